What follows belongs to an exercise in optimizing a design on an open flow for small area, a short achievable clock period and few clock cycles per item; a production flow would make more cautious choices.
Where RTL was checked, it was by simulation tests only, not by an equivalence proof against the original.
Runs are listed by start time; runs that overlapped did not see each other's results, and the first one shown may already differ from the original design.
Some runs may be left out. An edit can pass the tests and still lose a function that they never use.
Function not checked in runs 5, 6, 21 and 32: the RTL went through the layout flow alone.
In runs 14 to 35 the design's own scripts or RTL, not TritonCTS, make the clock network.
No driver is modelled on the clock port, so clock power and skew are understated where the tree is cut down; a real chip needs a root buffer or a tree.
No activity file was given, so power comes from the tool's default toggle rates.

### flow/design.v
module RIM(
    input clk,rst_n,in_valid,
    input [7:0] maze,
    output reg out_valid,
    output reg [2:0] out_row,out_col
);
reg [79:0] map;
reg [3:0] count_rat;
reg [2:0] count_maze;
reg [2:0] col,row;
reg [2:0] ans_col [0:14];
reg [2:0] ans_row [0:14];
reg [3:0] path_num;
wire [3:0] stack_path_num;
wire [2:0] stack_row,stack_col;
wire down_right;
wire [6:0] project_p,project_p_d,project_p_r;
assign project_p = (row<<3)+row+col;
assign project_p_d = project_p+9;
assign project_p_r = project_p+1;
wire dead_path;
wire [6:0] map_l;
assign map_l = {count_maze,count_maze};
wire complete_ans;
assign complete_ans = (path_num==15 && count_rat!=15)? 1'b1:1'b0;
always@(posedge clk or negedge rst_n)begin
    if(!rst_n)begin
        count_maze <= 3'd0;
        col <= 3'd0;
        row <= 3'd0;
        map <= 80'd0;
        path_num <= 4'd15;
    end else begin
        if(in_valid)begin
            map[map_l]   <= maze[0];
            map[map_l+1] <= maze[1];
            map[map_l+2] <= maze[2];
            map[map_l+3] <= maze[3];
            map[map_l+4] <= maze[4];
            map[map_l+5] <= maze[5];
            map[map_l+6] <= maze[6];
            map[map_l+7] <= maze[7];
            map[79] <= 1'b1;
            count_maze <= count_maze+1;
            col<=3'd0;
            row<=3'd0;
            path_num <= 4'd0;
        end else begin
            map[project_p] <= 1'b0;
            if (path_num != 4'd15) begin
                if(dead_path) begin
                    row <= stack_row;
                    col <= stack_col;
                    path_num <= stack_path_num;
                end else begin
                    ans_row[path_num] <= row;
                    ans_col[path_num] <= col;
                    if(down_right)
                        col<=col+1;
                    else
                        row<=row+1;
                    path_num <= path_num+1;
                end
            end 
        end
    end
end
wire stack_w_en;
corner now_corner(
    .down_p(map[project_p_d]),
    .right_p(map[project_p_r]),
    .down_right(down_right),
    .dead_path(dead_path),
    .is_corner_out(stack_w_en)
);
stack my_stack(
    .clk(clk),
    .rst_n(rst_n),
    .w_en(stack_w_en),
    .pop(dead_path),
    .clr(in_valid),
    .row_in(row),
    .col_in(col),
    .path_num_in(path_num),
    .row_out(stack_row),
    .col_out(stack_col),
    .path_num_out(stack_path_num)
);
always@(posedge clk or negedge rst_n)begin
    if(!rst_n)begin
        count_rat<=4'd15;
        out_col<=0;
        out_row<=0;
    end else begin
        if(in_valid)begin
            count_rat<=0;
            out_col<=0;
            out_row<=0;
        end else if(complete_ans)begin
            out_col <=ans_col[count_rat];
            out_row <=ans_row[count_rat];
            count_rat <= count_rat+1;
        end else begin
            out_col<=0;
            out_row<=0;
        end
    end
end
always@(posedge clk,negedge rst_n)begin
    if(!rst_n)begin
        out_valid<=0;
    end else begin
        if(complete_ans)
            out_valid <= 1;
        else 
            out_valid <= 0;
    end
end
endmodule
module corner(
    input down_p,right_p,
    output down_right,dead_path,
    output is_corner_out
);
assign is_corner_out = down_p & right_p;
assign down_right = right_p ^ is_corner_out;
assign dead_path = ~(right_p | down_p);
endmodule
module stack(
    input clk,rst_n,w_en,pop,clr,
    input [2:0] row_in,col_in,
    input [3:0] path_num_in,
    output [2:0] row_out,col_out,
    output [3:0] path_num_out
);
reg [2:0] count;
reg [2:0] stack_row [0:6];
reg [2:0] stack_col [0:6];
reg [3:0] stack_path_num [0:6];
assign row_out=stack_row[count-1];
assign col_out=stack_col[count-1];
assign path_num_out=stack_path_num[count-1];
always@(posedge clk or negedge rst_n)begin
    if(!rst_n)begin
        count<=0;
    end else begin
        if(clr)
            count<=0;
        else if(w_en)begin
            stack_row[count] <= row_in;
            stack_col[count] <= col_in;
            stack_path_num[count] <= path_num_in;
            count <= count + 1;
        end else if(pop)
            count <= count - 1; 
    end
end
endmodule
### flow/run.sh
#!/bin/bash
# synth_recipe.tcl (not shown) runs the flow's synth.tcl, then flattens the netlist and writes it again
# the make line also repeats each setting of config.mk as NAME=value (left out here)
make -C /OpenROAD-flow-scripts/flow DESIGN_CONFIG=/design/flow/config.mk WORK_HOME=/design/flow/orfs CLKGATE_MAP_FILE= SYNTH_SCRIPT=/design/flow/synth_recipe.tcl finish
### flow/config.mk
export PLATFORM = sky130hd
export DESIGN_NAME = RIM
export DESIGN_NICKNAME = RIM
export VERILOG_FILES = /design/flow/design.v
export SDC_FILE = /design/flow/constraint.sdc
export NUM_CORES = 4
export LEC_CHECK = 0
export CAP_MARGIN = 20
export CORE_MARGIN = 2
export CORE_UTILIZATION = 40
export SLEW_MARGIN = 20
### flow/constraint.sdc
create_clock -name core_clock -period 8.0 [get_ports {clk}]
set_input_delay 1.6000 -clock core_clock [delete_from_list [all_inputs] [get_ports {clk}]]
set_output_delay 1.6000 -clock core_clock [all_outputs]
set_load 0.01 [all_outputs]
==> flow_summary.toml, run 1 <==
[status]
status = "complete, no violations"

[clock_network]
cts_tree = "done"
post_cts_resized = 0
clk_path_buf_depth = 3
ctsHoldBuffers = 0
root_buffer = "clkbuf_16"
cts_buffers = 26
clk_pin_slew_ps = 70
ctsHtreeMaxLevel = 1
cts_setup_buffers = 0
clock_latency_ps = 560
clock-sinks = 267

[timing]
fin_setup_tns_ps = 0
maxSlewHeadroom_pct = 8.78
slew_violations = 0
fin_crit_ps = 5840
clock_skew_ps = 12.2
rsz0062_at_grt = "no"
hold_viol_final = 0
finalSetupViolations = 0
tightestPinTransition_ps = 1360
fin_crit_sh_pct = 72.9
max_freq_ghz = 0.171

[critical_path]
critPathRequiredTime_ps = 8460
end_kind = "flop"
crit_cells = 14
crit_end = "map[12]"
cp_top_family = "compound AO/OA/AOI/OAI gates"
startpoint_type = "flop"
slowest_delay_ps = 850
cp_max_fo = 21
startpoint = "count_maze[2]"
crit_path_top_delay_cell = "o22ai_1"
cp_num_buf_inv = 3
reg2regPathDepth = 14
r2r_setup_slack_ps = 2160
r2r-start = "count_maze[2]"
worstPathArrival_ps = 6300
reg2reg_to = "map[12]"
crit_path_cell_trace = "buf_4, inv_1, ha_1, inv_1, ha_1, a211o_1, or3_1, nor2_1, mux2i_1, o22ai_1, a22oi_1, o22ai_1, a22oi_1, o21ai_0"
criticalPathCategory = "reg2reg"

[floorplan]
rows = 86
die_y_um = 240
dieWidth_um = 240
design.portCount = 18
die_area_mm2 = 0.0578
coreArea_mm2 = 0.0552
initial_core_util_pct = 40.5

[global_routing]
grt_usage_pct = 51.2
grt_pass1_wl_um = 205000
grt_overflow = 0
grt_pass1_vias = 24526
grt_max_degree = 87
grt-busiest-layer = "met1"
grt_use_met1_pct = 65.4
use_met3_pct = 28.5
met2_usage_pct = 65.0
antenna_found_initial = 10

[synth]
synth_top_flop_cell = "edfxtp_1"
muxShareOfSynthArea_pct = 4.06
synth_top_area_share_pct = 21.5
ys_async_sr_fraction_pct = 40.1
synth-simple-area-share_pct = 22.4
ys_ff_latch = 267
synthAdderAreaFrac_pct = 3.26
yosysSeqAreaShare_pct = 33.5
synth.cell_area_mm2 = 0.0224
synth_top_cell_by_area = "edfxtp_1"
postSynthAreaPerCell_um2 = 8.07
yosysWarnings = 7
synthXorXnorAreaFrac_pct = 1.49
synth.net_count = 2839
synth-edff-count = 160
synth_top_family_by_area = "compound AO/OA/AOI/OAI gates"
synth.distinct_cells = 105
synth_compound_area_share_pct = 30.6
syn_inst = 2772
yosys-top-cells-area = "edfxtp_1 21%, dfrtp_1 11%, nand2_1 6.7%, nor2_1 4.9%, o21ai_0 4.6%"

[finish]
fill_cells = 5468
drive_above_1_share_pct = 8.77
syn_to_final_growth_pct = 7.88
fin_area_mm2 = 0.0241
final_nets = 2739

[detailed_routing]
vias_per_cell = 7.90
finalWirelength_um = 151000
antenna_left = 0
first_iter_violations = 6608
detail_route.wl_per_cell_um = 43.8
firstDrtPassIters = 13
drc = 0
dr_total_vias = 27219

[flow_run]
maxCapViolations = 0

[place]
place.gp.congestion = 1.17
place_area_mm2 = 0.0232
hpwl_um = 114000
io_buffers = 17

[min_path]
hp-class = "reg2reg"
routing by layer:
metal | vias up | wire length (um)
met5 | - | 107
met4 | 10 | 13500
met3 | 671 | 27600
met2 | 2941 | 54100
met1 | 13149 | 55400
li1 | 10448 | -
through the flow:
| stage | setup WS (ps) | cells | hold WS, ps | utilization (%) |
|---|---|---|---|---|
| 6_report | 2160 | 3444 | 479 | 43.7 |
| 5_1_grt | 2020 | 3440 | 503 | 43.7 |
| 4_1_cts | 2170 | 3439 | 472 | 43.7 |
| 3_5_place_dp | 2210 | 3391 | 457 | 42.0 |
| 3_3_place_gp | 2210 | 3391 | 446 | 42.0 |
| 2_1_floorplan | 3380 | 2772 | 434 | - |
logic make-up (layout without fill, tap and decap cells):
logic type	count (synthesis)	after routing
other cells	0	4
compound gates	986	986
mux	70	70
simple gates	1099	1099
buf+inv	262	182
fa+ha+maj	58	58
flops	267	267
xor+xnor	30	30
cell usage in the layout (no fill, tap or decap), types with 15 or more instances in the layout:
cell type / instances
edfxtp_1: 160
nor2_1: 289
mux4_2: 15
mux2_2: 15
a211oi_1: 23
ha_1: 53
o21a_1: 17
nor2b_1: 21
and2_1: 39
mux2i_1: 39
a221oi_1: 24
clkbuf_16: 26
a31oi_1: 34
a22o_1: 20
and3_1: 37
buf_4: 88
clkdlybuf4s50_1: 15
nor3_1: 60
inv_1: 27
a22oi_1: 73
o211ai_1: 35
a222oi_1: 61
nand4_1: 18
a21oi_1: 129
or2_2: 15
nand2_1: 397
dfrtp_1: 99
a32oi_1: 20
o21ai_0: 204
o221ai_1: 46
nand2b_1: 29
nand3_1: 118
o22ai_1: 157
how the worst min path moves through the flow:
stage / start / endpoint / slack [ps] / cells past startpoint
final: map[79] / map[79] / 480 / 1
after global routing: map[79] / map[79] / 500 / 1
after CTS: map[79] / map[79] / 470 / 1
after detailed placement: map[79] / map[79] / 460 / 1
after global placement: map[79] / map[79] / 450 / 1
after floorplan: map[79] / map[79] / 430 / 1
registers in the layout, summed over array words and instances, names as in the netlist:
name,flops
map,80
ans_col,45
ans_row,45
my_stack.stack_path_num,28
my_stack.stack_col,21
my_stack.stack_row,21
count_rat,4
path_num,4
col,3
count_maze,3
my_stack.count,3
out_col,3
out_row,3
row,3
out_valid,1
cell usage after synthesis (all sizes together), types with 47 or more instances:
library cell	count
a21oi	130
edfxtp	160
clkbuf	185
o221ai	47
dfrtp	99
nand2	400
o21ai	219
o22ai	158
ha	55
nand3	118
nor2	294
nor3	62
a222oi	61
a22oi	73
layout make-up:
class	instances	area, um2	area share (%)
clock buffers	36	728	3.02
repair buffers	103	811	3.36
inverters	31	116	0.482
diodes	4	10.0	0.0415
flip-flops and latches	267	7490	31.1
well taps	748	936	3.88
clock inverters	12	168	0.695
multi-input cells	2243	13900	57.5
Testbench counts, summed over its fixed seeds: cycles 19,984, mazes 480.
Power of run 1 is not shown: the default activity estimate is doubtful for this run.
==> run 2: changes to the inputs <==
==> flow/design.v (replaced) <==
module RIM(
    input clk,rst_n,in_valid,
    input [7:0] maze,
    output reg out_valid,
    output reg [2:0] out_row,out_col
);
reg  [62:8] a;
wire [63:8] R = {1'b1, a};
wire [71:8] B;    
reg  [2:0] cnt;
reg        m_prev;
assign B[71:64] = 8'd0;
genvar r, c;
generate
    for (r = 1; r <= 7; r = r + 1) begin : g_r
        for (c = 0; c <= 7; c = c + 1) begin : g_c
            if (r == 7 && c == 7) begin : g_t
                assign B[63] = 1'b1;
            end else if (c == 7) begin : g_e
                assign B[r*8+c] = R[r*8+c] & B[(r+1)*8+c];
            end else begin : g_i
                assign B[r*8+c] = R[r*8+c] & (B[(r+1)*8+c] | B[r*8+c+1]);
            end
        end
    end
endgenerate
wire shift = ~out_valid | m_prev;
integer i;
always @(posedge clk) begin
    for (i = 8; i < 56; i = i + 1)
        a[i] <= shift ? R[i+8] : B[i];
    for (i = 56; i < 63; i = i + 1)
        a[i] <= ~out_valid ? maze[i-56] : (m_prev | B[i]);
end
wire at_start = (out_row == 3'd0) && (out_col == 3'd0);
wire at_end   = (out_row == 3'd7) && (out_col == 3'd7);
wire [7:0] below = m_prev ? R[23:16] : R[15:8];
wire down = at_start ? B[8] : ((out_row != 3'd7) && below[out_col]);
always @(posedge clk) begin
    m_prev <= out_valid & ~at_end & down;
end
always @(posedge clk or negedge rst_n) begin
    if (!rst_n) begin
        cnt <= 3'd0;
        out_valid <= 1'b0;
        out_row <= 3'd0;
        out_col <= 3'd0;
    end else begin
        if (in_valid)
            cnt <= cnt + 3'd1;
        if (out_valid) begin
            if (at_end) begin
                out_valid <= 1'b0;
                out_row <= 3'd0;
                out_col <= 3'd0;
            end else if (down)
                out_row <= out_row + 3'd1;
            else
                out_col <= out_col + 3'd1;
        end else if (in_valid && cnt == 3'd7)
            out_valid <= 1'b1;
    end
end
endmodule
==> flow_summary.toml, run 2 <==
[status]
status = "complete, no violations"

[finish]
antennaDiodeCount = 0
final_nets = 324
multi_input_area_mm2 = 0.00134
layout_commonest_cell = "nand2_1"
syn_to_final_growth_pct = 14.8
regArea_mm2 = 0.00131
fill_cells = 648
top_register = "a"
post-route-util_pct = 46.8
instances_no_fill = 390
drive_above_1_share_pct = 11.6
largest_reg_flops = 49
final_cell_mix = "70 x nand2_1, 44 x dfxtp_1, 22 x o21ai_0, 16 x clkdlybuf4s50_1, 13 x clkbuf_8"

[power_and_ir_drop]
powerDensity_mw_per_mm2 = 363
vdd_ir_drop_max_mv = 0.175
leakagePower_nw = 1.32

[timing]
finalSetupViolations = 0
fin_crit_sh_pct = 44.2
rsz0062_at_grt = "no"
hold_viol_final = 0
clock_skew_ps = 7.15
maxSlewHeadroom_pct = 63.4
hold_slack_ps = 448
fin_setup_tns_ps = 0
slew_violations = 0
fin_crit_ps = 3540
max_freq_ghz = 0.283
tightestPinTransition_ps = 549

[critical_path]
critPathRequiredTime_ps = 8220
crit_path_cell_trace = "a21oi_1, o22ai_1, o31a_1, o21ai_1, a21bo_2, a32oi_2, and2_4, o22ai_1, o2111a_1, nor4_2, nand2b_1, mux2_1"
worstPathArrival_ps = 3760
end_kind = "flop"
cp_max_fo = 5
criticalPathCategory = "reg2reg"
startpoint_type = "flop"
cp_num_buf_inv = 0
cp_top_family = "compound AO/OA/AOI/OAI gates"
crit_top_cell = "o22ai_1"
crit_path_top_delay_cell = "edfxtp_1"
slowest_delay_ps = 460

[detailed_routing]
vias_per_cell = 5.28
drc = 0
finalWirelength_um = 5120
dr_total_vias = 2058
firstDrtPassIters = 5
first_iter_violations = 78
antenna_left = 0
detail_route.wl_per_cell_um = 13.1

[clock_network]
ctsHtreeMaxLevel = 3
post_cts_resized = 0
clk_path_buf_depth = 2
clk_pin_slew_ps = 70
root_buffer = "clkbuf_8"
ctsHoldBuffers = 0
clock_latency_ps = 330
cts_buffers = 9
clock-sinks = 60
cts_setup_buffers = 0
cts_tree = "done"

[flow_run]
maxCapViolations = 0

[floorplan]
dieWidth_um = 86.8
rows = 30
design.portCount = 18
initial_core_util_pct = 40.8
die_y_um = 86.8
coreArea_mm2 = 0.00672
die_area_mm2 = 0.00753

[synth]
ys_ff_latch = 60
synth_most_common_cell = "nand2_1"
ys_top_cells_by_count = "70 x nand2_1, 44 x dfxtp_1, 22 x o21ai_0"
synth.distinct_cells = 54
synth.net_count = 308
yosys-top-cells-area = "dfxtp_1 32%, nand2_1 9.6%, dfrtp_1 9.1%, edfxtp_1 6.6%, o21ai_0 4.0%"
synth.cell_area_mm2 = 0.00274
synth_top_area_share_pct = 32.1
yosysSeqAreaShare_pct = 47.9
syn_inst = 289
postSynthAreaPerCell_um2 = 9.48
synth_top_cell_by_area = "dfxtp_1"
yosysWarnings = 1
synth-edff-count = 6
synth_top_flop_cell = "dfxtp_1"
ys_async_sr_fraction_pct = 16.7

[global_routing]
grt_overflow = 0
grt_usage_pct = 15.6
grt_pass1_wl_um = 9200
antenna_found_initial = 0
grt_max_degree = 48
grt_pass1_vias = 2011

[place]
io_buffers = 16
dp_cells = 374
hpwl_um = 3490
place.gp.congestion = 0.739

[min_path]
hp-class = "reg2reg"
==> run 2: cell types whose count changed after synthesis, moves of 108 or more <==
cell	previous run	this run
nand2_1	397	70
nor2_1	294	9
o21ai_0	206	22
clkbuf_1	185	9
edfxtp_1	160	6
o22ai_1	157	3
a21oi_1	129	9
nand3_1	118	10
==> run 2: cell families after synthesis <==
kind of cell / synth area share, %
AO/OA/AOI/OAI: 20.4
AND/OR/NAND/NOR: 17.9
buffers and inverters: 3.29
adder cells (fa/ha/maj): 3.65
flip-flops: 47.9
multiplexers: 6.53
XOR/XNOR: 0.320
==> run 2: worst paths after layout <==
check                       from         end  slack, ps  cells after the start
max                        a[54]  out_row[2]       4460                     12
min                        a[58]       a[50]        450                      2
max reg2reg                a[54]  out_row[2]       4460                     12
min reg2reg                a[58]       a[50]        450                      2
max in group asynchronous  rst_n      cnt[2]       6100                      1
min in group asynchronous  rst_n  out_row[0]       1580                      1
==> run 2: report_power, final <==
| group | internal (mW) | switching, mW | total [mW] | leakage [nW] |
|---|---|---|---|---|
| Sequential | 0.417 | 0.111 | 0.528 | 0.536 |
| Combinational | 0.161 | 0.195 | 0.357 | 0.682 |
| Clock | 0.146 | 0.111 | 0.258 | 0.0997 |
==> run 2: final cells by class <==
class / count / share of cell area (%)
multi-input cells: 208 / 42.5
flip-flops and latches: 60 / 41.7
repair buffers: 18 / 5.57
clock buffers: 15 / 5.92
well taps: 80 / 3.18
inverters: 8 / 0.954
clock inverters: 1 / 0.159
==> run 2: worst reg2reg max path, stage by stage, from the launching register on <==
cell and delay (ps):
edfxtp_1 460, a21oi_1 180, o22ai_1 170, o31a_1 340, o21ai_1 230, a21bo_2 280, a32oi_2 270, and2_4 210
o22ai_1 110, o2111a_1 290, nor4_2 350, nand2b_1 210, mux2_1 330
==> run 2: stage by stage <==
| stage | setup WS [ps] | total power [mW] | cell area (um2) |
|---|---|---|---|
| 2_1_floorplan | 4860 | 0.780 | 2740 |
| 3_3_place_gp | 4470 | 0.883 | 2960 |
| 3_5_place_dp | 4480 | 0.894 | 2960 |
| 4_1_cts | 4450 | 1.16 | 3150 |
| 5_1_grt | 4180 | 1.24 | 3150 |
| 6_report | 4460 | 1.14 | 3150 |
==> run 2: layer usage <==
layer | vias to the layer above | track usage [%] | routed length [um]
met3 | 6 | 3.43 | 137
met2 | 31 | 24.4 | 2310
met4 | 0 | 8.24 | 75
met1 | 955 | 20.2 | 2600
met5 | - | 0 | 0
li1 | 1066 | - | -
Testbench counts for the RTL of run 2, summed over its fixed seeds: cycles 10,560, mazes 480.
==> run 3: changes to the inputs <==
--- a/flow/config.mk
+++ b/flow/config.mk
@@ -7,5 +7,6 @@
 export LEC_CHECK = 0
 export CAP_MARGIN = 20
 export CORE_MARGIN = 2
-export CORE_UTILIZATION = 40
+export CORE_UTILIZATION = 60
+export SETUP_SLACK_MARGIN = 5
 export SLEW_MARGIN = 20
==> flow_summary.toml, run 3 <==
[status]
status = "complete, no violations"

[global_routing]
grt_pass1_vias = 2001
grt_pass1_wl_um = 9350
grt_max_degree = 45
grt_usage_pct = 23.9
antenna_found_initial = 0
grt_overflow = 0

[finish]
syn_to_final_growth_pct = 23.1
layout_commonest_cell = "nand2_1"
final_cell_mix = "68 x nand2_1, 41 x dfxtp_1, 21 x o21ai_0, 16 x clkdlybuf4s50_1"
antennaDiodeCount = 0
post-route-util_pct = 76.9
fill_cells = 300
final_nets = 334
top_register = "a"
regArea_mm2 = 0.00132
drive_above_1_share_pct = 23.4
largest_reg_flops = 49
multi_input_area_mm2 = 0.00153

[synth]
ys_async_sr_fraction_pct = 16.7
synth_top_area_share_pct = 32.1
synth.net_count = 308
synth.cell_area_mm2 = 0.00274
yosysSeqAreaShare_pct = 47.9
synth_most_common_cell = "nand2_1"
ys_ff_latch = 60
synth.distinct_cells = 54
postSynthAreaPerCell_um2 = 9.48
synth_top_flop_cell = "dfxtp_1"
synth-edff-count = 6
yosysWarnings = 1
syn_inst = 289
yosys-top-cells-area = "dfxtp_1 32%, nand2_1 9.6%, dfrtp_1 9.1%, edfxtp_1 6.6%, o21ai_0 4.0%"
synth_top_cell_by_area = "dfxtp_1"
ys_top_cells_by_count = "70 x nand2_1, 44 x dfxtp_1, 22 x o21ai_0"

[clock_network]
root_buffer = "clkbuf_8"
ctsHtreeMaxLevel = 3
cts_tree = "done"
clock-sinks = 60
ctsHoldBuffers = 0
clk_path_buf_depth = 2
clock_latency_ps = 340
clk_pin_slew_ps = 60
cts_buffers = 9

[critical_path]
startpoint_type = "flop"
criticalPathCategory = "reg2reg"
cp_max_fo = 5
r2r-start = "a[60]"
worstPathArrival_ps = 3530
critPathRequiredTime_ps = 8220
r2r_setup_slack_ps = 4700
reg2reg_to = "out_row[2]"
end_kind = "flop"
reg2regPathDepth = 13
startpoint = "a[60]"

[detailed_routing]
dr_total_vias = 2171
finalWirelength_um = 5790
vias_per_cell = 5.84
antenna_left = 0
first_iter_violations = 94
drc = 0
firstDrtPassIters = 4
detail_route.wl_per_cell_um = 15.6

[floorplan]
die_y_um = 71.6
initial_core_util_pct = 62.5
dieWidth_um = 71.6
coreArea_mm2 = 0.00438
rows = 24
die_area_mm2 = 0.00512
design.portCount = 18

[place]
place.gp.congestion = 0.765
hpwl_um = 3630
io_buffers = 16

[power_and_ir_drop]
power.total_mw = 1.19
vdd_ir_drop_max_mv = 0.257
powerDensity_mw_per_mm2 = 353
leakagePower_nw = 1.37

[timing]
fin_crit_ps = 3300
fin_crit_sh_pct = 41.3
tightestPinTransition_ps = 650
max_freq_ghz = 0.303
finalSetupViolations = 0
clock_skew_ps = 8.20
hold_viol_final = 0
slew_violations = 0
fin_setup_tns_ps = 0
maxSlewHeadroom_pct = 56.6
rsz0062_at_grt = "yes"

[min_path]
hp-class = "reg2reg"
worstHoldStart = "a[32]"
hold-path-endpoint = "a[24]"
hold_depth = 2

[flow_run]
maxCapViolations = 0
run 3: cell count changes in the layout (fill, tap and decap cells not counted), sizes merged:
cell | previous run | this run
buf | 2 | 12
clkinv | 1 | 2
clkbuf | 15 | 14
run 3: final cells by class:
| cell class | instances | area share, % |
|---|---|---|
| flip-flops and latches | 60 | 39.1 |
| clock inverters | 2 | 0.297 |
| multi-input cells | 208 | 45.4 |
| inverters | 8 | 0.891 |
| repair buffers | 28 | 7.53 |
| clock buffers | 14 | 4.82 |
| well taps | 52 | 1.93 |
run 3: metal layers:
| metal | wire length, um | part of all wire [%] | global-route usage, % |
|---|---|---|---|
| met1 | 2680 | 46 | 33.5 |
| met5 | 0 | 0 | 0 |
| met2 | 2720 | 47 | 34.4 |
| met3 | 250 | 4.3 | 5.91 |
| met4 | 133 | 2.3 | 11.9 |
run 3: worst max path at each step:
stage | to | cells after the start
6_report | out_row[2] | 13
5_1_grt | out_row[2] | 13
4_1_cts | out_row[2] | 12
3_5_place_dp | out_row[2] | 12
3_3_place_gp | out_row[2] | 12
2_1_floorplan | out_row[2] | 12
run 3: stage by stage:
stage / std cells / hold WS [ps] / cell area [um2] / worst slack (ps)
floorplan: 289 / 409 / 2760 / 4940
global placement: 346 / 426 / 2940 / 4530
detailed placement: 346 / 431 / 2940 / 4510
CTS: 368 / 446 / 3210 / 4590
global route: 372 / 462 / 3370 / 4520
finish: 372 / 436 / 3370 / 4700
run 3: critical path, cell delays in order (launching register included):
cell and delay [ps]:
dfxtp_1 350, o2111a_1 290, o31a_1 330, buf_4 170, o21ai_4 190, nand2_2 80, a22o_4 250, a32oi_4 230
a21boi_1 130, o21ai_2 250, a21oi_4 110, nor4_4 320, nand2b_4 190, mux2_4 300
run 3: power by group:
| part | total (mW) | internal (mW) | switching [mW] |
|---|---|---|---|
| combinational | 0.419 | 0.193 | 0.226 |
| clock | 0.242 | 0.129 | 0.113 |
| sequential | 0.529 | 0.421 | 0.108 |
run 3: kinds of logic after synthesis:
kind of cell | count (synthesis) | synth area share [%]
compound gates | 78 | 20.4
xor+xnor | 1 | 0.320
fa+ha+maj | 8 | 3.65
buf+inv | 21 | 3.29
flops | 60 | 47.9
mux | 12 | 6.53
simple gates | 109 | 17.9
run 3: what timing repair did:
item,4_1_cts,5_1_grt
pin swaps,9,16
buffers inserted,6,4
gates resized for setup,15,27
endpoints found under the setup margin,9,9
==> run 4: changes to the inputs <==
--- a/flow/config.mk
+++ b/flow/config.mk
@@ -5,8 +5,9 @@
 export SDC_FILE = /design/flow/constraint.sdc
 export NUM_CORES = 4
 export LEC_CHECK = 0
+export ABC_CLOCK_PERIOD_IN_PS = 2500
 export CAP_MARGIN = 20
 export CORE_MARGIN = 2
-export CORE_UTILIZATION = 60
+export CORE_UTILIZATION = 40
 export SETUP_SLACK_MARGIN = 5
 export SLEW_MARGIN = 20
==> flow_summary.toml, run 4 <==
[synth]
yosysSeqAreaShare_pct = 47.9
synth_top_cell_by_area = "dfxtp_1"
ys_async_sr_fraction_pct = 16.7
synth_top_flop_cell = "dfxtp_1"
synth.net_count = 308
syn_inst = 289
ys_ff_latch = 60
postSynthAreaPerCell_um2 = 9.48
ys_top_cells_by_count = "70 x nand2_1, 44 x dfxtp_1, 22 x o21ai_0"
synth_most_common_cell = "nand2_1"
synth.distinct_cells = 54
synth_top_area_share_pct = 32.1
synth-edff-count = 6
yosys-top-cells-area = "dfxtp_1 32%, nand2_1 9.6%, dfrtp_1 9.1%, edfxtp_1 6.6%, o21ai_0 4.0%"
yosysWarnings = 1
synth.cell_area_mm2 = 0.00274

[detailed_routing]
antenna_left = 0
drc = 0
vias_per_cell = 5.26
firstDrtPassIters = 4
finalWirelength_um = 5250
dr_total_vias = 2088
detail_route.wl_per_cell_um = 13.2
first_iter_violations = 81

[global_routing]
grt_overflow = 0
grt_pass1_vias = 2000
grt-busiest-layer = "met2"
antenna_found_initial = 0
grt_usage_pct = 15.4
grt_use_met1_pct = 19.5
grt_pass1_wl_um = 9040
grt_max_degree = 36
use_met3_pct = 4.57
met2_usage_pct = 24.6

[timing]
rsz0062_at_grt = "yes"
tightestPinTransition_ps = 742
hold_viol_final = 0
fin_crit_sh_pct = 41.0
max_freq_ghz = 0.305
slew_violations = 0
fin_setup_tns_ps = 0
hold_slack_ps = 436
layout_setup_ws_ps = 4720
fin_crit_ps = 3280
finalSetupViolations = 0
maxSlewHeadroom_pct = 50.5
clock_skew_ps = 6.54

[power_and_ir_drop]
vdd_ir_drop_max_mv = 0.171
seq_power_share_pct = 44.1
pwr-share-comb_pct = 35.2
power.total_mw = 1.20
switchingPower_mw = 0.450
p_clk_share_pct = 20.7
powerDensity_mw_per_mm2 = 350
intPower_mw = 0.746
leakagePower_nw = 1.36
p_sw_share_pct = 37.6

[place]
dp_cells = 374
io_buffers = 16
pre_cts_ws_ps = 4530
place.gp.congestion = 0.732
place_area_mm2 = 0.00297
hpwl_um = 3510

[floorplan]
rows = 30
initial_core_util_pct = 40.8
die_area_mm2 = 0.00753
dieWidth_um = 86.8
design.portCount = 18
coreArea_mm2 = 0.00672
die_y_um = 86.8

[critical_path]
slowest_delay_ps = 500
critPathRequiredTime_ps = 8230
crit_path_cell_trace = "and3_4, o31a_1, o31ai_4, nand2_2, a22o_4, a32oi_4, buf_6, a21boi_4, o21ai_4, a21oi_4, nor4_4, nand2b_4, mux2_4"
r2r-start = "a[54]"
reg2regPathDepth = 13
criticalPathCategory = "reg2reg"
startpoint_type = "flop"
startpoint = "a[54]"
end_kind = "flop"
worstPathArrival_ps = 3510
cp_max_fo = 5
reg2reg_to = "out_row[2]"
r2r_setup_slack_ps = 4720
crit_path_top_delay_cell = "edfxtp_1"

[finish]
final_cell_mix = "68 x nand2_1, 40 x dfxtp_1, 21 x o21ai_0, 16 x clkdlybuf4s50_1, 11 x clkbuf_8"
final_nets = 331
antennaDiodeCount = 0
drive_above_1_share_pct = 25.6
top_register = "a"
post-route-util_pct = 50.8
syn_to_final_growth_pct = 24.7
fin_area_mm2 = 0.00342
layout_commonest_cell = "nand2_1"
largest_reg_flops = 49
instances_no_fill = 397

[min_path]
hold-path-endpoint = "a[24]"
hp-class = "reg2reg"
worstHoldStart = "a[32]"
hold_depth = 2

[clock_network]
clk_path_buf_depth = 2
clock_latency_ps = 340
ctsHoldBuffers = 0
clk_pin_slew_ps = 70
cts_buffers = 9
clock-sinks = 60
root_buffer = "clkbuf_8"
ctsHtreeMaxLevel = 3
cts_tree = "done"

[flow_run]
maxCapViolations = 0

[status]
status = "complete, no violations"
[run 4: routing by layer]
metal	share of wire (%)	up-vias
met5	0	-
met4	1.8	0
met3	3.3	10
met2	47	32
met1	48	970
li1	-	1076
[run 4: final cells by class]
class                   instances  area [um2]
repair buffers                 25         231
well taps                      80         100
clock buffers                  12         155
multi-input cells             208        1550
flip-flops and latches         60        1320
inverters                       8        30.0
fillers                       627        3300
clock inverters                 4        23.8
[run 4: what timing repair did]
action / 4_1_cts / 5_1_grt
gates resized for setup: 14 / 37
setup buffers: 5 / 2
setup endpoints to repair: 9 / 9
cloned: 0 / 0
pin swaps: 7 / 17
[run 4: power by group through the flow]
stage | Clock (mW) | Sequential (mW) | Combinational [mW]
final | 0.247 | 0.528 | 0.420
after global routing | 0.269 | 0.546 | 0.473
after CTS | 0.255 | 0.518 | 0.401
after detailed placement | 0 | 0.534 | 0.363
after global placement | 0 | 0.533 | 0.355
after floorplan | 0 | 0.496 | 0.288
[run 4: kinds of logic (layout without fill, tap and decap cells)]
family                     after synthesis  after routing  synth area share (%)
and+or+nand+nor                        109            109                  17.9
AOI/OAI and AO/OA                       78             78                  20.4
DFF                                     60             60                  47.9
buffers and inverters                   21             49                  3.29
muxes                                   12             12                  6.53
adders and majority gates                8              8                  3.65
xor gates and xnor gates                 1              1                 0.320
[run 4: worst max path at each step]
stage / endpoint / slack (ps) / cells after the start
finish: out_row[2] / 4720 / 13
global route: out_row[2] / 4560 / 13
CTS: out_row[2] / 4610 / 12
detailed placement: out_row[2] / 4530 / 12
global placement: out_row[2] / 4520 / 12
floorplan: out_row[2] / 4940 / 12
[run 4: worst max-delay path: cells and delay by family (launching register included)]
kind	cells	cell delay, ps
AO/OA/AOI/OAI	7	1450
AND/OR/NAND/NOR	4	790
multiplexers	1	290
flip-flops	1	500
buffers and inverters	1	140
==> run 5: changes to the inputs <==
==> flow/design.v (replaced) <==
module RIM(
    input clk,rst_n,in_valid,
    input [7:0] maze,
    output reg out_valid,
    output reg [2:0] out_row,out_col
);
localparam CUT = 7;
reg  [62:8] a;
wire [63:8] R = {1'b1, a};
wire [71:8] B;    
reg  [2:0] cnt;
reg        calc;
reg        m_prev;
assign B[71:64] = 8'd0;
genvar r, c;
generate
    for (r = 1; r <= 7; r = r + 1) begin : g_r
        for (c = 0; c <= 7; c = c + 1) begin : g_c
            if (r == 7 && c == 7) begin : g_t
                assign B[63] = 1'b1;
            end else if (r + c == CUT - 1) begin : g_u
                assign B[r*8+c] = R[r*8+c] & (R[(r+1)*8+c] | ((c == 7) ? 1'b0 : R[r*8+c+1]));
            end else if (c == 7) begin : g_e
                assign B[r*8+c] = R[r*8+c] & B[(r+1)*8+c];
            end else begin : g_i
                assign B[r*8+c] = R[r*8+c] & (B[(r+1)*8+c] | B[r*8+c+1]);
            end
        end
    end
endgenerate
wire busy = calc | out_valid;
wire shift = ~busy | m_prev;
integer i;
always @(posedge clk) begin
    for (i = 8; i < 56; i = i + 1)
        a[i] <= shift ? R[i+8] : B[i];
    for (i = 56; i < 63; i = i + 1)
        a[i] <= ~busy ? maze[i-56] : (m_prev | B[i]);
end
wire at_start = (out_row == 3'd0) && (out_col == 3'd0);
wire at_end   = (out_row == 3'd7) && (out_col == 3'd7);
wire [7:0] below = m_prev ? R[23:16] : R[15:8];
wire down_w = (out_row != 3'd7) && below[out_col];
wire down = at_start ? B[8] : down_w;
always @(posedge clk) begin
    m_prev <= out_valid & ~at_end & down;
end
always @(posedge clk or negedge rst_n) begin
    if (!rst_n) begin
        cnt <= 3'd0;
        calc <= 1'b0;
        out_valid <= 1'b0;
        out_row <= 3'd0;
        out_col <= 3'd0;
    end else begin
        if (in_valid)
            cnt <= cnt + 3'd1;
        calc <= in_valid && cnt == 3'd7;
        if (calc)
            out_valid <= 1'b1;
        else if (out_valid) begin
            if (at_end) begin
                out_valid <= 1'b0;
                out_row <= 3'd0;
                out_col <= 3'd0;
            end else if (at_start) begin
                out_row <= {2'b00, B[8]};
                out_col <= {2'b00, ~B[8]};
            end else if (down_w)
                out_row <= out_row + 3'd1;
            else
                out_col <= out_col + 3'd1;
        end
    end
end
endmodule
==> flow/config.mk (replaced) <==
export PLATFORM = sky130hd
export DESIGN_NAME = RIM
export DESIGN_NICKNAME = RIM
export VERILOG_FILES = /design/flow/design.v
export SDC_FILE = /design/flow/constraint.sdc
export NUM_CORES = 4
export LEC_CHECK = 0
export CAP_MARGIN = 20
export CORE_MARGIN = 2
export CORE_UTILIZATION = 40
export SLEW_MARGIN = 20
==> flow_summary.toml, run 5 <==
[place]
place.gp.congestion = 0.746
io_buffers = 16
hpwl_um = 3330

[synth]
synth.distinct_cells = 43
syn_inst = 292
ys_top_cells_by_count = "62 x nand2_1, 44 x dfxtp_1, 38 x o21ai_0"
synth_top_cell_by_area = "dfxtp_1"
yosys-top-cells-area = "dfxtp_1 33%, dfrtp_1 10%, nand2_1 8.8%, o21ai_0 7.2%, edfxtp_1 6.8%"
synth_most_common_cell = "nand2_1"
yosysWarnings = 1
synth_top_area_share_pct = 33.3
synth_top_flop_cell = "dfxtp_1"
postSynthAreaPerCell_um2 = 9.07
synth.net_count = 311
ys_async_sr_fraction_pct = 18.0
ys_ff_latch = 61
synth-edff-count = 6
yosysSeqAreaShare_pct = 50.5
synth.cell_area_mm2 = 0.00265

[detailed_routing]
finalWirelength_um = 5000
dr_total_vias = 2029
drc = 0
first_iter_violations = 161
antenna_left = 0
detail_route.wl_per_cell_um = 12.8
vias_per_cell = 5.19
firstDrtPassIters = 4

[finish]
layout_commonest_cell = "nand2_1"
fill_cells = 634
drive_above_1_share_pct = 8.60
final_nets = 328
top_register = "a"
syn_to_final_growth_pct = 16.0
final_cell_mix = "62 x nand2_1, 44 x dfxtp_1, 38 x o21ai_0, 22 x nor2_1, 16 x clkdlybuf4s50_1"
largest_reg_flops = 49
antennaDiodeCount = 0

[timing]
max_freq_ghz = 0.321
fin_setup_tns_ps = 0
rsz0062_at_grt = "no"
clock_skew_ps = 6.30
hold_viol_final = 0
fin_crit_sh_pct = 38.9
fin_crit_ps = 3110
finalSetupViolations = 0
maxSlewHeadroom_pct = 40.4
slew_violations = 0
tightestPinTransition_ps = 892

[critical_path]
cp_num_buf_inv = 1
startpoint_type = "flop"
reg2regPathDepth = 6
r2r_setup_slack_ps = 5660
cp_top_family = "buffers and inverters"
slowest_delay_ps = 610
criticalPathCategory = "reg2out"
cp_max_fo = 11
worstPathArrival_ps = 1510
r2r-start = "out_valid"
crit_path_top_delay_cell = "clkdlybuf4s50_1"
reg2reg_to = "a[35]"
end_kind = "output pin"
crit_path_cell_trace = "clkdlybuf4s50_1"
critPathRequiredTime_ps = 6400

[clock_network]
clock-sinks = 61
cts_buffers = 9
clock_latency_ps = 330
clk_path_buf_depth = 2
cts_setup_buffers = 0
ctsHoldBuffers = 0
clk_pin_slew_ps = 70
post_cts_resized = 0
root_buffer = "clkbuf_8"
ctsHtreeMaxLevel = 3
cts_tree = "done"

[power_and_ir_drop]
power.total_mw = 1.26
powerDensity_mw_per_mm2 = 410
vdd_ir_drop_max_mv = 0.260
seq_power_share_pct = 42.4
pwr-share-comb_pct = 35.0
p_sw_share_pct = 37.0
p_clk_share_pct = 22.6
leakagePower_nw = 1.24
intPower_mw = 0.795
switchingPower_mw = 0.466

[floorplan]
initial_core_util_pct = 41.5
die_area_mm2 = 0.00729
rows = 29
dieWidth_um = 85.4
design.portCount = 18
die_y_um = 85.4
coreArea_mm2 = 0.00639

[global_routing]
grt-busiest-layer = "met2"
grt_pass1_wl_um = 8780
grt_pass1_vias = 1880
grt_use_met1_pct = 21.6
grt_max_degree = 58
met2_usage_pct = 21.7
use_met3_pct = 3.21
antenna_found_initial = 0
grt_overflow = 0
grt_usage_pct = 15.3

[min_path]
hold-path-endpoint = "a[17]"
hold_depth = 2
hp-class = "reg2reg"
worstHoldStart = "a[25]"

[status]
status = "complete, no violations"

[flow_run]
maxCapViolations = 0
==> run 5: how the worst max path moves through the flow <==
stage | depth (start not counted) | end | startpoint
5_1_grt | 1 | out_valid | out_valid
3_3_place_gp | 1 | out_valid | out_valid
6_report | 1 | out_valid | out_valid
4_1_cts | 1 | out_valid | out_valid
2_1_floorplan | 8 | out_col[1] | out_col[1]
3_5_place_dp | 1 | out_valid | out_valid
==> run 5: power groups by stage <==
stage                     logic, mW  clock network, mW  registers, mW
final                         0.442              0.284          0.535
after detailed placement      0.447                  0          0.543
after CTS                     0.448              0.292          0.537
after global routing          0.510              0.307          0.555
after global placement        0.439                  0          0.540
after floorplan               0.358                  0          0.505
==> run 5: through the flow <==
stage / instances / hold slack (ps) / instance area [um2] / worst slack, ps / util (%)
global route: 391 / 451 / 3070 / 4840 / 48.1
finish: 391 / 435 / 3070 / 4890 / 48.1
floorplan: 292 / 416 / 2650 / 5830 / -
CTS: 391 / 438 / 3070 / 4880 / 48.1
detailed placement: 375 / 428 / 2860 / 5240 / 44.8
global placement: 375 / 423 / 2860 / 5250 / 44.8
==> run 5: final cells by class <==
type / count / area (um2) / area share [%]
flip-flops and latches: 61 / 1340 / 43.5
multi-input cells: 210 / 1220 / 39.8
repair buffers: 17 / 168 / 5.46
clock buffers: 12 / 165 / 5.38
well taps: 77 / 96.3 / 3.14
clock inverters: 4 / 45.0 / 1.47
inverters: 10 / 37.5 / 1.22
==> run 5: cells by family after synthesis <==
family / synth area share, %
adders and majority gates: 3.78
AOI/OAI and AO/OA: 20.2
DFF: 50.5
muxes: 5.58
and+or+nand+nor: 16.3
xor gates and xnor gates: 0.331
buffers and inverters: 3.31
==> run 5: per-layer routing <==
| metal | wire (um) | vias up |
|---|---|---|
| li1 | - | 1059 |
| met1 | 2580 | 931 |
| met2 | 2150 | 32 |
| met3 | 170 | 7 |
| met4 | 100 | 0 |
| met5 | 0 | - |
==> run 6: changes to the inputs <==
--- a/flow/config.mk
+++ b/flow/config.mk
@@ -5,7 +5,9 @@
 export SDC_FILE = /design/flow/constraint.sdc
 export NUM_CORES = 4
 export LEC_CHECK = 0
+export ABC_CLOCK_PERIOD_IN_PS = 2500
 export CAP_MARGIN = 20
 export CORE_MARGIN = 2
 export CORE_UTILIZATION = 40
+export SETUP_SLACK_MARGIN = 5
 export SLEW_MARGIN = 20
==> flow_summary.toml, run 6 <==
[synth]
syn_inst = 292
ys_top_cells_by_count = "62 x nand2_1, 44 x dfxtp_1, 38 x o21ai_0"
synth.cell_area_mm2 = 0.00265
postSynthAreaPerCell_um2 = 9.07
ys_ff_latch = 61
synth_top_cell_by_area = "dfxtp_1"
synth.net_count = 311
yosysWarnings = 1
synth.distinct_cells = 43
ys_async_sr_fraction_pct = 18.0
yosysSeqAreaShare_pct = 50.5
synth-edff-count = 6
synth_top_flop_cell = "dfxtp_1"
yosys-top-cells-area = "dfxtp_1 33%, dfrtp_1 10%, nand2_1 8.8%, o21ai_0 7.2%, edfxtp_1 6.8%"
synth_top_area_share_pct = 33.3
synth_most_common_cell = "nand2_1"

[critical_path]
cp_max_fo = 9
slowest_delay_ps = 560
cp_top_family = "buffers and inverters"
crit_path_top_delay_cell = "clkdlybuf4s50_1"
reg2reg_to = "a[35]"
r2r_setup_slack_ps = 5620
cp_num_buf_inv = 1
startpoint = "out_col[0]"
criticalPathCategory = "reg2out"
end_kind = "output pin"
startpoint_type = "flop"
r2r-start = "out_valid"
reg2regPathDepth = 7
worstPathArrival_ps = 1330
crit_path_cell_trace = "clkdlybuf4s50_1"
critPathRequiredTime_ps = 6400

[status]
status = "complete, no violations"

[detailed_routing]
finalWirelength_um = 5020
antenna_left = 0
firstDrtPassIters = 4
dr_total_vias = 2043
wl_met2_um = 2120
vias_per_cell = 5.20
wl_met1_um = 2640
routed.top_layer = "met4"
detail_route.wl_per_cell_um = 12.8
wl_met3_um = 157
drc = 0
first_iter_violations = 164

[finish]
syn_to_final_growth_pct = 16.8
drive_above_1_share_pct = 10.4
largest_reg_flops = 49
layout_commonest_cell = "nand2_1"
instances_no_fill = 393
final_nets = 330
antennaDiodeCount = 0
final_cell_mix = "62 x nand2_1, 44 x dfxtp_1, 38 x o21ai_0, 22 x nor2_1, 16 x clkdlybuf4s50_1"
top_register = "a"

[place]
hpwl_um = 3330
place.gp.congestion = 0.746
dp_cells = 375
io_buffers = 16

[floorplan]
rows = 29
dieWidth_um = 85.4
die_area_mm2 = 0.00729
coreArea_mm2 = 0.00639
initial_core_util_pct = 41.5
design.portCount = 18
die_y_um = 85.4

[clock_network]
clock-sinks = 61
clk_pin_slew_ps = 70
cts_tree = "done"
cts_buffers = 9
ctsHoldBuffers = 0
root_buffer = "clkbuf_8"
clock_latency_ps = 330
ctsHtreeMaxLevel = 3
clk_path_buf_depth = 2

[timing]
finalSetupViolations = 0
clock_skew_ps = 5.64
hold_slack_ps = 436
fin_crit_sh_pct = 36.6
hold_viol_final = 0
fin_setup_tns_ps = 0
slew_violations = 0
rsz0062_at_grt = "no"
maxSlewHeadroom_pct = 40.4
fin_crit_ps = 2930
tightestPinTransition_ps = 893
max_freq_ghz = 0.341

[global_routing]
grt_pass1_vias = 1880
antenna_found_initial = 0
grt_usage_pct = 15.3
grt_overflow = 0
grt_pass1_wl_um = 8780
grt_max_degree = 58

[power_and_ir_drop]
seq_power_share_pct = 41.3
vdd_ir_drop_max_mv = 0.267
p_clk_share_pct = 22.3
switchingPower_mw = 0.470
powerDensity_mw_per_mm2 = 412
pwr-share-comb_pct = 36.4
intPower_mw = 0.803
p_sw_share_pct = 36.9
leakagePower_nw = 1.24

[flow_run]
maxCapViolations = 0

[min_path]
hold_depth = 2
hold-path-endpoint = "a[17]"
hp-class = "reg2reg"
worstHoldStart = "a[25]"
## run 6: power groups by stage
stage | Clock, mW | Combinational [mW] | Sequential [mW]
finish | 0.284 | 0.463 | 0.525
global route | 0.307 | 0.530 | 0.545
CTS | 0.292 | 0.448 | 0.539
detailed placement | 0 | 0.447 | 0.543
global placement | 0 | 0.439 | 0.540
floorplan | 0 | 0.358 | 0.505
## run 6: worst max-delay path by stage
stage | depth (start not counted) | slack [ps] | endpoint
CTS | 1 | 4990 | out_valid
floorplan | 8 | 5830 | out_col[1]
global route | 1 | 5030 | out_col[0]
detailed placement | 1 | 5240 | out_valid
global placement | 1 | 5250 | out_valid
finish | 1 | 5070 | out_col[0]
## run 6: cells by family after synthesis
| kind of cell | Yosys count | share of synthesized area [%] |
|---|---|---|
| flip-flops | 61 | 50.5 |
| multiplexers | 11 | 5.58 |
| AO/OA/AOI/OAI | 87 | 20.2 |
| buffers and inverters | 21 | 3.31 |
| AND/OR/NAND/NOR | 103 | 16.3 |
| XOR/XNOR | 1 | 0.331 |
| adder cells (fa/ha/maj) | 8 | 3.78 |
## run 6: worst min-delay path, cell delays in order (launching register included)
cell	delay [ps]
dfxtp_1	310
nand2_1	50
nand2_1	40
## run 6: what timing repair did
action                                  CTS  global route
buffers inserted                          0             2
endpoints found under the setup margin    3             3
resized for setup                         3             1
## run 6: area by class of cell
cell class,instances,area (um2)
Multi-Input combinational cell,210,1220
Tap cell,77,96.3
Clock buffer,12,165
Timing Repair Buffer,19,183
Fill cell,632,3290
Inverter,10,37.5
Clock inverter,4,45.0
Sequential cell,61,1340
## run 6: layer usage
| layer | up-vias | global-route usage [%] |
|---|---|---|
| met5 | - | 0 |
| met4 | 0 | 8.23 |
| met3 | 8 | 3.21 |
| met2 | 33 | 21.7 |
| met1 | 939 | 21.6 |
| li1 | 1063 | - |
## run 6: per-stage QoR
stage / power (mW) / util, % / area [um2] / setup slack (ps)
CTS: 1.28 / 48.2 / 3080 / 4990
floorplan: 0.863 / - / 2650 / 5830
detailed placement: 0.990 / 44.8 / 2860 / 5240
global route: 1.38 / 48.4 / 3090 / 5030
finish: 1.27 / 48.4 / 3090 / 5070
global placement: 0.979 / 44.8 / 2860 / 5250
==> run 7: changes to the inputs <==
==> flow/design.v (replaced) <==
module RIM(
    input clk,rst_n,in_valid,
    input [7:0] maze,
    output reg out_valid,
    output reg [2:0] out_row,out_col
);
reg  [62:8] a;
wire [63:8] R = {1'b1, a};
wire [71:8] B;    
reg  [2:0] cnt;
reg        m_prev;
assign B[71:64] = 8'd0;
genvar r, c;
generate
    for (r = 1; r <= 7; r = r + 1) begin : g_r
        for (c = 0; c <= 7; c = c + 1) begin : g_c
            if (r == 7 && c == 7) begin : g_t
                assign B[63] = 1'b1;
            end else if (c == 7) begin : g_e
                assign B[r*8+c] = R[r*8+c] & B[(r+1)*8+c];
            end else begin : g_i
                assign B[r*8+c] = R[r*8+c] & (B[(r+1)*8+c] | B[r*8+c+1]);
            end
        end
    end
endgenerate
wire shift = ~out_valid | m_prev;
integer i;
always @(posedge clk) begin
    for (i = 8; i < 56; i = i + 1)
        a[i] <= shift ? R[i+8] : B[i];
    for (i = 56; i < 63; i = i + 1)
        a[i] <= ~out_valid ? maze[i-56] : (m_prev | B[i]);
end
wire at_start = (out_row == 3'd0) && (out_col == 3'd0);
wire at_end   = (out_row == 3'd7) && (out_col == 3'd7);
wire [7:0] below = m_prev ? R[23:16] : R[15:8];
wire down = at_start ? B[8] : ((out_row != 3'd7) && below[out_col]);
always @(posedge clk) begin
    m_prev <= out_valid & ~at_end & down;
end
always @(posedge clk or negedge rst_n) begin
    if (!rst_n) begin
        cnt <= 3'd0;
        out_valid <= 1'b0;
        out_row <= 3'd0;
        out_col <= 3'd0;
    end else begin
        if (in_valid)
            cnt <= cnt + 3'd1;
        if (out_valid) begin
            if (at_end) begin
                out_valid <= 1'b0;
                out_row <= 3'd0;
                out_col <= 3'd0;
            end else if (down)
                out_row <= out_row + 3'd1;
            else
                out_col <= out_col + 3'd1;
        end else if (in_valid && cnt == 3'd7)
            out_valid <= 1'b1;
    end
end
endmodule
==> flow/flow/run.sh (new file) <==
#!/bin/bash
set -euo pipefail
MARGIN=$(cat flow/margin.txt)
bash standard.sh SETUP_SLACK_MARGIN=$MARGIN finish > standard_flow.log 2>&1
==> flow/flow/margin.txt (new file) <==
5.6
==> flow/standard.sh (new file) <==
#!/bin/bash
# synth_recipe.tcl (not shown) runs the flow's synth.tcl, then flattens the netlist and writes it again
# the make line also repeats each setting of config.mk as NAME=value (left out here)
make -C /OpenROAD-flow-scripts/flow DESIGN_CONFIG=/design/flow/config.mk WORK_HOME=/design/flow/orfs CLKGATE_MAP_FILE= SYNTH_SCRIPT=/design/flow/synth_recipe.tcl "${@:-finish}"
--- a/flow/config.mk
+++ b/flow/config.mk
@@ -9,5 +9,4 @@
 export CAP_MARGIN = 20
 export CORE_MARGIN = 2
 export CORE_UTILIZATION = 40
-export SETUP_SLACK_MARGIN = 5
 export SLEW_MARGIN = 20
removed: flow/run.sh
==> flow_summary.toml, run 7 <==
[status]
status = "complete, no violations"

[global_routing]
antenna_found_initial = 0
grt_max_degree = 49
grt_pass1_wl_um = 9800
grt_usage_pct = 16.5
grt_pass1_vias = 2218
grt_overflow = 0

[detailed_routing]
wl_met3_um = 211
wl_met1_um = 2740
detail_route.wl_per_cell_um = 13.6
dr_total_vias = 2212
antenna_left = 0
finalWirelength_um = 5760
first_iter_violations = 69
vias_per_cell = 5.24
wl_met2_um = 2700
routed.top_layer = "met4"
firstDrtPassIters = 5
drc = 0

[finish]
fill_cells = 601
antennaDiodeCount = 0
multi_input_area_mm2 = 0.00160
syn_to_final_growth_pct = 34.3
regArea_mm2 = 0.00132
drive_above_1_share_pct = 33.3
final_nets = 356
final_cell_mix = "66 x nand2_1, 40 x dfxtp_1, 27 x buf_4, 20 x o21ai_0, 11 x clkbuf_8"
post-route-util_pct = 54.8
largest_reg_flops = 49
layout_commonest_cell = "nand2_1"
top_register = "a"

[clock_network]
clk_pin_slew_ps = 70
ctsHtreeMaxLevel = 3
root_buffer = "clkbuf_8"
clock-sinks = 60
clk_path_buf_depth = 2
cts_buffers = 9
cts_tree = "done"
ctsHoldBuffers = 0
clock_latency_ps = 340

[synth]
synth.distinct_cells = 54
synth_most_common_cell = "nand2_1"
synth.net_count = 308
synth_top_family_by_area = "compound AO/OA/AOI/OAI gates"
synth_compound_area_share_pct = 20.4
synth.cell_area_mm2 = 0.00274
synth_top_area_share_pct = 32.1
ys_async_sr_fraction_pct = 16.7
syn_inst = 289
synthXorXnorAreaFrac_pct = 0.320
ys_top_cells_by_count = "70 x nand2_1, 44 x dfxtp_1, 22 x o21ai_0"
synth_top_cell_by_area = "dfxtp_1"
yosysWarnings = 1
yosys-top-cells-area = "dfxtp_1 32%, nand2_1 9.6%, dfrtp_1 9.1%, edfxtp_1 6.6%, o21ai_0 4.0%"
yosysSeqAreaShare_pct = 47.9
synth-simple-area-share_pct = 17.9
synthAdderAreaFrac_pct = 3.65
synth-edff-count = 6
ys_ff_latch = 60
synth_top_flop_cell = "dfxtp_1"
postSynthAreaPerCell_um2 = 9.48
muxShareOfSynthArea_pct = 6.53

[critical_path]
end_kind = "flop"
crit_path_cell_trace = "and3_4, o31a_1, o31ai_4, nand2_2, a22o_4, a32oi_4, and2_4, o22ai_4, o2111a_2, buf_6, nor3_4, o21ai_2, mux2_4"
cp_max_fo = 5
crit_path_top_delay_cell = "edfxtp_1"
cp_num_buf_inv = 1
slowest_delay_ps = 500
cp_top_family = "compound AO/OA/AOI/OAI gates"
startpoint_type = "flop"
worstPathArrival_ps = 3570
critPathRequiredTime_ps = 8220
criticalPathCategory = "reg2reg"

[timing]
tightestPinTransition_ps = 690
hold_slack_ps = 432
rsz0062_at_grt = "yes"
slew_violations = 0
maxSlewHeadroom_pct = 53.9
clock_skew_ps = 7.44
fin_crit_sh_pct = 41.9
fin_crit_ps = 3350
hold_viol_final = 0
finalSetupViolations = 0
fin_setup_tns_ps = 0
max_freq_ghz = 0.298

[floorplan]
dieWidth_um = 86.8
die_area_mm2 = 0.00753
die_y_um = 86.8
rows = 30
coreArea_mm2 = 0.00672
initial_core_util_pct = 40.8
design.portCount = 18

[power_and_ir_drop]
powerDensity_mw_per_mm2 = 350
leakagePower_nw = 1.53
vdd_ir_drop_max_mv = 0.268

[flow_run]
maxCapViolations = 0

[place]
place.gp.congestion = 0.752
io_buffers = 16
hpwl_um = 3510

[min_path]
hp-class = "reg2reg"
==> run 7: cell count changes after synthesis, sizes merged, moves of 4 or more <==
cell / change
a21boi: -8
a21oi: -4
a22oi: -5
and2: +4
mux2i: -4
nand2: +8
nor2: -14
o21ai: -11
o22a: +6
==> run 7: metal layers <==
metal	global-route usage [%]	vias to the layer above
li1	-	1130
met1	20.0	1037
met2	27.7	35
met4	5.54	0
met5	0	-
met3	5.52	10
==> run 7: final cells by class <==
cell class	instances	share of cell area (%)
Multi-Input combinational cell	208	43.5
Tap cell	80	2.72
Timing Repair Buffer	50	11.6
Clock buffer	12	4.21
Inverter	8	0.816
Sequential cell	60	35.9
Clock inverter	4	1.29
==> run 7: final timing paths <==
kind | startpoint | end | slack (ps) | depth (start not counted)
max | a[54] | out_col[1] | 4650 | 13
min | a[32] | a[24] | 430 | 2
max reg2reg | a[54] | out_col[1] | 4650 | 13
min reg2reg | a[32] | a[24] | 430 | 2
max in group asynchronous | rst_n | out_col[1] | 6100 | 1
min in group asynchronous | rst_n | out_row[2] | 1570 | 1
==> run 7: logic make-up (layout without fill, tap and decap cells) <==
| family | Yosys count | after routing |
|---|---|---|
| flip-flops | 60 | 60 |
| buffers and inverters | 21 | 74 |
| AO/OA/AOI/OAI | 78 | 78 |
| adder cells (fa/ha/maj) | 8 | 8 |
| XOR/XNOR | 1 | 1 |
| AND/OR/NAND/NOR | 109 | 109 |
| multiplexers | 12 | 12 |
==> run 7: worst min-delay path: stages, from the launching register on <==
cell,delay [ps]
dfxtp_1,310
nand2_1,50
nand2_1,40
==> run 7: timing repair <==
action / in CTS / in global routing
endpoints found under the setup margin: 21 / 24
endpoints found under the hold margin: 0 / 0
resized for setup: 43 / 45
pin swaps: 11 / 16
setup buffers: 16 / 15
==> run 7: per-stage QoR <==
step                      power, mW  std cells  setup slack (ps)  cell area, um2
after floorplan               0.789        289              4950            2770
after global placement        0.897        375              4580            2990
after detailed placement      0.906        375              4540            2990
final                          1.29        422              4650            3680
after CTS                      1.23        407              4620            3360
after global routing           1.38        422              4490            3680
==> run 7: power by group <==
group / leakage, nW / switching, mW / internal [mW]
clock network: 0.102 / 0.116 / 0.160
registers: 0.535 / 0.0947 / 0.421
logic: 0.888 / 0.260 / 0.236
total: 1.53 / 0.471 / 0.817
Testbench counts for the RTL of run 7, summed over its fixed seeds: cycles 10,560, mazes 480.
==> run 8: changes to the inputs <==
==> flow/design.v (replaced) <==
module RIM(
    input clk,rst_n,in_valid,
    input [7:0] maze,
    output reg out_valid,
    output reg [2:0] out_row,out_col
);
localparam CUT = 7;
reg  [62:8] a;
wire [63:8] R = {1'b1, a};
wire [71:8] B;    
reg  [2:0] cnt;
reg        calc;
reg        m_prev;
assign B[71:64] = 8'd0;
genvar r, c;
generate
    for (r = 1; r <= 7; r = r + 1) begin : g_r
        for (c = 0; c <= 7; c = c + 1) begin : g_c
            if (r == 7 && c == 7) begin : g_t
                assign B[63] = 1'b1;
            end else if (r + c == CUT - 1) begin : g_u
                assign B[r*8+c] = R[r*8+c] & (((r == 7) ? 1'b0 : R[(r+1)*8+c]) | ((c == 7) ? 1'b0 : R[r*8+c+1]));
            end else if (c == 7) begin : g_e
                assign B[r*8+c] = R[r*8+c] & B[(r+1)*8+c];
            end else begin : g_i
                assign B[r*8+c] = R[r*8+c] & (B[(r+1)*8+c] | B[r*8+c+1]);
            end
        end
    end
endgenerate
wire busy = calc | out_valid;
wire shift = ~busy | m_prev;
integer i;
always @(posedge clk) begin
    for (i = 8; i < 56; i = i + 1)
        a[i] <= shift ? R[i+8] : B[i];
    for (i = 56; i < 63; i = i + 1)
        a[i] <= ~busy ? maze[i-56] : (m_prev | B[i]);
end
wire at_start = (out_row == 3'd0) && (out_col == 3'd0);
wire at_end   = (out_row == 3'd7) && (out_col == 3'd7);
wire [7:0] below = m_prev ? R[23:16] : R[15:8];
wire down_w = (out_row != 3'd7) && below[out_col];
wire down = at_start ? B[8] : down_w;
always @(posedge clk) begin
    m_prev <= out_valid & ~at_end & down;
end
always @(posedge clk or negedge rst_n) begin
    if (!rst_n) begin
        cnt <= 3'd0;
        calc <= 1'b0;
        out_valid <= 1'b0;
        out_row <= 3'd0;
        out_col <= 3'd0;
    end else begin
        if (in_valid)
            cnt <= cnt + 3'd1;
        calc <= in_valid && cnt == 3'd7;
        if (calc)
            out_valid <= 1'b1;
        else if (out_valid) begin
            if (at_end) begin
                out_valid <= 1'b0;
                out_row <= 3'd0;
                out_col <= 3'd0;
            end else if (at_start) begin
                out_row <= {2'b00, B[8]};
                out_col <= {2'b00, ~B[8]};
            end else if (down_w)
                out_row <= out_row + 3'd1;
            else
                out_col <= out_col + 3'd1;
        end
    end
end
endmodule
==> flow_summary.toml, run 8 <==
[status]
status = "complete, no violations"

[place]
place.gp.congestion = 0.746
place_area_mm2 = 0.00286
hpwl_um = 3330
io_buffers = 16

[timing]
maxSlewHeadroom_pct = 62.3
fin_crit_ps = 2470
fin_setup_tns_ps = 0
slew_violations = 0
tightestPinTransition_ps = 563
finalSetupViolations = 0
hold_viol_final = 0
fin_crit_sh_pct = 30.8
hold_slack_ps = 436
max_freq_ghz = 0.405
clock_skew_ps = 7.12
rsz0062_at_grt = "yes"

[synth]
yosysSeqAreaShare_pct = 50.5
synth-edff-count = 6
synth.cell_area_mm2 = 0.00265
synth.net_count = 311
ys_async_sr_fraction_pct = 18.0
syn_inst = 292
ys_top_cells_by_count = "62 x nand2_1, 44 x dfxtp_1, 38 x o21ai_0"
synth_top_cell_by_area = "dfxtp_1"
synth_top_flop_cell = "dfxtp_1"
ys_ff_latch = 61
postSynthAreaPerCell_um2 = 9.07
yosys-top-cells-area = "dfxtp_1 33%, dfrtp_1 10%, nand2_1 8.8%, o21ai_0 7.2%, edfxtp_1 6.8%"
synth_most_common_cell = "nand2_1"
synth_top_area_share_pct = 33.3
yosysWarnings = 1
synth.distinct_cells = 43

[finish]
final_cell_mix = "62 x nand2_1, 44 x dfxtp_1, 38 x o21ai_0, 22 x nor2_1, 14 x a21oi_1"
syn_to_final_growth_pct = 18.2
layout_commonest_cell = "nand2_1"
drive_above_1_share_pct = 14.3
post-route-util_pct = 49.0
largest_reg_flops = 49
top_register = "a"
antennaDiodeCount = 0
multi_input_area_mm2 = 0.00122
fin_area_mm2 = 0.00313
final_nets = 336
regArea_mm2 = 0.00134
fill_cells = 637

[critical_path]
critPathRequiredTime_ps = 6400
cp_top_family = "flip-flops"
crit_path_cell_trace = "buf_2"
worstPathArrival_ps = 870
crit_path_top_delay_cell = "dfrtp_1"
slowest_delay_ps = 390
cp_max_fo = 2
criticalPathCategory = "reg2out"
startpoint_type = "flop"
cp_num_buf_inv = 1
end_kind = "output pin"

[power_and_ir_drop]
leakagePower_nw = 1.28
seq_power_share_pct = 40.0
p_sw_share_pct = 36.8
vdd_ir_drop_max_mv = 0.268
p_clk_share_pct = 22.1
switchingPower_mw = 0.474
powerDensity_mw_per_mm2 = 412
pwr-share-comb_pct = 37.9
intPower_mw = 0.814

[floorplan]
die_area_mm2 = 0.00729
rows = 29
design.portCount = 18
die_y_um = 85.4
dieWidth_um = 85.4
initial_core_util_pct = 41.5
coreArea_mm2 = 0.00639

[detailed_routing]
drc = 0
vias_per_cell = 5.14
dr_total_vias = 2052
antenna_left = 0
detail_route.wl_per_cell_um = 12.6
finalWirelength_um = 5030
firstDrtPassIters = 4
first_iter_violations = 147

[clock_network]
clk_pin_slew_ps = 70
clk_path_buf_depth = 2
root_buffer = "clkbuf_8"
ctsHtreeMaxLevel = 3
ctsHoldBuffers = 0
clock-sinks = 61
cts_buffers = 9
clock_latency_ps = 330
cts_tree = "done"

[global_routing]
grt_max_degree = 58
antenna_found_initial = 0
grt_usage_pct = 15.5
grt_overflow = 0
grt_pass1_vias = 1913
grt_pass1_wl_um = 8910

[flow_run]
maxCapViolations = 0

[min_path]
hp-class = "reg2reg"
run 8: cell count changes in the layout (fill, tap and decap cells not counted), moves of 5 or more:
cell      change
a21oi_1       +7
buf_4        -18
nor2_1       +14
a21boi_0     +10
o22a_1        -5
a22oi_1       +6
o21ai_0      +18
run 8: logic make-up (layout without fill, tap and decap cells):
family / count (synthesis) / in the layout / share of synthesized area [%]
DFF: 61 / 61 / 50.5
adders and majority gates: 8 / 8 / 3.78
muxes: 11 / 11 / 5.58
buffers and inverters: 21 / 51 / 3.31
and+or+nand+nor: 103 / 103 / 16.3
AOI/OAI and AO/OA: 87 / 87 / 20.2
xor gates and xnor gates: 1 / 1 / 0.331
run 8: repair_timing:
item	CTS	global route
endpoints found under the setup margin	7	52
pin swaps	0	0
buffers inserted	7	1
gates resized for setup	35	4
run 8: path summary, 6_finish.rpt:
check	slack, ps	endpoint	cells past startpoint	from
max reg2reg	5760	out_col[1]	8	out_col[1]
min	440	a[17]	2	a[25]
min reg2reg	440	a[17]	2	a[25]
max	5530	out_row[0]	1	out_row[0]
min in group asynchronous	1630	out_row[2]	1	rst_n
max in group asynchronous	5970	out_col[1]	1	rst_n
run 8: stage by stage:
step	power [mW]	setup slack (ps)	cells
floorplan	0.863	5830	292
global placement	0.979	5250	375
detailed placement	0.990	5240	375
CTS	1.30	5510	398
global route	1.40	5500	399
finish	1.29	5530	399
run 8: tightest hold or removal path, delay by kind of cell (launching register included):
| family | cells | cell delay, ps |
|---|---|---|
| flip-flops | 1 | 310 |
| AND/OR/NAND/NOR | 2 | 90 |
run 8: area by class of cell:
| class | count | area share (%) |
|---|---|---|
| timing repair buffer | 25 | 6.96 |
| inverter | 10 | 1.28 |
| multi-input combinational | 210 | 39.1 |
| sequential | 61 | 42.9 |
| clock inverter | 4 | 1.44 |
| tap | 77 | 3.08 |
| clock buffer | 12 | 5.28 |
run 8: power groups by stage:
stage | Sequential, mW | Clock [mW] | Combinational, mW
detailed placement | 0.543 | 0 | 0.447
CTS | 0.516 | 0.292 | 0.489
global placement | 0.540 | 0 | 0.439
finish | 0.515 | 0.285 | 0.488
global route | 0.532 | 0.307 | 0.561
floorplan | 0.505 | 0 | 0.358
run 8: routing by layer:
| metal | up-vias | track usage [%] | routed length, um |
|---|---|---|---|
| li1 | 1079 | - | - |
| met4 | 0 | 8.23 | 104 |
| met1 | 934 | 21.8 | 2580 |
| met3 | 8 | 3.21 | 160 |
| met5 | - | 0 | 0 |
| met2 | 31 | 22.3 | 2190 |
Testbench counts for the RTL of run 8, summed over its fixed seeds: cycles 11,040, mazes 480.
==> run 9: changes to the inputs <==
==> flow/flow/run.sh (replaced) <==
#!/bin/bash
# Standard ORFS layout (standard.sh, standard synthesis unchanged),
# with the extra make settings listed in flow/args.txt (one per line).
set -euo pipefail
mapfile -t ARGS < <(grep -v '^#' flow/args.txt | grep -v '^$')
bash standard.sh "${ARGS[@]}" finish > standard_flow.log 2>&1
==> flow/flow/args.txt (new file) <==
SETUP_SLACK_MARGIN=5.7
BUFFER_PORTS_ARGS=-buffer_cell sky130_fd_sc_hd__buf_2
removed: flow/flow/margin.txt
==> flow_summary.toml, run 9 <==
[clock_network]
ctsHtreeMaxLevel = 3
ctsHoldBuffers = 0
cts_buffers = 9
clk_path_buf_depth = 2
clock-sinks = 61
clk_pin_slew_ps = 70
cts_tree = "done"
clock_latency_ps = 330
root_buffer = "clkbuf_8"

[detailed_routing]
routed.top_layer = "met4"
detail_route.wl_per_cell_um = 12.9
antenna_left = 0
drc = 0
first_iter_violations = 153
wl_met1_um = 2590
dr_total_vias = 2092
wl_met2_um = 2330
finalWirelength_um = 5190
wl_met3_um = 178
firstDrtPassIters = 4
vias_per_cell = 5.20

[timing]
layout_setup_ws_ps = 5540
fin_crit_sh_pct = 30.8
finalSetupViolations = 0
fin_crit_ps = 2460
clock_skew_ps = 8.30
hold_slack_ps = 438
tightestPinTransition_ps = 542
hold_viol_final = 0
fin_setup_tns_ps = 0
max_freq_ghz = 0.406
slew_violations = 0
maxSlewHeadroom_pct = 63.8
rsz0062_at_grt = "yes"

[synth]
yosys-top-cells-area = "dfxtp_1 33%, dfrtp_1 10%, nand2_1 8.8%, o21ai_0 7.2%, edfxtp_1 6.8%"
synth_top_area_share_pct = 33.3
synth_most_common_cell = "nand2_1"
ys_top_cells_by_count = "62 x nand2_1, 44 x dfxtp_1, 38 x o21ai_0"
yosysSeqAreaShare_pct = 50.5
synth.cell_area_mm2 = 0.00265
yosysWarnings = 1
synth.net_count = 311
synth_top_cell_by_area = "dfxtp_1"
synth-edff-count = 6
synth_top_flop_cell = "dfxtp_1"
ys_async_sr_fraction_pct = 18.0
synth.distinct_cells = 43
syn_inst = 292
ys_ff_latch = 61
postSynthAreaPerCell_um2 = 9.07

[global_routing]
antenna_found_initial = 0
grt_pass1_wl_um = 8800
grt_pass1_vias = 1908
grt_max_degree = 58
grt_overflow = 0
grt_usage_pct = 15.4

[place]
hpwl_um = 3350
io_buffers = 16
pre_cts_ws_ps = 5630
place.gp.congestion = 0.752

[min_path]
hold_depth = 2
hold-path-endpoint = "a[17]"
worstHoldStart = "a[25]"
hp-class = "reg2reg"

[critical_path]
startpoint_type = "flop"
reg2reg_to = "out_col[1]"
crit_path_cell_trace = "buf_6"
reg2regPathDepth = 8
cp_top_family = "flip-flops"
r2r-start = "out_col[1]"
end_kind = "output pin"
worstPathArrival_ps = 860
crit_path_top_delay_cell = "dfrtp_2"
cp_max_fo = 2
r2r_setup_slack_ps = 5770
cp_num_buf_inv = 1
critPathRequiredTime_ps = 6400
slowest_delay_ps = 410
criticalPathCategory = "reg2out"

[floorplan]
rows = 29
initial_core_util_pct = 41.5
design.portCount = 18
dieWidth_um = 85.4
coreArea_mm2 = 0.00639
die_y_um = 85.4
die_area_mm2 = 0.00729

[flow_run]
maxCapViolations = 0

[power_and_ir_drop]
leakagePower_nw = 1.30
powerDensity_mw_per_mm2 = 424
vdd_ir_drop_max_mv = 0.267

[finish]
post-route-util_pct = 48.9
top_register = "a"
final_cell_mix = "62 x nand2_1, 44 x dfxtp_1, 37 x o21ai_0, 22 x nor2_1, 14 x a21oi_1"
drive_above_1_share_pct = 17.5
final_nets = 339
largest_reg_flops = 49
antennaDiodeCount = 0
syn_to_final_growth_pct = 18.1
layout_commonest_cell = "nand2_1"
fill_cells = 606

[status]
status = "complete, no violations"
-- run 9: cell count changes in the layout (fill, tap and decap cells not counted), sizes merged --
cell,delta
clkdlybuf4s50,-9
bufinv,+1
clkbuf,-1
buf,+12
-- run 9: what timing repair did --
item                                    4_1_cts  5_1_grt
resized for setup                             8        8
endpoints found under the setup margin       17       13
buffers inserted                              8        3
pin swaps                                     0        2
-- run 9: stage by stage --
step	total power, mW	area [um2]	instances
2_1_floorplan	0.863	2650	292
3_3_place_gp	0.961	2780	375
3_5_place_dp	0.972	2780	375
4_1_cts	1.31	3070	399
5_1_grt	1.43	3130	402
6_report	1.33	3130	402
-- run 9: logic make-up (layout without fill, tap and decap cells) --
| family | after synthesis | in the layout | synth area share (%) |
|---|---|---|---|
| simple gates | 103 | 103 | 16.3 |
| xor+xnor | 1 | 1 | 0.331 |
| fa+ha+maj | 8 | 8 | 3.78 |
| flops | 61 | 61 | 50.5 |
| compound gates | 87 | 87 | 20.2 |
| buf+inv | 21 | 54 | 3.31 |
| mux | 11 | 11 | 5.58 |
-- run 9: how the worst max path moves through the flow --
| stage | from | end | slack, ps | depth (start not counted) |
|---|---|---|---|---|
| finish | out_col[2] | out_col[2] | 5540 | 1 |
| global route | out_col[0] | out_col[0] | 5510 | 1 |
| CTS | out_col[0] | out_col[0] | 5520 | 1 |
| detailed placement | out_valid | a[35] | 5630 | 6 |
| global placement | out_valid | a[35] | 5650 | 6 |
| floorplan | out_col[1] | out_col[1] | 5830 | 8 |
-- run 9: cell type report --
class	instances	area, um2	area share (%)
tap	77	96.3	3.08
multi-input combinational	210	1250	39.9
sequential	61	1340	42.9
inverter	10	40.0	1.28
clock buffer	11	131	4.20
clock inverter	5	75.1	2.40
timing repair buffer	28	195	6.24
-- run 9: power by group --
part / switching [mW] / total, mW / internal, mW
clock: 0.115 / 0.289 / 0.174
combinational: 0.293 / 0.522 / 0.229
sequential: 0.0835 / 0.514 / 0.430
-- run 9: layer usage --
metal | up-vias | track usage, %
met5 | - | 0
met4 | 0 | 7.79
met3 | 11 | 3.21
met2 | 42 | 23.2
met1 | 961 | 21.0
li1 | 1078 | -
==> run 10: changes to the inputs <==
==> flow/flow/args.txt (replaced) <==
SETUP_SLACK_MARGIN=5.7
CTS_CLUSTER_SIZE=40
CTS_CLUSTER_DIAMETER=100
BUFFER_PORTS_ARGS=-buffer_cell sky130_fd_sc_hd__buf_1
==> flow_summary.toml, run 10 <==
[clock_network]
ctsHtreeMaxLevel = 3
cts_tree = "done"
clk_path_buf_depth = 2
clock_latency_ps = 330
cts_buffers = 9
clock-sinks = 61
ctsHoldBuffers = 0
clk_pin_slew_ps = 70
root_buffer = "clkbuf_8"

[critical_path]
cp_num_buf_inv = 1
end_kind = "output pin"
startpoint_type = "flop"
criticalPathCategory = "reg2out"
crit_path_cell_trace = "clkbuf_2"
worstPathArrival_ps = 880
startpoint = "out_col[0]"
critPathRequiredTime_ps = 6400
crit_cells = 1
cp_top_family = "flip-flops"
reg2regPathDepth = 8
r2r-start = "out_col[1]"
crit_path_top_delay_cell = "dfrtp_2"
slowest_delay_ps = 420
cp_max_fo = 2

[min_path]
hold_depth = 2
worstHoldStart = "a[25]"
hp-class = "reg2reg"

[detailed_routing]
routed.top_layer = "met4"
finalWirelength_um = 5030
vias_per_cell = 5.13
first_iter_violations = 93
wl_met3_um = 228
detail_route.wl_per_cell_um = 12.5
wl_met1_um = 2510
firstDrtPassIters = 4
antenna_left = 0
wl_met2_um = 2210
drc = 0
dr_total_vias = 2056

[synth]
synthAdderAreaFrac_pct = 3.78
synth_compound_area_share_pct = 20.2
synth.distinct_cells = 43
yosysWarnings = 1
ys_top_cells_by_count = "62 x nand2_1, 44 x dfxtp_1, 38 x o21ai_0"
ys_async_sr_fraction_pct = 18.0
synth.cell_area_mm2 = 0.00265
syn_inst = 292
yosysSeqAreaShare_pct = 50.5
synth-simple-area-share_pct = 16.3
synth_top_family_by_area = "compound AO/OA/AOI/OAI gates"
synth_top_flop_cell = "dfxtp_1"
yosys-top-cells-area = "dfxtp_1 33%, dfrtp_1 10%, nand2_1 8.8%, o21ai_0 7.2%, edfxtp_1 6.8%"
synth_top_area_share_pct = 33.3
muxShareOfSynthArea_pct = 5.58
synth-edff-count = 6
postSynthAreaPerCell_um2 = 9.07
ys_ff_latch = 61
synth_top_cell_by_area = "dfxtp_1"
synthXorXnorAreaFrac_pct = 0.331
synth.net_count = 311
synth_most_common_cell = "nand2_1"

[finish]
antennaDiodeCount = 0
drive_above_1_share_pct = 14.5
layout_commonest_cell = "nand2_1"
top_register = "a"
fill_cells = 626
final_nets = 338
final_cell_mix = "62 x nand2_1, 44 x dfxtp_1, 37 x o21ai_0, 22 x nor2_1, 14 x a21oi_1"
syn_to_final_growth_pct = 15.9
largest_reg_flops = 49
post-route-util_pct = 48.1

[place]
place.gp.congestion = 0.763
pre_cts_ws_ps = 5610
io_buffers = 16
hpwl_um = 3230

[global_routing]
grt_usage_pct = 14.7
grt_pass1_wl_um = 8390
antenna_found_initial = 0
grt_overflow = 0
grt_max_degree = 58
grt_pass1_vias = 1853

[timing]
hold_viol_final = 0
tightestPinTransition_ps = 601
slew_violations = 0
rsz0062_at_grt = "yes"
fin_setup_tns_ps = 0
maxSlewHeadroom_pct = 60.0
finalSetupViolations = 0
fin_crit_sh_pct = 31.0
max_freq_ghz = 0.404
clock_skew_ps = 9.79
layout_setup_ws_ps = 5520
fin_crit_ps = 2480

[floorplan]
die_area_mm2 = 0.00729
design.portCount = 18
rows = 29
die_y_um = 85.4
dieWidth_um = 85.4
initial_core_util_pct = 41.5
coreArea_mm2 = 0.00639

[power_and_ir_drop]
leakagePower_nw = 1.25
vdd_ir_drop_max_mv = 0.256
powerDensity_mw_per_mm2 = 418

[status]
status = "complete, no violations"

[flow_run]
maxCapViolations = 0
-- run 10: cell counts after synthesis --
No cell type changed its count.
-- run 10: layer usage --
layer | vias to the layer above | global-route usage, %
li1 | 1075 | -
met1 | 945 | 19.6
met2 | 30 | 22.3
met3 | 6 | 4.38
met4 | 0 | 6.06
met5 | - | 0
-- run 10: where the power goes --
part | switching, mW | internal [mW] | total, mW
Clock | 0.114 | 0.151 | 0.265
Sequential | 0.0838 | 0.430 | 0.514
Combinational | 0.286 | 0.217 | 0.503
Total | 0.483 | 0.799 | 1.28
-- run 10: through the flow --
| stage | total power, mW | std cells | hold WS (ps) | area (um2) |
|---|---|---|---|---|
| finish | 1.28 | 401 | 436 | 3070 |
| global placement | 0.956 | 375 | 424 | 2760 |
| CTS | 1.27 | 400 | 441 | 3030 |
| global route | 1.38 | 401 | 459 | 3070 |
| floorplan | 0.863 | 292 | 416 | 2650 |
| detailed placement | 0.964 | 375 | 429 | 2760 |
-- run 10: layout make-up --
type                            instances  area [um2]  area share [%]
Clock buffer                           12         145            4.73
Clock inverter                          4        47.5            1.55
Inverter                               10        40.0            1.30
Multi-Input combinational cell        210        1240            40.3
Sequential cell                        61        1340            43.7
Tap cell                               77        96.3            3.14
Timing Repair Buffer                   27         161            5.26
-- run 10: worst reg2reg max path, cell delays in order (launching register included) --
cell and delay, ps:
dfrtp_2 380, buf_6 140, mux4_2 480, nand2b_1 160
a31oi_2 220, a211oi_4 90, and2_4 200, nor2_2 120
mux2_4 300
-- run 10: cell families (layout without fill, tap and decap cells) --
family | after synthesis | after routing
and+or+nand+nor | 103 | 103
adders and majority gates | 8 | 8
DFF | 61 | 61
muxes | 11 | 11
xor gates and xnor gates | 1 | 1
buffers and inverters | 21 | 53
AOI/OAI and AO/OA | 87 | 87
-- run 10: what timing repair did --
action                                  4_1_cts  5_1_grt
buffers inserted                              9        1
pin swaps                                     0        2
resized for setup                             7       14
gates cloned                                  0        0
endpoints found under the setup margin       17       12
-- run 10: path summary, 6_finish.rpt --
path | end | slack, ps
setup / recovery | out_col[0] | 5520
hold / removal | a[17] | 440
setup reg to reg | out_col[1] | 5800
hold reg to reg | a[17] | 440
max in group asynchronous | out_valid | 6330
min in group asynchronous | out_row[2] | 1240
==> run 11: changes to the inputs <==
==> flow/flow/args.txt (replaced) <==
SETUP_SLACK_MARGIN=5.5
BUFFER_PORTS_ARGS=-buffer_cell sky130_fd_sc_hd__buf_1
==> flow_summary.toml, run 11 <==
[finish]
drive_above_1_share_pct = 12.7
top_register = "a"
syn_to_final_growth_pct = 14.6
instances_no_fill = 400
layout_commonest_cell = "nand2_1"
final_nets = 337
largest_reg_flops = 49
final_cell_mix = "62 x nand2_1, 44 x dfxtp_1, 38 x o21ai_0, 22 x nor2_1, 14 x a21oi_1"
antennaDiodeCount = 0

[synth]
ys_ff_latch = 61
synth_top_cell_by_area = "dfxtp_1"
synth_most_common_cell = "nand2_1"
yosysSeqAreaShare_pct = 50.5
synth.cell_area_mm2 = 0.00265
ys_async_sr_fraction_pct = 18.0
syn_inst = 292
synth_top_area_share_pct = 33.3
yosysWarnings = 1
synth_top_flop_cell = "dfxtp_1"
synth.net_count = 311
yosys-top-cells-area = "dfxtp_1 33%, dfrtp_1 10%, nand2_1 8.8%, o21ai_0 7.2%, edfxtp_1 6.8%"
ys_top_cells_by_count = "62 x nand2_1, 44 x dfxtp_1, 38 x o21ai_0"
synth-edff-count = 6
postSynthAreaPerCell_um2 = 9.07
synth.distinct_cells = 43

[power_and_ir_drop]
leakagePower_nw = 1.23
vdd_ir_drop_max_mv = 0.254
powerDensity_mw_per_mm2 = 415

[global_routing]
grt_pass1_vias = 1853
grt_pass1_wl_um = 8390
use_met3_pct = 4.38
grt_use_met1_pct = 19.6
grt-busiest-layer = "met2"
grt_max_degree = 58
met2_usage_pct = 22.3
grt_usage_pct = 14.7
antenna_found_initial = 0
grt_overflow = 0

[clock_network]
clock_latency_ps = 330
clk_path_buf_depth = 2
clock-sinks = 61
cts_tree = "done"
root_buffer = "clkbuf_8"
clk_pin_slew_ps = 70
ctsHoldBuffers = 0
ctsHtreeMaxLevel = 3
cts_buffers = 9

[critical_path]
worstPathArrival_ps = 880
cp_top_family = "flip-flops"
startpoint = "out_col[0]"
cp_max_fo = 2
crit_path_top_delay_cell = "dfrtp_2"
startpoint_type = "flop"
critPathRequiredTime_ps = 6400
slowest_delay_ps = 420
crit_path_cell_trace = "clkbuf_2"
cp_num_buf_inv = 1
criticalPathCategory = "reg2out"
r2r-start = "out_col[1]"
end_kind = "output pin"

[detailed_routing]
firstDrtPassIters = 4
antenna_left = 0
dr_total_vias = 2042
finalWirelength_um = 5000
vias_per_cell = 5.11
detail_route.wl_per_cell_um = 12.5
drc = 0
first_iter_violations = 92

[place]
io_buffers = 16
hpwl_um = 3230
place.gp.congestion = 0.763
dp_cells = 375

[flow_run]
maxCapViolations = 0

[timing]
hold_viol_final = 0
clock_skew_ps = 11.2
fin_setup_tns_ps = 0
fin_crit_sh_pct = 31.0
rsz0062_at_grt = "no"
max_freq_ghz = 0.403
fin_crit_ps = 2480
finalSetupViolations = 0
slew_violations = 0
maxSlewHeadroom_pct = 59.9
tightestPinTransition_ps = 601

[floorplan]
die_area_mm2 = 0.00729
design.portCount = 18
dieWidth_um = 85.4
die_y_um = 85.4
initial_core_util_pct = 41.5
coreArea_mm2 = 0.00639
rows = 29

[min_path]
hp-class = "reg2reg"
worstHoldStart = "a[25]"

[status]
status = "complete, no violations"
run 11: cell counts after synthesis:
No cell type changed its count.
run 11: timing repair:
item / CTS / global route
hold endpoints to repair: 0 / 0
endpoints found under the setup margin: 7 / 3
gates resized for setup: 6 / 3
buffers inserted: 9 / 0
gates cloned: 0 / 0
run 11: worst paths after layout:
path | slack (ps) | depth (start not counted) | endpoint
setup / recovery | 5520 | 1 | out_col[0]
min in group asynchronous | 1240 | 1 | out_row[2]
max in group asynchronous | 6330 | 1 | out_valid
setup reg to reg | 5770 | 8 | out_col[1]
hold reg to reg | 440 | 2 | a[17]
hold / removal | 440 | 2 | a[17]
run 11: per-layer routing:
layer / vias to the layer above / share of wire (%)
met5: - / 0
met4: 0 / 1.5
met3: 6 / 4.4
met2: 30 / 44
met1: 925 / 50
li1: 1081 / -
run 11: where the power goes:
group	internal, mW	switching, mW
Sequential	0.430	0.0826
Clock	0.151	0.115
Combinational	0.203	0.277
Total	0.785	0.474
run 11: final cells by class:
| class | instances | area [um2] |
|---|---|---|
| clock buffers | 12 | 145 |
| clock inverters | 4 | 47.5 |
| fillers | 630 | 3350 |
| inverters | 10 | 40.0 |
| multi-input cells | 210 | 1220 |
| flip-flops and latches | 61 | 1340 |
| well taps | 77 | 96.3 |
| repair buffers | 26 | 139 |
run 11: logic make-up (layout without fill, tap and decap cells):
group | count (synthesis) | in the layout | synth area share (%)
buffers and inverters | 21 | 52 | 3.31
AND/OR/NAND/NOR | 103 | 103 | 16.3
XOR/XNOR | 1 | 1 | 0.331
multiplexers | 11 | 11 | 5.58
adder cells (fa/ha/maj) | 8 | 8 | 3.78
AO/OA/AOI/OAI | 87 | 87 | 20.2
flip-flops | 61 | 61 | 50.5
run 11: metrics by stage:
step                cell area [um2]  util, %  power (mW)  setup WS (ps)  hold slack [ps]
floorplan                      2650        -       0.863           5830              416
global placement               2760     43.2       0.956           5650              424
detailed placement             2760     43.2       0.964           5610              429
CTS                            3030     47.4        1.27           5510              441
global route                   3030     47.5        1.36           5500              459
finish                         3030     47.5        1.26           5520              437
==> run 12: changes to the inputs <==
==> flow/flow/args.txt (replaced) <==
SETUP_SLACK_MARGIN=5.7
BUFFER_PORTS_ARGS=-buffer_cell sky130_fd_sc_hd__buf_1
--- a/flow/config.mk
+++ b/flow/config.mk
@@ -8,5 +8,5 @@
 export ABC_CLOCK_PERIOD_IN_PS = 2500
 export CAP_MARGIN = 20
 export CORE_MARGIN = 2
-export CORE_UTILIZATION = 40
+export CORE_UTILIZATION = 65
 export SLEW_MARGIN = 20
==> flow_summary.toml, run 12 <==
[detailed_routing]
detail_route.wl_per_cell_um = 14.4
vias_per_cell = 5.76
drc = 0
dr_total_vias = 2149
antenna_left = 0
firstDrtPassIters = 4
first_iter_violations = 190
finalWirelength_um = 5350

[synth]
synth_top_flop_cell = "dfxtp_1"
synthAdderAreaFrac_pct = 3.78
muxShareOfSynthArea_pct = 5.58
synth_top_area_share_pct = 33.3
postSynthAreaPerCell_um2 = 9.07
syn_inst = 292
yosysSeqAreaShare_pct = 50.5
synth.net_count = 311
ys_ff_latch = 61
synth.cell_area_mm2 = 0.00265
synth-simple-area-share_pct = 16.3
yosys-top-cells-area = "dfxtp_1 33%, dfrtp_1 10%, nand2_1 8.8%, o21ai_0 7.2%, edfxtp_1 6.8%"
synth_compound_area_share_pct = 20.2
synth_top_family_by_area = "compound AO/OA/AOI/OAI gates"
synth_most_common_cell = "nand2_1"
synthXorXnorAreaFrac_pct = 0.331
ys_async_sr_fraction_pct = 18.0
yosysWarnings = 1
synth.distinct_cells = 43
synth_top_cell_by_area = "dfxtp_1"
synth-edff-count = 6
ys_top_cells_by_count = "62 x nand2_1, 44 x dfxtp_1, 38 x o21ai_0"

[finish]
final_cell_mix = "62 x nand2_1, 44 x dfxtp_1, 36 x o21ai_0, 22 x nor2_1, 14 x a21oi_1"
regArea_mm2 = 0.00134
syn_to_final_growth_pct = 15.4
fill_cells = 295
layout_commonest_cell = "nand2_1"
final_nets = 337
largest_reg_flops = 49
instances_no_fill = 373
top_register = "a"
drive_above_1_share_pct = 13.9
multi_input_area_mm2 = 0.00124
antennaDiodeCount = 0

[timing]
max_freq_ghz = 0.404
finalSetupViolations = 0
fin_crit_ps = 2470
rsz0062_at_grt = "yes"
fin_setup_tns_ps = 0
tightestPinTransition_ps = 639
hold_slack_ps = 442
clock_skew_ps = 8.42
hold_viol_final = 0
fin_crit_sh_pct = 30.9
slew_violations = 0
maxSlewHeadroom_pct = 57.4

[place]
hpwl_um = 3370
place.gp.congestion = 0.846
io_buffers = 16
dp_cells = 348

[critical_path]
cp_num_buf_inv = 1
startpoint_type = "flop"
worstPathArrival_ps = 870
cp_max_fo = 2
cp_top_family = "flip-flops"
end_kind = "output pin"
slowest_delay_ps = 420
critPathRequiredTime_ps = 6400
criticalPathCategory = "reg2out"
crit_path_cell_trace = "buf_6"
crit_path_top_delay_cell = "dfrtp_2"

[global_routing]
grt_overflow = 0
grt_pass1_vias = 1941
antenna_found_initial = 0
grt_max_degree = 58
grt_usage_pct = 25.8
grt_pass1_wl_um = 8720

[clock_network]
clock_latency_ps = 340
clk_path_buf_depth = 2
root_buffer = "clkbuf_8"
clk_pin_slew_ps = 60
ctsHtreeMaxLevel = 3
clock-sinks = 61
cts_buffers = 9
cts_tree = "done"

[power_and_ir_drop]
vdd_ir_drop_max_mv = 0.391
leakagePower_nw = 1.26
powerDensity_mw_per_mm2 = 434

[floorplan]
rows = 23
coreArea_mm2 = 0.00397
design.portCount = 18
die_y_um = 67.8
dieWidth_um = 67.8
die_area_mm2 = 0.00460
initial_core_util_pct = 66.7

[status]
status = "complete, no violations"

[flow_run]
maxCapViolations = 0

[min_path]
hp-class = "reg2reg"
## run 12: cell count changes in the layout (fill, tap and decap cells not counted), sizes merged
cell	before	now
inv	10	11
clkinv	2	4
buf	25	23
bufinv	1	2
clkbuf	13	12
clkinvlp	1	0
## run 12: area by class of cell
class | count | share of cell area, %
clock inverter | 7 | 2.91
timing repair buffer | 26 | 5.12
multi-input combinational | 210 | 40.6
clock buffer | 9 | 4.05
sequential | 61 | 43.9
inverter | 10 | 1.39
tap | 50 | 2.05
## run 12: worst paths after layout
| check | slack, ps | start | depth (start not counted) | endpoint |
|---|---|---|---|---|
| max in group asynchronous | 6290 | rst_n | 1 | out_col[0] |
| setup / recovery | 5530 | out_col[0] | 1 | out_col[0] |
| hold reg to reg | 440 | a[25] | 2 | a[17] |
| setup reg to reg | 5730 | out_col[1] | 8 | out_col[1] |
| min in group asynchronous | 1250 | rst_n | 1 | cnt[2] |
| hold / removal | 440 | a[25] | 2 | a[17] |
## run 12: cell families after synthesis
group	count (synthesis)
AO/OA/AOI/OAI	87
XOR/XNOR	1
adder cells (fa/ha/maj)	8
buffers and inverters	21
flip-flops	61
multiplexers	11
AND/OR/NAND/NOR	103
## run 12: per-stage QoR
stage	cell area [um2]	setup WS, ps	util [%]	power [mW]
floorplan	2650	5830	-	0.863
global placement	2730	5690	68.7	0.949
detailed placement	2730	5660	68.7	0.965
CTS	3000	5530	75.6	1.29
global route	3060	5510	76.9	1.42
finish	3060	5530	76.9	1.33
## run 12: layer usage
metal  global-route usage (%)  share of wire (%)
met2                     40.1                 46
met4                     12.8                2.1
met3                     4.93                4.2
met5                        0                  0
met1                     34.7                 47
## run 12: tightest hold or removal path, delay by kind of cell (launching register included)
family	cells	cell delay, ps
DFF	1	310
and+or+nand+nor	2	90
## run 12: repair_timing
item | 4_1_cts | 5_1_grt
hold buffers | 0 | 0
buffers inserted | 7 | 2
resized for setup | 6 | 17
endpoints found under the setup margin | 11 | 14
pin swaps | 0 | 2
endpoints found under the hold margin | 0 | 0
## run 12: where the power goes
group / total, mW / leakage, nW / internal [mW] / switching (mW)
clock network: 0.294 / 0.106 / 0.174 / 0.120
registers: 0.517 / 0.547 / 0.430 / 0.0876
logic: 0.514 / 0.607 / 0.218 / 0.297
total: 1.33 / 1.26 / 0.821 / 0.504
==> run 13: changes to the inputs <==
--- a/flow/design.v
+++ b/flow/design.v
@@ -35,15 +35,15 @@
     for (i = 8; i < 56; i = i + 1)
         a[i] <= shift ? R[i+8] : B[i];
     for (i = 56; i < 63; i = i + 1)
-        a[i] <= ~busy ? maze[i-56] : (m_prev | B[i]);
+        a[i] <= ~busy ? maze[i-56] : (~m_prev & B[i]);
 end
 wire at_start = (out_row == 3'd0) && (out_col == 3'd0);
 wire at_end   = (out_row == 3'd7) && (out_col == 3'd7);
 wire [7:0] below = m_prev ? R[23:16] : R[15:8];
-wire down_w = (out_row != 3'd7) && below[out_col];
+wire down_w = below[out_col];
 wire down = at_start ? B[8] : down_w;
 always @(posedge clk) begin
-    m_prev <= out_valid & ~at_end & down;
+    m_prev <= out_valid & down;
 end
 always @(posedge clk or negedge rst_n) begin
     if (!rst_n) begin
@@ -63,10 +63,7 @@
                 out_valid <= 1'b0;
                 out_row <= 3'd0;
                 out_col <= 3'd0;
-            end else if (at_start) begin
-                out_row <= {2'b00, B[8]};
-                out_col <= {2'b00, ~B[8]};
-            end else if (down_w)
+            end else if (down)
                 out_row <= out_row + 3'd1;
             else
                 out_col <= out_col + 3'd1;
==> flow/flow/args.txt (replaced) <==
SETUP_SLACK_MARGIN=5.5
BUFFER_PORTS_ARGS=-buffer_cell sky130_fd_sc_hd__buf_1
--- a/flow/config.mk
+++ b/flow/config.mk
@@ -8,5 +8,5 @@
 export ABC_CLOCK_PERIOD_IN_PS = 2500
 export CAP_MARGIN = 20
 export CORE_MARGIN = 2
-export CORE_UTILIZATION = 65
+export CORE_UTILIZATION = 40
 export SLEW_MARGIN = 20
==> flow_summary.toml, run 13 <==
[detailed_routing]
antenna_left = 0
first_iter_violations = 119
finalWirelength_um = 4700
vias_per_cell = 4.93
detail_route.wl_per_cell_um = 12.5
drc = 0
firstDrtPassIters = 6
dr_total_vias = 1858

[critical_path]
crit_path_cell_trace = "buf_6"
criticalPathCategory = "reg2out"
cp_max_fo = 6
critPathRequiredTime_ps = 6400
crit_path_top_delay_cell = "dfrtp_2"
r2r_setup_slack_ps = 5670
reg2reg_to = "out_col[1]"
startpoint = "out_valid"
worstPathArrival_ps = 900
cp_num_buf_inv = 1
reg2regPathDepth = 9
r2r-start = "a[14]"
end_kind = "output pin"
slowest_delay_ps = 440
startpoint_type = "flop"
cp_top_family = "flip-flops"

[global_routing]
grt_overflow = 0
grt_max_degree = 53
grt_pass1_wl_um = 8400
grt_pass1_vias = 1804
grt_usage_pct = 15.1
antenna_found_initial = 0

[finish]
fill_cells = 601
top_register = "a"
final_cell_mix = "59 x nand2_1, 44 x dfxtp_1, 28 x o21ai_1, 17 x nor2_1, 12 x clkbuf_8"
layout_commonest_cell = "nand2_1"
drive_above_1_share_pct = 18.7
syn_to_final_growth_pct = 16.7
antennaDiodeCount = 0
final_nets = 314
multi_input_area_mm2 = 0.00118
regArea_mm2 = 0.00134
fin_area_mm2 = 0.00300
largest_reg_flops = 49

[synth]
synth-edff-count = 6
yosysSeqAreaShare_pct = 51.9
ys_top_cells_by_count = "59 x nand2_1, 44 x dfxtp_1, 28 x o21ai_1"
synth.net_count = 286
postSynthAreaPerCell_um2 = 9.64
yosysWarnings = 1
synth_top_area_share_pct = 34.2
synth_most_common_cell = "nand2_1"
syn_inst = 267
yosys-top-cells-area = "dfxtp_1 34%, dfrtp_1 11%, nand2_1 8.6%, edfxtp_1 7.0%, o21ai_1 5.4%"
synth.distinct_cells = 38
synth.cell_area_mm2 = 0.00257
synth_top_cell_by_area = "dfxtp_1"
ys_ff_latch = 61
ys_async_sr_fraction_pct = 18.0
synth_top_flop_cell = "dfxtp_1"

[floorplan]
die_area_mm2 = 0.00710
initial_core_util_pct = 41.0
rows = 29
die_y_um = 84.2
coreArea_mm2 = 0.00628
design.portCount = 18
dieWidth_um = 84.2

[clock_network]
clk_pin_slew_ps = 70
cts_buffers = 9
clk_path_buf_depth = 2
cts_tree = "done"
clock_latency_ps = 330
root_buffer = "clkbuf_8"
ctsHtreeMaxLevel = 3
clock-sinks = 61

[timing]
fin_setup_tns_ps = 0
hold_slack_ps = 445
finalSetupViolations = 0
rsz0062_at_grt = "yes"
clock_skew_ps = 6.38
max_freq_ghz = 0.399
maxSlewHeadroom_pct = 59.5
fin_crit_ps = 2500
layout_setup_ws_ps = 5500
fin_crit_sh_pct = 31.3
slew_violations = 0
hold_viol_final = 0
tightestPinTransition_ps = 608

[power_and_ir_drop]
p_clk_share_pct = 28.0
pwr-share-comb_pct = 29.6
seq_power_share_pct = 42.4
switchingPower_mw = 0.331
leakagePower_nw = 1.19
intPower_mw = 0.684
p_sw_share_pct = 32.6
vdd_ir_drop_max_mv = 0.216
powerDensity_mw_per_mm2 = 338

[place]
place.gp.congestion = 0.741
place_area_mm2 = 0.00271
io_buffers = 16
pre_cts_ws_ps = 5480
hpwl_um = 3110

[flow_run]
maxCapViolations = 0

[min_path]
hold-path-endpoint = "a[36]"
worstHoldStart = "a[44]"
hold_depth = 2
hp-class = "reg2reg"

[status]
status = "complete, no violations"
run 13: how the worst max path moves through the flow:
stage               depth (start not counted)          to
floorplan                                   7  out_row[2]
global placement                            6       a[56]
detailed placement                          6       a[56]
CTS                                         1   out_valid
global route                                1   out_valid
finish                                      1   out_valid
run 13: logic make-up (layout without fill, tap and decap cells):
logic type | count (synthesis) | in the layout | synth area share (%)
AO/OA/AOI/OAI | 81 | 81 | 20.9
XOR/XNOR | 1 | 1 | 0.340
adder cells (fa/ha/maj) | 8 | 8 | 3.89
buffers and inverters | 16 | 49 | 2.33
flip-flops | 61 | 61 | 51.9
multiplexers | 13 | 13 | 6.95
AND/OR/NAND/NOR | 87 | 87 | 13.7
run 13: power by group through the flow:
stage          registers, mW  clock network [mW]  logic, mW
2_1_floorplan          0.437                   0      0.195
3_3_place_gp           0.448                   0      0.250
3_5_place_dp           0.452                   0      0.255
4_1_cts                0.432               0.291      0.297
5_1_grt                0.441               0.307      0.342
6_report               0.430               0.284      0.300
run 13: stage by stage:
| stage | std cells | total power [mW] | util [%] |
|---|---|---|---|
| global placement | 353 | 0.698 | 43.2 |
| CTS | 375 | 1.02 | 47.4 |
| global route | 377 | 1.09 | 47.9 |
| floorplan | 267 | 0.632 | - |
| detailed placement | 353 | 0.707 | 43.2 |
| finish | 377 | 1.01 | 47.9 |
run 13: what timing repair did:
item                                    CTS  global route
setup buffers                             6             2
resized for setup                         6             6
hold buffers                              0             0
pin swaps                                 0             1
endpoints found under the setup margin    8             6
run 13: metal layers:
layer  track usage (%)  vias up  routed length (um)
li1                  -      991                   -
met1              20.0      839                2340
met2              22.9       18                2150
met3              2.75       10                  84
met4              9.24        0                 132
met5                 0        -                   0
run 13: cell type report:
| class | count | area share (%) |
|---|---|---|
| clock inverter | 4 | 1.50 |
| multi-input combinational | 190 | 39.2 |
| timing repair buffer | 25 | 4.91 |
| clock buffer | 12 | 5.50 |
| inverter | 8 | 1.08 |
| sequential | 61 | 44.6 |
| tap | 77 | 3.21 |
Testbench counts for the RTL of run 13, summed over its fixed seeds: cycles 11,040, mazes 480.
==> run 14: changes to the inputs <==
==> flow/flow/run.sh (replaced) <==
#!/bin/bash
# Standard ORFS layout (standard.sh, standard synthesis unchanged),
# with the extra make settings listed in flow/args.txt (one per line), and
# the clock tree replaced by flow/oneclk.tcl (run as the PRE_CTS hook).
set -euo pipefail
mapfile -t ARGS < <(grep -v '^#' flow/args.txt | grep -v '^$')
bash standard.sh "${ARGS[@]}" PRE_CTS_TCL=$PWD/flow/oneclk.tcl finish > standard_flow.log 2>&1
==> flow/flow/args.txt (replaced) <==
SETUP_SLACK_MARGIN=5.8
BUFFER_PORTS_ARGS=-buffer_cell sky130_fd_sc_hd__buf_1
==> flow/flow/oneclk.tcl (new file) <==
# PRE_CTS hook: replace the clock tree by a few clock buffers, each driving an
# equal share of the clock sinks (split by x position) from the centre of its
# share, so the clock reaches every register through exactly one buffer.
# TritonCTS is then skipped: clock_tree_synthesis becomes a no-op.
set clkbuf_cell sky130_fd_sc_hd__clkbuf_16
set sinks_per_buf 32
set db [ord::get_db]
set block [ord::get_db_block]
set m [$db findMaster $clkbuf_cell]
set clk [$block findNet clk]
set sinks {}
foreach it [$clk getITerms] {
  set bb [[$it getInst] getBBox]
  lappend sinks [list [expr {([$bb xMin]+[$bb xMax])/2}] [expr {([$bb yMin]+[$bb yMax])/2}] $it]
}
set sinks [lsort -integer -index 0 $sinks]
set ns [llength $sinks]
set nb [expr {($ns + $sinks_per_buf - 1) / $sinks_per_buf}]
puts "oneclk: $ns clock sinks, $nb buffers ($clkbuf_cell)"
for {set g 0} {$g < $nb} {incr g} {
  set lo [expr {$g*$ns/$nb}]
  set hi [expr {($g+1)*$ns/$nb - 1}]
  set nn [odb::dbNet_create $block clknet_root_$g]
  $nn setSigType CLOCK
  set inst [odb::dbInst_create $block $m clkbuf_root_$g]
  set xs 0; set ys 0; set n 0
  foreach s [lrange $sinks $lo $hi] {
    lassign $s x y it
    incr xs $x; incr ys $y; incr n
    $it disconnect
    $it connect $nn
  }
  $inst setLocation [expr {$xs/$n}] [expr {$ys/$n}]
  $inst setPlacementStatus PLACED
  foreach it [$inst getITerms] {
    set mt [[$it getMTerm] getName]
    if {$mt == "A"} {$it connect $clk}
    if {$mt == "X"} {$it connect $nn}
  }
}
detailed_placement
rename clock_tree_synthesis {}
proc clock_tree_synthesis {args} { puts "clock_tree_synthesis skipped: clock buffers placed by oneclk.tcl" }
==> flow_summary.toml, run 14 <==
[global_routing]
grt_max_degree = 53
grt_pass1_wl_um = 8120
grt_pass1_vias = 1749
antenna_found_initial = 0
grt_overflow = 0
grt_usage_pct = 13.3

[floorplan]
die_area_mm2 = 0.00710
dieWidth_um = 84.2
initial_core_util_pct = 41.0
rows = 29
die_y_um = 84.2
coreArea_mm2 = 0.00628
design.portCount = 18

[critical_path]
cp_num_buf_inv = 1
critPathRequiredTime_ps = 6400
crit_path_top_delay_cell = "dfrtp_1"
criticalPathCategory = "reg2out"
worstPathArrival_ps = 740
startpoint_type = "flop"
cp_top_family = "flip-flops"
crit_path_cell_trace = "clkbuf_2"
cp_max_fo = 4
end_kind = "output pin"
slowest_delay_ps = 430

[synth]
syn_inst = 267
ys_top_cells_by_count = "59 x nand2_1, 44 x dfxtp_1, 28 x o21ai_1"
synth_top_flop_cell = "dfxtp_1"
synth.net_count = 286
postSynthAreaPerCell_um2 = 9.64
yosysWarnings = 1
ys_ff_latch = 61
yosys-top-cells-area = "dfxtp_1 34%, dfrtp_1 11%, nand2_1 8.6%, edfxtp_1 7.0%, o21ai_1 5.4%"
yosysSeqAreaShare_pct = 51.9
synth-edff-count = 6
synth.distinct_cells = 38
synth_most_common_cell = "nand2_1"
ys_async_sr_fraction_pct = 18.0
synth.cell_area_mm2 = 0.00257
synth_top_area_share_pct = 34.2
synth_top_cell_by_area = "dfxtp_1"

[finish]
top_register = "a"
layout_commonest_cell = "nand2_1"
fill_cells = 593
final_nets = 316
fin_area_mm2 = 0.00302
largest_reg_flops = 49
regArea_mm2 = 0.00135
drive_above_1_share_pct = 25.4
antennaDiodeCount = 0
syn_to_final_growth_pct = 17.3
final_cell_mix = "59 x nand2_1, 37 x dfxtp_1, 28 x o21ai_1, 15 x nor2_1, 15 x buf_4"
multi_input_area_mm2 = 0.00126

[detailed_routing]
first_iter_violations = 84
drc = 0
finalWirelength_um = 4680
dr_total_vias = 1871
detail_route.wl_per_cell_um = 12.6
vias_per_cell = 5.03
firstDrtPassIters = 4
antenna_left = 0

[clock_network]
clock_latency_ps = 180
ctsHoldBuffers = 0
clk_pin_slew_ps = 120

[min_path]
hp-class = "reg2reg"

[timing]
fin_crit_ps = 2340
fin_setup_tns_ps = 0
tightestPinTransition_ps = 615
finalSetupViolations = 0
hold_viol_final = 0
clock_skew_ps = 17.0
maxSlewHeadroom_pct = 59.0
fin_crit_sh_pct = 29.3
max_freq_ghz = 0.427
slew_violations = 0
rsz0062_at_grt = "yes"

[place]
place.gp.congestion = 0.741
hpwl_um = 3110
place_area_mm2 = 0.00271
io_buffers = 16

[power_and_ir_drop]
vdd_ir_drop_max_mv = 0.191
powerDensity_mw_per_mm2 = 303
leakagePower_nw = 1.17

[flow_run]
maxCapViolations = 0

[status]
status = "complete, no violations"
-- run 14: cell counts after synthesis --
No cell type changed its count.
-- run 14: timing repair --
| item | 4_1_cts | 5_1_grt |
|---|---|---|
| gates resized for setup | 18 | 31 |
| cloned | 0 | 0 |
| endpoints found under the setup margin | 25 | 45 |
| buffers inserted | 7 | 10 |
| pin swaps | 10 | 10 |
-- run 14: layout make-up --
class                           count  share of cell area, %
Inverter                            8                   1.24
Buffer                              2                   1.66
Tap cell                           77                   3.19
Multi-Input combinational cell    190                   41.6
Timing Repair Buffer               34                   7.58
Sequential cell                    61                   44.7
-- run 14: worst paths after layout --
path / startpoint / to / slack [ps] / depth (start not counted)
worst max-delay path: out_row[0] / out_row[0] / 5660 / 1
worst min-delay path: a[44] / a[36] / 430 / 2
worst max register to register: a[42] / out_col[1] / 5750 / 9
worst min register to register: a[44] / a[36] / 430 / 2
max in group asynchronous: rst_n / out_valid / 6160 / 1
min in group asynchronous: rst_n / out_col[2] / 1390 / 1
-- run 14: stage by stage --
stage,util (%),hold slack (ps),cells,setup WS (ps),power [mW]
after floorplan,-,417,267,5870,0.632
after global placement,43.2,425,353,5490,0.698
after detailed placement,43.2,433,353,5480,0.707
after CTS,45.6,433,362,5770,0.827
after global routing,48.1,470,372,5620,0.986
final,48.1,431,372,5660,0.915
-- run 14: report_power, final --
group	internal, mW	switching [mW]	leakage, nW	total [mW]
Combinational	0.175	0.183	0.604	0.357
Sequential	0.384	0.0499	0.545	0.434
Clock	0.0467	0.0771	0.0246	0.124
-- run 14: routing by layer --
metal  track usage [%]  vias to the layer above  share of wire, %  wire length, um
li1                  -                      985                 -                -
met1              18.5                      864                49             2300
met2              24.0                       18                48             2240
met3             0.688                        4               1.8               84
met4             0.880                        0               1.3               62
met5                 0                        -                 0                0
-- run 14: kinds of logic (layout without fill, tap and decap cells) --
logic type / count (synthesis) / in the layout / share of synthesized area, %
compound gates: 81 / 81 / 20.9
xor+xnor: 1 / 1 / 0.340
fa+ha+maj: 8 / 8 / 3.89
buf+inv: 16 / 44 / 2.33
flops: 61 / 61 / 51.9
mux: 13 / 13 / 6.95
simple gates: 87 / 87 / 13.7
==> run 15: changes to the inputs <==
==> flow/flow/args.txt (replaced) <==
SETUP_SLACK_MARGIN=6.0
BUFFER_PORTS_ARGS=-buffer_cell sky130_fd_sc_hd__buf_1
==> flow_summary.toml, run 15 <==
[status]
status = "complete, no violations"

[finish]
final_cell_mix = "59 x nand2_1, 35 x dfxtp_1, 29 x o21ai_1, 17 x buf_4, 15 x nor2_1"
fin_area_mm2 = 0.00301
post-route-util_pct = 48.0
largest_reg_flops = 49
top_register = "a"
instances_no_fill = 371
drive_above_1_share_pct = 25.2
final_nets = 315
syn_to_final_growth_pct = 17.0
antennaDiodeCount = 0
fill_cells = 604
layout_commonest_cell = "nand2_1"

[synth]
yosys-top-cells-area = "dfxtp_1 34%, dfrtp_1 11%, nand2_1 8.6%, edfxtp_1 7.0%, o21ai_1 5.4%"
synth.distinct_cells = 38
synth.cell_area_mm2 = 0.00257
syn_inst = 267
synth_top_flop_cell = "dfxtp_1"
ys_ff_latch = 61
synth.net_count = 286
ys_async_sr_fraction_pct = 18.0
synth-edff-count = 6
ys_top_cells_by_count = "59 x nand2_1, 44 x dfxtp_1, 28 x o21ai_1"
yosysWarnings = 1
synth_top_cell_by_area = "dfxtp_1"
postSynthAreaPerCell_um2 = 9.64
synth_most_common_cell = "nand2_1"
synth_top_area_share_pct = 34.2
yosysSeqAreaShare_pct = 51.9

[power_and_ir_drop]
leakagePower_nw = 1.18
vdd_ir_drop_max_mv = 0.183
power.total_mw = 0.911
powerDensity_mw_per_mm2 = 302

[critical_path]
criticalPathCategory = "reg2out"
startpoint_type = "flop"
r2r-start = "a[42]"
crit_path_cell_trace = "buf_6"
slowest_delay_ps = 460
crit_path_top_delay_cell = "dfrtp_2"
end_kind = "output pin"
critPathRequiredTime_ps = 6400
cp_num_buf_inv = 1
cp_top_family = "flip-flops"
cp_max_fo = 3
startpoint = "out_col[0]"
worstPathArrival_ps = 760

[timing]
hold_viol_final = 0
fin_crit_sh_pct = 29.5
clock_skew_ps = 10.4
tightestPinTransition_ps = 483
rsz0062_at_grt = "yes"
maxSlewHeadroom_pct = 67.7
max_freq_ghz = 0.424
fin_setup_tns_ps = 0
fin_crit_ps = 2360
slew_violations = 0
finalSetupViolations = 0

[global_routing]
antenna_found_initial = 0
grt_pass1_wl_um = 8120
grt_overflow = 0
grt_pass1_vias = 1756
grt_usage_pct = 13.3
grt_max_degree = 53

[detailed_routing]
wl_met1_um = 2340
firstDrtPassIters = 4
wl_met3_um = 79
first_iter_violations = 71
dr_total_vias = 1890
antenna_left = 0
wl_met2_um = 2250
vias_per_cell = 5.09
detail_route.wl_per_cell_um = 12.7
finalWirelength_um = 4710
drc = 0
routed.top_layer = "met4"

[floorplan]
initial_core_util_pct = 41.0
rows = 29
design.portCount = 18
coreArea_mm2 = 0.00628
die_y_um = 84.2
die_area_mm2 = 0.00710
dieWidth_um = 84.2

[flow_run]
maxCapViolations = 0

[place]
place_area_mm2 = 0.00274
dp_cells = 353
io_buffers = 16
place.gp.congestion = 0.703
hpwl_um = 3080

[clock_network]
clk_pin_slew_ps = 120
ctsHoldBuffers = 0
clock_latency_ps = 180

[min_path]
worstHoldStart = "a[43]"
hp-class = "reg2reg"
## run 15: cell counts after synthesis
Identical to the previous run, type by type.
## run 15: timing repair
| action | in CTS | in global routing |
|---|---|---|
| cloned | 0 | 0 |
| buffers inserted | 11 | 5 |
| setup endpoints to repair | 68 | 18 |
| gates resized for setup | 22 | 16 |
| pin swaps | 7 | 12 |
| endpoints found under the hold margin | 0 | 0 |
## run 15: path summary, 6_finish.rpt
kind	to	slack, ps	cells after the start
max	out_col[0]	5640	1
min	a[35]	430	2
max reg2reg	out_col[1]	5770	9
min reg2reg	a[35]	430	2
max in group asynchronous	out_col[0]	6520	1
min in group asynchronous	out_row[2]	1270	1
## run 15: logic make-up after synthesis
family                     after synthesis  share of synthesized area (%)
AOI/OAI and AO/OA                       81                           20.9
xor gates and xnor gates                 1                          0.340
adders and majority gates                8                           3.89
buffers and inverters                   16                           2.33
DFF                                     61                           51.9
muxes                                   13                           6.95
and+or+nand+nor                         87                           13.7
## run 15: area by class of cell
type,instances,area [um2],share of cell area (%)
Multi-Input combinational cell,190,1250,41.6
Timing Repair Buffer,33,221,7.35
Sequential cell,61,1360,45.0
Buffer,2,50.0,1.66
Tap cell,77,96.3,3.20
Inverter,8,37.5,1.25
## run 15: report_power, final
part / switching (mW) / internal [mW] / leakage, nW
logic: 0.183 / 0.173 / 0.613
clock network: 0.0771 / 0.0467 / 0.0246
registers: 0.0477 / 0.384 / 0.546
## run 15: metrics by stage
stage               setup slack (ps)  hold WS, ps
CTS                             5790          434
detailed placement              5460          434
floorplan                       5950          415
finish                          5640          433
global placement                5460          423
global route                    5620          468
## run 15: routing by layer
metal / track usage, % / vias up
met5: 0 / -
met4: 1.03 / 0
met3: 0.590 / 3
met2: 22.5 / 15
met1: 19.9 / 882
li1: - / 990
==> run 16: changes to the inputs <==
==> flow/flow/args.txt (replaced) <==
SETUP_SLACK_MARGIN=5.3
BUFFER_PORTS_ARGS=-buffer_cell sky130_fd_sc_hd__buf_1
==> flow_summary.toml, run 16 <==
[critical_path]
criticalPathCategory = "reg2out"
cp_top_family = "flip-flops"
r2r_setup_slack_ps = 5630
startpoint_type = "flop"
worstPathArrival_ps = 890
r2r-start = "a[14]"
reg2regPathDepth = 9
end_kind = "output pin"
cp_max_fo = 7
reg2reg_to = "out_col[1]"
crit_path_top_delay_cell = "dfrtp_1"
slowest_delay_ps = 520
crit_path_cell_trace = "buf_1"
critPathRequiredTime_ps = 6400
cp_num_buf_inv = 1

[clock_network]
cts_setup_buffers = 0
ctsHoldBuffers = 0
clk_pin_slew_ps = 120
clock_latency_ps = 170

[global_routing]
grt_pass1_wl_um = 8060
grt_overflow = 0
grt_usage_pct = 13.2
grt_pass1_vias = 1728
grt_max_degree = 53
antenna_found_initial = 0

[floorplan]
die_area_mm2 = 0.00710
design.portCount = 18
die_y_um = 84.2
initial_core_util_pct = 41.0
coreArea_mm2 = 0.00628
dieWidth_um = 84.2
rows = 29

[synth]
syn_inst = 267
synth.distinct_cells = 38
ys_async_sr_fraction_pct = 18.0
ys_top_cells_by_count = "59 x nand2_1, 44 x dfxtp_1, 28 x o21ai_1"
synth.net_count = 286
synth.cell_area_mm2 = 0.00257
synth-edff-count = 6
yosysWarnings = 1
yosys-top-cells-area = "dfxtp_1 34%, dfrtp_1 11%, nand2_1 8.6%, edfxtp_1 7.0%, o21ai_1 5.4%"
postSynthAreaPerCell_um2 = 9.64
yosysSeqAreaShare_pct = 51.9
synth_top_flop_cell = "dfxtp_1"
synth_top_cell_by_area = "dfxtp_1"
synth_most_common_cell = "nand2_1"
synth_top_area_share_pct = 34.2
ys_ff_latch = 61

[finish]
antennaDiodeCount = 0
final_cell_mix = "59 x nand2_1, 44 x dfxtp_1, 28 x o21ai_1, 17 x nor2_1, 16 x buf_1"
syn_to_final_growth_pct = 7.19
top_register = "a"
fin_area_mm2 = 0.00276
post-route-util_pct = 44.0
layout_commonest_cell = "nand2_1"
instances_no_fill = 355
drive_above_1_share_pct = 9.35
largest_reg_flops = 49
final_nets = 299

[place]
io_buffers = 16
dp_cells = 353
place.gp.congestion = 0.741
place_area_mm2 = 0.00271
hpwl_um = 3110

[detailed_routing]
firstDrtPassIters = 4
finalWirelength_um = 4470
antenna_left = 0
drc = 0
vias_per_cell = 5.00
detail_route.wl_per_cell_um = 12.6
dr_total_vias = 1774
first_iter_violations = 95

[timing]
clock_skew_ps = 12.2
tightestPinTransition_ps = 669
hold_viol_final = 0
finalSetupViolations = 0
slew_violations = 0
max_freq_ghz = 0.401
fin_crit_sh_pct = 31.1
fin_crit_ps = 2490
fin_setup_tns_ps = 0
hold_slack_ps = 434
rsz0062_at_grt = "no"
maxSlewHeadroom_pct = 55.4

[min_path]
worstHoldStart = "a[44]"
hold_depth = 2
hold-path-endpoint = "a[36]"
hp-class = "reg2reg"

[power_and_ir_drop]
leakagePower_nw = 1.04
vdd_ir_drop_max_mv = 0.192
powerDensity_mw_per_mm2 = 296

[flow_run]
maxCapViolations = 0

[status]
status = "complete, no violations"
[run 16: cell counts after synthesis]
Identical to the previous run, type by type.
[run 16: cell type report]
class	count	area (um2)
buffer	2	50.0
fill	629	3520
inverter	8	31.3
multi-input combinational	190	1180
sequential	61	1340
tap	77	96.3
timing repair buffer	17	67.6
[run 16: how the worst max path moves through the flow]
stage	from	endpoint	slack (ps)	depth (start not counted)
after floorplan	m_prev	out_row[2]	5870	7
after global placement	out_valid	a[56]	5490	6
after detailed placement	out_valid	a[56]	5480	6
after CTS	out_valid	a[56]	5480	6
after global routing	out_valid	a[56]	5320	6
final	out_col[0]	out_col[0]	5510	1
[run 16: cell families (layout without fill, tap and decap cells)]
logic type	Yosys count	after routing	synth area share [%]
buffers and inverters	16	27	2.33
AND/OR/NAND/NOR	87	87	13.7
XOR/XNOR	1	1	0.340
adder cells (fa/ha/maj)	8	8	3.89
multiplexers	13	13	6.95
flip-flops	61	61	51.9
AO/OA/AOI/OAI	81	81	20.9
[run 16: layer usage]
layer  GRT usage (%)  wire, um
met3           0.688        72
met5               0         0
met2            23.7      2130
met1            18.5      2230
met4           0.880        40
[run 16: timing repair]
action                                 in CTS  in global routing
setup endpoints to repair                   0                  3
endpoints found under the hold margin       0                  0
gates resized for setup                     0                  1
[run 16: power breakdown]
group,internal [mW],switching [mW]
logic,0.102,0.149
registers,0.383,0.0596
clock network,0.0466,0.0761
total,0.532,0.285
[run 16: stage by stage]
stage	setup slack, ps	total power [mW]
after detailed placement	5480	0.707
after global routing	5320	0.886
after CTS	5480	0.800
final	5510	0.817
after global placement	5490	0.698
after floorplan	5870	0.632
==> run 17: changes to the inputs <==
==> flow/flow/args.txt (replaced) <==
SETUP_SLACK_MARGIN=5.65
BUFFER_PORTS_ARGS=-buffer_cell sky130_fd_sc_hd__buf_1
==> flow_summary.toml, run 17 <==
[status]
status = "complete, no violations"

[timing]
fin_setup_tns_ps = 0
hold_viol_final = 0
max_freq_ghz = 0.414
fin_crit_ps = 2420
rsz0062_at_grt = "yes"
finalSetupViolations = 0
maxSlewHeadroom_pct = 59.3
clock_skew_ps = 17.4
fin_crit_sh_pct = 30.2
slew_violations = 0
tightestPinTransition_ps = 610

[critical_path]
slowest_delay_ps = 470
end_kind = "output pin"
r2r-start = "a[14]"
critPathRequiredTime_ps = 6400
cp_max_fo = 7
worstPathArrival_ps = 820
r2r_setup_slack_ps = 5760
cp_num_buf_inv = 1
startpoint = "out_col[0]"
startpoint_type = "flop"
reg2regPathDepth = 9
criticalPathCategory = "reg2out"
reg2reg_to = "out_col[1]"
cp_top_family = "flip-flops"
crit_path_cell_trace = "buf_1"
crit_path_top_delay_cell = "dfrtp_2"

[place]
place_area_mm2 = 0.00271
io_buffers = 16
hpwl_um = 3110
place.gp.congestion = 0.741

[synth]
syn_inst = 267
synth.distinct_cells = 38
synth-edff-count = 6
synth.net_count = 286
synth_most_common_cell = "nand2_1"
synth_top_cell_by_area = "dfxtp_1"
yosys-top-cells-area = "dfxtp_1 34%, dfrtp_1 11%, nand2_1 8.6%, edfxtp_1 7.0%, o21ai_1 5.4%"
synth.cell_area_mm2 = 0.00257
synth_top_area_share_pct = 34.2
postSynthAreaPerCell_um2 = 9.64
ys_ff_latch = 61
yosysSeqAreaShare_pct = 51.9
ys_top_cells_by_count = "59 x nand2_1, 44 x dfxtp_1, 28 x o21ai_1"
synth_top_flop_cell = "dfxtp_1"
ys_async_sr_fraction_pct = 18.0
yosysWarnings = 1

[finish]
final_cell_mix = "59 x nand2_1, 36 x dfxtp_1, 31 x o21ai_1, 16 x nor2_1, 12 x buf_1"
syn_to_final_growth_pct = 12.4
post-route-util_pct = 46.1
largest_reg_flops = 49
antennaDiodeCount = 0
final_nets = 307
layout_commonest_cell = "nand2_1"
top_register = "a"
fill_cells = 613
regArea_mm2 = 0.00135
drive_above_1_share_pct = 19.9
multi_input_area_mm2 = 0.00122
fin_area_mm2 = 0.00290

[clock_network]
clock_latency_ps = 180
ctsHoldBuffers = 0
clk_pin_slew_ps = 120

[detailed_routing]
detail_route.wl_per_cell_um = 12.7
dr_total_vias = 1815
antenna_left = 0
firstDrtPassIters = 4
finalWirelength_um = 4610
first_iter_violations = 70
drc = 0
vias_per_cell = 5.00

[min_path]
worstHoldStart = "a[44]"
hold_depth = 2
hp-class = "reg2reg"
hold-path-endpoint = "a[36]"

[global_routing]
grt_overflow = 0
antenna_found_initial = 0
grt_usage_pct = 13.2
grt_max_degree = 53
grt_pass1_vias = 1728
grt_pass1_wl_um = 8060

[floorplan]
coreArea_mm2 = 0.00628
design.portCount = 18
dieWidth_um = 84.2
initial_core_util_pct = 41.0
die_y_um = 84.2
rows = 29
die_area_mm2 = 0.00710

[power_and_ir_drop]
leakagePower_nw = 1.11
powerDensity_mw_per_mm2 = 297
power.total_mw = 0.859
vdd_ir_drop_max_mv = 0.197

[flow_run]
maxCapViolations = 0
run 17: cell counts after synthesis:
Identical to the previous run, type by type.
run 17: report_power, final:
| group | total [mW] | switching (mW) | leakage [nW] | internal [mW] |
|---|---|---|---|---|
| logic | 0.295 | 0.164 | 0.542 | 0.131 |
| registers | 0.440 | 0.0556 | 0.545 | 0.385 |
| clock network | 0.124 | 0.0776 | 0.0246 | 0.0467 |
| total | 0.859 | 0.297 | 1.11 | 0.562 |
run 17: layout make-up:
class | instances | area share, %
repair buffers | 25 | 4.80
plain buffers | 2 | 1.73
well taps | 77 | 3.33
inverters | 8 | 1.12
multi-input cells | 190 | 42.3
flip-flops and latches | 61 | 46.7
run 17: worst max path at each step:
stage            endpoint  slack, ps  cells past startpoint
6_report       out_col[0]       5580                      1
5_1_grt        out_col[0]       5520                      1
4_1_cts        out_col[1]       5660                      9
3_5_place_dp        a[56]       5480                      6
3_3_place_gp        a[56]       5490                      6
2_1_floorplan  out_row[2]       5870                      7
run 17: metrics by stage:
stage	cells	hold slack (ps)	worst slack, ps
2_1_floorplan	267	417	5870
3_3_place_gp	353	425	5490
4_1_cts	355	434	5660
5_1_grt	363	464	5520
6_report	363	430	5580
3_5_place_dp	353	433	5480
run 17: per-layer routing:
layer | vias to the layer above | global-route usage, % | share of wire, %
met2 | 15 | 23.7 | 47
met5 | - | 0 | 0
met4 | 0 | 0.880 | 0.87
met1 | 827 | 18.5 | 50
li1 | 971 | - | -
met3 | 2 | 0.688 | 2.0
run 17: cells by family after synthesis:
logic type | after synthesis | synth area share [%]
AOI/OAI and AO/OA | 81 | 20.9
and+or+nand+nor | 87 | 13.7
adders and majority gates | 8 | 3.89
DFF | 61 | 51.9
buffers and inverters | 16 | 2.33
muxes | 13 | 6.95
xor gates and xnor gates | 1 | 0.340
run 17: timing repair:
action | in CTS | in global routing
pin swaps | 0 | 6
endpoints found under the hold margin | 0 | 0
setup endpoints to repair | 3 | 14
gates resized for setup | 1 | 32
buffers inserted | 0 | 8
run 17: worst reg2reg max path: cells and delay by family, from the launching register on:
kind	cells	cell delay (ps)
flip-flops	1	430
multiplexers	1	310
AO/OA/AOI/OAI	8	1370
==> run 18: changes to the inputs <==
==> flow/flow/args.txt (replaced) <==
SETUP_SLACK_MARGIN=5.5
BUFFER_PORTS_ARGS=-buffer_cell sky130_fd_sc_hd__buf_1
==> flow_summary.toml, run 18 <==
[critical_path]
end_kind = "output pin"
crit_path_cell_trace = "buf_1"
critPathRequiredTime_ps = 6400
cp_top_family = "flip-flops"
crit_cells = 1
reg2regPathDepth = 9
cp_num_buf_inv = 1
cp_max_fo = 7
startpoint_type = "flop"
criticalPathCategory = "reg2out"
crit_path_top_delay_cell = "dfrtp_2"
worstPathArrival_ps = 820
slowest_delay_ps = 470

[detailed_routing]
routed.top_layer = "met4"
firstDrtPassIters = 4
drc = 0
dr_total_vias = 1782
finalWirelength_um = 4470
wl_met3_um = 72
detail_route.wl_per_cell_um = 12.6
antenna_left = 0
vias_per_cell = 5.01
wl_met1_um = 2230
first_iter_violations = 80
wl_met2_um = 2130

[synth]
synth-edff-count = 6
synth_most_common_cell = "nand2_1"
ys_async_sr_fraction_pct = 18.0
yosys-top-cells-area = "dfxtp_1 34%, dfrtp_1 11%, nand2_1 8.6%, edfxtp_1 7.0%, o21ai_1 5.4%"
synth.distinct_cells = 38
syn_inst = 267
synth_top_flop_cell = "dfxtp_1"
synth.net_count = 286
synth.cell_area_mm2 = 0.00257
ys_top_cells_by_count = "59 x nand2_1, 44 x dfxtp_1, 28 x o21ai_1"
synth_top_cell_by_area = "dfxtp_1"
ys_ff_latch = 61
postSynthAreaPerCell_um2 = 9.64
synth_top_area_share_pct = 34.2
yosysSeqAreaShare_pct = 51.9
yosysWarnings = 1

[timing]
fin_setup_tns_ps = 0
clock_skew_ps = 11.5
layout_setup_ws_ps = 5580
max_freq_ghz = 0.414
hold_viol_final = 0
rsz0062_at_grt = "no"
maxSlewHeadroom_pct = 59.6
fin_crit_sh_pct = 30.2
slew_violations = 0
finalSetupViolations = 0
fin_crit_ps = 2420
tightestPinTransition_ps = 606

[finish]
drive_above_1_share_pct = 10.4
final_cell_mix = "59 x nand2_1, 44 x dfxtp_1, 28 x o21ai_1, 16 x nor2_1, 16 x buf_1"
final_nets = 300
layout_commonest_cell = "nand2_1"
largest_reg_flops = 49
antennaDiodeCount = 0
syn_to_final_growth_pct = 7.68
top_register = "a"

[floorplan]
design.portCount = 18
dieWidth_um = 84.2
die_y_um = 84.2
initial_core_util_pct = 41.0
rows = 29
die_area_mm2 = 0.00710
coreArea_mm2 = 0.00628

[power_and_ir_drop]
powerDensity_mw_per_mm2 = 295
vdd_ir_drop_max_mv = 0.196
power.total_mw = 0.818
seq_power_share_pct = 54.2
p_sw_share_pct = 34.9
switchingPower_mw = 0.286
intPower_mw = 0.533
pwr-share-comb_pct = 30.9
p_clk_share_pct = 15.0
leakagePower_nw = 1.05

[clock_network]
clock_latency_ps = 170
ctsHoldBuffers = 0
clk_pin_slew_ps = 110

[place]
io_buffers = 16
place.gp.congestion = 0.741
hpwl_um = 3110
pre_cts_ws_ps = 5480

[flow_run]
maxCapViolations = 0

[status]
status = "complete, no violations"

[global_routing]
grt_pass1_vias = 1728
grt_usage_pct = 13.2
grt_max_degree = 53
grt_pass1_wl_um = 8060
grt_overflow = 0
antenna_found_initial = 0

[min_path]
hold_depth = 2
hp-class = "reg2reg"
run 18: cell counts after synthesis:
No cell type changed its count.
run 18: cell type report:
type | instances | area, um2
Fill cell | 625 | 3500
Sequential cell | 61 | 1340
Multi-Input combinational cell | 190 | 1180
Tap cell | 77 | 96.3
Timing Repair Buffer | 18 | 75.1
Buffer | 2 | 50.0
Inverter | 8 | 32.5
run 18: per-layer routing:
layer	global-route usage, %	vias up
li1	-	950
met1	18.5	817
met2	23.7	13
met3	0.688	2
met4	0.880	0
met5	0	-
run 18: what timing repair did:
item | in CTS | in global routing
setup endpoints to repair | 1 | 4
setup buffers | 0 | 1
pin swaps | 0 | 1
gates resized for setup | 1 | 2
run 18: power by group through the flow:
stage	combinational, mW	sequential (mW)	clock (mW)
floorplan	0.195	0.437	0
global placement	0.250	0.448	0
detailed placement	0.255	0.452	0
CTS	0.257	0.453	0.0915
global route	0.292	0.457	0.139
finish	0.253	0.443	0.122
run 18: per-stage QoR:
| stage | utilization (%) | instances | hold slack [ps] | area [um2] |
|---|---|---|---|---|
| 2_1_floorplan | - | 267 | 417 | 2570 |
| 3_3_place_gp | 43.2 | 353 | 425 | 2710 |
| 3_5_place_dp | 43.2 | 353 | 433 | 2710 |
| 4_1_cts | 44.0 | 355 | 434 | 2760 |
| 5_1_grt | 44.2 | 356 | 470 | 2770 |
| 6_report | 44.2 | 356 | 435 | 2770 |
run 18: path summary, 6_finish.rpt:
check / start / endpoint / slack, ps
max: out_col[0] / out_col[0] / 5580
min: a[44] / a[36] / 440
max reg2reg: a[14] / out_col[1] / 5630
min reg2reg: a[44] / a[36] / 440
max in group asynchronous: rst_n / out_col[0] / 6190
min in group asynchronous: rst_n / out_col[2] / 1390
run 18: cell families (layout without fill, tap and decap cells):
logic type,count (synthesis),count (layout),synth area share [%]
muxes,13,13,6.95
AOI/OAI and AO/OA,81,81,20.9
xor gates and xnor gates,1,1,0.340
DFF,61,61,51.9
buffers and inverters,16,28,2.33
adders and majority gates,8,8,3.89
and+or+nand+nor,87,87,13.7
==> run 19: changes to the inputs <==
--- a/flow/flow/oneclk.tcl
+++ b/flow/flow/oneclk.tcl
@@ -2,8 +2,8 @@
 # equal share of the clock sinks (split by x position) from the centre of its
 # share, so the clock reaches every register through exactly one buffer.
 # TritonCTS is then skipped: clock_tree_synthesis becomes a no-op.
-set clkbuf_cell sky130_fd_sc_hd__clkbuf_16
-set sinks_per_buf 32
+set clkbuf_cell sky130_fd_sc_hd__clkbuf_8
+set sinks_per_buf 16
 set db [ord::get_db]
 set block [ord::get_db_block]
 set m [$db findMaster $clkbuf_cell]
==> flow_summary.toml, run 19 <==
[timing]
rsz0062_at_grt = "no"
slew_violations = 0
hold_viol_final = 0
fin_crit_ps = 2400
fin_setup_tns_ps = 0
max_freq_ghz = 0.417
hold_slack_ps = 438
maxSlewHeadroom_pct = 59.4
fin_crit_sh_pct = 30.0
clock_skew_ps = 12.0
finalSetupViolations = 0
tightestPinTransition_ps = 609

[synth]
synth_top_flop_cell = "dfxtp_1"
yosysSeqAreaShare_pct = 51.9
synth.distinct_cells = 38
yosysWarnings = 1
synth_most_common_cell = "nand2_1"
synth.net_count = 286
ys_async_sr_fraction_pct = 18.0
postSynthAreaPerCell_um2 = 9.64
ys_top_cells_by_count = "59 x nand2_1, 44 x dfxtp_1, 28 x o21ai_1"
synth_top_area_share_pct = 34.2
yosys-top-cells-area = "dfxtp_1 34%, dfrtp_1 11%, nand2_1 8.6%, edfxtp_1 7.0%, o21ai_1 5.4%"
synth-edff-count = 6
synth_top_cell_by_area = "dfxtp_1"
syn_inst = 267
synth.cell_area_mm2 = 0.00257
ys_ff_latch = 61

[critical_path]
worstPathArrival_ps = 800
cp_num_buf_inv = 1
criticalPathCategory = "reg2out"
crit_path_top_delay_cell = "dfrtp_2"
crit_path_cell_trace = "buf_1"
cp_top_family = "flip-flops"
slowest_delay_ps = 470
startpoint_type = "flop"
critPathRequiredTime_ps = 6400
cp_max_fo = 7
end_kind = "output pin"

[finish]
syn_to_final_growth_pct = 7.87
fin_area_mm2 = 0.00278
antennaDiodeCount = 0
instances_no_fill = 358
layout_commonest_cell = "nand2_1"
largest_reg_flops = 49
top_register = "a"
drive_above_1_share_pct = 11.0
final_cell_mix = "59 x nand2_1, 44 x dfxtp_1, 29 x o21ai_1, 16 x nor2_1, 16 x buf_1"
final_nets = 302

[power_and_ir_drop]
power.total_mw = 0.819
vdd_ir_drop_max_mv = 0.196
leakagePower_nw = 1.05
powerDensity_mw_per_mm2 = 295

[detailed_routing]
antenna_left = 0
dr_total_vias = 1804
drc = 0
finalWirelength_um = 4510
detail_route.wl_per_cell_um = 12.6
firstDrtPassIters = 4
first_iter_violations = 88
vias_per_cell = 5.04

[place]
io_buffers = 16
place.gp.congestion = 0.741
hpwl_um = 3110
place_area_mm2 = 0.00271
dp_cells = 353

[floorplan]
initial_core_util_pct = 41.0
die_area_mm2 = 0.00710
dieWidth_um = 84.2
rows = 29
die_y_um = 84.2
design.portCount = 18
coreArea_mm2 = 0.00628

[global_routing]
grt_pass1_wl_um = 8140
grt_usage_pct = 13.3
antenna_found_initial = 0
grt_overflow = 0
grt_pass1_vias = 1757
grt_max_degree = 53

[flow_run]
maxCapViolations = 0

[clock_network]
ctsHoldBuffers = 0
clk_pin_slew_ps = 100
clock_latency_ps = 160

[min_path]
hp-class = "reg2reg"

[status]
status = "complete, no violations"
## run 19: cell counts after synthesis
No cell type changed its count.
## run 19: final cells by class
cell class	count	area [um2]
repair buffers	18	75.1
flip-flops and latches	61	1340
inverters	8	32.5
plain buffers	4	55.1
fillers	622	3500
multi-input cells	190	1180
well taps	77	96.3
## run 19: metal layers
layer	global-route usage (%)	share of wire [%]	vias up
met5	0	0	-
met4	1.47	1.2	0
met3	0.787	2.0	3
met2	24.0	48	18
met1	18.4	48	832
li1	-	-	951
## run 19: cell families (layout without fill, tap and decap cells)
kind of cell	Yosys count	in the layout	synth area share, %
AO/OA/AOI/OAI	81	81	20.9
adder cells (fa/ha/maj)	8	8	3.89
multiplexers	13	13	6.95
XOR/XNOR	1	1	0.340
buffers and inverters	16	30	2.33
flip-flops	61	61	51.9
AND/OR/NAND/NOR	87	87	13.7
## run 19: path summary, 6_finish.rpt
path	start	to	slack (ps)	cells after the start
worst min-delay path	a[29]	a[21]	440	2
worst min register to register	a[29]	a[21]	440	2
max in group asynchronous	rst_n	out_col[0]	6170	1
worst max register to register	a[34]	out_col[1]	5690	9
worst max-delay path	out_col[0]	out_col[0]	5600	1
min in group asynchronous	rst_n	out_col[2]	1410	1
## run 19: what timing repair did
action / in CTS / in global routing
setup endpoints to repair: 1 / 4
buffers inserted: 0 / 1
pin swaps: 0 / 1
gates resized for setup: 1 / 3
## run 19: tightest hold or removal path, delay by kind of cell (launching register included)
kind / cells / cell delay [ps]
AOI/OAI and AO/OA: 1 / 50
DFF: 1 / 320
and+or+nand+nor: 1 / 50
## run 19: stage by stage
step,worst slack (ps),util (%)
floorplan,5870,-
CTS,5670,44.1
finish,5600,44.2
global placement,5490,43.2
global route,5520,44.2
detailed placement,5480,43.2
## run 19: report_power, final
group / switching (mW) / total, mW / internal (mW) / leakage (nW)
sequential: 0.0598 / 0.443 / 0.383 / 0.542
combinational: 0.150 / 0.253 / 0.103 / 0.481
clock: 0.0769 / 0.123 / 0.0463 / 0.0288
==> run 20: changes to the inputs <==
--- a/flow/flow/oneclk.tcl
+++ b/flow/flow/oneclk.tcl
@@ -2,8 +2,8 @@
 # equal share of the clock sinks (split by x position) from the centre of its
 # share, so the clock reaches every register through exactly one buffer.
 # TritonCTS is then skipped: clock_tree_synthesis becomes a no-op.
-set clkbuf_cell sky130_fd_sc_hd__clkbuf_8
-set sinks_per_buf 16
+set clkbuf_cell sky130_fd_sc_hd__clkbuf_16
+set sinks_per_buf 21
 set db [ord::get_db]
 set block [ord::get_db_block]
 set m [$db findMaster $clkbuf_cell]
==> flow_summary.toml, run 20 <==
[timing]
fin_crit_ps = 2390
tightestPinTransition_ps = 602
rsz0062_at_grt = "no"
clock_skew_ps = 9.08
max_freq_ghz = 0.419
hold_slack_ps = 441
fin_setup_tns_ps = 0
maxSlewHeadroom_pct = 59.9
hold_viol_final = 0
finalSetupViolations = 0
fin_crit_sh_pct = 29.8
slew_violations = 0

[synth]
ys_async_sr_fraction_pct = 18.0
syn_inst = 267
synth.cell_area_mm2 = 0.00257
muxShareOfSynthArea_pct = 6.95
synth.net_count = 286
synth-simple-area-share_pct = 13.7
synth_most_common_cell = "nand2_1"
synth_top_area_share_pct = 34.2
synth-edff-count = 6
synth_top_flop_cell = "dfxtp_1"
yosysWarnings = 1
synth_compound_area_share_pct = 20.9
synthXorXnorAreaFrac_pct = 0.340
synth_top_family_by_area = "compound AO/OA/AOI/OAI gates"
synth_top_cell_by_area = "dfxtp_1"
postSynthAreaPerCell_um2 = 9.64
ys_ff_latch = 61
yosys-top-cells-area = "dfxtp_1 34%, dfrtp_1 11%, nand2_1 8.6%, edfxtp_1 7.0%, o21ai_1 5.4%"
synthAdderAreaFrac_pct = 3.89
yosysSeqAreaShare_pct = 51.9
synth.distinct_cells = 38
ys_top_cells_by_count = "59 x nand2_1, 44 x dfxtp_1, 28 x o21ai_1"

[clock_network]
clock_latency_ps = 150
clk_pin_slew_ps = 90

[global_routing]
grt_pass1_wl_um = 8140
antenna_found_initial = 0
grt_max_degree = 53
grt_overflow = 0
grt_usage_pct = 13.3
grt_pass1_vias = 1744

[floorplan]
coreArea_mm2 = 0.00628
die_y_um = 84.2
rows = 29
design.portCount = 18
dieWidth_um = 84.2
die_area_mm2 = 0.00710
initial_core_util_pct = 41.0

[finish]
largest_reg_flops = 49
syn_to_final_growth_pct = 8.65
instances_no_fill = 357
drive_above_1_share_pct = 10.7
final_cell_mix = "59 x nand2_1, 44 x dfxtp_1, 29 x o21ai_1, 16 x nor2_1, 16 x buf_1"
final_nets = 301
layout_commonest_cell = "nand2_1"
top_register = "a"
antennaDiodeCount = 0

[detailed_routing]
dr_total_vias = 1799
drc = 0
firstDrtPassIters = 4
vias_per_cell = 5.04
first_iter_violations = 80
antenna_left = 0
finalWirelength_um = 4510
detail_route.wl_per_cell_um = 12.6

[place]
io_buffers = 16
place.gp.congestion = 0.741
dp_cells = 353
hpwl_um = 3110

[critical_path]
reg2regPathDepth = 9
crit_cells = 1
worstPathArrival_ps = 790
critPathRequiredTime_ps = 6400
cp_top_family = "flip-flops"
slowest_delay_ps = 460
cp_num_buf_inv = 1
crit_path_top_delay_cell = "dfrtp_2"
crit_path_cell_trace = "buf_1"
r2r-start = "a[34]"
startpoint_type = "flop"
cp_max_fo = 7
end_kind = "output pin"
criticalPathCategory = "reg2out"
r2r_setup_slack_ps = 5690
reg2reg_to = "out_col[1]"

[min_path]
worstHoldStart = "a[37]"
hold-path-endpoint = "a[29]"
hp-class = "reg2reg"
hold_depth = 2

[flow_run]
maxCapViolations = 0

[status]
status = "complete, no violations"

[power_and_ir_drop]
leakagePower_nw = 1.06
power.total_mw = 0.844
vdd_ir_drop_max_mv = 0.196
powerDensity_mw_per_mm2 = 302
-- run 20: worst max path at each step --
| stage | from | slack (ps) | to |
|---|---|---|---|
| after global placement | out_valid | 5490 | a[56] |
| final | out_col[0] | 5610 | out_col[0] |
| after CTS | a[14] | 5670 | out_col[1] |
| after global routing | a[42] | 5510 | out_row[2] |
| after floorplan | m_prev | 5870 | out_row[2] |
| after detailed placement | out_valid | 5480 | a[56] |
-- run 20: layout make-up --
| class | instances | area, um2 |
|---|---|---|
| Sequential cell | 61 | 1340 |
| Multi-Input combinational cell | 190 | 1180 |
| Tap cell | 77 | 96.3 |
| Inverter | 8 | 32.5 |
| Timing Repair Buffer | 18 | 75.1 |
| Buffer | 3 | 75.1 |
| Fill cell | 620 | 3480 |
-- run 20: worst min-delay path: stages (launching register included) --
cell	delay, ps
dfxtp_1	310
nand2_1	50
nand2_1	40
-- run 20: per-stage QoR --
step | util [%] | worst slack [ps] | cell area [um2]
2_1_floorplan | - | 5870 | 2570
3_3_place_gp | 43.2 | 5490 | 2710
3_5_place_dp | 43.2 | 5480 | 2710
4_1_cts | 44.4 | 5670 | 2790
5_1_grt | 44.6 | 5510 | 2800
6_report | 44.6 | 5610 | 2800
-- run 20: repair_timing --
| item | CTS | global route |
|---|---|---|
| gates cloned | 0 | 0 |
| setup buffers | 0 | 1 |
| pin swaps | 0 | 1 |
| endpoints found under the hold margin | 0 | 0 |
| setup endpoints to repair | 1 | 4 |
| hold buffers | 0 | 0 |
| resized for setup | 1 | 3 |
-- run 20: per-layer routing --
metal | up-vias | global-route usage, % | part of all wire [%]
met5 | - | 0 | 0
met4 | 0 | 1.17 | 0.89
met3 | 2 | 0.787 | 2.0
met2 | 17 | 23.7 | 47
met1 | 828 | 18.7 | 50
li1 | 952 | - | -
-- run 20: report_power, final --
part	leakage [nW]	total, mW	switching (mW)	internal [mW]
combinational	0.481	0.253	0.150	0.103
sequential	0.542	0.443	0.0599	0.383
clock	0.0370	0.148	0.0794	0.0684
-- run 20: kinds of logic after synthesis --
group	count (synthesis)
simple gates	87
compound gates	81
flops	61
buf+inv	16
mux	13
fa+ha+maj	8
xor+xnor	1
==> run 21: changes to the inputs <==
--- a/flow/design.v
+++ b/flow/design.v
@@ -45,17 +45,16 @@
 always @(posedge clk) begin
     m_prev <= out_valid & down;
 end
+always @(posedge clk) begin
+    cnt <= in_valid ? cnt + 3'd1 : 3'd0;
+    calc <= in_valid && cnt == 3'd7;
+end
 always @(posedge clk or negedge rst_n) begin
     if (!rst_n) begin
-        cnt <= 3'd0;
-        calc <= 1'b0;
         out_valid <= 1'b0;
         out_row <= 3'd0;
         out_col <= 3'd0;
     end else begin
-        if (in_valid)
-            cnt <= cnt + 3'd1;
-        calc <= in_valid && cnt == 3'd7;
         if (calc)
             out_valid <= 1'b1;
         else if (out_valid) begin
==> flow_summary.toml, run 21 <==
[timing]
fin_setup_tns_ps = 0
hold_slack_ps = 428
clock_skew_ps = 10.4
fin_crit_sh_pct = 30.3
tightestPinTransition_ps = 671
slew_violations = 0
max_freq_ghz = 0.412
hold_viol_final = 0
maxSlewHeadroom_pct = 55.2
fin_crit_ps = 2430
rsz0062_at_grt = "no"
finalSetupViolations = 0

[power_and_ir_drop]
vdd_ir_drop_max_mv = 0.219
leakagePower_nw = 1.16
power.total_mw = 0.896
powerDensity_mw_per_mm2 = 325

[synth]
synth_top_cell_by_area = "dfxtp_1"
synth_most_common_cell = "nand2_1"
ys_async_sr_fraction_pct = 11.5
postSynthAreaPerCell_um2 = 9.52
synth.net_count = 286
synth.cell_area_mm2 = 0.00254
synth-edff-count = 6
ys_top_cells_by_count = "59 x nand2_1, 48 x dfxtp_1, 28 x o21ai_1"
syn_inst = 267
yosysWarnings = 1
synth.distinct_cells = 37
synth_top_flop_cell = "dfxtp_1"
ys_ff_latch = 61
yosys-top-cells-area = "dfxtp_1 38%, nand2_1 8.7%, edfxtp_1 7.1%, dfrtp_1 6.9%, o21ai_1 5.5%"
synth_top_area_share_pct = 37.8
yosysSeqAreaShare_pct = 51.8

[floorplan]
dieWidth_um = 83.7
coreArea_mm2 = 0.00624
design.portCount = 18
rows = 29
die_y_um = 83.7
initial_core_util_pct = 40.7
die_area_mm2 = 0.00701

[critical_path]
cp_top_family = "flip-flops"
reg2reg_to = "out_row[2]"
end_kind = "output pin"
crit_path_cell_trace = "buf_1"
crit_end = "out_col[0]"
reg2regPathDepth = 9
critPathRequiredTime_ps = 6400
slowest_delay_ps = 490
r2r-start = "a[41]"
cp_max_fo = 7
worstPathArrival_ps = 830
startpoint = "out_col[0]"
cp_num_buf_inv = 1
crit_path_top_delay_cell = "dfrtp_1"
r2r_setup_slack_ps = 5680
startpoint_type = "flop"
criticalPathCategory = "reg2out"
crit_cells = 1

[finish]
drive_above_1_share_pct = 8.96
layout_commonest_cell = "nand2_1"
final_nets = 300
top_register = "a"
fin_area_mm2 = 0.00275
syn_to_final_growth_pct = 8.27
final_cell_mix = "59 x nand2_1, 48 x dfxtp_1, 29 x o21ai_1, 17 x nor2_1, 16 x buf_1"
largest_reg_flops = 49
antennaDiodeCount = 0

[detailed_routing]
drc = 0
vias_per_cell = 5.04
first_iter_violations = 95
firstDrtPassIters = 4
finalWirelength_um = 4310
detail_route.wl_per_cell_um = 12.1
antenna_left = 0
dr_total_vias = 1796

[clock_network]
cts_setup_buffers = 0
clk_pin_slew_ps = 90
post_cts_resized = 0
ctsHoldBuffers = 0
clock_latency_ps = 150

[global_routing]
grt_overflow = 0
grt_usage_pct = 11.9
grt_max_degree = 53
grt_pass1_wl_um = 7340
grt_pass1_vias = 1663
antenna_found_initial = 0

[status]
status = "complete, no violations"

[place]
place_area_mm2 = 0.00268
io_buffers = 16
hpwl_um = 2980
place.gp.congestion = 0.714

[min_path]
hp-class = "reg2reg"

[flow_run]
maxCapViolations = 0
[run 21: cell count changes after synthesis, sizes merged]
| cell | previous run | this run |
|---|---|---|
| xor2 | 1 | 0 |
| clkbuf | 6 | 4 |
| dfxtp | 44 | 48 |
| buf | 2 | 4 |
| and2 | 4 | 6 |
| nor2b | 1 | 2 |
| mux2 | 9 | 7 |
| dfrtp | 11 | 7 |
[run 21: worst min-delay path by stage]
stage / start / end / slack (ps) / cells after the start
6_report: cnt[0] / cnt[0] / 430 / 1
5_1_grt: cnt[0] / cnt[0] / 440 / 1
4_1_cts: cnt[0] / cnt[0] / 420 / 1
3_5_place_dp: cnt[0] / cnt[0] / 410 / 1
3_3_place_gp: cnt[0] / cnt[0] / 410 / 1
2_1_floorplan: cnt[0] / cnt[0] / 400 / 1
[run 21: power by group]
group	internal [mW]	switching (mW)	total, mW
clock	0.0683	0.0775	0.146
sequential	0.410	0.0798	0.490
combinational	0.123	0.138	0.260
[run 21: metrics by stage]
| stage | util [%] | std cells | worst slack [ps] |
|---|---|---|---|
| finish | 44.1 | 356 | 5570 |
| global route | 44.1 | 356 | 5530 |
| CTS | 44.1 | 356 | 5650 |
| detailed placement | 42.9 | 353 | 5640 |
| global placement | 42.9 | 353 | 5680 |
| floorplan | - | 267 | 5870 |
[run 21: layout make-up]
type	instances	area, um2
Multi-Input combinational cell	190	1170
Fill cell	603	3490
Tap cell	77	96.3
Sequential cell	61	1320
Inverter	8	31.3
Buffer	3	75.1
Timing Repair Buffer	17	67.6
[run 21: routing by layer]
layer	share of wire [%]	vias up	track usage, %
li1	-	953	-
met1	49	813	15.6
met2	46	26	22.5
met3	3.6	4	0.791
met4	0.83	0	0.880
met5	0	-	0
[run 21: cell families after synthesis]
kind of cell | count (synthesis) | synth area share (%)
AOI/OAI and AO/OA | 81 | 21.2
DFF | 61 | 51.8
muxes | 11 | 6.15
buffers and inverters | 16 | 2.36
and+or+nand+nor | 90 | 14.6
adders and majority gates | 8 | 3.94
==> run 22: changes to the inputs <==
--- a/flow/design.v
+++ b/flow/design.v
@@ -37,11 +37,9 @@
     for (i = 56; i < 63; i = i + 1)
         a[i] <= ~busy ? maze[i-56] : (~m_prev & B[i]);
 end
-wire at_start = (out_row == 3'd0) && (out_col == 3'd0);
 wire at_end   = (out_row == 3'd7) && (out_col == 3'd7);
-wire [7:0] below = m_prev ? R[23:16] : R[15:8];
-wire down_w = below[out_col];
-wire down = at_start ? B[8] : down_w;
+wire [7:0] below = m_prev ? R[23:16] : {R[15:9], B[8]};
+wire down = below[out_col];
 always @(posedge clk) begin
     m_prev <= out_valid & down;
 end
@@ -55,16 +53,11 @@
         out_row <= 3'd0;
         out_col <= 3'd0;
     end else begin
-        if (calc)
-            out_valid <= 1'b1;
-        else if (out_valid) begin
-            if (at_end) begin
-                out_valid <= 1'b0;
-                out_row <= 3'd0;
-                out_col <= 3'd0;
-            end else if (down)
+        out_valid <= calc | (out_valid & ~at_end);
+        if (out_valid) begin
+            if (down)
                 out_row <= out_row + 3'd1;
-            else
+            if (~down | at_end)
                 out_col <= out_col + 3'd1;
         end
     end
==> flow_summary.toml, run 22 <==
[floorplan]
design.portCount = 18
coreArea_mm2 = 0.00599
die_y_um = 83.4
die_area_mm2 = 0.00695
initial_core_util_pct = 42.1
rows = 28
dieWidth_um = 83.4

[clock_network]
post_cts_resized = 0
clock_latency_ps = 150
cts_setup_buffers = 0
clk_pin_slew_ps = 80
ctsHoldBuffers = 0

[synth]
yosys-top-cells-area = "dfxtp_1 38%, nand2_1 8.5%, edfxtp_1 7.1%, dfrtp_1 6.9%, o21ai_0 6.2%"
synth_top_flop_cell = "dfxtp_1"
synth_top_cell_by_area = "dfxtp_1"
postSynthAreaPerCell_um2 = 9.59
synth_top_area_share_pct = 38.1
synth.distinct_cells = 40
syn_inst = 263
synth_most_common_cell = "nand2_1"
synth.net_count = 280
synth.cell_area_mm2 = 0.00252
ys_async_sr_fraction_pct = 11.5
ys_top_cells_by_count = "57 x nand2_1, 48 x dfxtp_1, 31 x o21ai_0"
synth-edff-count = 6
ys_ff_latch = 61
yosysWarnings = 1
yosysSeqAreaShare_pct = 52.2

[critical_path]
startpoint_type = "flop"
reg2regPathDepth = 7
startpoint = "out_col[1]"
end_kind = "output pin"
worstPathArrival_ps = 820
criticalPathCategory = "reg2out"
crit_path_cell_trace = "buf_1"
cp_top_family = "flip-flops"
reg2reg_to = "out_row[1]"
critPathRequiredTime_ps = 6400
r2r_setup_slack_ps = 5830
crit_path_top_delay_cell = "dfrtp_1"
cp_num_buf_inv = 1
slowest_delay_ps = 490
cp_max_fo = 7
r2r-start = "out_col[1]"

[timing]
max_freq_ghz = 0.413
hold_viol_final = 0
slew_violations = 0
maxSlewHeadroom_pct = 63.5
finalSetupViolations = 0
fin_setup_tns_ps = 0
fin_crit_ps = 2420
rsz0062_at_grt = "no"
fin_crit_sh_pct = 30.3
clock_skew_ps = 6.41
tightestPinTransition_ps = 533

[flow_run]
maxCapViolations = 0

[detailed_routing]
first_iter_violations = 53
finalWirelength_um = 4390
antenna_left = 0
vias_per_cell = 5.21
dr_total_vias = 1829
drc = 0
firstDrtPassIters = 4
detail_route.wl_per_cell_um = 12.5

[global_routing]
grt_overflow = 0
grt_max_degree = 31
grt_pass1_wl_um = 7620
grt_usage_pct = 12.5
grt_pass1_vias = 1631
antenna_found_initial = 0

[min_path]
hp-class = "reg2reg"
hold_depth = 1
hold-path-endpoint = "cnt[0]"
worstHoldStart = "cnt[0]"

[finish]
layout_commonest_cell = "nand2_1"
antennaDiodeCount = 0
fill_cells = 562
instances_no_fill = 351
post-route-util_pct = 45.7
top_register = "a"
largest_reg_flops = 49
syn_to_final_growth_pct = 8.49
final_cell_mix = "57 x nand2_1, 48 x dfxtp_1, 31 x o21ai_0, 16 x nor2_1, 16 x buf_1"
final_nets = 295
drive_above_1_share_pct = 10.5

[place]
hpwl_um = 3070
dp_cells = 348
io_buffers = 16
place.gp.congestion = 0.732

[power_and_ir_drop]
intPower_mw = 0.597
pwr-share-comb_pct = 28.6
leakagePower_nw = 1.15
seq_power_share_pct = 55.2
p_sw_share_pct = 33.4
vdd_ir_drop_max_mv = 0.183
p_clk_share_pct = 16.2
powerDensity_mw_per_mm2 = 328
switchingPower_mw = 0.299

[status]
status = "complete, no violations"
==> run 22: changes by cell type after synthesis, sizes merged, moves of 2 or more <==
cell / previous run / this run
a22oi: 3 / 5
ha: 8 / 6
nand2: 59 / 57
xnor2: 0 / 2
==> run 22: kinds of logic after synthesis <==
kind of cell,after synthesis,share of synthesized area (%)
simple gates,85,13.7
compound gates,83,21.8
flops,61,52.2
buf+inv,15,2.43
mux,11,6.15
fa+ha+maj,6,2.98
xor+xnor,2,0.695
==> run 22: power by group through the flow <==
stage / logic [mW] / registers, mW / clock network (mW)
final: 0.256 / 0.495 / 0.145
after global routing: 0.293 / 0.512 / 0.161
after CTS: 0.259 / 0.504 / 0.113
after detailed placement: 0.258 / 0.503 / 0
after global placement: 0.252 / 0.500 / 0
after floorplan: 0.207 / 0.481 / 0
==> run 22: worst max-delay path by stage <==
stage,endpoint,cells past startpoint,slack (ps)
floorplan,out_valid,0,5940
global placement,a[22],4,5600
detailed placement,a[30],4,5610
CTS,a[22],4,5610
global route,out_col[1],1,5530
finish,out_col[1],1,5580
==> run 22: cell type report <==
| type | count | area (um2) | share of cell area [%] |
|---|---|---|---|
| plain buffers | 3 | 75.1 | 2.74 |
| inverters | 7 | 30.0 | 1.10 |
| well taps | 75 | 93.8 | 3.43 |
| repair buffers | 18 | 75.1 | 2.74 |
| flip-flops and latches | 61 | 1320 | 48.2 |
| multi-input cells | 187 | 1140 | 41.8 |
==> run 22: metrics by stage <==
stage | area (um2) | hold WS (ps) | power, mW | worst slack (ps)
floorplan | 2520 | 398 | 0.689 | 5940
global placement | 2660 | 414 | 0.752 | 5600
detailed placement | 2660 | 410 | 0.760 | 5610
CTS | 2730 | 411 | 0.876 | 5610
global route | 2740 | 445 | 0.966 | 5530
finish | 2740 | 421 | 0.896 | 5580
==> run 22: metal layers <==
| layer | track usage, % | share of wire [%] | wire, um |
|---|---|---|---|
| met4 | 0.745 | 0.73 | 32 |
| met5 | 0 | 0 | 0 |
| met1 | 18.6 | 52 | 2280 |
| met3 | 0.795 | 3.4 | 150 |
| met2 | 21.0 | 44 | 1920 |
Testbench counts for the RTL of run 22, summed over its fixed seeds: cycles 11,040, mazes 480.
==> run 23: changes to the inputs <==
--- a/flow/flow/oneclk.tcl
+++ b/flow/flow/oneclk.tcl
@@ -2,8 +2,8 @@
 # equal share of the clock sinks (split by x position) from the centre of its
 # share, so the clock reaches every register through exactly one buffer.
 # TritonCTS is then skipped: clock_tree_synthesis becomes a no-op.
-set clkbuf_cell sky130_fd_sc_hd__clkbuf_16
-set sinks_per_buf 21
+set clkbuf_cell sky130_fd_sc_hd__clkbuf_8
+set sinks_per_buf 16
 set db [ord::get_db]
 set block [ord::get_db_block]
 set m [$db findMaster $clkbuf_cell]
==> flow_summary.toml, run 23 <==
[critical_path]
crit_path_top_delay_cell = "dfrtp_1"
critPathRequiredTime_ps = 6400
worstPathArrival_ps = 840
r2r-start = "out_col[1]"
cp_max_fo = 7
startpoint = "out_col[1]"
crit_path_cell_trace = "buf_1"
startpoint_type = "flop"
reg2reg_to = "out_row[1]"
cp_top_family = "flip-flops"
end_kind = "output pin"
criticalPathCategory = "reg2out"
crit_cells = 1
cp_num_buf_inv = 1
reg2regPathDepth = 7
slowest_delay_ps = 490
crit_end = "out_col[1]"
r2r_setup_slack_ps = 5810

[synth]
syn_inst = 263
ys_ff_latch = 61
synth.distinct_cells = 40
synthAdderAreaFrac_pct = 2.98
postSynthAreaPerCell_um2 = 9.59
yosysWarnings = 1
yosysSeqAreaShare_pct = 52.2
synth-simple-area-share_pct = 13.7
synth.net_count = 280
ys_async_sr_fraction_pct = 11.5
synthXorXnorAreaFrac_pct = 0.695
synth_compound_area_share_pct = 21.8
muxShareOfSynthArea_pct = 6.15
synth-edff-count = 6
ys_top_cells_by_count = "57 x nand2_1, 48 x dfxtp_1, 31 x o21ai_0"
synth_most_common_cell = "nand2_1"
synth_top_area_share_pct = 38.1
synth.cell_area_mm2 = 0.00252
synth_top_family_by_area = "compound AO/OA/AOI/OAI gates"
synth_top_cell_by_area = "dfxtp_1"
yosys-top-cells-area = "dfxtp_1 38%, nand2_1 8.5%, edfxtp_1 7.1%, dfrtp_1 6.9%, o21ai_0 6.2%"
synth_top_flop_cell = "dfxtp_1"

[finish]
largest_reg_flops = 49
final_cell_mix = "57 x nand2_1, 48 x dfxtp_1, 31 x o21ai_0, 16 x nor2_1, 16 x buf_1"
syn_to_final_growth_pct = 7.69
post-route-util_pct = 45.3
drive_above_1_share_pct = 10.8
top_register = "a"
instances_no_fill = 352
layout_commonest_cell = "nand2_1"
final_nets = 296
antennaDiodeCount = 0

[clock_network]
ctsHoldBuffers = 0
clock_latency_ps = 160
clk_pin_slew_ps = 100
cts_setup_buffers = 0

[detailed_routing]
finalWirelength_um = 4440
dr_total_vias = 1806
vias_per_cell = 5.13
wl_met3_um = 94
firstDrtPassIters = 4
routed.top_layer = "met4"
drc = 0
antenna_left = 0
wl_met1_um = 2320
first_iter_violations = 47
detail_route.wl_per_cell_um = 12.6
wl_met2_um = 1980

[place]
place.gp.congestion = 0.732
dp_cells = 348
hpwl_um = 3070
pre_cts_ws_ps = 5610
io_buffers = 16

[power_and_ir_drop]
powerDensity_mw_per_mm2 = 322
leakagePower_nw = 1.14
switchingPower_mw = 0.300
intPower_mw = 0.575
vdd_ir_drop_max_mv = 0.166
seq_power_share_pct = 56.6
p_sw_share_pct = 34.3
p_clk_share_pct = 14.1
pwr-share-comb_pct = 29.3

[timing]
layout_setup_ws_ps = 5560
tightestPinTransition_ps = 531
max_freq_ghz = 0.410
finalSetupViolations = 0
fin_crit_ps = 2440
hold_viol_final = 0
slew_violations = 0
rsz0062_at_grt = "no"
clock_skew_ps = 12.9
maxSlewHeadroom_pct = 63.7
hold_slack_ps = 422
fin_crit_sh_pct = 30.5
fin_setup_tns_ps = 0

[min_path]
hp-class = "reg2reg"
worstHoldStart = "cnt[0]"

[global_routing]
antenna_found_initial = 0
grt_usage_pct = 12.6
grt_pass1_wl_um = 7730
grt_overflow = 0
grt_pass1_vias = 1647
grt_max_degree = 31

[floorplan]
dieWidth_um = 83.4
die_area_mm2 = 0.00695
coreArea_mm2 = 0.00599
initial_core_util_pct = 42.1
design.portCount = 18
rows = 28
die_y_um = 83.4

[flow_run]
maxCapViolations = 0

[status]
status = "complete, no violations"
==> run 23: final cells by class <==
class / count / area [um2]
multi-input combinational: 187 / 1140
buffer: 4 / 55.1
tap: 75 / 93.8
inverter: 7 / 30.0
sequential: 61 / 1320
timing repair buffer: 18 / 75.1
fill: 571 / 3280
==> run 23: power groups by stage <==
stage	clock, mW	combinational (mW)	sequential (mW)
2_1_floorplan	0	0.207	0.481
3_3_place_gp	0	0.252	0.500
3_5_place_dp	0	0.258	0.503
4_1_cts	0.0917	0.259	0.504
5_1_grt	0.140	0.293	0.512
6_report	0.123	0.256	0.496
==> run 23: kinds of logic after synthesis <==
| group | Yosys count |
|---|---|
| AND/OR/NAND/NOR | 85 |
| XOR/XNOR | 2 |
| buffers and inverters | 15 |
| AO/OA/AOI/OAI | 83 |
| adder cells (fa/ha/maj) | 6 |
| flip-flops | 61 |
| multiplexers | 11 |
==> run 23: worst min-delay path by stage <==
stage | endpoint | slack, ps | cells after the start
finish | cnt[0] | 420 | 1
global route | cnt[0] | 450 | 1
CTS | cnt[0] | 410 | 1
detailed placement | cnt[0] | 410 | 1
global placement | cnt[0] | 410 | 1
floorplan | cnt[0] | 400 | 1
==> run 23: per-layer routing <==
metal	track usage, %	vias up
li1	-	942
met1	18.6	843
met2	21.4	14
met3	0.795	7
met4	0.894	0
met5	0	-
==> run 23: timing repair <==
action | 4_1_cts | 5_1_grt
endpoints found under the hold margin | 0 | 0
resized for setup | 0 | 2
setup endpoints to repair | 0 | 23
==> run 23: through the flow <==
stage          cell area, um2  power (mW)
6_report                 2720       0.875
5_1_grt                  2720       0.945
4_1_cts                  2710       0.854
3_5_place_dp             2660       0.760
3_3_place_gp             2660       0.752
2_1_floorplan            2520       0.689
==> run 24: changes to the inputs <==
--- a/flow/flow/oneclk.tcl
+++ b/flow/flow/oneclk.tcl
@@ -2,8 +2,8 @@
 # equal share of the clock sinks (split by x position) from the centre of its
 # share, so the clock reaches every register through exactly one buffer.
 # TritonCTS is then skipped: clock_tree_synthesis becomes a no-op.
-set clkbuf_cell sky130_fd_sc_hd__clkbuf_8
-set sinks_per_buf 16
+set clkbuf_cell sky130_fd_sc_hd__clkbuf_16
+set sinks_per_buf 21
 set db [ord::get_db]
 set block [ord::get_db_block]
 set m [$db findMaster $clkbuf_cell]
--- a/flow/config.mk
+++ b/flow/config.mk
@@ -5,7 +5,7 @@
 export SDC_FILE = /design/flow/constraint.sdc
 export NUM_CORES = 4
 export LEC_CHECK = 0
-export ABC_CLOCK_PERIOD_IN_PS = 2500
+export ABC_AREA = 1
 export CAP_MARGIN = 20
 export CORE_MARGIN = 2
 export CORE_UTILIZATION = 40
==> flow_summary.toml, run 24 <==
[timing]
layout_setup_ws_ps = 5560
rsz0062_at_grt = "yes"
clock_skew_ps = 6.10
finalSetupViolations = 0
fin_crit_sh_pct = 30.5
tightestPinTransition_ps = 517
fin_crit_ps = 2440
max_freq_ghz = 0.410
maxSlewHeadroom_pct = 65.5
fin_setup_tns_ps = 0
slew_violations = 0
hold_viol_final = 0

[clock_network]
clock_latency_ps = 150
cts_setup_buffers = 0
clk_pin_slew_ps = 80

[finish]
layout_commonest_cell = "nand2_1"
largest_reg_flops = 49
final_cell_mix = "108 x nand2_1, 48 x dfxtp_1, 38 x o21ai_0, 19 x inv_1, 16 x buf_1"
final_nets = 328
drive_above_1_share_pct = 7.12
antennaDiodeCount = 0
top_register = "a"
syn_to_final_growth_pct = 8.87

[critical_path]
worstPathArrival_ps = 840
cp_top_family = "flip-flops"
criticalPathCategory = "reg2out"
crit_path_top_delay_cell = "dfrtp_1"
r2r_setup_slack_ps = 5690
critPathRequiredTime_ps = 6400
startpoint_type = "flop"
cp_num_buf_inv = 1
slowest_delay_ps = 500
cp_max_fo = 7
crit_path_cell_trace = "buf_1"
end_kind = "output pin"

[synth]
synth-edff-count = 6
synth_top_cell_by_area = "dfxtp_1"
ys_async_sr_fraction_pct = 11.5
synth_top_area_share_pct = 39.9
synth_most_common_cell = "nand2_1"
ys_ff_latch = 61
synth.net_count = 314
yosys-top-cells-area = "dfxtp_1 40%, nand2_1 17%, o21ai_0 7.9%, edfxtp_1 7.5%, dfrtp_1 7.3%"
postSynthAreaPerCell_um2 = 8.12
synth.distinct_cells = 23
synth_top_flop_cell = "dfxtp_1"
ys_top_cells_by_count = "108 x nand2_1, 48 x dfxtp_1, 38 x o21ai_0"
syn_inst = 297
synth.cell_area_mm2 = 0.00241
yosysWarnings = 1
yosysSeqAreaShare_pct = 54.6

[detailed_routing]
detail_route.wl_per_cell_um = 10.3
first_iter_violations = 62
antenna_left = 0
vias_per_cell = 4.66
dr_total_vias = 1791
drc = 0
firstDrtPassIters = 4
finalWirelength_um = 3950

[global_routing]
antenna_found_initial = 0
grt_overflow = 0
grt_pass1_vias = 1629
grt_pass1_wl_um = 7050
grt_max_degree = 55
grt_usage_pct = 12.6

[power_and_ir_drop]
leakagePower_nw = 1.30
powerDensity_mw_per_mm2 = 329
vdd_ir_drop_max_mv = 0.176

[place]
place.gp.congestion = 0.688
io_buffers = 16
pre_cts_ws_ps = 5450
hpwl_um = 2800

[floorplan]
die_area_mm2 = 0.00666
die_y_um = 81.6
initial_core_util_pct = 41.0
coreArea_mm2 = 0.00589
rows = 28
design.portCount = 18
dieWidth_um = 81.6

[flow_run]
maxCapViolations = 0

[status]
status = "complete, no violations"

[min_path]
hp-class = "reg2reg"
run 24: area by class of cell:
class	instances	area, um2
fill	628	3260
sequential	61	1320
buffer	3	75.1
multi-input combinational	207	988
inverter	21	82.6
tap	75	93.8
timing repair buffer	17	67.6
run 24: per-stage QoR:
stage	hold WS [ps]	utilization, %	std cells	power [mW]	area [um2]
6_report	422	44.6	384	0.864	2630
3_5_place_dp	415	43.2	381	0.728	2540
2_1_floorplan	395	-	297	0.666	2410
4_1_cts	415	44.5	384	0.844	2620
5_1_grt	452	44.6	384	0.944	2630
3_3_place_gp	405	43.2	381	0.720	2540
run 24: metal layers:
metal	wire [um]	share of wire (%)	vias to the layer above	GRT usage (%)
li1	-	-	991	-
met1	2000	51	773	16.5
met2	1800	46	25	23.6
met3	118	3.0	2	1.21
met4	31	0.78	0	0.833
met5	0	0	-	0
run 24: path summary, 6_finish.rpt:
check | startpoint | end | depth (start not counted)
worst min register to register | cnt[0] | cnt[0] | 1
worst min-delay path | cnt[0] | cnt[0] | 1
min in group asynchronous | rst_n | out_col[1] | 1
worst max register to register | out_valid | a[53] | 6
worst max-delay path | out_valid | out_valid | 1
max in group asynchronous | rst_n | out_col[0] | 1
run 24: logic make-up (layout without fill, tap and decap cells):
| kind of cell | after synthesis | after routing | share of synthesized area [%] |
|---|---|---|---|
| buffers and inverters | 29 | 41 | 4.51 |
| DFF | 61 | 61 | 54.6 |
| muxes | 1 | 1 | 0.415 |
| and+or+nand+nor | 138 | 138 | 23.0 |
| adders and majority gates | 6 | 6 | 3.11 |
| AOI/OAI and AO/OA | 62 | 62 | 14.4 |
run 24: timing repair:
action,4_1_cts,5_1_grt
endpoints found under the setup margin,7,34
gates resized for setup,1,2
hold buffers,0,0
run 24: power by group:
| group | internal, mW | total, mW | switching (mW) |
|---|---|---|---|
| combinational | 0.0925 | 0.238 | 0.146 |
| sequential | 0.410 | 0.480 | 0.0702 |
| clock | 0.0682 | 0.145 | 0.0769 |
==> run 25: changes to the inputs <==
==> flow/flow/args.txt (replaced) <==
SETUP_SLACK_MARGIN=5.65
BUFFER_PORTS_ARGS=-buffer_cell sky130_fd_sc_hd__buf_1
==> flow_summary.toml, run 25 <==
[floorplan]
dieWidth_um = 81.6
die_area_mm2 = 0.00666
design.portCount = 18
rows = 28
initial_core_util_pct = 41.0
die_y_um = 81.6
coreArea_mm2 = 0.00589

[timing]
max_freq_ghz = 0.427
fin_crit_ps = 2340
tightestPinTransition_ps = 479
rsz0062_at_grt = "yes"
fin_crit_sh_pct = 29.3
layout_setup_ws_ps = 5660
maxSlewHeadroom_pct = 68.0
hold_viol_final = 0
fin_setup_tns_ps = 0
finalSetupViolations = 0
clock_skew_ps = 6.01
slew_violations = 0

[synth]
syn_inst = 297
synth_most_common_cell = "nand2_1"
yosysSeqAreaShare_pct = 54.6
synth.net_count = 314
ys_top_cells_by_count = "108 x nand2_1, 48 x dfxtp_1, 38 x o21ai_0"
ys_ff_latch = 61
synth_compound_area_share_pct = 14.4
synth.cell_area_mm2 = 0.00241
synth-simple-area-share_pct = 23.0
yosysWarnings = 1
synthXorXnorAreaFrac_pct = 0
synth-edff-count = 6
synth.distinct_cells = 23
yosys-top-cells-area = "dfxtp_1 40%, nand2_1 17%, o21ai_0 7.9%, edfxtp_1 7.5%, dfrtp_1 7.3%"
synth_top_family_by_area = "simple AND/OR/NAND/NOR gates"
synth_top_area_share_pct = 39.9
ys_async_sr_fraction_pct = 11.5
synth_top_flop_cell = "dfxtp_1"
synth_top_cell_by_area = "dfxtp_1"
muxShareOfSynthArea_pct = 0.415
synthAdderAreaFrac_pct = 3.11
postSynthAreaPerCell_um2 = 8.12

[finish]
antennaDiodeCount = 0
final_nets = 335
layout_commonest_cell = "nand2_1"
syn_to_final_growth_pct = 11.5
top_register = "a"
fill_cells = 622
instances_no_fill = 391
multi_input_area_um2 = 988
drive_above_1_share_pct = 10.8
regArea_mm2 = 0.00132
final_cell_mix = "108 x nand2_1, 48 x dfxtp_1, 38 x o21ai_0, 19 x inv_1, 14 x buf_1"
largest_reg_flops = 49

[detailed_routing]
vias_per_cell = 4.63
dr_total_vias = 1810
first_iter_violations = 73
drc = 0
finalWirelength_um = 4000
detail_route.wl_per_cell_um = 10.2
antenna_left = 0
firstDrtPassIters = 4

[critical_path]
crit_path_cell_trace = "buf_6"
cp_num_buf_inv = 1
cp_top_family = "flip-flops"
criticalPathCategory = "reg2out"
crit_path_top_delay_cell = "dfrtp_2"
slowest_delay_ps = 460
end_kind = "output pin"
critPathRequiredTime_ps = 6400
cp_max_fo = 6
crit_cells = 1
reg2regPathDepth = 4
startpoint_type = "flop"
worstPathArrival_ps = 740

[clock_network]
clock_latency_ps = 150
ctsHoldBuffers = 0
clk_pin_slew_ps = 80

[global_routing]
grt_max_degree = 55
grt_pass1_vias = 1629
antenna_found_initial = 0
grt_usage_pct = 12.6
grt_pass1_wl_um = 7050
grt_overflow = 0

[place]
dp_cells = 381
pre_cts_ws_ps = 5450
place.gp.congestion = 0.688
io_buffers = 16
hpwl_um = 2800

[status]
status = "complete, no violations"

[power_and_ir_drop]
leakagePower_nw = 1.34
powerDensity_mw_per_mm2 = 329
vdd_ir_drop_max_mv = 0.177

[flow_run]
maxCapViolations = 0

[min_path]
hp-class = "reg2reg"
hold_depth = 1
## run 25: where the power goes
group	switching [mW]	internal, mW	leakage (nW)	total (mW)
Combinational	0.158	0.108	0.752	0.266
Sequential	0.0617	0.411	0.553	0.473
Clock	0.0769	0.0682	0.0370	0.145
## run 25: through the flow
stage,hold slack (ps),power (mW),instance area (um2),util (%)
after floorplan,395,0.666,2410,-
after detailed placement,415,0.728,2540,43.2
after global routing,452,0.965,2690,45.7
after global placement,405,0.720,2540,43.2
after CTS,415,0.845,2620,44.5
final,422,0.884,2690,45.7
## run 25: worst paths after layout
kind                                start    endpoint  slack [ps]
min in group asynchronous           rst_n  out_col[1]        1330
worst max-delay path            out_valid   out_valid        5660
worst min-delay path               cnt[0]      cnt[0]         420
worst max register to register  out_valid       a[46]        5830
worst min register to register     cnt[0]      cnt[0]         420
max in group asynchronous           rst_n  out_col[2]        6380
## run 25: cell type report
cell class                      count  share of cell area (%)
Sequential cell                    61                    49.2
Buffer                              3                    2.79
Tap cell                           75                    3.49
Inverter                           21                    2.98
Timing Repair Buffer               24                    4.80
Multi-Input combinational cell    207                    36.8
## run 25: cells by family (layout without fill, tap and decap cells)
group,count (synthesis),count (layout)
compound gates,62,62
fa+ha+maj,6,6
flops,61,61
buf+inv,29,48
simple gates,138,138
mux,1,1
## run 25: repair_timing
item,in CTS,in global routing
gates resized for setup,2,8
setup endpoints to repair,33,17
setup buffers,0,7
## run 25: metal layers
metal  GRT usage [%]  wire length (um)  up-vias
li1                -                 -     1002
met1            16.5              2010      781
met2            23.6              1840       25
met3            1.21               115        2
met4           0.833                31        0
met5               0                 0        -
==> run 26: changes to the inputs <==
==> flow/flow/args.txt (replaced) <==
SETUP_SLACK_MARGIN=5.75
BUFFER_PORTS_ARGS=-buffer_cell sky130_fd_sc_hd__buf_1
==> flow_summary.toml, run 26 <==
[finish]
syn_to_final_growth_pct = 13.3
final_cell_mix = "108 x nand2_1, 48 x dfxtp_1, 36 x o21ai_0, 19 x inv_1, 13 x o21ai_1"
final_nets = 337
largest_reg_flops = 49
fill_cells = 614
antennaDiodeCount = 0
post-route-util_pct = 46.4
fin_area_mm2 = 0.00273
top_register = "a"
multi_input_area_um2 = 988
drive_above_1_share_pct = 12.9
layout_commonest_cell = "nand2_1"
regArea_mm2 = 0.00132

[status]
status = "complete, no violations"

[power_and_ir_drop]
powerDensity_mw_per_mm2 = 328
leakagePower_nw = 1.38
vdd_ir_drop_max_mv = 0.178

[min_path]
hp-class = "reg2reg"
hold_depth = 1

[floorplan]
design.portCount = 18
die_area_mm2 = 0.00666
dieWidth_um = 81.6
coreArea_mm2 = 0.00589
initial_core_util_pct = 41.0
die_y_um = 81.6
rows = 28

[detailed_routing]
firstDrtPassIters = 4
antenna_left = 0
routed.top_layer = "met4"
dr_total_vias = 1825
finalWirelength_um = 4010
first_iter_violations = 72
wl_met2_um = 1830
detail_route.wl_per_cell_um = 10.2
drc = 0
wl_met3_um = 145
wl_met1_um = 2010
vias_per_cell = 4.64

[critical_path]
reg2regPathDepth = 4
criticalPathCategory = "reg2out"
cp_top_family = "flip-flops"
cp_max_fo = 6
crit_path_top_delay_cell = "dfrtp_2"
startpoint_type = "flop"
crit_path_cell_trace = "buf_6"
cp_num_buf_inv = 1
critPathRequiredTime_ps = 6400
slowest_delay_ps = 460
worstPathArrival_ps = 740
crit_cells = 1
end_kind = "output pin"

[timing]
tightestPinTransition_ps = 472
finalSetupViolations = 0
fin_crit_ps = 2340
rsz0062_at_grt = "yes"
fin_setup_tns_ps = 0
max_freq_ghz = 0.427
clock_skew_ps = 5.83
maxSlewHeadroom_pct = 68.5
hold_viol_final = 0
slew_violations = 0
fin_crit_sh_pct = 29.3

[synth]
ys_ff_latch = 61
syn_inst = 297
yosysSeqAreaShare_pct = 54.6
synth_top_flop_cell = "dfxtp_1"
synth-edff-count = 6
synth.distinct_cells = 23
ys_top_cells_by_count = "108 x nand2_1, 48 x dfxtp_1, 38 x o21ai_0"
synth.net_count = 314
synth_top_cell_by_area = "dfxtp_1"
ys_async_sr_fraction_pct = 11.5
synth.cell_area_mm2 = 0.00241
postSynthAreaPerCell_um2 = 8.12
synth_top_area_share_pct = 39.9
synth_most_common_cell = "nand2_1"
yosys-top-cells-area = "dfxtp_1 40%, nand2_1 17%, o21ai_0 7.9%, edfxtp_1 7.5%, dfrtp_1 7.3%"
yosysWarnings = 1

[clock_network]
clock_latency_ps = 150
ctsHoldBuffers = 0
clk_pin_slew_ps = 80

[global_routing]
grt_overflow = 0
grt_usage_pct = 12.6
antenna_found_initial = 0
grt_pass1_wl_um = 7050
grt_pass1_vias = 1629
grt_max_degree = 55

[place]
io_buffers = 16
place.gp.congestion = 0.688
place_area_mm2 = 0.00254
hpwl_um = 2800

[flow_run]
maxCapViolations = 0
-- run 26: cell counts after synthesis --
No cell type changed its count.
-- run 26: worst paths after layout --
path / from / endpoint / slack [ps]
max in group asynchronous: rst_n / out_col[2] / 6370
worst min-delay path: cnt[0] / cnt[0] / 420
worst max-delay path: out_valid / out_valid / 5660
worst max register to register: out_valid / a[54] / 5990
worst min register to register: cnt[0] / cnt[0] / 420
min in group asynchronous: rst_n / out_col[1] / 1330
-- run 26: kinds of logic after synthesis --
group                      after synthesis  share of synthesized area, %
AOI/OAI and AO/OA                       62                          14.4
adders and majority gates                6                          3.11
buffers and inverters                   29                          4.51
DFF                                     61                          54.6
muxes                                    1                         0.415
and+or+nand+nor                        138                          23.0
-- run 26: where the power goes --
part	switching (mW)	internal, mW	leakage (nW)
clock	0.0770	0.0683	0.0370
sequential	0.0633	0.411	0.553
combinational	0.158	0.119	0.786
-- run 26: per-stage QoR --
stage          instances  setup slack [ps]  hold WS [ps]  total power, mW
3_5_place_dp         381              5450           415            0.728
5_1_grt              393              5640           452            0.978
2_1_floorplan        297              5930           395            0.666
4_1_cts              384              5740           415            0.845
3_3_place_gp         381              5470           405            0.720
6_report             393              5660           422            0.897
-- run 26: per-layer routing --
layer | track usage, % | up-vias
met3 | 1.21 | 2
met2 | 23.6 | 27
met1 | 16.5 | 786
met5 | 0 | -
met4 | 0.833 | 0
li1 | - | 1010
-- run 26: layout make-up --
type,instances,share of cell area [%]
plain buffers,3,2.75
flip-flops and latches,61,48.4
inverters,21,2.93
multi-input cells,207,36.2
repair buffers,26,6.32
well taps,75,3.44
-- run 26: timing repair --
| action | CTS | global route |
|---|---|---|
| gates resized for setup | 3 | 21 |
| setup endpoints to repair | 34 | 42 |
| cloned | 0 | 0 |
| buffers inserted | 0 | 9 |
==> run 27: changes to the inputs <==
==> flow/flow/args.txt (replaced) <==
SETUP_SLACK_MARGIN=5.85
BUFFER_PORTS_ARGS=-buffer_cell sky130_fd_sc_hd__buf_1
==> flow_summary.toml, run 27 <==
[synth]
synth_most_common_cell = "nand2_1"
synth.net_count = 314
synth.cell_area_mm2 = 0.00241
ys_ff_latch = 61
synth_top_flop_cell = "dfxtp_1"
yosysWarnings = 1
synth_top_cell_by_area = "dfxtp_1"
postSynthAreaPerCell_um2 = 8.12
synth-edff-count = 6
yosysSeqAreaShare_pct = 54.6
syn_inst = 297
ys_async_sr_fraction_pct = 11.5
yosys-top-cells-area = "dfxtp_1 40%, nand2_1 17%, o21ai_0 7.9%, edfxtp_1 7.5%, dfrtp_1 7.3%"
synth.distinct_cells = 23
synth_top_area_share_pct = 39.9
ys_top_cells_by_count = "108 x nand2_1, 48 x dfxtp_1, 38 x o21ai_0"

[timing]
rsz0062_at_grt = "yes"
maxSlewHeadroom_pct = 68.1
hold_viol_final = 0
slew_violations = 0
tightestPinTransition_ps = 478
max_freq_ghz = 0.435
fin_setup_tns_ps = 0
layout_setup_ws_ps = 5700
fin_crit_ps = 2300
fin_crit_sh_pct = 28.7
finalSetupViolations = 0
clock_skew_ps = 5.31

[critical_path]
crit_path_top_delay_cell = "dfrtp_2"
startpoint_type = "flop"
cp_max_fo = 3
worstPathArrival_ps = 700
slowest_delay_ps = 430
cp_top_family = "flip-flops"
critPathRequiredTime_ps = 6400
cp_num_buf_inv = 1
crit_path_cell_trace = "buf_6"
criticalPathCategory = "reg2out"
end_kind = "output pin"

[place]
dp_cells = 381
hpwl_um = 2800
io_buffers = 16
pre_cts_ws_ps = 5450
place.gp.congestion = 0.688

[finish]
final_nets = 337
instances_no_fill = 393
top_register = "a"
drive_above_1_share_pct = 13.8
final_cell_mix = "108 x nand2_1, 45 x dfxtp_1, 34 x o21ai_0, 19 x inv_1, 14 x o21ai_1"
syn_to_final_growth_pct = 13.5
antennaDiodeCount = 0
largest_reg_flops = 49
layout_commonest_cell = "nand2_1"

[power_and_ir_drop]
powerDensity_mw_per_mm2 = 328
leakagePower_nw = 1.38
vdd_ir_drop_max_mv = 0.178

[min_path]
hp-class = "reg2reg"

[detailed_routing]
vias_per_cell = 4.64
finalWirelength_um = 4040
drc = 0
firstDrtPassIters = 4
detail_route.wl_per_cell_um = 10.3
antenna_left = 0
first_iter_violations = 53
dr_total_vias = 1825

[clock_network]
ctsHoldBuffers = 0
clock_latency_ps = 150
clk_pin_slew_ps = 80

[global_routing]
grt_pass1_wl_um = 7120
antenna_found_initial = 0
grt_usage_pct = 12.7
grt_pass1_vias = 1649
grt_max_degree = 55
grt_overflow = 0

[floorplan]
rows = 28
dieWidth_um = 81.6
coreArea_mm2 = 0.00589
initial_core_util_pct = 41.0
die_area_mm2 = 0.00666
design.portCount = 18
die_y_um = 81.6

[status]
status = "complete, no violations"

[flow_run]
maxCapViolations = 0
[run 27: repair_timing]
item	CTS	global route
pin swaps	0	3
endpoints found under the setup margin	37	47
resized for setup	9	17
hold endpoints to repair	0	0
buffers inserted	5	4
[run 27: per-layer routing]
layer	vias up	global-route usage [%]	wire [um]
met4	0	0.833	31
met3	2	1.21	106
met5	-	0	0
met1	788	16.4	2030
li1	1010	-	-
met2	25	24.0	1870
[run 27: final timing paths]
kind / from / to / slack, ps / depth (start not counted)
min in group asynchronous: rst_n / out_col[1] / 1330 / 1
setup reg to reg: out_valid / a[53] / 6020 / 7
max in group asynchronous: rst_n / out_valid / 6380 / 1
setup / recovery: out_valid / out_valid / 5700 / 1
hold reg to reg: cnt[0] / cnt[0] / 420 / 1
hold / removal: cnt[0] / cnt[0] / 420 / 1
[run 27: cell families (layout without fill, tap and decap cells)]
kind of cell             count (synthesis)  count (layout)  share of synthesized area [%]
adder cells (fa/ha/maj)                  6               6                           3.11
flip-flops                              61              61                           54.6
AND/OR/NAND/NOR                        138             138                           23.0
multiplexers                             1               1                          0.415
buffers and inverters                   29              50                           4.51
AO/OA/AOI/OAI                           62              62                           14.4
[run 27: cell type report]
class                      instances  area, um2
inverter                          21       80.1
tap                               75       93.8
multi-input combinational        207        997
buffer                             3       75.1
sequential                        61       1320
timing repair buffer              26        166
fill                             616       3150
[run 27: report_power, final]
group	switching [mW]	internal [mW]	leakage, nW	total [mW]
Sequential	0.0616	0.412	0.555	0.474
Clock	0.0768	0.0682	0.0370	0.145
Combinational	0.161	0.118	0.787	0.279
Total	0.299	0.598	1.38	0.897
[run 27: stage by stage]
stage / utilization (%) / area [um2] / hold slack [ps] / total power [mW]
final: 46.5 / 2740 / 422 / 0.897
after global routing: 46.5 / 2740 / 452 / 0.981
after CTS: 45.4 / 2670 / 415 / 0.859
after detailed placement: 43.2 / 2540 / 415 / 0.728
after global placement: 43.2 / 2540 / 405 / 0.720
after floorplan: - / 2410 / 395 / 0.666
==> run 28: changes to the inputs <==
==> flow/flow/args.txt (replaced) <==
SETUP_SLACK_MARGIN=5.8
BUFFER_PORTS_ARGS=-buffer_cell sky130_fd_sc_hd__buf_1
--- a/flow/flow/oneclk.tcl
+++ b/flow/flow/oneclk.tcl
@@ -39,5 +39,6 @@
   }
 }
 detailed_placement
+source [file join [file dirname [info script]] split.tcl]
 rename clock_tree_synthesis {}
 proc clock_tree_synthesis {args} { puts "clock_tree_synthesis skipped: clock buffers placed by oneclk.tcl" }
==> flow/flow/split.tcl (new file) <==
# Isolate each output port's register from its internal loads: the register
# then drives only the port's output buffer and one buffer that drives
# everything else, so the path to the port sees a light load.
set split_cell sky130_fd_sc_hd__buf_2
set block [ord::get_db_block]
foreach bterm [$block getBTerms] {
  if {[$bterm getIoType] != "OUTPUT"} continue
  set pnet [$bterm getNet]
  set obuf ""
  foreach it [$pnet getITerms] { if {[$it isOutputSignal]} { set obuf [$it getInst] } }
  if {$obuf == ""} continue
  set qnet ""
  foreach it [$obuf getITerms] { if {[$it isInputSignal]} { set qnet [$it getNet] } }
  if {$qnet == ""} continue
  set loads {}
  foreach it [$qnet getITerms] {
    if {[$it isInputSignal] && [[$it getInst] getName] != [$obuf getName]} {
      lappend loads [get_pins "[[$it getInst] getName]/[[$it getMTerm] getName]"]
    }
  }
  if {[llength $loads] > 0} {
    puts "split: [$bterm getName] net [$qnet getName]: [llength $loads] internal loads"
    insert_buffer -buffer_cell $split_cell -net [get_nets [$qnet getName]] -load_pins $loads
  }
}
detailed_placement
==> flow_summary.toml, run 28 <==
[status]
status = "complete, no violations"

[finish]
drive_above_1_share_pct = 11.6
syn_to_final_growth_pct = 11.6
largest_reg_flops = 49
top_register = "a"
fin_area_mm2 = 0.00269
fill_cells = 624
post-route-util_pct = 45.7
final_cell_mix = "108 x nand2_1, 48 x dfxtp_1, 35 x o21ai_0, 19 x inv_1, 14 x o21ai_1"
antennaDiodeCount = 0
final_nets = 337
layout_commonest_cell = "nand2_1"

[synth]
synth_top_area_share_pct = 39.9
ys_top_cells_by_count = "108 x nand2_1, 48 x dfxtp_1, 38 x o21ai_0"
synth_top_cell_by_area = "dfxtp_1"
synth_top_flop_cell = "dfxtp_1"
synth-edff-count = 6
synth.distinct_cells = 23
ys_ff_latch = 61
yosys-top-cells-area = "dfxtp_1 40%, nand2_1 17%, o21ai_0 7.9%, edfxtp_1 7.5%, dfrtp_1 7.3%"
ys_async_sr_fraction_pct = 11.5
synth.cell_area_mm2 = 0.00241
synth_most_common_cell = "nand2_1"
yosysSeqAreaShare_pct = 54.6
synth.net_count = 314
syn_inst = 297
yosysWarnings = 1
postSynthAreaPerCell_um2 = 8.12

[global_routing]
antenna_found_initial = 0
grt_max_degree = 55
grt_pass1_vias = 1658
grt_overflow = 0
grt_usage_pct = 12.9
grt_pass1_wl_um = 7210

[detailed_routing]
finalWirelength_um = 4100
drc = 0
antenna_left = 0
firstDrtPassIters = 4
first_iter_violations = 56
vias_per_cell = 4.68
detail_route.wl_per_cell_um = 10.4
dr_total_vias = 1838

[floorplan]
die_y_um = 81.6
rows = 28
dieWidth_um = 81.6
initial_core_util_pct = 41.0
die_area_mm2 = 0.00666
coreArea_mm2 = 0.00589
design.portCount = 18

[timing]
fin_crit_sh_pct = 28.4
rsz0062_at_grt = "yes"
fin_setup_tns_ps = 0
max_freq_ghz = 0.440
clock_skew_ps = 6.01
tightestPinTransition_ps = 514
slew_violations = 0
fin_crit_ps = 2270
hold_viol_final = 0
finalSetupViolations = 0
maxSlewHeadroom_pct = 65.7

[clock_network]
ctsHoldBuffers = 0
clock_latency_ps = 150
clk_pin_slew_ps = 80

[critical_path]
reg2reg_to = "a[54]"
r2r-start = "out_valid"
worstPathArrival_ps = 670
criticalPathCategory = "reg2out"
cp_max_fo = 2
reg2regPathDepth = 5
crit_cells = 1
critPathRequiredTime_ps = 6400
cp_top_family = "flip-flops"
slowest_delay_ps = 400
r2r_setup_slack_ps = 6050
startpoint_type = "flop"
end_kind = "output pin"
crit_path_cell_trace = "clkbuf_2"
crit_path_top_delay_cell = "dfrtp_1"
cp_num_buf_inv = 1

[power_and_ir_drop]
vdd_ir_drop_max_mv = 0.177
seq_power_share_pct = 52.9
leakagePower_nw = 1.38
intPower_mw = 0.586
powerDensity_mw_per_mm2 = 329
p_sw_share_pct = 33.8
p_clk_share_pct = 16.4
switchingPower_mw = 0.299
pwr-share-comb_pct = 30.6
power.total_mw = 0.885

[min_path]
hp-class = "reg2reg"
hold-path-endpoint = "cnt[0]"
worstHoldStart = "cnt[0]"
hold_depth = 1

[place]
hpwl_um = 2800
place_area_mm2 = 0.00254
io_buffers = 16
place.gp.congestion = 0.688

[flow_run]
maxCapViolations = 0
## run 28: cell counts after synthesis
Identical to the previous run, type by type.
## run 28: cell type report
class	instances	area, um2	share of cell area, %
multi-input cells	207	993	36.9
well taps	75	93.8	3.49
plain buffers	3	75.1	2.79
inverters	21	81.3	3.02
flip-flops and latches	61	1320	48.9
repair buffers	26	130	4.84
## run 28: per-stage QoR
step / hold slack (ps) / cells / worst slack (ps)
4_1_cts: 415 / 391 / 5870
5_1_grt: 452 / 393 / 5690
2_1_floorplan: 395 / 297 / 5930
3_3_place_gp: 405 / 381 / 5470
3_5_place_dp: 415 / 381 / 5450
6_report: 422 / 393 / 5730
## run 28: repair_timing
item,CTS,global route
endpoints found under the setup margin,33,46
gates resized for setup,3,12
setup buffers,0,2
## run 28: how the worst max path moves through the flow
stage            endpoint  slack (ps)  startpoint
3_3_place_gp        a[54]        5470   out_valid
4_1_cts             a[54]        5870   out_valid
6_report        out_valid        5730   out_valid
5_1_grt        out_col[2]        5690  out_col[2]
2_1_floorplan  out_col[0]        5930  out_col[0]
3_5_place_dp        a[54]        5450   out_valid
## run 28: layer usage
layer	vias up	GRT usage [%]	wire length, um
li1	1010	-	-
met1	799	16.7	2090
met3	2	1.21	108
met5	-	0	0
met2	27	24.2	1870
met4	0	0.833	31
## run 28: power groups by stage
| stage | clock [mW] | sequential, mW | combinational, mW |
|---|---|---|---|
| after floorplan | 0 | 0.475 | 0.191 |
| after detailed placement | 0 | 0.488 | 0.240 |
| after global placement | 0 | 0.486 | 0.235 |
| final | 0.145 | 0.468 | 0.271 |
| after global routing | 0.163 | 0.483 | 0.319 |
| after CTS | 0.113 | 0.477 | 0.265 |
## run 28: kinds of logic (layout without fill, tap and decap cells)
logic type      count (synthesis)  count (layout)  share of synthesized area [%]
compound gates                 62              62                           14.4
fa+ha+maj                       6               6                           3.11
buf+inv                        29              50                           4.51
flops                          61              61                           54.6
mux                             1               1                          0.415
simple gates                  138             138                           23.0
==> run 29: changes to the inputs <==
==> flow/flow/args.txt (replaced) <==
SETUP_SLACK_MARGIN=5.7
BUFFER_PORTS_ARGS=-buffer_cell sky130_fd_sc_hd__buf_1
==> flow_summary.toml, run 29 <==
[status]
status = "complete, no violations"

[floorplan]
die_area_mm2 = 0.00666
design.portCount = 18
coreArea_mm2 = 0.00589
initial_core_util_pct = 41.0
rows = 28
die_y_um = 81.6
dieWidth_um = 81.6

[finish]
instances_no_fill = 393
fin_area_mm2 = 0.00268
largest_reg_flops = 49
final_cell_mix = "108 x nand2_1, 48 x dfxtp_1, 38 x o21ai_0, 19 x inv_1, 13 x buf_1"
antennaDiodeCount = 0
fill_cells = 623
layout_commonest_cell = "nand2_1"
regArea_mm2 = 0.00132
top_register = "a"
final_nets = 337
syn_to_final_growth_pct = 11.1
drive_above_1_share_pct = 10.4
multi_input_area_um2 = 988

[global_routing]
grt_pass1_wl_um = 7190
grt_max_degree = 55
grt_overflow = 0
antenna_found_initial = 0
grt_pass1_vias = 1657
grt_usage_pct = 12.9

[detailed_routing]
antenna_left = 0
dr_total_vias = 1839
detail_route.wl_per_cell_um = 10.3
drc = 0
vias_per_cell = 4.68
firstDrtPassIters = 4
finalWirelength_um = 4040
first_iter_violations = 70

[synth]
synth.cell_area_mm2 = 0.00241
synth_top_cell_by_area = "dfxtp_1"
yosysSeqAreaShare_pct = 54.6
syn_inst = 297
ys_top_cells_by_count = "108 x nand2_1, 48 x dfxtp_1, 38 x o21ai_0"
synth_most_common_cell = "nand2_1"
synth-edff-count = 6
postSynthAreaPerCell_um2 = 8.12
muxShareOfSynthArea_pct = 0.415
synth_top_area_share_pct = 39.9
yosysWarnings = 1
synthXorXnorAreaFrac_pct = 0
synthAdderAreaFrac_pct = 3.11
ys_async_sr_fraction_pct = 11.5
synth_top_flop_cell = "dfxtp_1"
yosys-top-cells-area = "dfxtp_1 40%, nand2_1 17%, o21ai_0 7.9%, edfxtp_1 7.5%, dfrtp_1 7.3%"
synth-simple-area-share_pct = 23.0
synth_top_family_by_area = "simple AND/OR/NAND/NOR gates"
synth.net_count = 314
synth_compound_area_share_pct = 14.4
synth.distinct_cells = 23
ys_ff_latch = 61

[min_path]
hp-class = "reg2reg"
hold_depth = 1

[clock_network]
clock_latency_ps = 150
ctsHoldBuffers = 0
clk_pin_slew_ps = 80

[critical_path]
worstPathArrival_ps = 670
cp_max_fo = 2
slowest_delay_ps = 390
cp_top_family = "flip-flops"
crit_cells = 1
end_kind = "output pin"
criticalPathCategory = "reg2out"
cp_num_buf_inv = 1
crit_path_cell_trace = "clkbuf_2"
startpoint_type = "flop"
reg2regPathDepth = 5
crit_path_top_delay_cell = "dfrtp_1"
critPathRequiredTime_ps = 6400

[place]
place_area_mm2 = 0.00254
io_buffers = 16
hpwl_um = 2800
dp_cells = 381
place.gp.congestion = 0.688

[power_and_ir_drop]
powerDensity_mw_per_mm2 = 329
leakagePower_nw = 1.36
vdd_ir_drop_max_mv = 0.177
power.total_mw = 0.882

[timing]
fin_crit_sh_pct = 28.3
hold_viol_final = 0
hold_slack_ps = 422
max_freq_ghz = 0.441
slew_violations = 0
clock_skew_ps = 6.11
tightestPinTransition_ps = 486
maxSlewHeadroom_pct = 67.5
rsz0062_at_grt = "yes"
fin_crit_ps = 2270
finalSetupViolations = 0
fin_setup_tns_ps = 0

[flow_run]
maxCapViolations = 0
## run 29: cell counts after synthesis
No cell type changed its count.
## run 29: cell families (layout without fill, tap and decap cells)
family,after synthesis,after routing
compound gates,62,62
flops,61,61
fa+ha+maj,6,6
simple gates,138,138
buf+inv,29,50
mux,1,1
## run 29: final timing paths
kind / start / end / slack (ps)
hold reg to reg: cnt[0] / cnt[0] / 420
hold / removal: cnt[0] / cnt[0] / 420
setup / recovery: out_col[1] / out_col[1] / 5730
min in group asynchronous: rst_n / out_col[1] / 1330
max in group asynchronous: rst_n / out_row[2] / 6390
setup reg to reg: out_valid / a[54] / 5860
## run 29: what timing repair did
item	in CTS	in global routing
endpoints found under the setup margin	33	36
buffers inserted	0	2
resized for setup	2	4
gates cloned	0	0
## run 29: layout make-up
cell class	count	share of cell area, %
well taps	75	3.50
inverters	21	2.99
repair buffers	26	4.67
flip-flops and latches	61	49.1
multi-input cells	207	36.9
plain buffers	3	2.80
## run 29: stage by stage
stage,worst slack (ps),util [%]
detailed placement,5450,43.2
floorplan,5930,-
CTS,5740,45.1
global placement,5470,43.2
finish,5730,45.5
global route,5690,45.5
## run 29: power by group
| part | internal [mW] | switching, mW | total [mW] | leakage, nW |
|---|---|---|---|---|
| registers | 0.409 | 0.0581 | 0.468 | 0.559 |
| logic | 0.106 | 0.162 | 0.269 | 0.764 |
| clock network | 0.0683 | 0.0771 | 0.145 | 0.0370 |
| total | 0.584 | 0.298 | 0.882 | 1.36 |
## run 29: metal layers
layer	routed length, um	track usage, %
met3	111	1.21
met2	1860	24.1
met4	31	0.833
met5	0	0
met1	2030	16.7
==> run 30: changes to the inputs <==
--- a/flow/flow/oneclk.tcl
+++ b/flow/flow/oneclk.tcl
@@ -3,7 +3,7 @@
 # share, so the clock reaches every register through exactly one buffer.
 # TritonCTS is then skipped: clock_tree_synthesis becomes a no-op.
 set clkbuf_cell sky130_fd_sc_hd__clkbuf_16
-set sinks_per_buf 21
+set sinks_per_buf 32
 set db [ord::get_db]
 set block [ord::get_db_block]
 set m [$db findMaster $clkbuf_cell]
==> flow_summary.toml, run 30 <==
[clock_network]
ctsHoldBuffers = 0
clk_pin_slew_ps = 120
clock_latency_ps = 180

[global_routing]
grt_pass1_vias = 1630
grt_usage_pct = 12.7
grt_overflow = 0
met2_usage_pct = 23.9
grt-busiest-layer = "met2"
use_met3_pct = 0.769
antenna_found_initial = 0
grt_use_met1_pct = 16.7
grt_pass1_wl_um = 7060
grt_max_degree = 55

[synth]
synth_top_area_share_pct = 39.9
ys_async_sr_fraction_pct = 11.5
synth-edff-count = 6
syn_inst = 297
synth_most_common_cell = "nand2_1"
synth.net_count = 314
yosysSeqAreaShare_pct = 54.6
synth_top_cell_by_area = "dfxtp_1"
yosys-top-cells-area = "dfxtp_1 40%, nand2_1 17%, o21ai_0 7.9%, edfxtp_1 7.5%, dfrtp_1 7.3%"
yosysWarnings = 1
ys_ff_latch = 61
postSynthAreaPerCell_um2 = 8.12
synth.cell_area_mm2 = 0.00241
ys_top_cells_by_count = "108 x nand2_1, 48 x dfxtp_1, 38 x o21ai_0"
synth_top_flop_cell = "dfxtp_1"
synth.distinct_cells = 23

[timing]
finalSetupViolations = 0
fin_setup_tns_ps = 0
maxSlewHeadroom_pct = 68.2
hold_viol_final = 0
fin_crit_sh_pct = 28.8
clock_skew_ps = 10.9
slew_violations = 0
layout_setup_ws_ps = 5700
max_freq_ghz = 0.434
fin_crit_ps = 2300
rsz0062_at_grt = "yes"
tightestPinTransition_ps = 476

[min_path]
hp-class = "reg2reg"
hold-path-endpoint = "cnt[0]"
worstHoldStart = "cnt[0]"
hold_depth = 1

[finish]
fin_area_mm2 = 0.00266
antennaDiodeCount = 0
largest_reg_flops = 49
post-route-util_pct = 45.3
regArea_mm2 = 0.00132
syn_to_final_growth_pct = 10.5
fill_cells = 628
layout_commonest_cell = "nand2_1"
final_cell_mix = "108 x nand2_1, 48 x dfxtp_1, 38 x o21ai_0, 19 x inv_1, 11 x o21ai_1"
top_register = "a"
multi_input_area_um2 = 993
final_nets = 336
drive_above_1_share_pct = 11.4

[floorplan]
die_area_mm2 = 0.00666
die_y_um = 81.6
coreArea_mm2 = 0.00589
initial_core_util_pct = 41.0
design.portCount = 18
dieWidth_um = 81.6
rows = 28

[detailed_routing]
firstDrtPassIters = 6
vias_per_cell = 4.67
first_iter_violations = 81
detail_route.wl_per_cell_um = 10.4
drc = 0
antenna_left = 0
dr_total_vias = 1831
finalWirelength_um = 4070

[critical_path]
reg2reg_to = "a[53]"
slowest_delay_ps = 410
worstPathArrival_ps = 700
end_kind = "output pin"
criticalPathCategory = "reg2out"
r2r_setup_slack_ps = 5950
cp_max_fo = 2
cp_top_family = "flip-flops"
reg2regPathDepth = 7
critPathRequiredTime_ps = 6400
cp_num_buf_inv = 1
r2r-start = "out_valid"
crit_path_cell_trace = "clkbuf_2"
crit_path_top_delay_cell = "dfrtp_1"
startpoint_type = "flop"

[power_and_ir_drop]
vdd_ir_drop_max_mv = 0.193
leakagePower_nw = 1.36
powerDensity_mw_per_mm2 = 324

[place]
io_buffers = 16
place.gp.congestion = 0.688
place_area_mm2 = 0.00254
hpwl_um = 2800
pre_cts_ws_ps = 5450

[status]
status = "complete, no violations"

[flow_run]
maxCapViolations = 0
run 30: layer usage:
layer	vias up	part of all wire [%]	routed length, um
met2	23	46	1870
met4	0	0.57	23
met1	800	51	2070
met5	-	0	0
li1	1006	-	-
met3	2	2.4	99
run 30: timing repair:
action | CTS | global route
setup buffers | 0 | 2
setup endpoints to repair | 33 | 40
resized for setup | 2 | 9
run 30: worst max-delay path by stage:
| stage | start | to | slack (ps) | depth (start not counted) |
|---|---|---|---|---|
| detailed placement | out_valid | a[54] | 5450 | 4 |
| floorplan | out_col[0] | out_col[0] | 5930 | 0 |
| CTS | out_valid | a[54] | 5740 | 5 |
| global placement | out_valid | a[54] | 5470 | 4 |
| global route | out_col[2] | out_col[2] | 5640 | 1 |
| finish | out_valid | out_valid | 5700 | 1 |
run 30: cell families after synthesis:
family | share of synthesized area [%]
flip-flops | 54.6
adder cells (fa/ha/maj) | 3.11
AND/OR/NAND/NOR | 23.0
buffers and inverters | 4.51
multiplexers | 0.415
AO/OA/AOI/OAI | 14.4
run 30: where the power goes:
part	switching (mW)	internal [mW]
Sequential	0.0583	0.409
Clock	0.0768	0.0467
Combinational	0.163	0.108
run 30: cell type report:
| class | instances | area share (%) |
|---|---|---|
| repair buffers | 26 | 4.88 |
| multi-input cells | 207 | 37.3 |
| inverters | 21 | 3.01 |
| flip-flops and latches | 61 | 49.4 |
| plain buffers | 2 | 1.88 |
| well taps | 75 | 3.52 |
run 30: through the flow:
step	hold slack [ps]	total power, mW	cells
2_1_floorplan	395	0.666	297
3_3_place_gp	405	0.720	381
3_5_place_dp	415	0.728	381
4_1_cts	415	0.834	390
5_1_grt	457	0.942	392
6_report	427	0.862	392
==> run 31: changes to the inputs <==
--- a/flow/flow/oneclk.tcl
+++ b/flow/flow/oneclk.tcl
@@ -3,7 +3,7 @@
 # share, so the clock reaches every register through exactly one buffer.
 # TritonCTS is then skipped: clock_tree_synthesis becomes a no-op.
 set clkbuf_cell sky130_fd_sc_hd__clkbuf_16
-set sinks_per_buf 32
+set sinks_per_buf 21
 set db [ord::get_db]
 set block [ord::get_db_block]
 set m [$db findMaster $clkbuf_cell]
--- a/flow/flow/split.tcl
+++ b/flow/flow/split.tcl
@@ -1,7 +1,7 @@
 # Isolate each output port's register from its internal loads: the register
 # then drives only the port's output buffer and one buffer that drives
 # everything else, so the path to the port sees a light load.
-set split_cell sky130_fd_sc_hd__buf_2
+set split_cell sky130_fd_sc_hd__buf_1
 set block [ord::get_db_block]
 foreach bterm [$block getBTerms] {
   if {[$bterm getIoType] != "OUTPUT"} continue
==> flow_summary.toml, run 31 <==
[synth]
yosys-top-cells-area = "dfxtp_1 40%, nand2_1 17%, o21ai_0 7.9%, edfxtp_1 7.5%, dfrtp_1 7.3%"
synth_top_area_share_pct = 39.9
synth_top_flop_cell = "dfxtp_1"
ys_top_cells_by_count = "108 x nand2_1, 48 x dfxtp_1, 38 x o21ai_0"
yosysSeqAreaShare_pct = 54.6
syn_inst = 297
synth.distinct_cells = 23
ys_ff_latch = 61
synth.net_count = 314
synth.cell_area_mm2 = 0.00241
ys_async_sr_fraction_pct = 11.5
synth-edff-count = 6
synth_top_cell_by_area = "dfxtp_1"
postSynthAreaPerCell_um2 = 8.12
synth_most_common_cell = "nand2_1"
yosysWarnings = 1

[critical_path]
end_kind = "output pin"
critPathRequiredTime_ps = 6400
crit_path_top_delay_cell = "dfrtp_1"
startpoint_type = "flop"
cp_max_fo = 2
cp_top_family = "flip-flops"
worstPathArrival_ps = 680
criticalPathCategory = "reg2out"
reg2regPathDepth = 7
crit_cells = 1
cp_num_buf_inv = 1
crit_path_cell_trace = "clkbuf_2"
slowest_delay_ps = 400

[timing]
rsz0062_at_grt = "yes"
fin_setup_tns_ps = 0
clock_skew_ps = 5.48
layout_setup_ws_ps = 5720
fin_crit_sh_pct = 28.4
fin_crit_ps = 2280
finalSetupViolations = 0
slew_violations = 0
tightestPinTransition_ps = 405
hold_viol_final = 0
maxSlewHeadroom_pct = 73.0
max_freq_ghz = 0.440

[finish]
regArea_mm2 = 0.00132
fill_cells = 632
top_register = "a"
syn_to_final_growth_pct = 11.6
antennaDiodeCount = 0
post-route-util_pct = 45.7
multi_input_area_um2 = 998
instances_no_fill = 394
drive_above_1_share_pct = 9.40
final_nets = 338
largest_reg_flops = 49
layout_commonest_cell = "nand2_1"
final_cell_mix = "108 x nand2_1, 48 x dfxtp_1, 38 x o21ai_0, 19 x inv_1, 17 x buf_1"

[flow_run]
maxCapViolations = 0

[place]
hpwl_um = 2800
io_buffers = 16
place.gp.congestion = 0.688
pre_cts_ws_ps = 5450
dp_cells = 381

[floorplan]
die_y_um = 81.6
coreArea_mm2 = 0.00589
initial_core_util_pct = 41.0
rows = 28
dieWidth_um = 81.6
die_area_mm2 = 0.00666
design.portCount = 18

[global_routing]
grt_pass1_wl_um = 7210
grt_max_degree = 55
grt_usage_pct = 12.9
grt_overflow = 0
antenna_found_initial = 0
grt_pass1_vias = 1658

[power_and_ir_drop]
leakagePower_nw = 1.35
power.total_mw = 0.884
powerDensity_mw_per_mm2 = 328
vdd_ir_drop_max_mv = 0.177

[detailed_routing]
finalWirelength_um = 4090
dr_total_vias = 1842
first_iter_violations = 66
detail_route.wl_per_cell_um = 10.4
drc = 0
firstDrtPassIters = 4
antenna_left = 0
vias_per_cell = 4.68

[min_path]
hold_depth = 1
hp-class = "reg2reg"

[clock_network]
ctsHoldBuffers = 0
clock_latency_ps = 150
clk_pin_slew_ps = 80

[status]
status = "complete, no violations"
-- run 31: power by group --
group	total [mW]	switching, mW	internal, mW
sequential	0.468	0.0585	0.409
clock	0.145	0.0768	0.0682
combinational	0.271	0.164	0.107
-- run 31: what timing repair did --
item / 4_1_cts / 5_1_grt
hold endpoints to repair: 0 / 0
buffers inserted: 0 / 3
gates resized for setup: 3 / 8
endpoints found under the setup margin: 33 / 39
-- run 31: path summary, 6_finish.rpt --
check,start,endpoint,slack [ps]
max in group asynchronous,rst_n,out_row[2],6380
min reg2reg,cnt[0],cnt[0],420
max reg2reg,out_valid,a[53],5960
min in group asynchronous,rst_n,out_col[1],1330
max,out_valid,out_valid,5720
min,cnt[0],cnt[0],420
-- run 31: layout make-up --
class | instances | area share [%]
plain buffers | 3 | 2.79
repair buffers | 27 | 4.74
multi-input cells | 207 | 37.1
well taps | 75 | 3.49
inverters | 21 | 2.98
flip-flops and latches | 61 | 48.9
-- run 31: stage by stage --
| step | hold WS, ps | area, um2 |
|---|---|---|
| 6_report | 422 | 2690 |
| 4_1_cts | 415 | 2650 |
| 3_5_place_dp | 415 | 2540 |
| 2_1_floorplan | 395 | 2410 |
| 5_1_grt | 452 | 2690 |
| 3_3_place_gp | 405 | 2540 |
-- run 31: logic make-up (layout without fill, tap and decap cells) --
family	Yosys count	after routing	share of synthesized area [%]
AOI/OAI and AO/OA	62	62	14.4
adders and majority gates	6	6	3.11
buffers and inverters	29	51	4.51
DFF	61	61	54.6
muxes	1	1	0.415
and+or+nand+nor	138	138	23.0
-- run 31: metal layers --
layer  wire (um)  track usage [%]  vias up
met3         103             1.21        2
li1            -                -     1013
met5           0                0        -
met2        1880             24.2       27
met1        2070             16.7      800
met4          31            0.833        0
==> run 32: changes to the inputs <==
--- a/flow/design.v
+++ b/flow/design.v
@@ -10,7 +10,7 @@
 wire [71:8] B;    
 reg  [2:0] cnt;
 reg        calc;
-reg        m_prev;
+reg        shift;
 assign B[71:64] = 8'd0;
 genvar r, c;
 generate
@@ -29,23 +29,22 @@
     end
 endgenerate
 wire busy = calc | out_valid;
-wire shift = ~busy | m_prev;
 integer i;
 always @(posedge clk) begin
     for (i = 8; i < 56; i = i + 1)
         a[i] <= shift ? R[i+8] : B[i];
     for (i = 56; i < 63; i = i + 1)
-        a[i] <= ~busy ? maze[i-56] : (~m_prev & B[i]);
+        a[i] <= shift ? (~busy & maze[i-56]) : B[i];
 end
 wire at_end   = (out_row == 3'd7) && (out_col == 3'd7);
-wire [7:0] below = m_prev ? R[23:16] : {R[15:9], B[8]};
+wire [7:0] below = shift ? R[23:16] : {R[15:9], B[8]};
 wire down = below[out_col];
-always @(posedge clk) begin
-    m_prev <= out_valid & down;
-end
+wire calc_nxt = in_valid && cnt == 3'd7;
+wire valid_nxt = calc | (out_valid & ~at_end);
 always @(posedge clk) begin
     cnt <= in_valid ? cnt + 3'd1 : 3'd0;
-    calc <= in_valid && cnt == 3'd7;
+    calc <= calc_nxt;
+    shift <= ~(calc_nxt | valid_nxt) | (out_valid & down);
 end
 always @(posedge clk or negedge rst_n) begin
     if (!rst_n) begin
@@ -53,7 +52,7 @@
         out_row <= 3'd0;
         out_col <= 3'd0;
     end else begin
-        out_valid <= calc | (out_valid & ~at_end);
+        out_valid <= valid_nxt;
         if (out_valid) begin
             if (down)
                 out_row <= out_row + 3'd1;
--- a/flow/flow/split.tcl
+++ b/flow/flow/split.tcl
@@ -1,7 +1,7 @@
 # Isolate each output port's register from its internal loads: the register
 # then drives only the port's output buffer and one buffer that drives
 # everything else, so the path to the port sees a light load.
-set split_cell sky130_fd_sc_hd__buf_1
+set split_cell sky130_fd_sc_hd__buf_2
 set block [ord::get_db_block]
 foreach bterm [$block getBTerms] {
   if {[$bterm getIoType] != "OUTPUT"} continue
==> flow_summary.toml, run 32 <==
[status]
status = "complete, no violations"

[place]
io_buffers = 16
pre_cts_ws_ps = 5550
hpwl_um = 2740
dp_cells = 383
place.gp.congestion = 0.734

[synth]
synth.distinct_cells = 21
synth_top_flop_cell = "dfxtp_1"
ys_top_cells_by_count = "105 x nand2_1, 47 x dfxtp_1, 43 x o21ai_0"
yosys-top-cells-area = "dfxtp_1 39%, nand2_1 16%, o21ai_0 8.8%, edfxtp_1 8.6%, dfrtp_1 7.2%"
synth.net_count = 317
ys_ff_latch = 61
yosysSeqAreaShare_pct = 54.3
synth_top_area_share_pct = 38.5
postSynthAreaPerCell_um2 = 8.14
yosysWarnings = 1
synth.cell_area_mm2 = 0.00244
synth_most_common_cell = "nand2_1"
synth_top_cell_by_area = "dfxtp_1"
ys_async_sr_fraction_pct = 11.5
synth-edff-count = 7
syn_inst = 300

[finish]
multi_input_area_um2 = 968
final_cell_mix = "105 x nand2_1, 46 x dfxtp_1, 43 x o21ai_0, 27 x inv_1, 12 x nand2_2"
fill_cells = 595
layout_commonest_cell = "nand2_1"
drive_above_1_share_pct = 11.3
antennaDiodeCount = 0
syn_to_final_growth_pct = 10.6
instances_no_fill = 394
top_register = "a"
regArea_mm2 = 0.00133
final_nets = 338
largest_reg_flops = 49

[timing]
hold_slack_ps = 435
fin_crit_ps = 2270
slew_violations = 0
max_freq_ghz = 0.440
hold_viol_final = 0
clock_skew_ps = 11.2
rsz0062_at_grt = "yes"
fin_crit_sh_pct = 28.4
layout_setup_ws_ps = 5730
maxSlewHeadroom_pct = 72.8
tightestPinTransition_ps = 409
finalSetupViolations = 0
fin_setup_tns_ps = 0

[detailed_routing]
antenna_left = 0
firstDrtPassIters = 4
dr_total_vias = 1846
drc = 0
detail_route.wl_per_cell_um = 10.2
first_iter_violations = 95
finalWirelength_um = 4030
vias_per_cell = 4.69

[power_and_ir_drop]
leakagePower_nw = 1.37
powerDensity_mw_per_mm2 = 337
vdd_ir_drop_max_mv = 0.211

[floorplan]
die_area_mm2 = 0.00674
initial_core_util_pct = 41.2
coreArea_mm2 = 0.00592
die_y_um = 82.1
design.portCount = 18
dieWidth_um = 82.1
rows = 28

[critical_path]
startpoint_type = "flop"
slowest_delay_ps = 390
cp_top_family = "flip-flops"
cp_num_buf_inv = 1
end_kind = "output pin"
r2r_setup_slack_ps = 6020
cp_max_fo = 2
critPathRequiredTime_ps = 6400
crit_path_cell_trace = "clkbuf_2"
criticalPathCategory = "reg2out"
worstPathArrival_ps = 670
crit_path_top_delay_cell = "dfrtp_1"

[clock_network]
ctsHoldBuffers = 0
clock_latency_ps = 150
clk_pin_slew_ps = 90

[global_routing]
grt_pass1_wl_um = 7210
grt_overflow = 0
antenna_found_initial = 0
grt_max_degree = 86
grt_pass1_vias = 1733
grt_usage_pct = 12.8

[min_path]
hp-class = "reg2reg"

[flow_run]
maxCapViolations = 0
run 32: cell count changes after synthesis, moves of 2 or more:
cell / previous run / this run
nor2_1: 11 / 7
nand2_2: 9 / 12
o21ai_0: 38 / 43
inv_1: 19 / 27
o22ai_1: 2 / 6
clkbuf_1: 8 / 6
buf_1: 0 / 2
nand2_1: 108 / 105
a22o_1: 2 / 0
o21ai_1: 11 / 0
nand3_1: 9 / 11
a21oi_1: 2 / 4
run 32: layer usage:
metal	wire [um]	GRT usage, %
met2	1870	23.3
met1	2010	17.1
met5	0	0
met4	39	1.17
met3	112	1.09
run 32: final timing paths:
kind | from | end | cells after the start
worst max-delay path | out_col[0] | out_col[0] | 1
worst max register to register | shift | out_row[1] | 10
min in group asynchronous | rst_n | out_row[2] | 1
worst min-delay path | cnt[0] | cnt[0] | 1
max in group asynchronous | rst_n | out_row[0] | 1
worst min register to register | cnt[0] | cnt[0] | 1
run 32: kinds of logic (layout without fill, tap and decap cells):
group,after synthesis,count (layout),synth area share (%)
fa+ha+maj,6,6,3.08
compound gates,60,60,13.6
simple gates,136,136,23.0
buf+inv,37,56,6.00
flops,61,61,54.3
run 32: area by class of cell:
| class | count | share of cell area, % |
|---|---|---|
| timing repair buffer | 25 | 4.78 |
| sequential | 61 | 49.2 |
| multi-input combinational | 202 | 35.9 |
| tap | 75 | 3.48 |
| buffer | 3 | 2.78 |
| inverter | 28 | 3.89 |
run 32: stage by stage:
stage	utilization [%]	total power [mW]	cell area (um2)
after floorplan	-	0.691	2440
after global placement	43.3	0.748	2560
after detailed placement	43.3	0.759	2560
after CTS	45.2	0.886	2680
after global routing	45.6	0.992	2700
final	45.6	0.909	2700
run 32: report_power, final:
| group | switching [mW] | total [mW] | internal (mW) |
|---|---|---|---|
| Combinational | 0.176 | 0.285 | 0.110 |
| Clock | 0.0758 | 0.144 | 0.0682 |
| Sequential | 0.0596 | 0.480 | 0.420 |
| Total | 0.311 | 0.909 | 0.598 |
run 32: what timing repair did:
action | in CTS | in global routing
gates resized for setup | 1 | 8
buffers inserted | 0 | 1
pin swaps | 0 | 0
setup endpoints to repair | 7 | 12
==> run 33: changes to the inputs <==
--- a/flow/design.v
+++ b/flow/design.v
@@ -10,7 +10,7 @@
 wire [71:8] B;    
 reg  [2:0] cnt;
 reg        calc;
-reg        shift;
+reg        m_prev;
 assign B[71:64] = 8'd0;
 genvar r, c;
 generate
@@ -29,30 +29,31 @@
     end
 endgenerate
 wire busy = calc | out_valid;
+wire shift = ~busy | m_prev;
 integer i;
 always @(posedge clk) begin
     for (i = 8; i < 56; i = i + 1)
         a[i] <= shift ? R[i+8] : B[i];
     for (i = 56; i < 63; i = i + 1)
-        a[i] <= shift ? (~busy & maze[i-56]) : B[i];
+        a[i] <= ~busy ? maze[i-56] : (~m_prev & B[i]);
 end
 wire at_end   = (out_row == 3'd7) && (out_col == 3'd7);
-wire [7:0] below = shift ? R[23:16] : {R[15:9], B[8]};
+wire [7:0] below = m_prev ? R[23:16] : {R[15:9], B[8]};
 wire down = below[out_col];
-wire calc_nxt = in_valid && cnt == 3'd7;
-wire valid_nxt = calc | (out_valid & ~at_end);
 always @(posedge clk) begin
-    cnt <= in_valid ? cnt + 3'd1 : 3'd0;
-    calc <= calc_nxt;
-    shift <= ~(calc_nxt | valid_nxt) | (out_valid & down);
+    m_prev <= out_valid & down;
 end
 always @(posedge clk or negedge rst_n) begin
     if (!rst_n) begin
+        cnt <= 3'd0;
+        calc <= 1'b0;
         out_valid <= 1'b0;
         out_row <= 3'd0;
         out_col <= 3'd0;
     end else begin
-        out_valid <= valid_nxt;
+        cnt <= in_valid ? cnt + 3'd1 : 3'd0;
+        calc <= in_valid && cnt == 3'd7;
+        out_valid <= calc | (out_valid & ~at_end);
         if (out_valid) begin
             if (down)
                 out_row <= out_row + 3'd1;
==> flow_summary.toml, run 33 <==
[synth]
synth_top_cell_by_area = "dfxtp_1"
yosys-top-cells-area = "dfxtp_1 36%, nand2_1 17%, dfrtp_1 11%, o21ai_0 7.8%, edfxtp_1 7.4%"
yosysSeqAreaShare_pct = 55.0
synth.cell_area_mm2 = 0.00243
syn_inst = 297
synth.net_count = 314
synth-edff-count = 6
ys_ff_latch = 61
yosysWarnings = 1
synth.distinct_cells = 23
postSynthAreaPerCell_um2 = 8.19
ys_async_sr_fraction_pct = 18.0
synth_most_common_cell = "nand2_1"
ys_top_cells_by_count = "108 x nand2_1, 44 x dfxtp_1, 38 x o21ai_0"
synth_top_area_share_pct = 36.2
synth_top_flop_cell = "dfxtp_1"

[place]
io_buffers = 16
place.gp.congestion = 0.690
dp_cells = 381
hpwl_um = 2740

[timing]
finalSetupViolations = 0
tightestPinTransition_ps = 592
rsz0062_at_grt = "yes"
fin_crit_ps = 2280
slew_violations = 0
max_freq_ghz = 0.438
hold_viol_final = 0
maxSlewHeadroom_pct = 60.5
clock_skew_ps = 12.5
fin_setup_tns_ps = 0
fin_crit_sh_pct = 28.5

[detailed_routing]
dr_total_vias = 1820
vias_per_cell = 4.65
antenna_left = 0
first_iter_violations = 76
firstDrtPassIters = 4
finalWirelength_um = 3940
drc = 0
detail_route.wl_per_cell_um = 10.1

[finish]
layout_commonest_cell = "nand2_1"
largest_reg_flops = 49
top_register = "a"
drive_above_1_share_pct = 10.8
final_cell_mix = "108 x nand2_1, 44 x dfxtp_1, 38 x o21ai_0, 19 x inv_1"
instances_no_fill = 391
final_nets = 335
multi_input_area_um2 = 988
syn_to_final_growth_pct = 10.6
fill_cells = 605
post-route-util_pct = 45.7
regArea_mm2 = 0.00134
antennaDiodeCount = 0

[critical_path]
crit_path_cell_trace = "clkbuf_2"
crit_path_top_delay_cell = "dfrtp_1"
reg2reg_to = "a[14]"
r2r_setup_slack_ps = 5970
cp_num_buf_inv = 1
reg2regPathDepth = 5
critPathRequiredTime_ps = 6400
slowest_delay_ps = 400
r2r-start = "out_valid"
end_kind = "output pin"
cp_top_family = "flip-flops"
cp_max_fo = 2
startpoint_type = "flop"
criticalPathCategory = "reg2out"
worstPathArrival_ps = 680

[floorplan]
rows = 28
initial_core_util_pct = 41.3
coreArea_mm2 = 0.00589
die_area_mm2 = 0.00672
design.portCount = 18
die_y_um = 82.0
dieWidth_um = 82.0

[min_path]
hold-path-endpoint = "cnt[0]"
worstHoldStart = "cnt[0]"
hold_depth = 1
hp-class = "reg2reg"

[global_routing]
antenna_found_initial = 0
grt_usage_pct = 12.4
grt_max_degree = 61
grt_pass1_wl_um = 6980
grt_pass1_vias = 1646
grt_overflow = 0

[clock_network]
clock_latency_ps = 150
cts_setup_buffers = 0
ctsHoldBuffers = 0
clk_pin_slew_ps = 80

[power_and_ir_drop]
powerDensity_mw_per_mm2 = 325
leakagePower_nw = 1.38
vdd_ir_drop_max_mv = 0.182

[flow_run]
maxCapViolations = 0

[status]
status = "complete, no violations"
run 33: changes by cell type after synthesis, sizes merged, moves of 2 or more:
cell and delta:
clkbuf +2, dfxtp -3, a21oi -2, dfrtp +4, nor2 +5, o22ai -4, o21ai +6, inv -8
a22o +2, nand3 -2, buf -3
run 33: logic make-up (layout without fill, tap and decap cells):
logic type	count (synthesis)	in the layout	share of synthesized area, %
and+or+nand+nor	138	138	22.8
muxes	1	1	0.412
adders and majority gates	6	6	3.09
AOI/OAI and AO/OA	62	62	14.3
DFF	61	61	55.0
buffers and inverters	29	48	4.48
run 33: worst max-delay path by stage:
| stage | from | to | depth (start not counted) |
|---|---|---|---|
| global placement | out_valid | a[14] | 4 |
| global route | out_col[0] | out_col[0] | 1 |
| floorplan | out_col[0] | out_col[0] | 0 |
| detailed placement | out_valid | a[14] | 4 |
| CTS | out_valid | a[14] | 5 |
| finish | out_valid | out_valid | 1 |
run 33: layout make-up:
class	count	share of cell area, %
tap	75	3.49
multi-input combinational	207	36.8
buffer	3	2.79
inverter	21	2.98
timing repair buffer	24	4.24
sequential	61	49.7
run 33: repair_timing:
action,4_1_cts,5_1_grt
resized for setup,2,7
endpoints found under the setup margin,33,39
pin swaps,0,0
hold endpoints to repair,0,0
run 33: routing by layer:
layer	vias to the layer above	share of wire, %	track usage (%)
met3	3	2.6	0.879
met5	-	0	0
li1	1008	-	-
met4	0	1.1	1.00
met2	16	46	22.0
met1	793	51	17.4
run 33: where the power goes:
group          switching [mW]  total [mW]  internal, mW
Combinational           0.160       0.262         0.102
Sequential             0.0604       0.470         0.410
Clock                  0.0724       0.140        0.0680
run 33: stage by stage:
| stage | hold slack, ps | setup slack (ps) | area (um2) | total power [mW] |
|---|---|---|---|---|
| floorplan | 406 | 5930 | 2430 | 0.666 |
| global placement | 422 | 5540 | 2560 | 0.722 |
| detailed placement | 424 | 5540 | 2560 | 0.730 |
| CTS | 432 | 5800 | 2680 | 0.856 |
| global route | 460 | 5680 | 2690 | 0.959 |
| finish | 443 | 5720 | 2690 | 0.872 |
Testbench counts for the RTL of run 33, summed over its fixed seeds: cycles 11,040, mazes 480.
==> run 34: changes to the inputs <==
==> flow/flow/args.txt (replaced) <==
SETUP_SLACK_MARGIN=5.78
BUFFER_PORTS_ARGS=-buffer_cell sky130_fd_sc_hd__buf_1
--- a/flow/flow/oneclk.tcl
+++ b/flow/flow/oneclk.tcl
@@ -3,7 +3,7 @@
 # share, so the clock reaches every register through exactly one buffer.
 # TritonCTS is then skipped: clock_tree_synthesis becomes a no-op.
 set clkbuf_cell sky130_fd_sc_hd__clkbuf_16
-set sinks_per_buf 21
+set sinks_per_buf 16
 set db [ord::get_db]
 set block [ord::get_db_block]
 set m [$db findMaster $clkbuf_cell]
==> flow_summary.toml, run 34 <==
[detailed_routing]
first_iter_violations = 71
finalWirelength_um = 4000
vias_per_cell = 4.69
dr_total_vias = 1840
antenna_left = 0
detail_route.wl_per_cell_um = 10.2
drc = 0
firstDrtPassIters = 4

[min_path]
hold_depth = 1
hold-path-endpoint = "cnt[0]"
hp-class = "reg2reg"
worstHoldStart = "cnt[0]"

[timing]
clock_skew_ps = 8.09
layout_setup_ws_ps = 5740
fin_crit_ps = 2260
tightestPinTransition_ps = 592
hold_viol_final = 0
finalSetupViolations = 0
max_freq_ghz = 0.442
fin_setup_tns_ps = 0
slew_violations = 0
fin_crit_sh_pct = 28.3
maxSlewHeadroom_pct = 60.5
rsz0062_at_grt = "yes"

[critical_path]
r2r-start = "out_valid"
reg2reg_to = "a[18]"
worstPathArrival_ps = 660
cp_top_family = "flip-flops"
cp_num_buf_inv = 1
criticalPathCategory = "reg2out"
end_kind = "output pin"
reg2regPathDepth = 7
slowest_delay_ps = 390
critPathRequiredTime_ps = 6400
crit_path_top_delay_cell = "dfrtp_1"
cp_max_fo = 2
startpoint_type = "flop"
crit_path_cell_trace = "clkbuf_2"
r2r_setup_slack_ps = 6040
crit_cells = 1

[synth]
synth_compound_area_share_pct = 14.3
synth_top_flop_cell = "dfxtp_1"
ys_async_sr_fraction_pct = 18.0
synth_top_cell_by_area = "dfxtp_1"
yosysSeqAreaShare_pct = 55.0
ys_top_cells_by_count = "108 x nand2_1, 44 x dfxtp_1, 38 x o21ai_0"
synth.cell_area_mm2 = 0.00243
synthAdderAreaFrac_pct = 3.09
yosys-top-cells-area = "dfxtp_1 36%, nand2_1 17%, dfrtp_1 11%, o21ai_0 7.8%, edfxtp_1 7.4%"
syn_inst = 297
synth-edff-count = 6
synth_top_family_by_area = "simple AND/OR/NAND/NOR gates"
muxShareOfSynthArea_pct = 0.412
synth_most_common_cell = "nand2_1"
postSynthAreaPerCell_um2 = 8.19
synth-simple-area-share_pct = 22.8
synth_top_area_share_pct = 36.2
synth.net_count = 314
synth.distinct_cells = 23
ys_ff_latch = 61
yosysWarnings = 1
synthXorXnorAreaFrac_pct = 0

[floorplan]
dieWidth_um = 82.0
die_y_um = 82.0
die_area_mm2 = 0.00672
initial_core_util_pct = 41.3
design.portCount = 18
rows = 28
coreArea_mm2 = 0.00589

[finish]
antennaDiodeCount = 0
fill_cells = 600
drive_above_1_share_pct = 11.4
layout_commonest_cell = "nand2_1"
final_cell_mix = "108 x nand2_1, 44 x dfxtp_1, 36 x o21ai_0, 19 x inv_1, 13 x o21ai_1"
post-route-util_pct = 46.2
final_nets = 336
syn_to_final_growth_pct = 11.8
top_register = "a"
instances_no_fill = 392
largest_reg_flops = 49

[place]
dp_cells = 381
place.gp.congestion = 0.690
io_buffers = 16
pre_cts_ws_ps = 5540
hpwl_um = 2740

[power_and_ir_drop]
leakagePower_nw = 1.40
powerDensity_mw_per_mm2 = 331
vdd_ir_drop_max_mv = 0.184

[global_routing]
grt_pass1_wl_um = 7090
grt_overflow = 0
grt_max_degree = 61
grt_usage_pct = 12.6
antenna_found_initial = 0
grt_pass1_vias = 1666

[clock_network]
ctsHoldBuffers = 0
clk_pin_slew_ps = 70
cts_setup_buffers = 0
post_cts_resized = 2
clock_latency_ps = 140

[flow_run]
maxCapViolations = 0

[status]
status = "complete, no violations"
[run 34: cell count changes in the layout (fill, tap and decap cells not counted)]
cell and change:
buf_1 -1, o21ai_1 +2, nor2_2 -1, o21ai_0 -2
clkbuf_16 +1, clkbuf_2 +1, nor2_4 +1
[run 34: cell type report]
class	count	area [um2]	share of cell area, %
Timing Repair Buffer	24	115	4.23
Multi-Input combinational cell	207	993	36.5
Inverter	21	80.1	2.95
Tap cell	75	93.8	3.45
Sequential cell	61	1340	49.1
Buffer	4	100	3.68
[run 34: per-stage QoR]
step                      hold WS, ps  power (mW)  cell area [um2]
after floorplan                   406       0.666             2430
final                             441       0.901             2720
after CTS                         432       0.877             2700
after detailed placement          424       0.730             2560
after global placement            422       0.722             2560
after global routing              463       0.984             2720
[run 34: logic make-up after synthesis]
kind of cell,Yosys count
and+or+nand+nor,138
AOI/OAI and AO/OA,62
DFF,61
buffers and inverters,29
adders and majority gates,6
muxes,1
[run 34: how the worst max path moves through the flow]
stage	from	endpoint	slack (ps)
floorplan	out_col[0]	out_col[0]	5930
global placement	out_valid	a[14]	5540
detailed placement	out_valid	a[14]	5540
CTS	out_valid	a[14]	5800
global route	out_col[0]	out_col[0]	5700
finish	out_col[0]	out_col[0]	5740
[run 34: power by group]
group / internal (mW) / leakage [nW] / switching [mW]
Combinational: 0.103 / 0.769 / 0.160
Clock: 0.0898 / 0.0493 / 0.0764
Sequential: 0.410 / 0.579 / 0.0612
Total: 0.603 / 1.40 / 0.298
[run 34: metal layers]
metal  vias up  wire length, um  track usage [%]
met5         -                0                0
met3         5              122            0.989
met1       806             2000             17.3
li1       1007                -                -
met4         0               49             1.33
met2        22             1830             22.4
==> run 35: changes to the inputs <==
--- a/flow/flow/oneclk.tcl
+++ b/flow/flow/oneclk.tcl
@@ -3,7 +3,7 @@
 # share, so the clock reaches every register through exactly one buffer.
 # TritonCTS is then skipped: clock_tree_synthesis becomes a no-op.
 set clkbuf_cell sky130_fd_sc_hd__clkbuf_16
-set sinks_per_buf 16
+set sinks_per_buf 21
 set db [ord::get_db]
 set block [ord::get_db_block]
 set m [$db findMaster $clkbuf_cell]
==> flow_summary.toml, run 35 <==
[synth]
syn_inst = 297
synth_top_area_share_pct = 36.2
synth.distinct_cells = 23
synth-edff-count = 6
synth.net_count = 314
ys_ff_latch = 61
synth.cell_area_mm2 = 0.00243
synth_top_cell_by_area = "dfxtp_1"
ys_top_cells_by_count = "108 x nand2_1, 44 x dfxtp_1, 38 x o21ai_0"
ys_async_sr_fraction_pct = 18.0
yosysSeqAreaShare_pct = 55.0
yosys-top-cells-area = "dfxtp_1 36%, nand2_1 17%, dfrtp_1 11%, o21ai_0 7.8%, edfxtp_1 7.4%"
yosysWarnings = 1
synth_top_flop_cell = "dfxtp_1"
synth_most_common_cell = "nand2_1"
postSynthAreaPerCell_um2 = 8.19

[floorplan]
dieWidth_um = 82.0
design.portCount = 18
initial_core_util_pct = 41.3
die_area_mm2 = 0.00672
coreArea_mm2 = 0.00589
rows = 28
die_y_um = 82.0

[finish]
top_register = "a"
antennaDiodeCount = 0
drive_above_1_share_pct = 11.1
instances_no_fill = 391
layout_commonest_cell = "nand2_1"
syn_to_final_growth_pct = 10.8
fin_area_mm2 = 0.00269
largest_reg_flops = 49
final_cell_mix = "108 x nand2_1, 44 x dfxtp_1, 36 x o21ai_0, 19 x inv_1, 13 x o21ai_1"
final_nets = 335

[critical_path]
crit_path_cell_trace = "clkbuf_2"
cp_num_buf_inv = 1
worstPathArrival_ps = 680
slowest_delay_ps = 400
cp_top_family = "flip-flops"
startpoint_type = "flop"
end_kind = "output pin"
critPathRequiredTime_ps = 6400
criticalPathCategory = "reg2out"
cp_max_fo = 2
crit_path_top_delay_cell = "dfrtp_1"

[power_and_ir_drop]
leakagePower_nw = 1.39
seq_power_share_pct = 53.8
powerDensity_mw_per_mm2 = 325
pwr-share-comb_pct = 30.1
intPower_mw = 0.581
power.total_mw = 0.875
p_clk_share_pct = 16.1
switchingPower_mw = 0.294
p_sw_share_pct = 33.6
vdd_ir_drop_max_mv = 0.183

[timing]
layout_setup_ws_ps = 5720
finalSetupViolations = 0
max_freq_ghz = 0.439
fin_crit_ps = 2280
hold_viol_final = 0
tightestPinTransition_ps = 592
clock_skew_ps = 12.9
slew_violations = 0
fin_crit_sh_pct = 28.5
rsz0062_at_grt = "yes"
maxSlewHeadroom_pct = 60.5
fin_setup_tns_ps = 0

[global_routing]
antenna_found_initial = 0
grt_pass1_wl_um = 6980
grt_usage_pct = 12.4
grt_overflow = 0
grt_pass1_vias = 1646
grt_max_degree = 61

[flow_run]
maxCapViolations = 0

[status]
status = "complete, no violations"

[detailed_routing]
first_iter_violations = 77
detail_route.wl_per_cell_um = 10.1
dr_total_vias = 1814
antenna_left = 0
finalWirelength_um = 3940
firstDrtPassIters = 4
drc = 0
vias_per_cell = 4.64

[clock_network]
clk_pin_slew_ps = 80
cts_setup_buffers = 0
clock_latency_ps = 150

[min_path]
hp-class = "reg2reg"

[place]
dp_cells = 381
place.gp.congestion = 0.690
pre_cts_ws_ps = 5540
place_area_mm2 = 0.00256
hpwl_um = 2740
io_buffers = 16
run 35: changes by cell type in the layout (fill, tap and decap cells not counted), sizes merged:
cell,change
clkbuf,-1
run 35: stage by stage:
stage               hold slack [ps]  util, %
floorplan                       406        -
global placement                422     43.5
detailed placement              424     43.5
CTS                             432     45.5
global route                    460     45.8
finish                          443     45.8
run 35: timing repair:
action | CTS | global route
endpoints found under the hold margin | 0 | 0
gates resized for setup | 2 | 11
setup endpoints to repair | 33 | 45
hold buffers | 0 | 0
run 35: layer usage:
layer	vias up	part of all wire (%)	global-route usage (%)
met1	781	50	17.4
met5	-	0	0
met3	3	3.3	0.879
met2	22	46	22.0
li1	1008	-	-
met4	0	1.1	1.00
run 35: final timing paths:
kind | startpoint | end | slack (ps) | cells past startpoint
setup / recovery | out_valid | out_valid | 5720 | 1
hold / removal | cnt[0] | cnt[0] | 440 | 1
setup reg to reg | out_valid | a[50] | 6030 | 7
hold reg to reg | cnt[0] | cnt[0] | 440 | 1
max in group asynchronous | rst_n | cnt[2] | 6190 | 1
min in group asynchronous | rst_n | out_valid | 1420 | 1
run 35: final cells by class:
type,instances,area [um2]
Inverter,21,80.1
Buffer,3,75.1
Fill cell,603,3190
Multi-Input combinational cell,207,993
Tap cell,75,93.8
Timing Repair Buffer,24,115
Sequential cell,61,1340
run 35: power by group through the flow:
stage | logic [mW] | clock network (mW) | registers [mW]
final | 0.263 | 0.141 | 0.471
after global routing | 0.315 | 0.160 | 0.485
after CTS | 0.263 | 0.113 | 0.480
after detailed placement | 0.240 | 0 | 0.490
after global placement | 0.235 | 0 | 0.487
after floorplan | 0.192 | 0 | 0.475
run 35: kinds of logic after synthesis:
| logic type | count (synthesis) | share of synthesized area, % |
|---|---|---|
| mux | 1 | 0.412 |
| flops | 61 | 55.0 |
| buf+inv | 29 | 4.48 |
| compound gates | 62 | 14.3 |
| simple gates | 138 | 22.8 |
| fa+ha+maj | 6 | 3.09 |

==> what the ideal ports hide <==
In the flow no input, the clock included, has a driving cell. The finished layouts below were timed again as built, in two steps.
Step 1: set_driving_cell puts a clkbuf_16 on clk and a buf_2 on each other input, an assumption about the parent block.
Step 2 times the ports against the registers' clock, not the clock port: input delays grow and output delays shrink by t, the midpoint of the rising clock arrivals with the driver on.
a / b / c = ideal ports / drivers / drivers and shift; a / b = the first two.
run	t (ns)	slack for setup (ns)	worst setup path at the end
run 1	0.613	2.164 / 2.164 / 2.164	register to register
run 2	0.357	4.462 / 4.462 / 4.462	register to register
run 3	0.367	4.695 / 4.695 / 4.695	register to register
run 4	0.365	4.719 / 4.719 / 4.719	register to register
run 5	0.358	4.889 / 4.859 / 5.217	register to output
run 6	0.359	5.069 / 5.039 / 5.373	input to register
run 7	0.361	4.646 / 4.646 / 4.646	register to register
run 8	0.358	5.534 / 5.504 / 5.373	input to register
run 9	0.354	5.536 / 5.508 / 5.774	register to register
run 10	0.357	5.524 / 5.495 / 5.715	input to register
run 11	0.358	5.521 / 5.492 / 5.714	input to register
run 12	0.365	5.527 / 5.500 / 5.731	register to register
run 13	0.357	5.496 / 5.469 / 5.672	register to register
run 14	0.217	5.660 / 5.613 / 5.752	register to register
run 15	0.217	5.642 / 5.595 / 5.768	register to register
run 16	0.214	5.508 / 5.463 / 5.629	register to register
run 17	0.215	5.585 / 5.539 / 5.749	input to register
run 18	0.213	5.583 / 5.537 / 5.628	register to register
run 19	0.205	5.599 / 5.548 / 5.691	register to register
run 20	0.206	5.612 / 5.554 / 5.685	register to register
run 21	0.203	5.573 / 5.516 / 5.675	register to register
run 22	0.203	5.579 / 5.522 / 5.725	register to output
run 23	0.202	5.564 / 5.513 / 5.714	register to output
run 24	0.207	5.563 / 5.503 / 5.691	register to register
run 25	0.207	5.657 / 5.597 / 5.804	register to output
run 26	0.206	5.656 / 5.596 / 5.802	register to output
run 27	0.206	5.701 / 5.642 / 5.848	register to output
run 28	0.207	5.727 / 5.667 / 5.874	register to output
run 29	0.206	5.732 / 5.673 / 5.859	register to register
run 30	0.216	5.696 / 5.650 / 5.866	register to output
run 31	0.206	5.725 / 5.665 / 5.871	register to output
run 32	0.204	5.727 / 5.669 / 5.872	register to output
run 33	0.203	5.717 / 5.658 / 5.861	register to output
run 34	0.204	5.737 / 5.668 / 5.872	register to output
run 35	0.203	5.721 / 5.663 / 5.865	register to output
After both steps every run listed still meets setup and hold. The setup slack of run 8, which loses most, moves by -0.030 ns with the drivers and by -0.161 ns with both steps.
